Context: an optimization exercise on an open-source flow, tuned for small area. The choices shown serve that exercise and are no tape-out recipe. The RTL was checked by simulation tests, not by an equivalence proof against the original design. Order is by start time. A run may have started before the one above it ended, and the first run may already hold edits. Some runs may be left out. An edit can pass the tests and still lose a function that they never use. The clock cells of runs 10 to 12, 14 to 18 and 20 to 23 come from the design's own scripts or RTL, not from TritonCTS. The clock input has no modelled driver; a real chip could not lean on it and would need a root buffer or a full tree. Power figures rest on the tool's default switching activity, not on a simulated workload.

File: flow/run.sh
#!/bin/bash
# synth_recipe.tcl (not shown) runs the flow's synth.tcl, then flattens the netlist and writes it again
# the make line also repeats each setting of config.mk as NAME=value (left out here)
make -C /OpenROAD-flow-scripts/flow DESIGN_CONFIG=/design/flow/config.mk WORK_HOME=/design/flow/orfs CLKGATE_MAP_FILE= SYNTH_SCRIPT=/design/flow/synth_recipe.tcl finish
File: flow/config.mk
export PLATFORM = sky130hd
export DESIGN_NAME = super_mario_music
export DESIGN_NICKNAME = super_mario_music
export VERILOG_FILES = /design/flow/design.v
export SDC_FILE = /design/flow/constraint.sdc
export NUM_CORES = 4
export LEC_CHECK = 0
export CAP_MARGIN = 20
export CORE_MARGIN = 2
export CORE_UTILIZATION = 40
export SLEW_MARGIN = 20
export SYNTH_MEMORY_MAX_BITS = 65536
File: flow/constraint.sdc
create_clock -name core_clock -period 125.0 [get_ports {clk_1MHz}]
set_input_delay 25.0000 -clock core_clock [delete_from_list [all_inputs] [get_ports {clk_1MHz}]]
set_output_delay 25.0000 -clock core_clock [all_outputs]
set_load 0.01 [all_outputs]
File: flow/design.v
module super_mario_music (
    input wire clk_1MHz,  
    input wire rst,
    output reg piezo      
);
    integer note_index;               
    reg [31:0] counter;               
    reg [31:0] duration_counter;      
    reg [15:0] tempo;
    reg [31:0] tempo_count;
    always @(posedge clk_1MHz or posedge rst) begin
        if(rst) begin
            note_index = 0;
            counter = 0;
            duration_counter = 0;
            tempo = 200;
            tempo_count = 0;
            piezo <= 0;
        end
        else begin
            if(frequency(notes(note_index))==0)begin
                piezo <= 0;
            end
            else if (counter >= ((10000 / frequency(notes(note_index))) / 2)) begin
                piezo <= ~piezo;  
                counter <= 0;
            end else begin
                counter <= counter + 1;
            end
            if (duration_counter >= (((4*60)*10000)/(durations(note_index)*tempo))) begin
                duration_counter <= 0;
                note_index <= note_index + 1;
                if (note_index == 308) begin  
                    note_index <= 0;
                end
            end else begin
                duration_counter <= duration_counter + 1;
            end
            if(tempo_count >= 50000) begin
                tempo_count <= 0;
                tempo = tempo + 2;
                if(tempo >= 400)
                    tempo = 400;
            end
            else begin
                tempo_count <= tempo_count + 1;
            end
        end
    end
    function [8*4-1:0] notes(input [31:0] idx);
        case (idx)
            0: notes = "E5";
            1: notes = "E5";
            2: notes = "REST";
            3: notes = "E5";
            4: notes = "REST";
            5: notes = "C5";
            6: notes = "E5";
            7: notes = "G5";
            8: notes = "REST";
            9: notes = "G4";
            10: notes = "REST";
            11: notes = "C5";
            12: notes = "G4";
            13: notes = "REST";
            14: notes = "E4";
            15: notes = "A4";
            16: notes = "B4";
            17: notes = "AS4";
            18: notes = "A4";
            19: notes = "G4";
            20: notes = "E5";
            21: notes = "G5";
            22: notes = "A5";
            23: notes = "F5";
            24: notes = "G5";
            25: notes = "REST";
            26: notes = "E5";
            27: notes = "C5";
            28: notes = "D5";
            29: notes = "B4";
            30: notes = "C5";
            31: notes = "G4";
            32: notes = "REST";
            33: notes = "E4";
            34: notes = "A4";
            35: notes = "B4";
            36: notes = "AS4";
            37: notes = "A4";
            38: notes = "G4";
            39: notes = "E5";
            40: notes = "G5";
            41: notes = "A5";
            42: notes = "F5";
            43: notes = "G5";
            44: notes = "REST";
            45: notes = "E5";
            46: notes = "C5";
            47: notes = "D5";
            48: notes = "B4";
            49: notes = "REST";
            50: notes = "G5";
            51: notes = "FS5";
            52: notes = "F5";
            53: notes = "DS5";
            54: notes = "E5";
            55: notes = "REST";
            56: notes = "GS4";
            57: notes = "A4";
            58: notes = "C4";
            59: notes = "REST";
            60: notes = "A4";
            61: notes = "C5";
            62: notes = "D5";
            63: notes = "REST";
            64: notes = "DS5";
            65: notes = "REST";
            66: notes = "D5";
            67: notes = "C5";
            68: notes = "REST";
            69: notes = "REST";
            70: notes = "G5";
            71: notes = "FS5";
            72: notes = "F5";
            73: notes = "DS5";
            74: notes = "E5";
            75: notes = "REST";
            76: notes = "GS4";
            77: notes = "A4";
            78: notes = "C4";
            79: notes = "REST";
            80: notes = "A4";
            81: notes = "C5";
            82: notes = "D5";
            83: notes = "REST";
            84: notes = "DS5";
            85: notes = "REST";
            86: notes = "D5";
            87: notes = "C5";
            88: notes = "REST";
            89: notes = "C5";
            90: notes = "C5";
            91: notes = "C5";
            92: notes = "REST";
            93: notes = "C5";
            94: notes = "D5";
            95: notes = "E5";
            96: notes = "C5";
            97: notes = "A4";
            98: notes = "G4";
            99: notes = "C5";
            100: notes = "C5";
            101: notes = "C5";
            102: notes = "REST";
            103: notes = "C5";
            104: notes = "D5";
            105: notes = "E5";
            106: notes = "REST";
            107: notes = "C5";
            108: notes = "C5";
            109: notes = "C5";
            110: notes = "REST";
            111: notes = "C5";
            112: notes = "D5";
            113: notes = "E5";
            114: notes = "C5";
            115: notes = "A4";
            116: notes = "G4";
            117: notes = "E5";
            118: notes = "E5";
            119: notes = "REST";
            120: notes = "E5";
            121: notes = "REST";
            122: notes = "C5";
            123: notes = "E5";
            124: notes = "G5";
            125: notes = "REST";
            126: notes = "G4";
            127: notes = "REST";
            128: notes = "C5";
            129: notes = "G4";
            130: notes = "REST";
            131: notes = "E4";
            132: notes = "A4";
            133: notes = "B4";
            134: notes = "AS4";
            135: notes = "A4";
            136: notes = "G4";
            137: notes = "E5";
            138: notes = "G5";
            139: notes = "A5";
            140: notes = "F5";
            141: notes = "G5";
            142: notes = "REST";
            143: notes = "E5";
            144: notes = "C5";
            145: notes = "D5";
            146: notes = "B4";
            147: notes = "C5";
            148: notes = "G4";
            149: notes = "REST";
            150: notes = "E4";
            151: notes = "A4";
            152: notes = "B4";
            153: notes = "AS4";
            154: notes = "A4";
            155: notes = "G4";
            156: notes = "E5";
            157: notes = "G5";
            158: notes = "A5";
            159: notes = "F5";
            160: notes = "G5";
            161: notes = "REST";
            162: notes = "E5";
            163: notes = "C5";
            164: notes = "D5";
            165: notes = "B4";
            166: notes = "E5";
            167: notes = "C5";
            168: notes = "G4";
            169: notes = "REST";
            170: notes = "GS4";
            171: notes = "A4";
            172: notes = "F5";
            173: notes = "F5";
            174: notes = "A4";
            175: notes = "D5";
            176: notes = "A5";
            177: notes = "A5";
            178: notes = "A5";
            179: notes = "G5";
            180: notes = "F5";
            181: notes = "E5";
            182: notes = "C5";
            183: notes = "A4";
            184: notes = "G4";
            185: notes = "E5";
            186: notes = "C5";
            187: notes = "G4";
            188: notes = "REST";
            189: notes = "GS4";
            190: notes = "A4";
            191: notes = "F5";
            192: notes = "F5";
            193: notes = "A4";
            194: notes = "B4";
            195: notes = "F5";
            196: notes = "F5";
            197: notes = "F5";
            198: notes = "E5";
            199: notes = "D5";
            200: notes = "C5";
            201: notes = "E4";
            202: notes = "E4";
            203: notes = "C4";
            204: notes = "E5";
            205: notes = "C5";
            206: notes = "G4";
            207: notes = "REST";
            208: notes = "GS4";
            209: notes = "A4";
            210: notes = "F5";
            211: notes = "F5";
            212: notes = "A4";
            213: notes = "D5";
            214: notes = "A5";
            215: notes = "A5";
            216: notes = "A5";
            217: notes = "G5";
            218: notes = "F5";
            219: notes = "E5";
            220: notes = "C5";
            221: notes = "A4";
            222: notes = "G4";
            223: notes = "E5";
            224: notes = "C5";
            225: notes = "G4";
            226: notes = "REST";
            227: notes = "GS4";
            228: notes = "A4";
            229: notes = "F5";
            230: notes = "F5";
            231: notes = "A4";
            232: notes = "B4";
            233: notes = "F5";
            234: notes = "F5";
            235: notes = "F5";
            236: notes = "E5";
            237: notes = "D5";
            238: notes = "C5";
            239: notes = "E4";
            240: notes = "E4";
            241: notes = "C4";
            242: notes = "C5";
            243: notes = "C5";
            244: notes = "C5";
            245: notes = "REST";
            246: notes = "C5";
            247: notes = "D5";
            248: notes = "E5";
            249: notes = "REST";
            250: notes = "C5";
            251: notes = "C5";
            252: notes = "C5";
            253: notes = "REST";
            254: notes = "C5";
            255: notes = "D5";
            256: notes = "E5";
            257: notes = "C5";
            258: notes = "A4";
            259: notes = "G4";
            260: notes = "E5";
            261: notes = "E5";
            262: notes = "REST";
            263: notes = "E5";
            264: notes = "REST";
            265: notes = "C5";
            266: notes = "E5";
            267: notes = "G5";
            268: notes = "REST";
            269: notes = "G4";
            270: notes = "REST";
            271: notes = "E5";
            272: notes = "C5";
            273: notes = "G4";
            274: notes = "REST";
            275: notes = "GS4";
            276: notes = "A4";
            277: notes = "F5";
            278: notes = "F5";
            279: notes = "A4";
            280: notes = "D5";
            281: notes = "A5";
            282: notes = "A5";
            283: notes = "A5";
            284: notes = "G5";
            285: notes = "F5";
            286: notes = "E5";
            287: notes = "C5";
            288: notes = "A4";
            289: notes = "G4";
            290: notes = "E5";
            291: notes = "C5";
            292: notes = "G4";
            293: notes = "REST";
            294: notes = "GS4";
            295: notes = "A4";
            296: notes = "F5";
            297: notes = "F5";
            298: notes = "A4";
            299: notes = "B4";
            300: notes = "F5";
            301: notes = "F5";
            302: notes = "F5";
            303: notes = "E5";
            304: notes = "D5";
            305: notes = "C5";
            306: notes = "E4";
            307: notes = "E4";
            308: notes = "C4";
            default: notes = 0;
        endcase
    endfunction
    function [31:0] durations(input [31:0] idx);
        case (idx)
            0: durations = 8;
            1: durations = 8;
            2: durations = 8;
            3: durations = 8;
            4: durations = 8;
            5: durations = 8;
            6: durations = 8;
            7: durations = 4;
            8: durations = 4;
            9: durations = 8;
            10: durations = 4;
            11: durations = 6;
            12: durations = 8;
            13: durations = 4;
            14: durations = 6;
            15: durations = 4;
            16: durations = 4;
            17: durations = 8;
            18: durations = 4;
            19: durations = 12;
            20: durations = 12;
            21: durations = 12;
            22: durations = 4;
            23: durations = 8;
            24: durations = 8;
            25: durations = 8;
            26: durations = 4;
            27: durations = 8;
            28: durations = 8;
            29: durations = 6;
            30: durations = 6;
            31: durations = 8;
            32: durations = 4;
            33: durations = 6;
            34: durations = 4;
            35: durations = 4;
            36: durations = 8;
            37: durations = 4;
            38: durations = 12;
            39: durations = 12;
            40: durations = 12;
            41: durations = 4;
            42: durations = 8;
            43: durations = 8;
            44: durations = 8;
            45: durations = 4;
            46: durations = 8;
            47: durations = 8;
            48: durations = 6;
            49: durations = 4;
            50: durations = 8;
            51: durations = 8;
            52: durations = 8;
            53: durations = 4;
            54: durations = 8;
            55: durations = 8;
            56: durations = 8;
            57: durations = 8;
            58: durations = 8;
            59: durations = 8;
            60: durations = 8;
            61: durations = 8;
            62: durations = 8;
            63: durations = 4;
            64: durations = 4;
            65: durations = 8;
            66: durations = 6;
            67: durations = 2;
            68: durations = 2;
            69: durations = 4;
            70: durations = 8;
            71: durations = 8;
            72: durations = 8;
            73: durations = 4;
            74: durations = 8;
            75: durations = 8;
            76: durations = 8;
            77: durations = 8;
            78: durations = 8;
            79: durations = 8;
            80: durations = 8;
            81: durations = 8;
            82: durations = 8;
            83: durations = 4;
            84: durations = 4;
            85: durations = 8;
            86: durations = 6;
            87: durations = 2;
            88: durations = 2;
            89: durations = 8;
            90: durations = 4;
            91: durations = 8;
            92: durations = 8;
            93: durations = 8;
            94: durations = 4;
            95: durations = 8;
            96: durations = 4;
            97: durations = 8;
            98: durations = 2;
            99: durations = 8;
            100: durations = 4;
            101: durations = 8;
            102: durations = 8;
            103: durations = 8;
            104: durations = 8;
            105: durations = 8;
            106: durations = 1;
            107: durations = 8;
            108: durations = 4;
            109: durations = 8;
            110: durations = 8;
            111: durations = 8;
            112: durations = 4;
            113: durations = 8;
            114: durations = 4;
            115: durations = 8;
            116: durations = 2;
            117: durations = 8;
            118: durations = 8;
            119: durations = 8;
            120: durations = 8;
            121: durations = 8;
            122: durations = 8;
            123: durations = 4;
            124: durations = 4;
            125: durations = 4;
            126: durations = 4;
            127: durations = 4;
            128: durations = 6;
            129: durations = 8;
            130: durations = 4;
            131: durations = 6;
            132: durations = 4;
            133: durations = 4;
            134: durations = 8;
            135: durations = 4;
            136: durations = 12;
            137: durations = 12;
            138: durations = 12;
            139: durations = 4;
            140: durations = 8;
            141: durations = 8;
            142: durations = 8;
            143: durations = 4;
            144: durations = 8;
            145: durations = 8;
            146: durations = 6;
            147: durations = 6;
            148: durations = 8;
            149: durations = 4;
            150: durations = 6;
            151: durations = 4;
            152: durations = 4;
            153: durations = 8;
            154: durations = 4;
            155: durations = 12;
            156: durations = 12;
            157: durations = 12;
            158: durations = 4;
            159: durations = 8;
            160: durations = 8;
            161: durations = 8;
            162: durations = 4;
            163: durations = 8;
            164: durations = 8;
            165: durations = 6;
            166: durations = 8;
            167: durations = 4;
            168: durations = 8;
            169: durations = 4;
            170: durations = 4;
            171: durations = 8;
            172: durations = 4;
            173: durations = 8;
            174: durations = 2;
            175: durations = 12;
            176: durations = 12;
            177: durations = 12;
            178: durations = 12;
            179: durations = 12;
            180: durations = 12;
            181: durations = 8;
            182: durations = 4;
            183: durations = 8;
            184: durations = 2;
            185: durations = 8;
            186: durations = 4;
            187: durations = 8;
            188: durations = 4;
            189: durations = 4;
            190: durations = 8;
            191: durations = 4;
            192: durations = 8;
            193: durations = 2;
            194: durations = 8;
            195: durations = 4;
            196: durations = 8;
            197: durations = 12;
            198: durations = 12;
            199: durations = 12;
            200: durations = 8;
            201: durations = 4;
            202: durations = 8;
            203: durations = 2;
            204: durations = 8;
            205: durations = 4;
            206: durations = 8;
            207: durations = 4;
            208: durations = 4;
            209: durations = 8;
            210: durations = 4;
            211: durations = 8;
            212: durations = 2;
            213: durations = 12;
            214: durations = 12;
            215: durations = 12;
            216: durations = 12;
            217: durations = 12;
            218: durations = 12;
            219: durations = 8;
            220: durations = 4;
            221: durations = 8;
            222: durations = 2;
            223: durations = 8;
            224: durations = 4;
            225: durations = 8;
            226: durations = 4;
            227: durations = 4;
            228: durations = 8;
            229: durations = 4;
            230: durations = 8;
            231: durations = 2;
            232: durations = 8;
            233: durations = 4;
            234: durations = 8;
            235: durations = 12;
            236: durations = 12;
            237: durations = 12;
            238: durations = 8;
            239: durations = 4;
            240: durations = 8;
            241: durations = 2;
            242: durations = 8;
            243: durations = 4;
            244: durations = 8;
            245: durations = 8;
            246: durations = 8;
            247: durations = 8;
            248: durations = 8;
            249: durations = 1;
            250: durations = 8;
            251: durations = 4;
            252: durations = 8;
            253: durations = 8;
            254: durations = 8;
            255: durations = 4;
            256: durations = 8;
            257: durations = 4;
            258: durations = 8;
            259: durations = 2;
            260: durations = 8;
            261: durations = 8;
            262: durations = 8;
            263: durations = 8;
            264: durations = 8;
            265: durations = 8;
            266: durations = 4;
            267: durations = 4;
            268: durations = 4;
            269: durations = 4;
            270: durations = 4;
            271: durations = 8;
            272: durations = 4;
            273: durations = 8;
            274: durations = 4;
            275: durations = 4;
            276: durations = 8;
            277: durations = 4;
            278: durations = 8;
            279: durations = 2;
            280: durations = 12;
            281: durations = 12;
            282: durations = 12;
            283: durations = 12;
            284: durations = 12;
            285: durations = 12;
            286: durations = 8;
            287: durations = 4;
            288: durations = 8;
            289: durations = 2;
            290: durations = 8;
            291: durations = 4;
            292: durations = 8;
            293: durations = 4;
            294: durations = 4;
            295: durations = 8;
            296: durations = 4;
            297: durations = 8;
            298: durations = 2;
            299: durations = 8;
            300: durations = 4;
            301: durations = 8;
            302: durations = 12;
            303: durations = 12;
            304: durations = 12;
            305: durations = 8;
            306: durations = 4;
            307: durations = 8;
            308: durations = 2;
            default: durations = 0;
        endcase
    endfunction
    function [31:0] frequency(input [8*4-1:0] note);
        case (note)
            "B0": frequency = 31;
            "C1": frequency = 33;
            "CS1": frequency = 35;
            "D1": frequency = 37;
            "DS1": frequency = 39;
            "E1": frequency = 41;
            "F1": frequency = 44;
            "FS1": frequency = 46;
            "G1": frequency = 49;
            "GS1": frequency = 52;
            "A1": frequency = 55;
            "AS1": frequency = 58;
            "B1": frequency = 62;
            "C2": frequency = 65;
            "CS2": frequency = 69;
            "D2": frequency = 73;
            "DS2": frequency = 78;
            "E2": frequency = 82;
            "F2": frequency = 87;
            "FS2": frequency = 93;
            "G2": frequency = 98;
            "GS2": frequency = 104;
            "A2": frequency = 110;
            "AS2": frequency = 117;
            "B2": frequency = 123;
            "C3": frequency = 131;
            "CS3": frequency = 139;
            "D3": frequency = 147;
            "DS3": frequency = 156;
            "E3": frequency = 165;
            "F3": frequency = 175;
            "FS3": frequency = 185;
            "G3": frequency = 196;
            "GS3": frequency = 208;
            "A3": frequency = 220;
            "AS3": frequency = 233;
            "B3": frequency = 247;
            "C4": frequency = 262;
            "CS4": frequency = 277;
            "D4": frequency = 294;
            "DS4": frequency = 311;
            "E4": frequency = 330;
            "F4": frequency = 349;
            "FS4": frequency = 370;
            "G4": frequency = 392;
            "GS4": frequency = 415;
            "A4": frequency = 440;
            "AS4": frequency = 466;
            "B4": frequency = 494;
            "C5": frequency = 523;
            "CS5": frequency = 554;
            "D5": frequency = 587;
            "DS5": frequency = 622;
            "E5": frequency = 659;
            "F5": frequency = 698;
            "FS5": frequency = 740;
            "G5": frequency = 784;
            "GS5": frequency = 831;
            "A5": frequency = 880;
            "AS5": frequency = 932;
            "B5": frequency = 988;
            "C6": frequency = 1047;
            "CS6": frequency = 1109;
            "D6": frequency = 1175;
            "DS6": frequency = 1245;
            "E6": frequency = 1319;
            "F6": frequency = 1397;
            "FS6": frequency = 1480;
            "G6": frequency = 1568;
            "GS6": frequency = 1661;
            "A6": frequency = 1760;
            "AS6": frequency = 1865;
            "B6": frequency = 1976;
            "C7": frequency = 2093;
            "CS7": frequency = 2217;
            "D7": frequency = 2349;
            "DS7": frequency = 2489;
            "E7": frequency = 2637;
            "F7": frequency = 2794;
            "FS7": frequency = 2960;
            "G7": frequency = 3136;
            "GS7": frequency = 3322;
            "A7": frequency = 3520;
            "AS7": frequency = 3729;
            "B7": frequency = 3951;
            "C8": frequency = 4186;
            "CS8": frequency = 4435;
            "D8": frequency = 4699;
            "DS8": frequency = 4978;
            "REST": frequency = 0;
            default: frequency = 0;
        endcase
    endfunction
endmodule
==> results of run 1 <==
cell usage in the layout (no fill, tap or decap), drive strengths merged, types with 21 or more instances in the layout:
cell type and count:
a211oi 70, a21boi 32, a21o 373, a21oi 614
a311oi 32, a31o 23, a31oi 82, and2 132
and3 96, and4 24, buf 125, conb 57
dfrtp 141, fa 27, ha 862, inv 299
mux2 130, mux2i 56, nand2 657, nand2b 267
nand3 224, nand4 125, nor2 777, nor2b 121
nor3 273, nor3b 23, nor4 64, o211ai 47
o21a 304, o21ai 567, o21bai 56, o22ai 33
o311ai 24, o31a 25, o31ai 174, or2 48
or3 91, or4 21, xnor2 352, xor2 203
kinds of logic (layout without fill, tap and decap cells):
group / after synthesis / count (layout) / synth area share
AO/OA/AOI/OAI: 2722 / 2722 / 0.3155
XOR/XNOR: 556 / 556 / 0.08420
adder cells (fa/ha/maj): 891 / 891 / 0.1950
buffers and inverters: 604 / 473 / 0.04355
flip-flops: 144 / 144 / 0.06200
multiplexers: 189 / 189 / 0.03650
other: 2 / 58 / 0.0001291
AND/OR/NAND/NOR: 3019 / 3020 / 0.2631
routing by layer:
layer,up-vias,routed length [um],GRT usage,part of all wire
met5,-,0,0,0
met4,0,6260,0.07717,0.033
met3,431,11140,0.02186,0.058
met2,1985,86390,0.4163,0.45
met1,28470,87270,0.3354,0.46
li1,30060,-,-,-
area by class of cell:
| type | instances | area [sq um] | share of cell area |
|---|---|---|---|
| inverter | 313 | 1244 | 0.02026 |
| antenna | 1 | 2.502 | 0.00004075 |
| timing repair inverter | 1 | 5.005 | 0.00008151 |
| clock buffer | 17 | 425.4 | 0.006928 |
| multi-input combinational | 7435 | 52570 | 0.8562 |
| tap | 1903 | 2381 | 0.03878 |
| clock inverter | 15 | 145.1 | 0.002364 |
| sequential | 144 | 3621 | 0.05897 |
| timing repair buffer | 127 | 1003 | 0.01634 |
metrics by stage:
stage	setup TNS, ns	utilization	cells	area [sq um]
after floorplan	0	-	8182	58380
after global placement	0	0.4194	9897	60390
after detailed placement	0	0.4194	9897	60390
after CTS	0	0.4233	9929	60960
after global routing	-0.1464	0.4264	9955	61400
final	0	0.4264	9956	61400
what timing repair did:
item,4_1_cts,5_1_grt
setup buffers,0,24
resized for setup,0,60
setup endpoints to repair,0,64
flip-flops by register name (all words and copies together) (netlist names):
name and cells:
duration_counter 32, piezo 1, tempo_count 32, note_index 32
counter 32, tempo 15
==> impl_metrics.yaml, run 1 <==
timing:
  hold_viol_final: 0
  slew_headroom: 0.3108
  holdWs_ns: 0.4908
  post-route-min-period_ns: 115.58
  setup_slack_ns: 9.418
  max_freq_ghz: 0.008652
  fin_skew_ns: 0.01194
  slew_violations: 0
  period_share: 0.9247
  setup_violations: 0
  worstMarginPinSlew_ns: 1.008
pwr:
  internal_power_mw: 285.7
  powerSeq_uw: 60.1
  total_power_mw: 667.7
  cellLeakagePower_nw: 25.40
  power_frac_comb: 1.000
  pg_clk_uw: 50.7
  p_sw_mw: 382.0
  clkPwrFrac: 0
  p_comb_mw: 668
  seqPwrFrac: 0
  ir_worst_vdd_mv: 12.94
  netSwitchingFraction: 0.5720
  p_per_area_nw_per_um2: 10870
  power_leader: "combinational cells"
drt:
  ant_nets: 0
  drt-initial-drc-count: 5457
  drc_errors: 0
  dr.pass1.iters: 7
  finalWirelength_um: 191100
  via_per_inst: 6.122
  wl_per_cell_um: 19.19
  vias: 60950
cts:
  clock_path_buffers: 2
  hold_buffers: 0
  path_clk_slew_ns: 0.07
  root_buffer: "clkbuf_16"
  cts_buffers: 17
  cts_tree: "yes"
  clock_latency_ns: 0.46
  cts_max_level: 4
  cts.sinks: 144
synthesis:
  synth_area_per_cell_sq_um: 7.158
  synth_common_cells: "ha_1, nor2_1, nand2_1"
  ys_top_cells_by_area: "ha_1, dfrtp_1, xnor2_1, a21oi_1, nor2_1"
  synth_seq_cells: 144
  synth.cell_area_sq_um: 58180
  synthFlopType: "dfrtp_1"
  yosysSeqAreaShare: 0.06200
  synth_top_area_frac: 0.1854
  yosys_warnings: 1
  synth_most_common_cell: "ha_1"
  synth_cell_types: 155
  synthArstFlopShare: 1.000
  synth-edff-count: 0
  yosysTopAreaCell: "ha_1"
  syn_inst: 8127
min_path:
  min_to: "note_index[31]"
  hold_path_depth: 1
  hold_path.class: "flop to flop"
  hold_path.startpoint: "note_index[31]"
setup_path:
  cp_data_required_time_ns: 125.38
  reg2reg_setup_slack_ns: 9.42
  endpoint: "note_index[31]"
  critPathLaunchType: "flop"
  crit_arrival_ns: 115.96
  cp_top_family: "compound AO/OA/AOI/OAI gates"
  end_kind: "flop"
  critical_path_class: "flop to flop"
  cpPeakStageDelay_ns: 0.63
  crit_cells: 655
  cp_common_cell: "o21a_1"
  r2r-end: "note_index[31]"
  r2r_start: "note_index[2]"
  path_max_fanout: 42
  critPathSlowestCell: "dfrtp_4"
  reg2reg_depth: 655
  cp.buffers_inverters: 36
  crit_start: "note_index[2]"
die:
  start_util: 0.4040
  die_x_um: 385.4
  core_area_sq_um: 144000
  rows: 139
  die-area_sq_um: 148500
  io_pins: 3
  die_h_um: 385.4
placed_design:
  dp_hpwl_um: 145200
  port_buffers: 2
  dp_slack_ns: 3.314
  place_congestion: 0.9909
global_routing:
  grt_pass1_wl_um: 306600
  grt_util_all_layers: 0.2484
  grt_max_degree: 77
  grt.overflow.total: 0
  grt_pass1_vias: 57700
  antenna_found_initial: 0
final_layout:
  synthToLayoutAreaGrowth_pct: 5.542
  drive_gt1_frac: 0.06682
  fillers: 14810
  nets: 8930
run:
  drv_cap: 0
run_status:
  status: "finished clean"
==> run 2: changes to the inputs <==
==> flow/design.v (replaced) <==
module super_mario_music (
    input wire clk_1MHz,  
    input wire rst,
    output reg piezo      
);
    reg [6:0]  a;         
    reg [4:0]  p;         
    reg [4:0]  cnt;       
    reg [13:0] b;         
    reg [13:0] t0;        
    reg [15:0] tc;        
    wire [8:0] u_o;
    smm_u u_rom (.i(a), .o(u_o));
    wire [3:0] tcode = u_o[3:0];
    wire [3:0] dv    = u_o[7:4];
    wire       last  = u_o[8];
    wire [6:0] nstart;
    smm_p p_rom (.i(p), .o(nstart));
    wire [5:0] t_o;
    smm_t t_rom (.i({piezo, tcode, cnt}), .o(t_o));
    wire [6:0] dl;
    smm_d d_rom (.i(t0[12:5]), .o(dl));
    function [13:0] add14_4(input [13:0] x, input [3:0] y);
        integer i; reg c;
        begin
            c = 1'b0;
            for (i = 0; i < 14; i = i + 1) begin
                add14_4[i] = x[i] ^ (i < 4 ? y[i] : 1'b0) ^ c;
                c = (x[i] & (i < 4 ? y[i] : 1'b0)) | (c & (x[i] ^ (i < 4 ? y[i] : 1'b0)));
            end
        end
    endfunction
    function gt14(input [13:0] x, input [13:0] y);  
        integer i; reg g;
        begin
            g = 1'b0;
            for (i = 0; i < 14; i = i + 1)
                g = (x[i] & ~y[i]) | (~(x[i] ^ y[i]) & g);
            gt14 = g;
        end
    endfunction
    function [13:0] sub14_7(input [13:0] x, input [6:0] y);
        integer i; reg bw; reg yi;
        begin
            bw = 1'b0;
            for (i = 0; i < 14; i = i + 1) begin
                yi = (i < 7) ? y[i] : 1'b0;
                sub14_7[i] = x[i] ^ yi ^ bw;
                bw = (~x[i] & yi) | (bw & ~(x[i] ^ yi));
            end
        end
    endfunction
    function [6:0] inc7(input [6:0] x);
        integer i; reg c;
        begin
            c = 1'b1;
            for (i = 0; i < 7; i = i + 1) begin
                inc7[i] = x[i] ^ c;
                c = c & x[i];
            end
        end
    endfunction
    function [4:0] inc5(input [4:0] x);
        integer i; reg c;
        begin
            c = 1'b1;
            for (i = 0; i < 5; i = i + 1) begin
                inc5[i] = x[i] ^ c;
                c = c & x[i];
            end
        end
    endfunction
    wire [13:0] bn   = add14_4(b, dv);
    wire        nend = gt14(bn, t0);                    
    wire        tend = (tc == 16'd6656);               
    wire        inc  = tend & (t0 != 14'd6000);
    wire        fb   = tc[15] ^ tc[13] ^ tc[12] ^ tc[10] ^ tend;
    always @(posedge clk_1MHz or posedge rst) begin
        if (rst) begin
            a <= 7'd0; p <= 5'd0; cnt <= 5'd0; piezo <= 1'b0;
            b <= 14'd0; t0 <= 14'd12000; tc <= 16'd13312;
        end else begin
            cnt   <= t_o[4:0];
            piezo <= t_o[5];
            b     <= nend ? 14'd0 : bn;
            if (nend) begin
                if (last) begin
                    a <= nstart;
                    p <= (p == 5'd25) ? 5'd0 : inc5(p);
                end else begin
                    a <= inc7(a);
                end
            end
            t0 <= sub14_7(t0, inc ? dl : 7'd0);
            tc <= {tc[14:0], fb};
        end
    end
endmodule
module smm_u (
    input  wire [6:0] i,
    output wire [8:0] o
);
  wire new_n17, new_n18, new_n19, new_n20, new_n21, new_n22, new_n23,
  new_n24, new_n25, new_n26, new_n27, new_n28, new_n29, new_n30, new_n31,
  new_n32, new_n33, new_n34, new_n35, new_n36, new_n37, new_n38, new_n39,
  new_n40, new_n41, new_n42, new_n43, new_n44, new_n45, new_n46, new_n47,
  new_n48, new_n49, new_n50, new_n51, new_n52, new_n53, new_n54, new_n55,
  new_n56, new_n57, new_n58, new_n59, new_n60, new_n61, new_n62, new_n63,
  new_n65, new_n66, new_n67, new_n68, new_n69, new_n70, new_n71, new_n72,
  new_n73, new_n74, new_n75, new_n76, new_n77, new_n78, new_n79, new_n80,
  new_n81, new_n82, new_n83, new_n84, new_n85, new_n86, new_n87, new_n88,
  new_n89, new_n90, new_n91, new_n92, new_n93, new_n94, new_n95, new_n96,
  new_n97, new_n98, new_n99, new_n100, new_n101, new_n102, new_n103,
  new_n104, new_n105, new_n106, new_n107, new_n108, new_n109, new_n110,
  new_n111, new_n112, new_n113, new_n114, new_n115, new_n116, new_n117,
  new_n118, new_n119, new_n120, new_n121, new_n122, new_n123, new_n124,
  new_n125, new_n126, new_n127, new_n129, new_n130, new_n131, new_n132,
  new_n133, new_n134, new_n135, new_n136, new_n137, new_n138, new_n139,
  new_n140, new_n141, new_n142, new_n143, new_n144, new_n145, new_n146,
  new_n148, new_n149, new_n150, new_n151, new_n152, new_n153, new_n154,
  new_n155, new_n156, new_n157, new_n158, new_n159, new_n160, new_n161,
  new_n162, new_n163, new_n164, new_n165, new_n166, new_n167, new_n168,
  new_n169, new_n170, new_n171, new_n173, new_n174, new_n175, new_n176,
  new_n177, new_n178, new_n179, new_n180, new_n181, new_n182, new_n183,
  new_n184, new_n185, new_n186, new_n187, new_n188, new_n189, new_n190,
  new_n191, new_n192, new_n193, new_n194, new_n195, new_n196, new_n197,
  new_n198, new_n199, new_n200, new_n202, new_n203, new_n206, new_n207,
  new_n208, new_n209, new_n210, new_n211, new_n212, new_n213, new_n214,
  new_n215, new_n217, new_n218, new_n219, new_n220, new_n221;
  assign new_n17 = ~i[0] & i[1];
  assign new_n18 = i[5] & new_n17;
  assign new_n19 = i[0] & i[3];
  assign new_n20 = ~i[0] & ~i[2];
  assign new_n21 = ~new_n19 & ~new_n20;
  assign new_n22 = i[4] & ~new_n21;
  assign new_n23 = i[3] & ~new_n22;
  assign new_n24 = ~i[0] & i[5];
  assign new_n25 = ~i[3] & i[4];
  assign new_n26 = i[1] & ~new_n25;
  assign new_n27 = i[2] & ~new_n26;
  assign new_n28 = ~new_n24 & ~new_n27;
  assign new_n29 = ~new_n23 & new_n28;
  assign new_n30 = i[3] & ~i[4];
  assign new_n31 = i[0] & i[1];
  assign new_n32 = new_n30 & ~new_n31;
  assign new_n33 = i[6] & ~new_n32;
  assign new_n34 = ~new_n29 & new_n33;
  assign new_n35 = ~i[4] & ~i[6];
  assign new_n36 = ~i[1] & ~i[3];
  assign new_n37 = ~i[2] & new_n36;
  assign new_n38 = ~i[2] & i[5];
  assign new_n39 = ~i[1] & ~new_n38;
  assign new_n40 = ~new_n20 & ~new_n39;
  assign new_n41 = ~new_n37 & ~new_n40;
  assign new_n42 = new_n35 & ~new_n41;
  assign new_n43 = i[1] & i[3];
  assign new_n44 = new_n42 & ~new_n43;
  assign new_n45 = i[6] & new_n38;
  assign new_n46 = new_n31 & new_n45;
  assign new_n47 = i[0] & i[2];
  assign new_n48 = ~new_n20 & ~new_n47;
  assign new_n49 = ~i[0] & ~i[6];
  assign new_n50 = ~i[4] & ~i[5];
  assign new_n51 = i[1] & new_n50;
  assign new_n52 = ~new_n49 & new_n51;
  assign new_n53 = ~new_n48 & new_n52;
  assign new_n54 = ~new_n46 & ~new_n53;
  assign new_n55 = ~new_n36 & new_n48;
  assign new_n56 = i[4] & i[5];
  assign new_n57 = ~i[2] & i[3];
  assign new_n58 = new_n56 & ~new_n57;
  assign new_n59 = i[4] & ~i[6];
  assign new_n60 = ~new_n58 & new_n59;
  assign new_n61 = ~new_n55 & new_n60;
  assign new_n62 = new_n54 & ~new_n61;
  assign new_n63 = ~new_n44 & new_n62;
  assign o[1] = new_n34 | ~new_n63;
  assign new_n65 = ~i[2] & i[4];
  assign new_n66 = o[1] & ~new_n65;
  assign new_n67 = i[5] & new_n31;
  assign new_n68 = ~i[5] & ~i[6];
  assign new_n69 = i[0] & ~i[1];
  assign new_n70 = new_n68 & new_n69;
  assign new_n71 = ~new_n67 & ~new_n70;
  assign new_n72 = ~o[1] & new_n71;
  assign new_n73 = ~i[3] & ~new_n72;
  assign new_n74 = ~new_n66 & new_n73;
  assign new_n75 = ~new_n18 & ~new_n74;
  assign new_n76 = ~new_n17 & ~new_n69;
  assign new_n77 = ~new_n68 & ~new_n76;
  assign new_n78 = new_n31 & new_n68;
  assign new_n79 = ~new_n77 & ~new_n78;
  assign new_n80 = i[3] & ~new_n79;
  assign new_n81 = ~i[3] & new_n67;
  assign new_n82 = i[1] & i[4];
  assign new_n83 = new_n49 & new_n82;
  assign new_n84 = ~new_n81 & ~new_n83;
  assign new_n85 = ~new_n80 & new_n84;
  assign new_n86 = ~new_n75 & new_n85;
  assign new_n87 = i[1] & i[5];
  assign new_n88 = i[0] & ~new_n87;
  assign new_n89 = ~new_n25 & ~new_n88;
  assign new_n90 = ~i[1] & ~i[2];
  assign new_n91 = ~new_n87 & ~new_n90;
  assign new_n92 = new_n32 & new_n91;
  assign new_n93 = i[6] & ~new_n92;
  assign new_n94 = ~i[5] & ~new_n69;
  assign new_n95 = new_n25 & new_n94;
  assign new_n96 = ~new_n93 & ~new_n95;
  assign new_n97 = ~new_n89 & ~new_n96;
  assign new_n98 = ~new_n86 & ~new_n97;
  assign new_n99 = i[2] & ~new_n98;
  assign new_n100 = ~i[2] & ~new_n85;
  assign new_n101 = ~new_n99 & ~new_n100;
  assign new_n102 = ~new_n19 & ~new_n24;
  assign new_n103 = ~new_n47 & new_n102;
  assign new_n104 = new_n42 & new_n103;
  assign new_n105 = ~i[0] & new_n56;
  assign new_n106 = ~new_n104 & ~new_n105;
  assign new_n107 = new_n101 & new_n106;
  assign new_n108 = ~new_n24 & ~new_n82;
  assign new_n109 = i[3] & ~new_n108;
  assign new_n110 = ~i[2] & ~i[3];
  assign new_n111 = new_n50 & new_n110;
  assign new_n112 = ~new_n36 & ~new_n111;
  assign new_n113 = ~i[0] & ~new_n112;
  assign new_n114 = ~new_n109 & ~new_n113;
  assign new_n115 = new_n58 & new_n114;
  assign new_n116 = ~new_n50 & ~new_n115;
  assign new_n117 = ~i[1] & ~i[5];
  assign new_n118 = new_n19 & ~new_n117;
  assign new_n119 = i[2] & i[3];
  assign new_n120 = ~new_n18 & ~new_n119;
  assign new_n121 = i[2] & new_n30;
  assign new_n122 = ~new_n120 & ~new_n121;
  assign new_n123 = ~new_n118 & ~new_n122;
  assign new_n124 = ~i[6] & ~new_n123;
  assign new_n125 = ~new_n116 & new_n124;
  assign new_n126 = i[6] & ~new_n114;
  assign new_n127 = ~new_n125 & ~new_n126;
  assign o[0] = ~new_n107 | ~new_n127;
  assign new_n129 = new_n82 & new_n101;
  assign new_n130 = new_n124 & ~new_n129;
  assign new_n131 = i[2] & ~new_n25;
  assign new_n132 = ~i[1] & ~new_n131;
  assign new_n133 = i[5] & new_n110;
  assign new_n134 = ~new_n132 & ~new_n133;
  assign new_n135 = i[6] & ~new_n134;
  assign new_n136 = i[0] & ~new_n50;
  assign new_n137 = ~new_n58 & ~new_n136;
  assign new_n138 = ~new_n135 & new_n137;
  assign new_n139 = i[2] & i[6];
  assign new_n140 = ~new_n69 & new_n139;
  assign new_n141 = new_n136 & ~new_n140;
  assign new_n142 = ~i[0] & new_n50;
  assign new_n143 = new_n114 & new_n142;
  assign new_n144 = ~new_n141 & ~new_n143;
  assign new_n145 = ~new_n138 & new_n144;
  assign new_n146 = ~new_n74 & ~new_n145;
  assign o[2] = new_n130 | ~new_n146;
  assign new_n148 = new_n31 & new_n110;
  assign new_n149 = ~new_n35 & ~new_n148;
  assign new_n150 = i[2] & new_n19;
  assign new_n151 = ~i[4] & ~new_n150;
  assign new_n152 = ~new_n149 & new_n151;
  assign new_n153 = i[0] & ~i[2];
  assign new_n154 = new_n117 & new_n153;
  assign new_n155 = i[2] & ~i[5];
  assign new_n156 = ~new_n154 & ~new_n155;
  assign new_n157 = new_n152 & ~new_n156;
  assign new_n158 = ~i[6] & ~new_n65;
  assign new_n159 = new_n87 & ~new_n158;
  assign new_n160 = ~new_n61 & new_n159;
  assign new_n161 = ~new_n157 & ~new_n160;
  assign new_n162 = i[3] & ~new_n161;
  assign new_n163 = new_n25 & new_n153;
  assign new_n164 = ~new_n96 & new_n163;
  assign new_n165 = i[5] & new_n47;
  assign new_n166 = new_n152 & new_n165;
  assign new_n167 = ~new_n38 & ~new_n121;
  assign new_n168 = i[6] & new_n69;
  assign new_n169 = ~new_n167 & new_n168;
  assign new_n170 = ~new_n166 & ~new_n169;
  assign new_n171 = ~new_n164 & new_n170;
  assign o[3] = new_n162 | ~new_n171;
  assign new_n173 = i[1] & ~i[5];
  assign new_n174 = ~new_n36 & ~new_n173;
  assign new_n175 = ~new_n139 & ~new_n174;
  assign new_n176 = ~i[0] & ~new_n175;
  assign new_n177 = ~new_n78 & ~new_n176;
  assign new_n178 = i[4] & ~new_n177;
  assign new_n179 = ~i[4] & new_n153;
  assign new_n180 = new_n82 & new_n155;
  assign new_n181 = ~new_n25 & ~new_n180;
  assign new_n182 = ~new_n179 & new_n181;
  assign new_n183 = new_n93 & new_n182;
  assign new_n184 = ~new_n154 & ~new_n183;
  assign new_n185 = ~new_n178 & new_n184;
  assign new_n186 = new_n85 & ~new_n117;
  assign new_n187 = new_n185 & ~new_n186;
  assign new_n188 = new_n149 & ~new_n187;
  assign new_n189 = new_n20 & new_n114;
  assign new_n190 = new_n54 & new_n152;
  assign new_n191 = ~new_n189 & new_n190;
  assign new_n192 = ~new_n188 & ~new_n191;
  assign new_n193 = i[2] & new_n174;
  assign new_n194 = ~new_n22 & ~new_n165;
  assign new_n195 = ~new_n193 & new_n194;
  assign new_n196 = new_n93 & ~new_n195;
  assign new_n197 = ~new_n17 & new_n155;
  assign new_n198 = new_n30 & new_n91;
  assign new_n199 = ~new_n197 & new_n198;
  assign new_n200 = ~new_n196 & ~new_n199;
  assign o[6] = new_n192 | ~new_n200;
  assign new_n202 = ~new_n36 & o[6];
  assign new_n203 = new_n158 & ~new_n202;
  assign o[7] = ~new_n185 | new_n203;
  assign o[4] = new_n111 & ~o[7];
  assign new_n206 = new_n69 & ~new_n139;
  assign new_n207 = ~new_n140 & ~new_n206;
  assign new_n208 = ~i[3] & ~new_n207;
  assign new_n209 = ~o[7] & new_n208;
  assign new_n210 = ~new_n71 & ~new_n123;
  assign new_n211 = ~new_n203 & new_n210;
  assign new_n212 = new_n37 & new_n56;
  assign new_n213 = new_n42 & new_n199;
  assign new_n214 = ~new_n212 & ~new_n213;
  assign new_n215 = ~new_n211 & new_n214;
  assign o[5] = new_n209 | ~new_n215;
  assign new_n217 = new_n17 & new_n30;
  assign new_n218 = new_n107 & new_n217;
  assign new_n219 = ~new_n211 & ~new_n218;
  assign new_n220 = ~new_n42 & ~new_n219;
  assign new_n221 = ~o[4] & ~new_n209;
  assign o[8] = new_n220 | ~new_n221;
endmodule
module smm_p (
    input  wire [4:0] i,
    output wire [6:0] o
);
  wire new_n13, new_n14, new_n15, new_n16, new_n17, new_n18, new_n19,
  new_n20, new_n21, new_n22, new_n23, new_n24, new_n25, new_n26, new_n27,
  new_n28, new_n29, new_n30, new_n32, new_n33, new_n34, new_n35, new_n36,
  new_n37, new_n38, new_n39, new_n40, new_n41, new_n43, new_n44, new_n45,
  new_n46, new_n48, new_n49, new_n50, new_n51, new_n54, new_n56;
  assign new_n13 = ~i[2] & i[4];
  assign new_n14 = ~i[3] & ~new_n13;
  assign new_n15 = i[0] & ~new_n14;
  assign new_n16 = ~i[0] & i[2];
  assign new_n17 = ~i[3] & new_n16;
  assign new_n18 = ~new_n15 & ~new_n17;
  assign new_n19 = ~i[0] & i[4];
  assign new_n20 = ~i[3] & ~new_n19;
  assign new_n21 = ~new_n18 & new_n20;
  assign new_n22 = i[0] & i[2];
  assign new_n23 = ~i[4] & new_n22;
  assign new_n24 = ~new_n13 & ~new_n23;
  assign new_n25 = i[1] & ~i[4];
  assign new_n26 = ~i[1] & i[4];
  assign new_n27 = ~new_n25 & ~new_n26;
  assign new_n28 = ~new_n24 & new_n27;
  assign new_n29 = i[3] & new_n19;
  assign new_n30 = ~new_n28 & ~new_n29;
  assign o[5] = new_n21 | ~new_n30;
  assign new_n32 = i[2] & ~o[5];
  assign new_n33 = ~i[1] & ~i[2];
  assign new_n34 = ~i[3] & ~new_n33;
  assign new_n35 = ~new_n32 & new_n34;
  assign new_n36 = ~i[3] & new_n23;
  assign new_n37 = new_n19 & ~new_n33;
  assign new_n38 = ~new_n36 & ~new_n37;
  assign new_n39 = ~new_n13 & ~new_n25;
  assign new_n40 = i[0] & i[3];
  assign new_n41 = ~new_n39 & new_n40;
  assign o[1] = new_n38 & ~new_n41;
  assign new_n43 = ~i[1] & i[3];
  assign new_n44 = ~new_n24 & new_n43;
  assign new_n45 = ~new_n21 & ~new_n44;
  assign new_n46 = o[1] & new_n45;
  assign o[0] = ~new_n35 & new_n46;
  assign new_n48 = ~new_n27 & ~new_n38;
  assign new_n49 = ~new_n18 & ~new_n48;
  assign new_n50 = ~i[3] & i[4];
  assign new_n51 = new_n33 & ~new_n50;
  assign o[2] = ~new_n49 & ~new_n51;
  assign o[3] = new_n45 & ~new_n48;
  assign new_n54 = i[1] & ~new_n18;
  assign o[4] = new_n35 | new_n54;
  assign new_n56 = ~new_n19 & new_n51;
  assign o[6] = ~new_n35 & ~new_n56;
endmodule
module smm_t (
    input  wire [9:0] i,
    output wire [5:0] o
);
  wire new_n17, new_n18, new_n19, new_n20, new_n21, new_n22, new_n23,
  new_n24, new_n25, new_n26, new_n27, new_n28, new_n29, new_n30, new_n31,
  new_n32, new_n33, new_n34, new_n35, new_n36, new_n37, new_n38, new_n39,
  new_n40, new_n41, new_n42, new_n43, new_n44, new_n45, new_n46, new_n47,
  new_n48, new_n49, new_n50, new_n51, new_n52, new_n53, new_n54, new_n55,
  new_n56, new_n57, new_n58, new_n59, new_n60, new_n61, new_n62, new_n63,
  new_n64, new_n65, new_n66, new_n67, new_n68, new_n69, new_n71, new_n72,
  new_n73, new_n74, new_n75, new_n76, new_n77, new_n78, new_n79, new_n80,
  new_n81, new_n82, new_n83, new_n84, new_n85, new_n86, new_n87, new_n89,
  new_n90, new_n91, new_n92, new_n93, new_n94, new_n95, new_n96, new_n97,
  new_n98, new_n99, new_n100, new_n102, new_n103, new_n104, new_n105,
  new_n106, new_n108, new_n109, new_n110, new_n111, new_n113, new_n114,
  new_n115, new_n116, new_n117;
  assign new_n17 = ~i[7] & ~i[8];
  assign new_n18 = ~i[5] & ~i[6];
  assign new_n19 = new_n17 & new_n18;
  assign new_n20 = i[0] & new_n19;
  assign new_n21 = ~i[0] & ~i[1];
  assign new_n22 = i[5] & new_n21;
  assign new_n23 = new_n17 & ~new_n22;
  assign new_n24 = ~i[3] & ~i[4];
  assign new_n25 = i[3] & i[8];
  assign new_n26 = i[3] & i[7];
  assign new_n27 = new_n22 & new_n26;
  assign new_n28 = ~new_n25 & ~new_n27;
  assign new_n29 = ~i[2] & ~new_n28;
  assign new_n30 = ~new_n24 & ~new_n29;
  assign new_n31 = ~new_n23 & ~new_n30;
  assign new_n32 = i[0] & i[1];
  assign new_n33 = i[2] & i[5];
  assign new_n34 = ~i[4] & ~new_n33;
  assign new_n35 = new_n32 & ~new_n34;
  assign new_n36 = i[4] & i[5];
  assign new_n37 = i[8] & ~new_n36;
  assign new_n38 = ~new_n35 & new_n37;
  assign new_n39 = ~i[0] & new_n25;
  assign new_n40 = ~i[2] & new_n24;
  assign new_n41 = ~new_n39 & ~new_n40;
  assign new_n42 = ~new_n38 & new_n41;
  assign new_n43 = i[5] & ~new_n42;
  assign new_n44 = ~new_n31 & ~new_n43;
  assign new_n45 = i[6] & ~new_n38;
  assign new_n46 = ~i[7] & ~new_n45;
  assign new_n47 = i[1] & ~i[5];
  assign new_n48 = ~new_n32 & ~new_n47;
  assign new_n49 = ~i[7] & ~new_n48;
  assign new_n50 = new_n24 & ~new_n49;
  assign new_n51 = ~i[2] & ~i[4];
  assign new_n52 = i[7] & new_n48;
  assign new_n53 = i[3] & ~new_n52;
  assign new_n54 = new_n51 & ~new_n53;
  assign new_n55 = ~new_n50 & ~new_n54;
  assign new_n56 = ~new_n46 & new_n55;
  assign new_n57 = ~i[2] & new_n26;
  assign new_n58 = ~i[1] & new_n57;
  assign new_n59 = i[8] & ~new_n32;
  assign new_n60 = ~new_n25 & ~new_n59;
  assign new_n61 = ~new_n58 & new_n60;
  assign new_n62 = new_n56 & new_n61;
  assign new_n63 = i[6] & ~new_n62;
  assign new_n64 = new_n44 & ~new_n63;
  assign new_n65 = i[2] & ~i[6];
  assign new_n66 = i[8] & ~new_n65;
  assign new_n67 = i[4] & ~new_n66;
  assign new_n68 = ~i[0] & ~new_n67;
  assign new_n69 = ~new_n64 & new_n68;
  assign o[0] = new_n20 | new_n69;
  assign new_n71 = ~new_n22 & new_n26;
  assign new_n72 = ~i[4] & ~new_n44;
  assign new_n73 = i[8] & ~new_n72;
  assign new_n74 = ~new_n71 & ~new_n73;
  assign new_n75 = ~i[6] & ~new_n74;
  assign new_n76 = ~new_n64 & ~new_n75;
  assign new_n77 = ~new_n33 & ~new_n51;
  assign new_n78 = i[8] & ~new_n77;
  assign new_n79 = ~i[1] & ~new_n78;
  assign new_n80 = ~new_n76 & new_n79;
  assign new_n81 = i[6] & ~new_n47;
  assign new_n82 = ~new_n32 & new_n57;
  assign new_n83 = new_n81 & new_n82;
  assign new_n84 = i[1] & ~new_n19;
  assign new_n85 = ~new_n83 & new_n84;
  assign new_n86 = ~new_n69 & new_n85;
  assign new_n87 = ~new_n21 & ~new_n86;
  assign o[1] = ~new_n80 & new_n87;
  assign new_n89 = new_n32 & new_n51;
  assign new_n90 = ~new_n64 & new_n89;
  assign new_n91 = ~new_n18 & new_n59;
  assign new_n92 = ~new_n19 & ~new_n91;
  assign new_n93 = i[2] & ~new_n92;
  assign new_n94 = ~i[7] & ~new_n18;
  assign new_n95 = ~new_n21 & new_n94;
  assign new_n96 = ~new_n81 & new_n95;
  assign new_n97 = i[2] & ~i[3];
  assign new_n98 = ~new_n32 & new_n97;
  assign new_n99 = ~new_n96 & new_n98;
  assign new_n100 = ~new_n93 & ~new_n99;
  assign o[2] = new_n90 | ~new_n100;
  assign new_n102 = i[3] & ~new_n92;
  assign new_n103 = ~new_n17 & new_n32;
  assign new_n104 = new_n97 & new_n103;
  assign new_n105 = ~new_n83 & ~new_n104;
  assign new_n106 = ~new_n29 & new_n105;
  assign o[3] = new_n102 | ~new_n106;
  assign new_n108 = i[6] & new_n25;
  assign new_n109 = ~o[3] & new_n108;
  assign new_n110 = i[4] & ~new_n92;
  assign new_n111 = ~new_n75 & new_n110;
  assign o[4] = new_n109 | new_n111;
  assign new_n113 = i[9] & ~new_n64;
  assign new_n114 = i[5] & new_n64;
  assign new_n115 = ~new_n56 & ~new_n114;
  assign new_n116 = ~new_n75 & new_n115;
  assign new_n117 = ~i[9] & ~new_n116;
  assign o[5] = new_n113 | new_n117;
endmodule
module smm_d (
    input  wire [7:0] i,
    output wire [6:0] o
);
  wire new_n16, new_n17, new_n18, new_n19, new_n20, new_n21, new_n22,
  new_n23, new_n24, new_n25, new_n26, new_n27, new_n28, new_n29, new_n30,
  new_n31, new_n32, new_n33, new_n34, new_n35, new_n36, new_n37, new_n38,
  new_n39, new_n40, new_n41, new_n42, new_n43, new_n44, new_n45, new_n46,
  new_n47, new_n48, new_n49, new_n50, new_n51, new_n52, new_n53, new_n54,
  new_n55, new_n56, new_n57, new_n58, new_n59, new_n60, new_n61, new_n62,
  new_n63, new_n64, new_n65, new_n66, new_n67, new_n68, new_n69, new_n70,
  new_n71, new_n72, new_n73, new_n75, new_n76, new_n77, new_n78, new_n79,
  new_n80, new_n81, new_n82, new_n83, new_n84, new_n85, new_n86, new_n87,
  new_n88, new_n89, new_n90, new_n91, new_n92, new_n93, new_n94, new_n95,
  new_n96, new_n97, new_n98, new_n100, new_n101, new_n102, new_n103,
  new_n104, new_n105, new_n106, new_n107, new_n108, new_n109, new_n110,
  new_n111, new_n112, new_n113, new_n114, new_n115, new_n116, new_n117,
  new_n118, new_n119, new_n120, new_n121, new_n122, new_n123, new_n124,
  new_n126, new_n127, new_n128, new_n129, new_n130, new_n131, new_n132,
  new_n133, new_n134, new_n135, new_n136, new_n138, new_n139, new_n140,
  new_n141, new_n142, new_n143, new_n144, new_n145, new_n147, new_n148,
  new_n149;
  assign new_n16 = ~i[0] & ~i[2];
  assign new_n17 = ~i[6] & new_n16;
  assign new_n18 = ~i[2] & ~i[4];
  assign new_n19 = i[7] & new_n18;
  assign new_n20 = ~new_n17 & ~new_n19;
  assign new_n21 = i[3] & ~new_n20;
  assign new_n22 = ~i[0] & ~new_n21;
  assign new_n23 = ~i[5] & ~new_n22;
  assign new_n24 = ~i[1] & ~i[2];
  assign new_n25 = ~i[0] & ~i[3];
  assign new_n26 = new_n24 & new_n25;
  assign new_n27 = i[6] & new_n26;
  assign new_n28 = ~i[6] & i[7];
  assign new_n29 = i[5] & ~new_n28;
  assign new_n30 = i[2] & i[6];
  assign new_n31 = ~new_n29 & ~new_n30;
  assign new_n32 = i[4] & ~new_n31;
  assign new_n33 = ~new_n27 & ~new_n32;
  assign new_n34 = ~new_n23 & new_n33;
  assign new_n35 = ~i[6] & new_n25;
  assign new_n36 = i[3] & ~i[5];
  assign new_n37 = i[7] & new_n36;
  assign new_n38 = ~new_n35 & ~new_n37;
  assign new_n39 = i[4] & ~new_n38;
  assign new_n40 = ~i[2] & new_n39;
  assign new_n41 = i[1] & i[7];
  assign new_n42 = new_n18 & new_n41;
  assign new_n43 = i[2] & ~i[3];
  assign new_n44 = i[5] & i[6];
  assign new_n45 = i[0] & ~new_n44;
  assign new_n46 = ~new_n43 & new_n45;
  assign new_n47 = ~new_n42 & new_n46;
  assign new_n48 = ~new_n40 & new_n47;
  assign new_n49 = ~new_n34 & ~new_n48;
  assign new_n50 = ~i[1] & i[7];
  assign new_n51 = ~i[3] & ~new_n50;
  assign new_n52 = ~i[4] & ~i[5];
  assign new_n53 = ~i[6] & new_n24;
  assign new_n54 = i[0] & ~i[1];
  assign new_n55 = ~i[4] & new_n54;
  assign new_n56 = i[3] & ~new_n55;
  assign new_n57 = ~new_n53 & new_n56;
  assign new_n58 = ~new_n52 & ~new_n57;
  assign new_n59 = ~i[0] & ~i[1];
  assign new_n60 = ~new_n41 & ~new_n59;
  assign new_n61 = ~i[0] & ~i[4];
  assign new_n62 = new_n60 & new_n61;
  assign new_n63 = i[1] & new_n18;
  assign new_n64 = i[5] & new_n41;
  assign new_n65 = ~new_n17 & ~new_n64;
  assign new_n66 = ~new_n63 & new_n65;
  assign new_n67 = ~new_n62 & new_n66;
  assign new_n68 = ~new_n58 & new_n67;
  assign new_n69 = ~new_n51 & ~new_n68;
  assign new_n70 = ~i[2] & i[5];
  assign new_n71 = ~i[6] & ~new_n70;
  assign new_n72 = new_n29 & new_n71;
  assign new_n73 = ~new_n69 & ~new_n72;
  assign o[0] = new_n49 | ~new_n73;
  assign new_n75 = ~i[0] & new_n50;
  assign new_n76 = i[2] & ~new_n75;
  assign new_n77 = ~new_n27 & ~new_n76;
  assign new_n78 = i[6] & ~i[7];
  assign new_n79 = ~i[4] & ~new_n78;
  assign new_n80 = i[1] & ~new_n79;
  assign new_n81 = i[0] & i[7];
  assign new_n82 = ~new_n52 & ~new_n81;
  assign new_n83 = ~new_n80 & new_n82;
  assign new_n84 = i[7] & new_n52;
  assign new_n85 = ~new_n25 & new_n84;
  assign new_n86 = ~new_n83 & ~new_n85;
  assign new_n87 = ~new_n77 & new_n86;
  assign new_n88 = ~new_n30 & ~new_n41;
  assign new_n89 = ~i[3] & ~new_n88;
  assign new_n90 = new_n36 & new_n60;
  assign new_n91 = ~new_n89 & ~new_n90;
  assign new_n92 = i[4] & ~new_n91;
  assign new_n93 = i[4] & i[7];
  assign new_n94 = i[5] & new_n24;
  assign new_n95 = ~new_n93 & new_n94;
  assign new_n96 = ~new_n28 & ~new_n95;
  assign new_n97 = ~new_n21 & new_n96;
  assign new_n98 = ~new_n92 & new_n97;
  assign o[1] = new_n87 | ~new_n98;
  assign new_n100 = ~i[3] & ~i[5];
  assign new_n101 = ~new_n93 & new_n100;
  assign new_n102 = ~new_n37 & ~new_n101;
  assign new_n103 = ~new_n27 & ~new_n102;
  assign new_n104 = i[3] & ~new_n50;
  assign new_n105 = ~i[2] & i[6];
  assign new_n106 = new_n104 & ~new_n105;
  assign new_n107 = ~i[4] & new_n30;
  assign new_n108 = ~i[3] & ~new_n53;
  assign new_n109 = ~new_n107 & new_n108;
  assign new_n110 = ~new_n106 & ~new_n109;
  assign new_n111 = i[4] & new_n78;
  assign new_n112 = ~new_n42 & ~new_n100;
  assign new_n113 = ~new_n111 & new_n112;
  assign new_n114 = ~new_n110 & new_n113;
  assign new_n115 = ~new_n103 & ~new_n114;
  assign new_n116 = i[2] & i[3];
  assign new_n117 = i[6] & ~new_n52;
  assign new_n118 = new_n116 & ~new_n117;
  assign new_n119 = ~i[6] & new_n52;
  assign new_n120 = i[4] & i[5];
  assign new_n121 = i[3] & new_n120;
  assign new_n122 = ~new_n119 & ~new_n121;
  assign new_n123 = i[0] & ~new_n122;
  assign new_n124 = ~new_n118 & ~new_n123;
  assign o[2] = new_n115 | ~new_n124;
  assign new_n126 = ~new_n54 & new_n116;
  assign new_n127 = new_n44 & ~new_n126;
  assign new_n128 = i[7] & new_n26;
  assign new_n129 = ~new_n71 & ~new_n128;
  assign new_n130 = ~new_n127 & new_n129;
  assign new_n131 = ~i[4] & ~new_n130;
  assign new_n132 = ~i[7] & new_n18;
  assign new_n133 = ~new_n25 & new_n132;
  assign new_n134 = ~new_n28 & ~new_n62;
  assign new_n135 = ~new_n133 & new_n134;
  assign new_n136 = ~new_n39 & new_n135;
  assign o[3] = new_n131 | ~new_n136;
  assign new_n138 = i[7] & ~new_n26;
  assign new_n139 = new_n52 & ~new_n138;
  assign new_n140 = i[1] & ~i[5];
  assign new_n141 = new_n30 & ~new_n140;
  assign new_n142 = new_n104 & new_n141;
  assign new_n143 = ~i[7] & new_n25;
  assign new_n144 = new_n120 & ~new_n143;
  assign new_n145 = ~new_n142 & ~new_n144;
  assign o[4] = new_n139 | ~new_n145;
  assign new_n147 = i[4] & ~new_n43;
  assign new_n148 = new_n138 & ~new_n147;
  assign new_n149 = ~new_n117 & ~new_n119;
  assign o[5] = new_n148 | ~new_n149;
  assign o[6] = ~i[7] & ~new_n119;
endmodule
--- a/flow/config.mk
+++ b/flow/config.mk
@@ -7,2 +7,3 @@
 export LEC_CHECK = 0
+export ABC_AREA = 1
 export CAP_MARGIN = 20
==> run 2 against run 1 <==
Effect of this change:
- critical path type is now flop to output pin
- critical endpoint is now piezo
- synthesized cell count fell by 92%
- setup slack improved by 89 ns
- global-route usage fell by 6.5 points
- still clean
- clock-buffer cell count fell by 8
==> impl_metrics.yaml, run 2 <==
timing:
  worstMarginPinSlew_ns: 0.9073
  final.setup.tns_ns: 0
  slew_headroom: 0.3937
  period_share: 0.2098
  fin_skew_ns: 0.005987
  setup_slack_ns: 98.78
  rsz0062_at_grt: "no"
  max_freq_ghz: 0.03814
  slew_violations: 0
  hold_viol_final: 0
  post-route-min-period_ns: 26.22
  setup_violations: 0
cts:
  clock_path_buffers: 2
  cts_buffers: 9
  cts_max_level: 3
  clock_latency_ns: 0.33
  cts.sinks: 62
  cts_resized: 0
  root_buffer: "clkbuf_16"
  hold_buffers: 0
  path_clk_slew_ns: 0.05
  postCtsSetupBuffers: 0
  cts_tree: "yes"
synthesis:
  yosysTopAreaCell: "dfrtp_1"
  synthArstFlopShare: 1.000
  synth_top_area_frac: 0.2588
  synth_area_per_cell_sq_um: 7.373
  synthFlopType: "dfrtp_1"
  synth-edff-count: 0
  ys_top_cells_by_area: "dfrtp_1, ha_1, nand2_1, inv_1, dfstp_2"
  synth_seq_cells: 62
  syn_inst: 682
  yosys_warnings: 1
  synth.cell_area_sq_um: 5029
  synth_cell_types: 54
  yosysSeqAreaShare: 0.3110
  synth_most_common_cell: "nand2_1"
  synth_common_cells: "nand2_1, inv_1, nor2_1"
setup_path:
  path_cells: "clkdlybuf4s50_1"
  path_max_fanout: 3
  cp_data_required_time_ns: 100.00
  crit_arrival_ns: 1.22
  end_kind: "output pin"
  cp.buffers_inverters: 1
  critPathSlowestCell: "clkdlybuf4s50_1"
  critPathLaunchType: "flop"
  cp_top_family: "buffers and inverters"
  critical_path_class: "flop to output pin"
  cpPeakStageDelay_ns: 0.54
min_path:
  hold_path.class: "flop to flop"
placed_design:
  port_buffers: 2
  place_congestion: 0.9900
  dp_hpwl_um: 8412
  dp_slack_ns: 98.87
die:
  die_h_um: 116.1
  start_util: 0.4135
  die_x_um: 116.1
  core_area_sq_um: 12160
  die-area_sq_um: 13480
  rows: 40
  io_pins: 3
run_status:
  status: "finished clean"
final_layout:
  final_common_cell: "nand2_1"
  largest-register: "tc"
  largest_reg_flops: 16
  final_cell_mix: "nand2_1, inv_1, nor2_1"
  fillers: 1200
  synthToLayoutAreaGrowth_pct: 9.505
  antenna_cells: 0
  drive_gt1_frac: 0.1022
  nets: 738
  largestRegisters: "tc x16, b x14, t0 x14"
global_routing:
  grt_pass1_vias: 4202
  grt_max_degree: 63
  grt.overflow.total: 0
  antenna_found_initial: 0
  grt_util_all_layers: 0.1839
  grt_pass1_wl_um: 19760
drt:
  via_per_inst: 5.271
  vias: 4496
  dr.pass1.iters: 5
  ant_nets: 0
  drt-initial-drc-count: 378
  drc_errors: 0
  finalWirelength_um: 11410
  wl_per_cell_um: 13.38
run:
  drv_cap: 0
-- run 2: cell count changes in the layout (fill, tap and decap cells not counted), sizes merged, moves of 177 or more --
cell	before	now
ha	862	47
nor2	777	70
a21oi	614	31
o21ai	567	48
nand2	657	170
a21o	373	0
xnor2	352	1
o21a	304	0
nand2b	267	0
nor3	273	12
xor2	203	4
nand3	224	34
inv	299	122
-- run 2: kinds of logic after synthesis --
kind of cell / Yosys count / synth area share
buffers and inverters: 140 / 0.1140
AND/OR/NAND/NOR: 308 / 0.2819
AO/OA/AOI/OAI: 111 / 0.1316
adder cells (fa/ha/maj): 56 / 0.1528
XOR/XNOR: 5 / 0.008708
flip-flops: 62 / 0.3110
-- run 2: area by class of cell --
type / instances / area, sq um / area share
Tap cell: 168 / 210.2 / 0.03817
Inverter: 124 / 465.4 / 0.08453
Clock buffer: 9 / 225.2 / 0.04090
Multi-Input combinational cell: 480 / 2892 / 0.5251
Timing Repair Buffer: 3 / 27.53 / 0.004999
Clock inverter: 7 / 122.6 / 0.02227
Sequential cell: 62 / 1564 / 0.2840
-- run 2: worst paths after layout --
kind	start	cells past startpoint	slack [ns]	to
hold / removal	tc[4]	0	0.38	tc[5]
max in group asynchronous	rst	3	99.28	cnt[1]
min in group asynchronous	rst	3	25.21	b[11]
setup / recovery	piezo	1	98.78	piezo
hold reg to reg	tc[4]	0	0.38	tc[5]
setup reg to reg	a[3]	35	117.70	p[3]
-- run 2: per-layer routing --
metal	vias to the layer above	global-route usage	share of wire	routed length, um
met5	-	0	0	0
met4	0	0.06349	0.024	274
met3	25	0.03892	0.064	732
met2	186	0.2901	0.46	5245
met1	2070	0.2527	0.45	5157
li1	2215	-	-	-
-- run 2: per-stage QoR --
step	hold WS, ns	instances	utilization	instance area (sq um)
floorplan	0.3540	682	-	5029
global placement	0.3630	837	0.4242	5159
detailed placement	0.3648	837	0.4242	5159
CTS	0.3786	853	0.4528	5507
global route	0.3823	853	0.4528	5507
finish	0.3764	853	0.4528	5507
Power of run 2 is not shown: the default activity estimate is doubtful for this run.
==> run 3: changes to the inputs <==
--- a/flow/config.mk
+++ b/flow/config.mk
@@ -11,2 +11,5 @@
 export CORE_UTILIZATION = 40
+export CTS_BUF_LIST = sky130_fd_sc_hd__clkbuf_4
+export CTS_CLUSTER_DIAMETER = 500
+export CTS_CLUSTER_SIZE = 64
 export SLEW_MARGIN = 20
==> run 3 against run 2 <==
Effect of this change:
- design area down 2.9%
- setup slack got worse by 0.11 ns
- via count fell by 0.11%
- register-to-register slack is essentially flat
- core utilization is 1.3 points lower
- worst hold slack improved by 0.012 ns
- die area stayed put
- global-route usage down 0.19 points
- critical path depth is the same
- critical path type unchanged
==> impl_metrics.yaml, run 3 <==
setup_path:
  crit_arrival_ns: 1.33
  cp_data_required_time_ns: 100.00
  cp.buffers_inverters: 1
  cpPeakStageDelay_ns: 0.54
  critPathLaunchType: "flop"
  cp_top_family: "buffers and inverters"
  critical_path_class: "flop to output pin"
  r2r_start: "a[3]"
  path_max_fanout: 3
  crit_start: "piezo"
  path_cells: "clkdlybuf4s50_1"
  end_kind: "output pin"
  critPathSlowestCell: "clkdlybuf4s50_1"
synthesis:
  synth_cell_types: 54
  syn_inst: 682
  synth_common_cells: "nand2_1, inv_1, nor2_1"
  synth_compound_area_frac: 0.1316
  ys_top_cells_by_area: "dfrtp_1, ha_1, nand2_1, inv_1, dfstp_2"
  yosysSeqAreaShare: 0.3110
  yosysTopAreaCell: "dfrtp_1"
  synth-xor-area-share: 0.008709
  synth_most_common_cell: "nand2_1"
  synth-adder-area-share: 0.1528
  synth-simple-area-share: 0.2819
  synthArstFlopShare: 1.000
  synth_top_area_frac: 0.2588
  synth_top_family_by_area: "simple AND/OR/NAND/NOR gates"
  synthFlopType: "dfrtp_1"
  yosys_warnings: 1
  synth-edff-count: 0
  synth_seq_cells: 62
  synth.cell_area_sq_um: 5029
  synth_area_per_cell_sq_um: 7.373
  synthMuxAreaShare: 0
drt:
  via_per_inst: 5.265
  drc_errors: 0
  drt-initial-drc-count: 395
  vias: 4491
  ant_nets: 0
  dr.pass1.iters: 7
  wl_per_cell_um: 13.17
  finalWirelength_um: 11240
final_layout:
  fillers: 1223
  antenna_cells: 0
  final_cell_mix: "nand2_1, inv_1, nor2_1"
  nets: 738
  regArea_sq_um: 1564
  largest_reg_flops: 16
  drive_gt1_frac: 0.1022
  final_common_cell: "nand2_1"
  largest-register: "tc"
  multiInputGateArea_sq_um: 2892
  largestRegisters: "tc x16, b x14, t0 x14"
  synthToLayoutAreaGrowth_pct: 6.370
cts:
  postCtsSetupBuffers: 0
  root_buffer: "clkbuf_4"
  clock_path_buffers: 2
  hold_buffers: 0
  cts_buffers: 9
  cts_tree: "yes"
  cts_resized: 0
  clock_latency_ns: 0.42
  cts_max_level: 3
  path_clk_slew_ns: 0.11
  cts.sinks: 62
timing:
  setup_violations: 0
  rsz0062_at_grt: "no"
  worstMarginPinSlew_ns: 0.9009
  final.setup.tns_ns: 0
  fin_skew_ns: 0.01196
  slew_headroom: 0.3980
  slew_violations: 0
  post-route-min-period_ns: 26.33
  period_share: 0.2106
  max_freq_ghz: 0.03798
  hold_viol_final: 0
global_routing:
  grt_pass1_vias: 4181
  antenna_found_initial: 0
  grt_pass1_wl_um: 19640
  grt_max_degree: 63
  grt.overflow.total: 0
  grt_util_all_layers: 0.1820
die:
  rows: 40
  die_x_um: 116.1
  core_area_sq_um: 12160
  io_pins: 3
  die_h_um: 116.1
  die-area_sq_um: 13480
  start_util: 0.4135
run_status:
  status: "finished clean"
min_path:
  hold_path.startpoint: "tc[4]"
  hold_path.class: "flop to flop"
placed_design:
  port_buffers: 2
  place_congestion: 0.9900
  dp_hpwl_um: 8412
run:
  drv_cap: 0
[run 3: cell count changes in the layout (fill, tap and decap cells not counted)]
cell       before  now
clkbuf_16       9    0
clkbuf_4        0    9
[run 3: cell type report]
class                      instances  share of cell area
timing repair buffer               3            0.005146
clock buffer                       9             0.01263
multi-input combinational        480              0.5406
sequential                        62              0.2924
tap                              168             0.03930
clock inverter                     7             0.02292
inverter                         124             0.08702
[run 3: routing by layer]
metal,track usage,vias to the layer above,share of wire,routed length [um]
li1,-,2213,-,-
met1,0.2514,2048,0.45,5034
met2,0.2873,195,0.46,5136
met3,0.03736,35,0.069,775
met4,0.06111,0,0.026,292
met5,0,-,0,0
[run 3: kinds of logic after synthesis]
family          after synthesis
compound gates              111
fa+ha+maj                    56
simple gates                308
flops                        62
buf+inv                     140
xor+xnor                      5
[run 3: path summary, 6_finish.rpt]
check	slack (ns)	end	cells after the start
min in group asynchronous	25.11	b[11]	3
setup / recovery	98.67	piezo	1
hold / removal	0.39	tc[5]	0
setup reg to reg	117.70	p[3]	35
max in group asynchronous	99.39	piezo	3
hold reg to reg	0.39	tc[5]	0
[run 3: worst reg2reg max path: cells and delay by family, from the launching register on]
kind,cells,cell delay (ns)
fa+ha+maj,13,3.35
buf+inv,2,0.37
flops,1,0.67
compound gates,5,0.47
simple gates,15,2.34
[run 3: stage by stage]
stage	hold slack, ns	util	setup slack (ns)	instance area (sq um)	std cells
finish	0.3884	0.4398	98.67	5349	853
global route	0.3888	0.4398	98.58	5349	853
CTS	0.3850	0.4398	98.62	5349	853
detailed placement	0.3648	0.4242	98.87	5159	837
global placement	0.3630	0.4242	98.86	5159	837
floorplan	0.3540	-	98.48	5029	682
Power of run 3 is not shown: the default activity estimate is doubtful for this run.
==> run 4: changes to the inputs <==
--- a/flow/config.mk
+++ b/flow/config.mk
@@ -10,6 +10,6 @@
 export CORE_MARGIN = 2
-export CORE_UTILIZATION = 40
-export CTS_BUF_LIST = sky130_fd_sc_hd__clkbuf_4
+export CORE_UTILIZATION = 70
+export CTS_BUF_LIST = sky130_fd_sc_hd__clkbuf_8
 export CTS_CLUSTER_DIAMETER = 500
-export CTS_CLUSTER_SIZE = 64
+export CTS_CLUSTER_SIZE = 100
 export SLEW_MARGIN = 20
==> run 4 against run 3 <==
Effect of this change:
- non-clock buffer count stayed put
- highest routed layer unchanged
- synthesized area is the same
- critical path type unchanged
- still clean on timing, DRC and antenna
- critical endpoint unchanged
- synthesized cell count is the same
==> impl_metrics.yaml, run 4 <==
synthesis:
  synthArstFlopShare: 1.000
  yosysSeqAreaShare: 0.3110
  synthFlopType: "dfrtp_1"
  synth.cell_area_sq_um: 5029
  synth_cell_types: 54
  syn_inst: 682
  synth_common_cells: "nand2_1, inv_1, nor2_1"
  ys_top_cells_by_area: "dfrtp_1, ha_1, nand2_1, inv_1, dfstp_2"
  synth_most_common_cell: "nand2_1"
  yosysTopAreaCell: "dfrtp_1"
  synth_top_area_frac: 0.2588
  synth-edff-count: 0
  synth_seq_cells: 62
  yosys_warnings: 1
  synth_area_per_cell_sq_um: 7.373
drt:
  ant_nets: 0
  finalWirelength_um: 11570
  wl_per_cell_um: 14.82
  drt-initial-drc-count: 410
  drc_errors: 0
  via_per_inst: 5.944
  vias: 4642
  dr.pass1.iters: 5
setup_path:
  cpPeakStageDelay_ns: 0.55
  endpoint: "piezo"
  reg2reg_setup_slack_ns: 117.59
  path_cells: "clkdlybuf4s50_1"
  r2r_start: "a[3]"
  r2r-end: "p[2]"
  path_max_fanout: 3
  cp.buffers_inverters: 1
  crit_cells: 1
  critPathLaunchType: "flop"
  critical_path_class: "flop to output pin"
  critPathSlowestCell: "clkdlybuf4s50_1"
  crit_start: "piezo"
  cp_data_required_time_ns: 100.00
  reg2reg_depth: 35
  cp_top_family: "buffers and inverters"
  crit_arrival_ns: 1.24
  end_kind: "output pin"
global_routing:
  grt_max_degree: 63
  grt_pass1_vias: 4331
  grt_util_all_layers: 0.3202
  grt.overflow.total: 0
  antenna_found_initial: 0
  grt_pass1_wl_um: 19730
timing:
  max_freq_ghz: 0.03811
  rsz0062_at_grt: "no"
  slew_violations: 0
  worstMarginPinSlew_ns: 0.8994
  slew_headroom: 0.3990
  fin_skew_ns: 0.005158
  setup_violations: 0
  hold_viol_final: 0
  final.setup.tns_ns: 0
  post-route-min-period_ns: 26.24
  period_share: 0.2099
final_layout:
  drive_gt1_frac: 0.1007
  antenna_cells: 0
  synthToLayoutAreaGrowth_pct: 4.553
  largestRegisters: "tc x16, b x14, t0 x14"
  largest-register: "tc"
  final_common_cell: "nand2_1"
  multiInputGateArea_sq_um: 2892
  largest_reg_flops: 16
  fillers: 503
  regArea_sq_um: 1564
  nets: 738
  final_cell_mix: "nand2_1, inv_1, nor2_1"
die:
  io_pins: 3
  die_h_um: 88.76
  start_util: 0.7321
  core_area_sq_um: 6869
  die-area_sq_um: 7877
  die_x_um: 88.76
  rows: 30
run_status:
  status: "finished clean"
min_path:
  hold_path_depth: 0
  hold_path.class: "flop to flop"
  hold_path.startpoint: "tc[3]"
cts:
  cts.sinks: 62
  cts_resized: 0
  path_clk_slew_ns: 0.07
  cts_tree: "yes"
  hold_buffers: 0
  cts_buffers: 9
  root_buffer: "clkbuf_8"
  cts_max_level: 3
  postCtsSetupBuffers: 0
  clock_latency_ns: 0.33
  clock_path_buffers: 2
placed_design:
  place_congestion: 0.9691
  port_buffers: 2
  dp_hpwl_um: 8477
run:
  drv_cap: 0
[run 4: cell counts after synthesis]
No cell type changed its count.
[run 4: worst min path at each step]
stage	to
2_1_floorplan	tc[2]
3_3_place_gp	tc[10]
3_5_place_dp	tc[4]
4_1_cts	tc[4]
5_1_grt	tc[4]
6_report	tc[4]
[run 4: logic make-up after synthesis]
| kind of cell | count (synthesis) | share of synthesized area |
|---|---|---|
| AO/OA/AOI/OAI | 111 | 0.1316 |
| XOR/XNOR | 5 | 0.008708 |
| AND/OR/NAND/NOR | 308 | 0.2819 |
| adder cells (fa/ha/maj) | 56 | 0.1528 |
| buffers and inverters | 140 | 0.1140 |
| flip-flops | 62 | 0.3110 |
[run 4: cell type report]
type,instances,share of cell area
Clock buffer,9,0.02356
Clock inverter,7,0.01238
Inverter,124,0.08853
Multi-Input combinational cell,480,0.5500
Sequential cell,62,0.2975
Tap cell,96,0.02285
Timing Repair Buffer,3,0.005236
[run 4: metrics by stage]
step / setup WS (ns) / instances / area, sq um / util / hold slack [ns]
after global placement: 98.92 / 765 / 5069 / 0.7379 / 0.3581
after CTS: 98.74 / 781 / 5258 / 0.7654 / 0.3765
after global routing: 98.68 / 781 / 5258 / 0.7654 / 0.3802
final: 98.76 / 781 / 5258 / 0.7654 / 0.3752
after detailed placement: 98.90 / 765 / 5069 / 0.7379 / 0.3654
after floorplan: 98.48 / 682 / 5029 / - / 0.3540
[run 4: layer usage]
layer | vias to the layer above | global-route usage | share of wire
li1 | 2222 | - | -
met5 | - | 0 | 0
met4 | 0 | 0.1212 | 0.025
met1 | 2104 | 0.4414 | 0.43
met3 | 49 | 0.05597 | 0.089
met2 | 267 | 0.5068 | 0.46
Power of run 4 is not shown: the default activity estimate is doubtful for this run.
==> run 5: changes to the inputs <==
==> flow/flow/run.sh (new file) <==
#!/bin/bash
# standard layout, full log kept in the work folder
bash standard.sh > standard.log 2>&1
==> flow/standard.sh (new file) <==
#!/bin/bash
# synth_recipe.tcl (not shown) runs the flow's synth.tcl, then flattens the netlist and writes it again
# the make line also repeats each setting of config.mk as NAME=value (left out here)
make -C /OpenROAD-flow-scripts/flow DESIGN_CONFIG=/design/flow/config.mk WORK_HOME=/design/flow/orfs CLKGATE_MAP_FILE= SYNTH_SCRIPT=/design/flow/synth_recipe.tcl "${@:-finish}"
--- a/flow/config.mk
+++ b/flow/config.mk
@@ -10,6 +10,3 @@
 export CORE_MARGIN = 2
-export CORE_UTILIZATION = 70
-export CTS_BUF_LIST = sky130_fd_sc_hd__clkbuf_8
-export CTS_CLUSTER_DIAMETER = 500
-export CTS_CLUSTER_SIZE = 100
+export CORE_UTILIZATION = 40
 export SLEW_MARGIN = 20
removed: flow/run.sh
==> run 5 against run 4 <==
Effect of this change:
- core utilization fell by 31 points
- via count fell by 3.1%
- synthesized area did not move
- critical endpoint unchanged
- synthesized cell count did not move
- still clean
- non-clock buffer count did not move
- sequential cell count did not move
- design area rose by 4.7%
- setup slack improved by 0.019 ns
- register-to-register slack improved by 0.11 ns
- sequential share of layout area fell by 1.3 points
- clock skew rose by 0.00083 ns
- highest routed layer unchanged
- final cell count rose by 9.2%
==> impl_metrics.yaml, run 5 <==
die:
  io_pins: 3
  die-area_sq_um: 13480
  die_h_um: 116.1
  start_util: 0.4135
  core_area_sq_um: 12160
  die_x_um: 116.1
  rows: 40
synthesis:
  synth_cell_types: 54
  ys_top_cells_by_area: "dfrtp_1, ha_1, nand2_1, inv_1, dfstp_2"
  syn_inst: 682
  yosysTopAreaCell: "dfrtp_1"
  synth_most_common_cell: "nand2_1"
  synth_seq_cells: 62
  yosys_warnings: 1
  synthFlopType: "dfrtp_1"
  synthArstFlopShare: 1.000
  synth-edff-count: 0
  synth.cell_area_sq_um: 5029
  synth_top_area_frac: 0.2588
  synth_area_per_cell_sq_um: 7.373
  synth_common_cells: "nand2_1, inv_1, nor2_1"
  yosysSeqAreaShare: 0.3110
cts:
  clock_latency_ns: 0.33
  root_buffer: "clkbuf_16"
  cts.sinks: 62
  cts_tree: "yes"
  hold_buffers: 0
  path_clk_slew_ns: 0.05
  cts_buffers: 9
  clock_path_buffers: 2
  postCtsSetupBuffers: 0
  cts_resized: 0
  cts_max_level: 3
setup_path:
  cp.buffers_inverters: 1
  cp_top_family: "buffers and inverters"
  critPathLaunchType: "flop"
  cp_data_required_time_ns: 100.00
  critPathSlowestCell: "clkdlybuf4s50_1"
  cpPeakStageDelay_ns: 0.54
  r2r_start: "a[3]"
  path_cells: "clkdlybuf4s50_1"
  reg2reg_setup_slack_ns: 117.70
  crit_arrival_ns: 1.22
  reg2reg_depth: 35
  r2r-end: "p[3]"
  end_kind: "output pin"
  critical_path_class: "flop to output pin"
  path_max_fanout: 3
global_routing:
  grt_util_all_layers: 0.1839
  grt_pass1_vias: 4202
  grt_pass1_wl_um: 19760
  grt.overflow.total: 0
  grt_max_degree: 63
  antenna_found_initial: 0
final_layout:
  final_common_cell: "nand2_1"
  synthToLayoutAreaGrowth_pct: 9.505
  antenna_cells: 0
  largest-register: "tc"
  drive_gt1_frac: 0.1022
  final_cell_mix: "nand2_1, inv_1, nor2_1"
  largest_reg_flops: 16
  post-route-util: 0.4528
  nets: 738
  largestRegisters: "tc x16, b x14, t0 x14"
  fin_area_sq_um: 5507
timing:
  fin_skew_ns: 0.005987
  period_share: 0.2098
  worstMarginPinSlew_ns: 0.9073
  slew_headroom: 0.3937
  post-route-min-period_ns: 26.22
  max_freq_ghz: 0.03814
  rsz0062_at_grt: "no"
  setup_slack_ns: 98.78
  slew_violations: 0
  hold_viol_final: 0
  setup_violations: 0
  final.setup.tns_ns: 0
drt:
  drt-initial-drc-count: 378
  dr.pass1.iters: 5
  vias: 4496
  finalWirelength_um: 11410
  ant_nets: 0
  drc_errors: 0
  via_per_inst: 5.271
  wl_per_cell_um: 13.38
min_path:
  hold_path.class: "flop to flop"
  min_to: "tc[5]"
  hold_path.startpoint: "tc[4]"
  hold_path_depth: 0
placed_design:
  post_dp_cell_area_sq_um: 5159
  dp_slack_ns: 98.87
  dp_hpwl_um: 8412
  place_congestion: 0.9900
  port_buffers: 2
run:
  drv_cap: 0
run_status:
  status: "finished clean"
-- run 5: cell counts after synthesis --
No cell type changed its count.
-- run 5: logic make-up (layout without fill, tap and decap cells) --
| logic type | after synthesis | after routing | share of synthesized area |
|---|---|---|---|
| and+or+nand+nor | 308 | 308 | 0.2819 |
| buffers and inverters | 140 | 143 | 0.1140 |
| AOI/OAI and AO/OA | 111 | 111 | 0.1316 |
| DFF | 62 | 62 | 0.3110 |
| adders and majority gates | 56 | 56 | 0.1528 |
| xor gates and xnor gates | 5 | 5 | 0.008708 |
-- run 5: worst max path at each step --
stage                      from     to  depth (start not counted)
after global routing      piezo  piezo                          1
final                     piezo  piezo                          1
after floorplan             rst   a[0]                          1
after CTS                 piezo  piezo                          1
after global placement      rst  tc[9]                          3
after detailed placement    rst  piezo                          3
-- run 5: stage by stage --
stage / hold slack, ns / cells
after CTS: 0.3786 / 853
final: 0.3764 / 853
after floorplan: 0.3540 / 682
after global routing: 0.3823 / 853
after global placement: 0.3630 / 837
after detailed placement: 0.3648 / 837
-- run 5: cell type report --
type / count / area [sq um]
clock inverter: 7 / 122.6
fill: 1200 / 6655
inverter: 124 / 465.4
sequential: 62 / 1564
timing repair buffer: 3 / 27.53
clock buffer: 9 / 225.2
multi-input combinational: 480 / 2892
tap: 168 / 210.2
-- run 5: metal layers --
| metal | up-vias | share of wire | global-route usage |
|---|---|---|---|
| met4 | 0 | 0.024 | 0.06349 |
| met5 | - | 0 | 0 |
| li1 | 2215 | - | - |
| met3 | 25 | 0.064 | 0.03892 |
| met1 | 2070 | 0.45 | 0.2527 |
| met2 | 186 | 0.46 | 0.2901 |
Power of run 5 is not shown: the default activity estimate is doubtful for this run.
==> run 6: changes to the inputs <==
==> flow/flow/run.sh (replaced) <==
#!/bin/bash
# Standard ORFS layout with one extra step: before floorplanning, every
# combinational cell is swapped to its smallest drive strength (the clock
# period is long, so the upsizing done during synthesis buys nothing).
# Each tool's full output goes to standard.log in this folder.
set -uo pipefail
export PRE_FLOORPLAN_TCL=$PWD/flow/downsize.tcl
bash standard.sh > standard.log 2>&1
==> flow/flow/downsize.tcl (new file) <==
# Swap each combinational cell to the smallest-area variant of the same function
# (same base name, different drive strength). Registers keep their cell type.
set db [ord::get_db]
set block [ord::get_db_block]
set dont_use {}
if {[info exists ::env(DONT_USE_CELLS)]} { set dont_use $::env(DONT_USE_CELLS) }
array set best {}
foreach lib [$db getLibs] {
  foreach m [$lib getMasters] {
    set n [$m getName]
    if {![regexp {^(sky130_fd_sc_hd__[a-z0-9]+)_([0-9]+)$} $n -> base drv]} { continue }
    set skip 0
    foreach pat $dont_use { if {[string match $pat $n]} { set skip 1 } }
    if {$skip} { continue }
    set a [expr {[$m getWidth] * [$m getHeight]}]
    if {![info exists best($base)] || $a < [lindex $best($base) 1]} { set best($base) [list $m $a] }
  }
}
set nswap 0
foreach inst [$block getInsts] {
  set m [$inst getMaster]
  set n [$m getName]
  if {![regexp {^(sky130_fd_sc_hd__[a-z0-9]+)_([0-9]+)$} $n -> base drv]} { continue }
  if {[regexp {^sky130_fd_sc_hd__(df|sdf|edf|dl|tap|fill|decap|conb|lpflow)} $n]} { continue }
  if {![info exists best($base)]} { continue }
  set bm [lindex $best($base) 0]
  set ba [lindex $best($base) 1]
  set a [expr {[$m getWidth] * [$m getHeight]}]
  if {$ba < $a} {
    $inst swapMaster $bm
    incr nswap
  }
}
puts "downsize: swapped $nswap instances"
--- a/flow/config.mk
+++ b/flow/config.mk
@@ -10,3 +10,6 @@
 export CORE_MARGIN = 2
-export CORE_UTILIZATION = 40
+export CORE_UTILIZATION = 70
+export CTS_BUF_LIST = sky130_fd_sc_hd__clkbuf_8
+export CTS_CLUSTER_DIAMETER = 500
+export CTS_CLUSTER_SIZE = 100
 export SLEW_MARGIN = 20
==> run 6 against run 5 <==
Effect of this change:
- wire length grew 5.0%
- first-iteration DRC count increased by 13%
- synthesized cell count unchanged
- design area fell by 8.1%
- maximum frequency about the same
- global-route usage is 16 points higher
- core utilization up 30 points
- largest cell class unchanged
==> impl_metrics.yaml, run 6 <==
synthesis:
  syn_inst: 682
  yosys_warnings: 1
min_path:
  hold_path.class: "flop to flop"
  hold_path.startpoint: "tc[4]"
drt:
  wl_per_cell_um: 15.66
  ant_nets: 0
  dr.pass1.iters: 5
  drt-initial-drc-count: 426
  drc_errors: 0
  finalWirelength_um: 11980
  vias: 4643
  via_per_inst: 6.069
placed_design:
  port_buffers: 2
  place_congestion: 1.027
  dp_hpwl_um: 8965
  numPlacedInstances: 749
setup_path:
  path_max_fanout: 3
  crit_arrival_ns: 1.24
  critPathLaunchType: "flop"
  cpPeakStageDelay_ns: 0.54
  end_kind: "output pin"
  path_cells: "clkdlybuf4s50_1"
  crit_start: "piezo"
  critical_path_class: "flop to output pin"
  reg2reg_setup_slack_ns: 117.37
  cp_top_family: "buffers and inverters"
  cp.buffers_inverters: 1
  critPathSlowestCell: "clkdlybuf4s50_1"
  cp_data_required_time_ns: 100.00
  r2r_start: "a[5]"
timing:
  slew_violations: 0
  fin_skew_ns: 0.01045
  slew_headroom: 0.3741
  max_freq_ghz: 0.03811
  rsz0062_at_grt: "no"
  post-route-min-period_ns: 26.24
  final.setup.tns_ns: 0
  period_share: 0.2099
  hold_viol_final: 0
  setup_violations: 0
  worstMarginPinSlew_ns: 0.9366
final_layout:
  fillers: 516
  antenna_cells: 0
  largestRegisters: "tc x16, b x14, t0 x14"
  final_common_cell: "nand2_1"
  final_cell_mix: "nand2_1, inv_1, nor2_1"
  multiInputGateArea_sq_um: 2728
  nets: 738
  largest-register: "tc"
  drive_gt1_frac: 0.04964
  layout.cells.non_filler: 765
  regArea_sq_um: 1564
  largest_reg_flops: 16
cts:
  cts_buffers: 9
  cts_resized: 0
  root_buffer: "clkbuf_8"
  hold_buffers: 0
  clock_path_buffers: 2
  clock_latency_ns: 0.34
  path_clk_slew_ns: 0.07
  postCtsSetupBuffers: 0
  cts_tree: "yes"
  cts_max_level: 3
  cts.sinks: 62
die:
  die_x_um: 86.96
  io_pins: 3
  core_area_sq_um: 6719
  start_util: 0.7169
  die-area_sq_um: 7561
  die_h_um: 86.96
  rows: 30
global_routing:
  grt_pass1_wl_um: 20660
  grt_pass1_vias: 4600
  grt_util_all_layers: 0.3436
  antenna_found_initial: 0
  grt.overflow.total: 0
  grt_max_degree: 63
run:
  drv_cap: 0
run_status:
  status: "finished clean"
[run 6: cell type report]
| type | count | share of cell area |
|---|---|---|
| Inverter | 124 | 0.09194 |
| Sequential cell | 62 | 0.3089 |
| Clock inverter | 5 | 0.005190 |
| Clock buffer | 11 | 0.02991 |
| Multi-Input combinational cell | 480 | 0.5388 |
| Timing Repair Buffer | 3 | 0.005437 |
| Tap cell | 80 | 0.01977 |
[run 6: worst paths after layout]
path,endpoint,cells past startpoint
worst max-delay path,piezo,1
worst min-delay path,tc[5],0
worst max register to register,p[1],34
worst min register to register,tc[5],0
max in group asynchronous,a[5],3
min in group asynchronous,cnt[3],3
[run 6: per-layer routing]
| layer | track usage | wire [um] |
|---|---|---|
| met3 | 0.07488 | 1044 |
| met1 | 0.4605 | 5031 |
| met2 | 0.5621 | 5662 |
| met5 | 0 | 0 |
| met4 | 0.09801 | 243 |
[run 6: through the flow]
stage	hold slack (ns)	utilization	area [sq um]	setup WS, ns
global placement	0.3590	0.7270	4885	98.90
finish	0.3784	0.7534	5062	98.76
CTS	0.3783	0.7534	5062	98.74
detailed placement	0.3637	0.7270	4885	98.90
global route	0.3875	0.7534	5062	98.70
floorplan	0.3540	-	4817	98.48
Power of run 6 is not shown: the default activity estimate is doubtful for this run.
==> run 7: changes to the inputs <==
--- a/flow/flow/run.sh
+++ b/flow/flow/run.sh
@@ -7,2 +7,3 @@
 export PRE_FLOORPLAN_TCL=$PWD/flow/downsize.tcl
+export CTS_ARGS="-sink_clustering_enable -sink_clustering_size 100 -sink_clustering_max_diameter 2000 -buf_list sky130_fd_sc_hd__clkbuf_16 -dont_use_dummy_load -repair_clock_nets"
 bash standard.sh > standard.log 2>&1
==> run 7 against run 6 <==
Effect of this change:
- sequential share of layout area shrank 0.29 points
- setup slack gained 0.018 ns
- largest cell class unchanged
- die area is the same
- wire length grew 2.5%
- worst hold slack lost 0.0055 ns
==> impl_metrics.yaml, run 7 <==
setup_path:
  crit_start: "piezo"
  r2r-end: "p[1]"
  critPathSlowestCell: "clkdlybuf4s50_1"
  crit_cells: 1
  critical_path_class: "flop to output pin"
  cpPeakStageDelay_ns: 0.54
  end_kind: "output pin"
  reg2reg_setup_slack_ns: 117.33
  reg2reg_depth: 34
  endpoint: "piezo"
  critPathLaunchType: "flop"
  crit_arrival_ns: 1.23
  path_cells: "clkdlybuf4s50_1"
  cp_top_family: "buffers and inverters"
  path_max_fanout: 3
  cp.buffers_inverters: 1
  r2r_start: "a[5]"
  cp_data_required_time_ns: 100.00
cts:
  cts_resized: 0
  clock_latency_ns: 0.33
  cts_tree: "yes"
  postCtsSetupBuffers: 0
  path_clk_slew_ns: 0.05
  cts.sinks: 62
  cts_buffers: 9
  root_buffer: "clkbuf_16"
  cts_max_level: 3
  hold_buffers: 0
  clock_path_buffers: 2
drt:
  drt-initial-drc-count: 439
  dr.pass1.iters: 10
  wl_met1_um: 4991
  met3_length_um: 1138
  ant_nets: 0
  drc_errors: 0
  wl_met2_um: 5695
  via_per_inst: 6.199
  finalWirelength_um: 12280
  wl_per_cell_um: 16.20
  vias: 4699
  highest_layer: "met4"
run_status:
  status: "finished clean"
die:
  rows: 30
  die-area_sq_um: 7561
  die_h_um: 86.96
  io_pins: 3
  core_area_sq_um: 6719
  die_x_um: 86.96
  start_util: 0.7169
synthesis:
  yosys_warnings: 1
  syn_inst: 682
final_layout:
  largest_reg_flops: 16
  nets: 738
  largestRegisters: "tc x16, b x14, t0 x14"
  drive_gt1_frac: 0.04130
  final_cell_mix: "nand2_1, inv_1, nor2_1"
  final_common_cell: "nand2_1"
  largest-register: "tc"
  antenna_cells: 0
  layout.cells.non_filler: 758
timing:
  period_share: 0.2098
  setup_violations: 0
  post-route-min-period_ns: 26.23
  final.setup.tns_ns: 0
  fin_skew_ns: 0.01653
  worstMarginPinSlew_ns: 0.9470
  hold_viol_final: 0
  rsz0062_at_grt: "no"
  slew_violations: 0
  slew_headroom: 0.3671
  max_freq_ghz: 0.03813
placed_design:
  dp_hpwl_um: 8965
  place_congestion: 1.027
  numPlacedInstances: 749
  port_buffers: 2
min_path:
  hold_path_depth: 0
  hold_path.class: "flop to flop"
global_routing:
  grt_max_degree: 63
  grt_pass1_vias: 4666
  antenna_found_initial: 0
  grt_pass1_wl_um: 21050
  grt.overflow.total: 0
  grt_util_all_layers: 0.3524
run:
  drv_cap: 0
==> run 7: worst min-delay path by stage <==
stage	start	to	slack (ns)
global placement	tc[9]	tc[10]	0.36
floorplan	tc[1]	tc[2]	0.35
CTS	tc[4]	tc[5]	0.37
detailed placement	tc[4]	tc[5]	0.36
finish	tc[11]	tc[12]	0.37
global route	tc[12]	tc[13]	0.38
==> run 7: layout make-up <==
type / instances / area (sq um)
fill: 506 / 1609
timing repair buffer: 3 / 27.53
clock buffer: 9 / 225.2
sequential: 62 / 1564
multi-input combinational: 480 / 2728
tap: 80 / 100.1
inverter: 124 / 465.4
==> run 7: metrics by stage <==
step / hold slack (ns) / setup WS, ns / cell area, sq um / util
3_5_place_dp: 0.3637 / 98.90 / 4885 / 0.7270
2_1_floorplan: 0.3540 / 98.48 / 4817 / -
5_1_grt: 0.3845 / 98.74 / 5110 / 0.7605
4_1_cts: 0.3740 / 98.77 / 5110 / 0.7605
3_3_place_gp: 0.3590 / 98.90 / 4885 / 0.7270
6_report: 0.3729 / 98.77 / 5110 / 0.7605
==> run 7: per-layer routing <==
layer  track usage  up-vias
met2        0.5822      273
li1              -     2196
met1        0.4477     2159
met3       0.08531       71
met5             0        -
met4        0.1321        0
Power of run 7 is not shown: the default activity estimate is doubtful for this run.
==> run 8: changes to the inputs <==
--- a/flow/flow/run.sh
+++ b/flow/flow/run.sh
@@ -7,3 +7,3 @@
 export PRE_FLOORPLAN_TCL=$PWD/flow/downsize.tcl
-export CTS_ARGS="-sink_clustering_enable -sink_clustering_size 100 -sink_clustering_max_diameter 2000 -buf_list sky130_fd_sc_hd__clkbuf_16 -dont_use_dummy_load -repair_clock_nets"
+export CTS_ARGS="-buf_list sky130_fd_sc_hd__clkbuf_8 -dont_use_dummy_load -repair_clock_nets"
 bash standard.sh > standard.log 2>&1
==> run 8 against run 7 <==
Effect of this change:
- design area fell by 2.0%
- worst hold slack about the same
- critical path depth unchanged
- wire length is 3.0% lower
- die area unchanged
- setup slack got worse by 0.0052 ns
- non-clock buffer count unchanged
- highest routed layer unchanged
- first-iteration DRC count fell by 5.0%
==> impl_metrics.yaml, run 8 <==
global_routing:
  grt_pass1_vias: 4583
  grt.overflow.total: 0
  antenna_found_initial: 0
  grt_util_all_layers: 0.3416
  grt_pass1_wl_um: 20600
  grt_max_degree: 63
timing:
  setup_violations: 0
  post-route-min-period_ns: 26.23
  hold_viol_final: 0
  slew_violations: 0
  fin_skew_ns: 0.02110
  slew_headroom: 0.3706
  period_share: 0.2098
  final.setup.tns_ns: 0
  worstMarginPinSlew_ns: 0.9418
  max_freq_ghz: 0.03812
  rsz0062_at_grt: "no"
drt:
  vias: 4647
  drt-initial-drc-count: 417
  via_per_inst: 6.131
  wl_per_cell_um: 15.71
  drc_errors: 0
  dr.pass1.iters: 5
  ant_nets: 0
  finalWirelength_um: 11910
final_layout:
  layout.cells.non_filler: 758
  final_cell_mix: "nand2_1, inv_1, nor2_1"
  largest_reg_flops: 16
  nets: 738
  final_common_cell: "nand2_1"
  antenna_cells: 0
  largestRegisters: "tc x16, b x14, t0 x14"
  drive_gt1_frac: 0.04130
  largest-register: "tc"
synthesis:
  syn_inst: 682
  yosys_warnings: 1
cts:
  root_buffer: "clkbuf_8"
  path_clk_slew_ns: 0.07
  hold_buffers: 0
  cts_max_level: 3
  cts_buffers: 9
  cts.sinks: 62
  clock_path_buffers: 2
  clock_latency_ns: 0.34
  cts_resized: 0
  postCtsSetupBuffers: 0
  cts_tree: "yes"
min_path:
  hold_path_depth: 0
  hold_path.class: "flop to flop"
placed_design:
  place_congestion: 1.027
  port_buffers: 2
  numPlacedInstances: 749
  dp_hpwl_um: 8965
setup_path:
  crit_cells: 1
  cpPeakStageDelay_ns: 0.54
  path_cells: "clkdlybuf4s50_1"
  critPathLaunchType: "flop"
  end_kind: "output pin"
  crit_arrival_ns: 1.23
  cp.buffers_inverters: 1
  cp_data_required_time_ns: 100.00
  critPathSlowestCell: "clkdlybuf4s50_1"
  reg2reg_setup_slack_ns: 117.38
  path_max_fanout: 3
  cp_top_family: "buffers and inverters"
  reg2reg_depth: 36
  critical_path_class: "flop to output pin"
die:
  core_area_sq_um: 6719
  die_h_um: 86.96
  start_util: 0.7169
  rows: 30
  die_x_um: 86.96
  io_pins: 3
  die-area_sq_um: 7561
run:
  drv_cap: 0
run_status:
  status: "finished clean"
run 8: path summary, 6_finish.rpt:
kind | from | end
max in group asynchronous | rst | a[5]
setup reg to reg | a[1] | p[1]
hold / removal | tc[11] | tc[12]
hold reg to reg | tc[11] | tc[12]
setup / recovery | piezo | piezo
min in group asynchronous | rst | cnt[3]
run 8: per-stage QoR:
stage / cell area, sq um / hold WS, ns / util / worst slack (ns)
floorplan: 4817 / 0.3540 / - / 98.48
global placement: 4885 / 0.3590 / 0.7270 / 98.90
detailed placement: 4885 / 0.3637 / 0.7270 / 98.90
CTS: 5009 / 0.3762 / 0.7454 / 98.75
global route: 5009 / 0.3855 / 0.7454 / 98.72
finish: 5009 / 0.3730 / 0.7454 / 98.77
run 8: cell type report:
type	count	area, sq um
clock buffer	9	123.9
fill	523	1710
inverter	124	465.4
multi-input combinational	480	2728
sequential	62	1564
tap	80	100.1
timing repair buffer	3	27.53
run 8: metal layers:
layer	track usage	wire [um]	up-vias
met4	0.09659	235	0
met1	0.4544	5048	2163
met3	0.06635	961	35
met2	0.5690	5663	250
met5	0	0	-
li1	-	-	2199
run 8: worst register-to-register path: cells and delay by family, from the launching register on:
family,cells,cell delay (ns)
flip-flops,1,0.55
adder cells (fa/ha/maj),14,3.58
AND/OR/NAND/NOR,14,2.39
AO/OA/AOI/OAI,6,0.86
buffers and inverters,2,0.15
Power of run 8 is not shown: the default activity estimate is doubtful for this run.
==> run 9: changes to the inputs <==
==> flow/flow/run.sh (replaced) <==
#!/bin/bash
# Standard ORFS layout with two extra steps:
#  * before floorplanning, every combinational cell is swapped to its smallest
#    drive strength (the clock period is long, so synthesis's upsizing buys nothing);
#  * after CTS, the clock tree is replaced by one clock buffer driving every register.
# Each tool's full output goes to standard.log in this folder.
set -uo pipefail
export PRE_FLOORPLAN_TCL=$PWD/flow/downsize.tcl
export POST_CTS_TCL=$PWD/flow/cts_single.tcl
export FLOW_CLOCK_PORT=clk_1MHz
export FLOW_CLOCK_BUF=sky130_fd_sc_hd__clkbuf_16
export CTS_ARGS="-buf_list sky130_fd_sc_hd__clkbuf_8 -dont_use_dummy_load -repair_clock_nets"
bash standard.sh > standard.log 2>&1
==> flow/flow/cts_single.tcl (new file) <==
# Replace the clock tree that CTS built with one clock buffer that drives every
# register clock pin directly (all registers see the same clock arrival).
set db [ord::get_db]
set block [ord::get_db_block]
set clk_bterm [$block findBTerm $::env(FLOW_CLOCK_PORT)]
set root_net [$clk_bterm getNet]
set sinks {}
set old_insts {}
set old_nets {}
proc collect_sinks {net} {
  global sinks old_insts old_nets
  foreach it [$net getITerms] {
    if {![$it isInputSignal] && [$it getIoType] ne "INPUT"} { continue }
    set inst [$it getInst]
    set mname [[$inst getMaster] getName]
    if {[string match "sky130_fd_sc_hd__clkbuf_*" $mname] || [string match "sky130_fd_sc_hd__clkinv*" $mname] || [string match "sky130_fd_sc_hd__bufinv*" $mname]} {
      lappend old_insts $inst
      foreach ot [$inst getITerms] {
        if {[$ot isOutputSignal]} {
          set on [$ot getNet]
          if {$on ne "NULL" && $on ne ""} { lappend old_nets $on; collect_sinks $on }
        }
      }
    } else {
      lappend sinks $it
    }
  }
}
collect_sinks $root_net
puts "cts_single: [llength $sinks] sinks, removing [llength $old_insts] clock cells"
set master [$db findMaster $::env(FLOW_CLOCK_BUF)]
set buf [odb::dbInst_create $block $master "clkbuf_root"]
set net [odb::dbNet_create $block "clknet_root"]
$net setSigType CLOCK
set sx 0; set sy 0
foreach it $sinks {
  set bb [[$it getInst] getBBox]
  set sx [expr {$sx + ([$bb xMin] + [$bb xMax]) / 2}]
  set sy [expr {$sy + ([$bb yMin] + [$bb yMax]) / 2}]
  $it disconnect
  $it connect $net
}
foreach inst $old_insts { odb::dbInst_destroy $inst }
foreach n $old_nets { if {[llength [$n getITerms]] == 0} { odb::dbNet_destroy $n } }
foreach it [$buf getITerms] {
  set mt [$it getMTerm]
  if {[$mt getName] eq "A"} { $it connect $root_net }
  if {[$mt getName] eq "X"} { $it connect $net }
}
set n [llength $sinks]
$buf setLocation [expr {$sx / $n}] [expr {$sy / $n}]
$buf setPlacementStatus PLACED
detailed_placement
check_placement -verbose
estimate_parasitics -placement
report_clock_skew
==> run 9 against run 8 <==
Effect of this change:
- the run now fails in clock tree synthesis (4_1_cts)
- synthesized cell count stayed put
==> impl_metrics.yaml, run 9 <==
die:
  die_x_um: 86.96
  die_h_um: 86.96
  rows: 30
  start_util: 0.7169
  io_pins: 3
run_status:
  status: "aborted with a tool error"
  lastStage: "clock tree synthesis (4_1_cts)"
  firstError: "Error: cts.tcl, 90 divide by zero"
synthesis:
  syn_inst: 682
  yosys_warnings: 1
placed_design:
  port_buffers: 2
  dp_hpwl_um: 8965
  place_congestion: 1.027
[run 9: how the worst min path moves through the flow]
stage | cells after the start | slack (ns) | to | start
detailed placement | 0 | 0.36 | tc[5] | tc[4]
global placement | 0 | 0.36 | tc[10] | tc[9]
floorplan | 0 | 0.35 | tc[2] | tc[1]
[run 9: power groups by stage]
stage / registers (mW) / clock network, mW / logic, mW
3_5_place_dp: 0.0204 / 0 / 0.000456
3_3_place_gp: 0.0204 / 0 / 0.000453
2_1_floorplan: 0.0204 / 0 / 0.000292
[run 9: stage by stage]
| stage | util | cells | setup WS, ns | area (sq um) | hold WS (ns) |
|---|---|---|---|---|---|
| after floorplan | - | 682 | 98.48 | 4817 | 0.3540 |
| after global placement | 0.7270 | 749 | 98.90 | 4885 | 0.3590 |
| after detailed placement | 0.7270 | 749 | 98.90 | 4885 | 0.3637 |
==> run 10: changes to the inputs <==
--- a/flow/flow/run.sh
+++ b/flow/flow/run.sh
@@ -11,2 +11,3 @@
 export FLOW_CLOCK_BUF=sky130_fd_sc_hd__clkbuf_16
+export FLOW_CLOCK_GROUPS=3
 export CTS_ARGS="-buf_list sky130_fd_sc_hd__clkbuf_8 -dont_use_dummy_load -repair_clock_nets"
==> flow/flow/cts_single.tcl (replaced) <==
# Replace the clock tree that CTS built with one clock buffer that drives every
# register clock pin directly (all registers see the same clock arrival).
set db [ord::get_db]
set block [ord::get_db_block]
set clk_bterm [$block findBTerm $::env(FLOW_CLOCK_PORT)]
set root_net [$clk_bterm getNet]
set ::cs_sinks {}
set ::cs_old_insts {}
set ::cs_old_nets {}
proc collect_sinks {net} {

  foreach it [$net getITerms] {
    if {![$it isInputSignal] && [$it getIoType] ne "INPUT"} { continue }
    set inst [$it getInst]
    set mname [[$inst getMaster] getName]
    if {[string match "sky130_fd_sc_hd__clkbuf_*" $mname] || [string match "sky130_fd_sc_hd__clkinv*" $mname] || [string match "sky130_fd_sc_hd__bufinv*" $mname]} {
      lappend ::cs_old_insts $inst
      foreach ot [$inst getITerms] {
        if {[$ot isOutputSignal]} {
          set on [$ot getNet]
          if {$on ne "NULL" && $on ne ""} { lappend ::cs_old_nets $on; collect_sinks $on }
        }
      }
    } else {
      lappend ::cs_sinks $it
    }
  }
}
collect_sinks $root_net
puts "cts_single: [llength $::cs_sinks] sinks, removing [llength $::cs_old_insts] clock cells"
set master [$db findMaster $::env(FLOW_CLOCK_BUF)]
set ngroups $::env(FLOW_CLOCK_GROUPS)
# sink positions
set pts {}
foreach it $::cs_sinks {
  set bb [[$it getInst] getBBox]
  lappend pts [list [expr {([$bb xMin] + [$bb xMax]) / 2.0}] [expr {([$bb yMin] + [$bb yMax]) / 2.0}]]
  $it disconnect
}
foreach inst $::cs_old_insts { odb::dbInst_destroy $inst }
foreach n $::cs_old_nets { if {[llength [$n getITerms]] == 0} { odb::dbNet_destroy $n } }
# k-means on sink positions, seeded by sorting on x then y
set n [llength $pts]
set order [lsort -real -index 0 $pts]
set cents {}
for {set g 0} {$g < $ngroups} {incr g} {
  lappend cents [lindex $order [expr {int(($g + 0.5) * $n / $ngroups)}]]
}
for {set iter 0} {$iter < 50} {incr iter} {
  set asg {}
  foreach p $pts {
    set bd 1e18; set bg 0
    for {set g 0} {$g < $ngroups} {incr g} {
      set c [lindex $cents $g]
      set d [expr {abs([lindex $p 0] - [lindex $c 0]) + abs([lindex $p 1] - [lindex $c 1])}]
      if {$d < $bd} { set bd $d; set bg $g }
    }
    lappend asg $bg
  }
  set newc {}
  for {set g 0} {$g < $ngroups} {incr g} {
    set sx 0.0; set sy 0.0; set k 0
    foreach p $pts a $asg { if {$a == $g} { set sx [expr {$sx + [lindex $p 0]}]; set sy [expr {$sy + [lindex $p 1]}]; incr k } }
    if {$k > 0} { lappend newc [list [expr {$sx / $k}] [expr {$sy / $k}]] } else { lappend newc [lindex $cents $g] }
  }
  set cents $newc
}
for {set g 0} {$g < $ngroups} {incr g} {
  set buf [odb::dbInst_create $block $master "clkbuf_root_$g"]
  set net [odb::dbNet_create $block "clknet_root_$g"]
  $net setSigType CLOCK
  foreach it [$buf getITerms] {
    set mt [$it getMTerm]
    if {[$mt getName] eq "A"} { $it connect $root_net }
    if {[$mt getName] eq "X"} { $it connect $net }
  }
  set k 0
  foreach it $::cs_sinks a $asg { if {$a == $g} { $it connect $net; incr k } }
  set c [lindex $cents $g]
  $buf setLocation [expr {int([lindex $c 0])}] [expr {int([lindex $c 1])}]
  $buf setPlacementStatus PLACED
  puts "cts_single: buffer $g drives $k registers"
}
detailed_placement
check_placement -verbose
estimate_parasitics -placement
report_clock_skew
==> run 10 against run 9 <==
Effect of this change:
- synthesized cell count unchanged
- the run now finishes clean
==> impl_metrics.yaml, run 10 <==
die:
  core_area_sq_um: 6719
  rows: 30
  die_x_um: 86.96
  die_h_um: 86.96
  die-area_sq_um: 7561
  start_util: 0.7169
  io_pins: 3
drt:
  ant_nets: 0
  vias: 4607
  dr.pass1.iters: 9
  drt-initial-drc-count: 336
  via_per_inst: 6.126
  wl_per_cell_um: 15.68
  drc_errors: 0
  finalWirelength_um: 11790
setup_path:
  cpPeakStageDelay_ns: 0.54
  cp_data_required_time_ns: 100.00
  end_kind: "output pin"
  path_cells: "clkdlybuf4s50_1"
  path_max_fanout: 3
  cp.buffers_inverters: 1
  critPathLaunchType: "flop"
  crit_arrival_ns: 1.06
  critPathSlowestCell: "clkdlybuf4s50_1"
  critical_path_class: "flop to output pin"
  cp_top_family: "buffers and inverters"
min_path:
  hold_path.class: "flop to flop"
timing:
  worstMarginPinSlew_ns: 0.9409
  rsz0062_at_grt: "no"
  fin_skew_ns: 0.009555
  setup_violations: 0
  slew_headroom: 0.3712
  period_share: 0.2084
  slew_violations: 0
  post-route-min-period_ns: 26.06
  hold_viol_final: 0
  final.setup.tns_ns: 0
  max_freq_ghz: 0.03838
final_layout:
  fillers: 530
  largestRegisters: "tc x16, b x14, t0 x14"
  drive_gt1_frac: 0.03274
  antenna_cells: 0
  largest_reg_flops: 16
  final_cell_mix: "nand2_1, inv_1, nor2_1"
  largest-register: "tc"
  nets: 732
  final_common_cell: "nand2_1"
synthesis:
  yosys_warnings: 1
  syn_inst: 682
global_routing:
  antenna_found_initial: 0
  grt_util_all_layers: 0.3347
  grt_pass1_vias: 4545
  grt_pass1_wl_um: 20470
  grt.overflow.total: 0
  grt_max_degree: 63
cts:
  clock_latency_ns: 0.15
  cts.sinks: 62
  path_clk_slew_ns: 0.09
run_status:
  status: "finished clean"
placed_design:
  dp_hpwl_um: 8965
  port_buffers: 2
  place_congestion: 1.027
run:
  drv_cap: 0
==> run 10: area by class of cell <==
class	count	area (sq um)	area share
multi-input combinational	480	2728	0.5499
inverter	124	465.4	0.09384
sequential	62	1564	0.3153
tap	80	100.1	0.02018
buffer	3	75.07	0.01514
timing repair buffer	3	27.53	0.005550
==> run 10: final timing paths <==
check / end / from / slack [ns] / cells past startpoint
max in group asynchronous: a[6] / rst / 99.11 / 3
max: piezo / piezo / 98.94 / 1
max reg2reg: p[1] / a[5] / 117.35 / 34
min: tc[5] / tc[4] / 0.38 / 0
min in group asynchronous: piezo / rst / 25.38 / 3
min reg2reg: tc[5] / tc[4] / 0.38 / 0
==> run 10: worst reg2reg max path, delay by kind of cell, from the launching register on <==
family,cells,cell delay (ns)
flops,1,0.58
fa+ha+maj,13,3.27
compound gates,5,0.99
simple gates,14,2.58
buf+inv,2,0.15
==> run 10: routing by layer <==
layer / up-vias / GRT usage / part of all wire
met5: - / 0 / 0
met4: 0 / 0.07813 / 0.018
li1: 2184 / - / -
met1: 2146 / 0.4473 / 0.42
met3: 28 / 0.05213 / 0.087
met2: 249 / 0.5725 / 0.48
==> run 10: through the flow <==
| step | instance area, sq um | setup slack (ns) | utilization | hold WS (ns) | std cells |
|---|---|---|---|---|---|
| 5_1_grt | 4960 | 98.90 | 0.7382 | 0.3904 | 752 |
| 2_1_floorplan | 4817 | 98.48 | - | 0.3540 | 682 |
| 3_3_place_gp | 4885 | 98.90 | 0.7270 | 0.3590 | 749 |
| 6_report | 4960 | 98.94 | 0.7382 | 0.3841 | 752 |
| 3_5_place_dp | 4885 | 98.90 | 0.7270 | 0.3637 | 749 |
Power of run 10 is not shown: the default activity estimate is doubtful for this run.
==> run 11: changes to the inputs <==
--- a/flow/flow/run.sh
+++ b/flow/flow/run.sh
@@ -11,3 +11,3 @@
 export FLOW_CLOCK_BUF=sky130_fd_sc_hd__clkbuf_16
-export FLOW_CLOCK_GROUPS=3
+export FLOW_CLOCK_GROUPS=2
 export CTS_ARGS="-buf_list sky130_fd_sc_hd__clkbuf_8 -dont_use_dummy_load -repair_clock_nets"
==> run 11 against run 10 <==
Effect of this change:
- design area down 0.50%
- synthesized cell count unchanged
- critical endpoint unchanged
- die area unchanged
- maximum frequency down 0.16%
- sequential share of layout area up 0.16 points
- highest routed layer unchanged
- critical path type unchanged
- global-route usage up 0.054 points
- clock skew down 0.0013 ns
==> impl_metrics.yaml, run 11 <==
run_status:
  status: "finished clean"
die:
  die_h_um: 86.96
  core_area_sq_um: 6719
  start_util: 0.7169
  io_pins: 3
  die_x_um: 86.96
  rows: 30
  die-area_sq_um: 7561
final_layout:
  nets: 731
  largest_reg_flops: 16
  final_cell_mix: "nand2_1, inv_1, nor2_1"
  drive_gt1_frac: 0.03130
  largest-register: "tc"
  largestRegisters: "tc x16, b x14, t0 x14"
  final_common_cell: "nand2_1"
  antenna_cells: 0
timing:
  slew_headroom: 0.3660
  setup_violations: 0
  post-route-min-period_ns: 26.10
  period_share: 0.2088
  rsz0062_at_grt: "no"
  fin_skew_ns: 0.008253
  final.setup.tns_ns: 0
  max_freq_ghz: 0.03832
  slew_violations: 0
  worstMarginPinSlew_ns: 0.9487
  setup_slack_ns: 98.90
  hold_viol_final: 0
synthesis:
  syn_inst: 682
  yosys_warnings: 1
placed_design:
  port_buffers: 2
  place_congestion: 1.027
  dp_slack_ns: 98.90
  dp_hpwl_um: 8965
global_routing:
  grt_max_degree: 63
  antenna_found_initial: 0
  grt.overflow.total: 0
  grt_util_all_layers: 0.3352
  grt_pass1_wl_um: 20550
  grt_pass1_vias: 4559
drt:
  drc_errors: 0
  wl_per_cell_um: 15.76
  finalWirelength_um: 11840
  dr.pass1.iters: 7
  ant_nets: 0
  drt-initial-drc-count: 408
  vias: 4628
  via_per_inst: 6.162
setup_path:
  critical_path_class: "flop to output pin"
  cp_top_family: "buffers and inverters"
  end_kind: "output pin"
  path_cells: "clkdlybuf4s50_1"
  cpPeakStageDelay_ns: 0.54
  crit_arrival_ns: 1.10
  crit_start: "piezo"
  r2r_start: "a[4]"
  path_max_fanout: 3
  cp.buffers_inverters: 1
  critPathLaunchType: "flop"
  cp_data_required_time_ns: 100.00
  critPathSlowestCell: "clkdlybuf4s50_1"
cts:
  clock_latency_ns: 0.17
  path_clk_slew_ns: 0.12
  cts.sinks: 62
min_path:
  hold_path.startpoint: "tc[14]"
  hold_path.class: "flop to flop"
run:
  drv_cap: 0
-- run 11: changes by cell type in the layout (fill, tap and decap cells not counted), sizes merged --
cell	previous run	this run
clkbuf	3	2
-- run 11: per-layer routing --
metal,vias to the layer above,global-route usage,part of all wire
met5,-,0,0
met4,0,0.08239,0.020
met3,34,0.04739,0.085
met2,250,0.5684,0.47
met1,2155,0.4538,0.42
li1,2189,-,-
-- run 11: area by class of cell --
| cell class | instances | area (sq um) |
|---|---|---|
| tap | 80 | 100.1 |
| fill | 530 | 1784 |
| sequential | 62 | 1564 |
| multi-input combinational | 480 | 2728 |
| buffer | 2 | 50.05 |
| timing repair buffer | 3 | 27.53 |
| inverter | 124 | 465.4 |
-- run 11: metrics by stage --
step	utilization	cell area (sq um)	hold WS, ns	cells
3_3_place_gp	0.7270	4885	0.3590	749
6_report	0.7345	4935	0.3918	751
5_1_grt	0.7345	4935	0.3940	751
3_5_place_dp	0.7270	4885	0.3637	749
2_1_floorplan	-	4817	0.3540	682
-- run 11: final timing paths --
| kind | endpoint | slack, ns | cells after the start |
|---|---|---|---|
| setup / recovery | piezo | 98.90 | 1 |
| hold / removal | tc[15] | 0.39 | 0 |
| setup reg to reg | p[1] | 117.39 | 34 |
| hold reg to reg | tc[15] | 0.39 | 0 |
| max in group asynchronous | t0[8] | 99.14 | 3 |
| min in group asynchronous | cnt[3] | 25.34 | 3 |
Power of run 11 is not shown: the default activity estimate is doubtful for this run.
==> run 12: changes to the inputs <==
==> flow/design.v (replaced) <==
module super_mario_music (
    input wire clk_1MHz,  
    input wire rst,
    output reg piezo      
);
    wire [3:0] sid;       
    reg  [4:0] off;       
    wire [8:0] a = {sid, off};
    reg [4:0]  p;         
    reg [4:0]  cnt;       
    reg [13:0] b;         
    reg [13:0] t0;        
    reg [15:0] tc;        
    wire [8:0] u_o;
    smm_u u_rom (.i(a), .o(u_o));
    wire [3:0] tcode = u_o[3:0];
    wire [3:0] dcode = u_o[4+3:4];
    wire       last  = u_o[8];
    wire [3:0] dv = dcode;
    smm_p p_rom (.i(p), .o(sid));
    wire ge_o;
    smm_g g_rom (.i({tcode, cnt}), .o(ge_o));
    wire rest = ~tcode[0] & ~tcode[1] & ~tcode[2] & ~tcode[3];
    wire [5:0] t_o = rest ? {1'b0, cnt} : ge_o ? {~piezo, 5'd0} : {piezo, nx_cnt(cnt)};
    wire [6:0] dl;
    smm_d d_rom (.i(t0[12:5]), .o(dl));
    function [13:0] add14_4(input [13:0] x, input [3:0] y);
        integer i; reg c;
        begin
            c = 1'b0;
            for (i = 0; i < 14; i = i + 1) begin
                add14_4[i] = x[i] ^ (i < 4 ? y[i] : 1'b0) ^ c;
                c = (x[i] & (i < 4 ? y[i] : 1'b0)) | (c & (x[i] ^ (i < 4 ? y[i] : 1'b0)));
            end
        end
    endfunction
    function gt14(input [13:0] x, input [13:0] y);  
        integer i; reg g;
        begin
            g = 1'b0;
            for (i = 0; i < 14; i = i + 1)
                g = (x[i] & ~y[i]) | (~(x[i] ^ y[i]) & g);
            gt14 = g;
        end
    endfunction
    function [13:0] sub14_7(input [13:0] x, input [6:0] y);
        integer i; reg bw; reg yi;
        begin
            bw = 1'b0;
            for (i = 0; i < 14; i = i + 1) begin
                yi = (i < 7) ? y[i] : 1'b0;
                sub14_7[i] = x[i] ^ yi ^ bw;
                bw = (~x[i] & yi) | (bw & ~(x[i] ^ yi));
            end
        end
    endfunction
    function [6:0] inc7(input [6:0] x);
        integer i; reg c;
        begin
            c = 1'b1;
            for (i = 0; i < 7; i = i + 1) begin
                inc7[i] = x[i] ^ c;
                c = c & x[i];
            end
        end
    endfunction
    function [4:0] nx_off(input [4:0] x);
        nx_off = inc5(x);
    endfunction
    function [4:0] nx_p(input [4:0] x);  
        nx_p = {x[3:0], x[4] ^ x[2]};
    endfunction
    function [4:0] nx_cnt(input [4:0] x);
        nx_cnt = inc5(x);
    endfunction
    function [4:0] inc5(input [4:0] x);
        integer i; reg c;
        begin
            c = 1'b1;
            for (i = 0; i < 5; i = i + 1) begin
                inc5[i] = x[i] ^ c;
                c = c & x[i];
            end
        end
    endfunction
    wire [13:0] bn   = add14_4(b, dv);
    wire        nend = gt14(bn, t0);                    
    wire        tend = (tc == 16'd6656);               
    wire        inc  = tend;
    wire        fb   = tc[15] ^ tc[13] ^ tc[12] ^ tc[10] ^ tend;
    always @(posedge clk_1MHz or posedge rst) begin
        if (rst) begin
            off <= 5'd0;
            p <= 5'd1; cnt <= 5'd0; piezo <= 1'b0;
            b <= 14'd0; t0 <= 14'd12000; tc <= 16'd13312;
        end else begin
            cnt   <= t_o[4:0];
            piezo <= t_o[5];
            b     <= nend ? 14'd0 : bn;
            if (nend) begin
                if (last) begin
                    off <= 5'd0;
                    p <= (p == 5'd26) ? 5'd1 : nx_p(p);
                end else begin
                    off <= nx_off(off);
                end
            end
            t0 <= sub14_7(t0, inc ? dl : 7'd0);
            tc <= {tc[14:0], fb};
        end
    end
endmodule
module smm_u (
    input  wire [8:0] i,
    output wire [8:0] o
);
  wire new_n19, new_n20, new_n21, new_n22, new_n23, new_n24, new_n25,
  new_n26, new_n27, new_n28, new_n29, new_n30, new_n31, new_n32, new_n33,
  new_n34, new_n35, new_n36, new_n37, new_n38, new_n39, new_n40, new_n41,
  new_n42, new_n43, new_n44, new_n45, new_n46, new_n47, new_n48, new_n49,
  new_n50, new_n51, new_n52, new_n53, new_n54, new_n55, new_n56, new_n57,
  new_n58, new_n59, new_n60, new_n61, new_n62, new_n63, new_n64, new_n65,
  new_n66, new_n67, new_n68, new_n69, new_n70, new_n71, new_n72, new_n73,
  new_n74, new_n75, new_n76, new_n77, new_n78, new_n79, new_n81, new_n82,
  new_n83, new_n84, new_n85, new_n86, new_n87, new_n88, new_n89, new_n90,
  new_n91, new_n92, new_n93, new_n94, new_n95, new_n96, new_n97, new_n98,
  new_n99, new_n100, new_n101, new_n102, new_n103, new_n104, new_n105,
  new_n106, new_n107, new_n108, new_n109, new_n110, new_n111, new_n112,
  new_n113, new_n114, new_n115, new_n116, new_n117, new_n118, new_n119,
  new_n120, new_n121, new_n122, new_n123, new_n124, new_n125, new_n126,
  new_n127, new_n128, new_n130, new_n131, new_n132, new_n133, new_n134,
  new_n135, new_n136, new_n137, new_n138, new_n139, new_n140, new_n141,
  new_n142, new_n143, new_n144, new_n145, new_n146, new_n147, new_n148,
  new_n149, new_n150, new_n151, new_n152, new_n153, new_n154, new_n155,
  new_n157, new_n158, new_n159, new_n160, new_n161, new_n162, new_n163,
  new_n164, new_n165, new_n166, new_n167, new_n168, new_n169, new_n170,
  new_n171, new_n172, new_n173, new_n174, new_n175, new_n176, new_n179,
  new_n180, new_n181, new_n182, new_n183, new_n184, new_n185, new_n186,
  new_n187, new_n188, new_n189, new_n190, new_n191, new_n192, new_n194,
  new_n195, new_n196, new_n197, new_n198, new_n199, new_n200, new_n201,
  new_n202, new_n203, new_n204, new_n205, new_n206, new_n207, new_n208,
  new_n209, new_n210, new_n211, new_n212, new_n213, new_n214, new_n215,
  new_n216, new_n217, new_n218, new_n220, new_n221, new_n222, new_n223,
  new_n224, new_n225, new_n226, new_n227, new_n228, new_n229, new_n230,
  new_n231, new_n232, new_n233, new_n234, new_n235, new_n236, new_n237,
  new_n238, new_n239, new_n240, new_n241, new_n243, new_n244, new_n245,
  new_n246, new_n247;
  assign new_n19 = ~i[1] & ~i[3];
  assign new_n20 = ~i[5] & ~i[7];
  assign new_n21 = ~i[8] & new_n20;
  assign new_n22 = new_n19 & new_n21;
  assign new_n23 = i[5] & i[7];
  assign new_n24 = ~i[1] & ~new_n23;
  assign new_n25 = i[5] & ~i[7];
  assign new_n26 = i[1] & ~new_n25;
  assign new_n27 = ~new_n24 & ~new_n26;
  assign new_n28 = i[6] & i[7];
  assign new_n29 = i[2] & ~new_n28;
  assign new_n30 = ~new_n27 & new_n29;
  assign new_n31 = ~new_n22 & new_n30;
  assign new_n32 = i[1] & i[6];
  assign new_n33 = ~i[4] & ~i[5];
  assign new_n34 = new_n32 & ~new_n33;
  assign new_n35 = i[1] & ~i[7];
  assign new_n36 = ~new_n34 & new_n35;
  assign new_n37 = ~i[6] & new_n25;
  assign new_n38 = i[3] & new_n37;
  assign new_n39 = ~i[3] & new_n23;
  assign new_n40 = ~i[2] & ~new_n39;
  assign new_n41 = ~new_n38 & new_n40;
  assign new_n42 = ~new_n36 & new_n41;
  assign new_n43 = ~new_n31 & ~new_n42;
  assign new_n44 = i[0] & ~new_n43;
  assign new_n45 = new_n19 & new_n25;
  assign new_n46 = ~i[0] & ~new_n45;
  assign new_n47 = i[1] & i[2];
  assign new_n48 = ~i[5] & ~i[6];
  assign new_n49 = ~i[7] & ~new_n48;
  assign new_n50 = new_n47 & ~new_n49;
  assign new_n51 = ~i[5] & i[7];
  assign new_n52 = ~i[6] & new_n51;
  assign new_n53 = ~new_n34 & ~new_n52;
  assign new_n54 = ~new_n50 & new_n53;
  assign new_n55 = new_n46 & new_n54;
  assign new_n56 = ~new_n44 & ~new_n55;
  assign new_n57 = i[0] & ~i[1];
  assign new_n58 = i[8] & ~new_n57;
  assign new_n59 = ~i[2] & ~i[6];
  assign new_n60 = ~i[1] & i[3];
  assign new_n61 = ~i[0] & new_n60;
  assign new_n62 = ~new_n59 & new_n61;
  assign new_n63 = ~new_n58 & ~new_n62;
  assign new_n64 = ~i[1] & ~i[2];
  assign new_n65 = ~i[3] & new_n64;
  assign new_n66 = ~new_n63 & ~new_n65;
  assign new_n67 = i[5] & i[6];
  assign new_n68 = ~i[7] & new_n19;
  assign new_n69 = ~new_n47 & ~new_n68;
  assign new_n70 = new_n67 & ~new_n69;
  assign new_n71 = i[0] & ~i[5];
  assign new_n72 = ~i[0] & ~i[8];
  assign new_n73 = ~new_n71 & ~new_n72;
  assign new_n74 = ~i[3] & ~i[6];
  assign new_n75 = ~new_n73 & new_n74;
  assign new_n76 = ~new_n51 & ~new_n75;
  assign new_n77 = ~new_n70 & new_n76;
  assign new_n78 = new_n64 & ~new_n77;
  assign new_n79 = ~new_n66 & ~new_n78;
  assign o[0] = new_n56 | ~new_n79;
  assign new_n81 = ~i[2] & ~i[3];
  assign new_n82 = i[2] & ~i[7];
  assign new_n83 = ~i[3] & ~new_n26;
  assign new_n84 = new_n82 & ~new_n83;
  assign new_n85 = i[5] & new_n35;
  assign new_n86 = ~new_n47 & ~new_n85;
  assign new_n87 = ~i[0] & ~new_n86;
  assign new_n88 = ~i[5] & i[6];
  assign new_n89 = i[0] & new_n88;
  assign new_n90 = ~new_n87 & ~new_n89;
  assign new_n91 = ~new_n84 & ~new_n90;
  assign new_n92 = ~new_n81 & ~new_n91;
  assign new_n93 = ~i[8] & new_n71;
  assign new_n94 = ~new_n32 & ~new_n93;
  assign new_n95 = ~i[4] & ~new_n94;
  assign new_n96 = ~i[1] & ~i[6];
  assign new_n97 = ~new_n95 & ~new_n96;
  assign new_n98 = new_n20 & ~new_n97;
  assign new_n99 = ~i[8] & new_n81;
  assign new_n100 = ~new_n98 & new_n99;
  assign new_n101 = ~new_n92 & ~new_n100;
  assign new_n102 = ~i[1] & i[2];
  assign new_n103 = ~i[0] & ~new_n102;
  assign new_n104 = ~i[2] & ~new_n60;
  assign new_n105 = new_n37 & ~new_n104;
  assign new_n106 = i[1] & ~i[6];
  assign new_n107 = new_n23 & new_n106;
  assign new_n108 = i[0] & ~i[3];
  assign new_n109 = i[8] & ~new_n108;
  assign new_n110 = ~new_n107 & ~new_n109;
  assign new_n111 = ~new_n105 & new_n110;
  assign new_n112 = ~new_n103 & ~new_n111;
  assign new_n113 = ~i[0] & ~i[5];
  assign new_n114 = new_n28 & new_n113;
  assign new_n115 = new_n23 & new_n74;
  assign new_n116 = ~new_n114 & ~new_n115;
  assign new_n117 = ~new_n62 & new_n116;
  assign new_n118 = new_n64 & ~new_n117;
  assign new_n119 = new_n21 & new_n50;
  assign new_n120 = i[1] & i[4];
  assign new_n121 = i[5] & new_n120;
  assign new_n122 = i[6] & ~new_n23;
  assign new_n123 = ~new_n74 & new_n102;
  assign new_n124 = ~new_n122 & new_n123;
  assign new_n125 = ~new_n121 & ~new_n124;
  assign new_n126 = ~new_n119 & new_n125;
  assign new_n127 = ~new_n118 & new_n126;
  assign new_n128 = ~new_n112 & new_n127;
  assign o[1] = new_n101 | ~new_n128;
  assign new_n130 = i[3] & ~i[5];
  assign new_n131 = ~new_n64 & new_n130;
  assign new_n132 = ~i[1] & i[4];
  assign new_n133 = i[0] & ~new_n132;
  assign new_n134 = ~new_n131 & new_n133;
  assign new_n135 = ~new_n70 & new_n134;
  assign new_n136 = ~i[2] & new_n52;
  assign new_n137 = new_n64 & new_n67;
  assign new_n138 = ~new_n120 & ~new_n137;
  assign new_n139 = new_n46 & new_n138;
  assign new_n140 = ~new_n136 & new_n139;
  assign new_n141 = ~new_n47 & ~new_n65;
  assign new_n142 = i[8] & ~new_n141;
  assign new_n143 = ~new_n25 & ~new_n60;
  assign new_n144 = ~new_n82 & new_n143;
  assign new_n145 = i[6] & ~new_n47;
  assign new_n146 = ~new_n144 & new_n145;
  assign new_n147 = ~new_n142 & ~new_n146;
  assign new_n148 = new_n140 & new_n147;
  assign new_n149 = ~new_n135 & ~new_n148;
  assign new_n150 = ~new_n25 & ~new_n57;
  assign new_n151 = i[2] & new_n74;
  assign new_n152 = ~new_n51 & ~new_n151;
  assign new_n153 = ~new_n150 & ~new_n152;
  assign new_n154 = ~i[1] & new_n52;
  assign new_n155 = ~new_n153 & ~new_n154;
  assign o[2] = new_n149 | ~new_n155;
  assign new_n157 = i[1] & new_n108;
  assign new_n158 = new_n82 & new_n157;
  assign new_n159 = i[7] & ~new_n47;
  assign new_n160 = ~i[0] & ~new_n64;
  assign new_n161 = new_n159 & new_n160;
  assign new_n162 = ~new_n158 & ~new_n161;
  assign new_n163 = new_n88 & ~new_n162;
  assign new_n164 = new_n20 & ~new_n64;
  assign new_n165 = i[0] & i[3];
  assign new_n166 = ~new_n37 & new_n165;
  assign new_n167 = ~new_n164 & new_n166;
  assign new_n168 = ~i[4] & new_n108;
  assign new_n169 = ~new_n61 & ~new_n168;
  assign new_n170 = ~i[2] & new_n37;
  assign new_n171 = ~new_n169 & new_n170;
  assign new_n172 = i[0] & new_n47;
  assign new_n173 = ~i[3] & ~new_n172;
  assign new_n174 = i[8] & ~new_n173;
  assign new_n175 = ~new_n171 & ~new_n174;
  assign new_n176 = ~new_n167 & new_n175;
  assign o[3] = new_n163 | ~new_n176;
  assign o[4] = new_n52 & new_n172;
  assign new_n179 = ~i[0] & ~i[4];
  assign new_n180 = ~new_n67 & new_n179;
  assign new_n181 = ~new_n48 & new_n180;
  assign new_n182 = ~new_n105 & ~new_n181;
  assign new_n183 = new_n68 & ~new_n182;
  assign new_n184 = ~new_n157 & ~new_n183;
  assign new_n185 = new_n170 & ~new_n184;
  assign new_n186 = ~i[1] & ~new_n71;
  assign new_n187 = i[4] & ~new_n186;
  assign new_n188 = ~i[8] & ~new_n67;
  assign new_n189 = i[0] & ~new_n188;
  assign new_n190 = ~new_n51 & ~new_n189;
  assign new_n191 = i[3] & ~new_n190;
  assign new_n192 = ~new_n187 & ~new_n191;
  assign o[5] = new_n185 | ~new_n192;
  assign new_n194 = ~new_n57 & ~new_n159;
  assign new_n195 = ~i[3] & new_n67;
  assign new_n196 = ~new_n194 & new_n195;
  assign new_n197 = ~i[2] & i[7];
  assign new_n198 = ~new_n106 & new_n197;
  assign new_n199 = ~new_n132 & ~new_n198;
  assign new_n200 = new_n71 & ~new_n199;
  assign new_n201 = ~new_n102 & ~new_n108;
  assign new_n202 = i[8] & ~new_n201;
  assign new_n203 = ~new_n51 & ~new_n88;
  assign new_n204 = new_n172 & new_n203;
  assign new_n205 = ~new_n202 & ~new_n204;
  assign new_n206 = ~new_n200 & new_n205;
  assign new_n207 = ~new_n196 & new_n206;
  assign new_n208 = ~i[5] & ~new_n72;
  assign new_n209 = i[3] & ~new_n208;
  assign new_n210 = ~new_n85 & ~new_n209;
  assign new_n211 = new_n59 & ~new_n210;
  assign new_n212 = i[3] & i[6];
  assign new_n213 = ~new_n24 & new_n212;
  assign new_n214 = ~new_n107 & ~new_n114;
  assign new_n215 = ~new_n213 & new_n214;
  assign new_n216 = i[2] & ~new_n215;
  assign new_n217 = ~new_n183 & ~new_n216;
  assign new_n218 = ~new_n211 & new_n217;
  assign o[6] = ~new_n207 | ~new_n218;
  assign new_n220 = ~new_n57 & new_n173;
  assign new_n221 = ~new_n102 & ~new_n220;
  assign new_n222 = ~i[3] & ~new_n48;
  assign new_n223 = ~new_n221 & ~new_n222;
  assign new_n224 = ~new_n39 & ~new_n170;
  assign new_n225 = ~new_n194 & ~new_n224;
  assign new_n226 = ~new_n223 & ~new_n225;
  assign new_n227 = i[3] & new_n88;
  assign new_n228 = ~new_n95 & ~new_n227;
  assign new_n229 = ~i[2] & ~i[7];
  assign new_n230 = ~new_n228 & new_n229;
  assign new_n231 = ~i[0] & i[7];
  assign new_n232 = i[2] & ~i[3];
  assign new_n233 = ~new_n231 & new_n232;
  assign new_n234 = ~new_n90 & new_n233;
  assign new_n235 = i[7] & new_n81;
  assign new_n236 = ~new_n132 & new_n188;
  assign new_n237 = ~new_n235 & new_n236;
  assign new_n238 = ~new_n38 & new_n237;
  assign new_n239 = ~i[0] & ~new_n238;
  assign new_n240 = ~new_n234 & ~new_n239;
  assign new_n241 = ~new_n230 & new_n240;
  assign o[7] = ~new_n226 | ~new_n241;
  assign new_n243 = i[3] & ~new_n88;
  assign new_n244 = new_n26 & new_n243;
  assign new_n245 = ~new_n113 & new_n120;
  assign new_n246 = ~o[4] & ~new_n245;
  assign new_n247 = ~new_n244 & new_n246;
  assign o[8] = new_n191 | ~new_n247;
endmodule
module smm_p (
    input  wire [4:0] i,
    output wire [3:0] o
);
  wire new_n10, new_n11, new_n12, new_n13, new_n14, new_n15, new_n16,
  new_n17, new_n18, new_n19, new_n20, new_n21, new_n22, new_n23, new_n24,
  new_n25, new_n27, new_n28, new_n29, new_n30, new_n31, new_n32, new_n33,
  new_n35, new_n36, new_n37, new_n38, new_n39, new_n40, new_n42, new_n43,
  new_n44;
  assign new_n10 = i[3] & i[4];
  assign new_n11 = ~i[1] & ~i[2];
  assign new_n12 = new_n10 & new_n11;
  assign new_n13 = i[0] & ~i[4];
  assign new_n14 = ~i[2] & new_n13;
  assign new_n15 = i[0] & i[1];
  assign new_n16 = i[4] & ~new_n15;
  assign new_n17 = i[1] & i[2];
  assign new_n18 = ~new_n16 & ~new_n17;
  assign new_n19 = ~new_n14 & new_n18;
  assign new_n20 = ~new_n12 & ~new_n19;
  assign new_n21 = i[0] & i[2];
  assign new_n22 = i[4] & ~new_n21;
  assign new_n23 = ~i[3] & ~new_n22;
  assign new_n24 = i[2] & ~new_n10;
  assign new_n25 = ~new_n23 & new_n24;
  assign o[0] = ~new_n20 | new_n25;
  assign new_n27 = i[3] & ~i[4];
  assign new_n28 = ~new_n11 & ~new_n17;
  assign new_n29 = new_n27 & ~new_n28;
  assign new_n30 = ~i[0] & ~i[1];
  assign new_n31 = i[3] & ~new_n30;
  assign new_n32 = new_n16 & ~new_n31;
  assign new_n33 = ~new_n21 & ~new_n32;
  assign o[1] = new_n29 | ~new_n33;
  assign new_n35 = ~new_n15 & ~new_n30;
  assign new_n36 = i[3] & ~new_n35;
  assign new_n37 = ~i[4] & ~new_n17;
  assign new_n38 = ~i[1] & ~i[3];
  assign new_n39 = new_n22 & ~new_n38;
  assign new_n40 = ~new_n37 & ~new_n39;
  assign o[2] = new_n36 | new_n40;
  assign new_n42 = ~i[0] & i[3];
  assign new_n43 = ~new_n14 & ~new_n42;
  assign new_n44 = i[1] & ~new_n43;
  assign o[3] = ~new_n27 & new_n44;
endmodule
module smm_d (
    input  wire [7:0] i,
    output wire [6:0] o
);
  wire new_n16, new_n17, new_n18, new_n19, new_n20, new_n21, new_n22,
  new_n23, new_n24, new_n25, new_n26, new_n27, new_n28, new_n29, new_n30,
  new_n31, new_n32, new_n33, new_n34, new_n35, new_n36, new_n37, new_n38,
  new_n39, new_n40, new_n41, new_n42, new_n43, new_n44, new_n45, new_n46,
  new_n47, new_n48, new_n49, new_n50, new_n51, new_n52, new_n53, new_n54,
  new_n55, new_n56, new_n57, new_n58, new_n59, new_n60, new_n61, new_n62,
  new_n63, new_n64, new_n66, new_n67, new_n68, new_n69, new_n70, new_n71,
  new_n72, new_n73, new_n74, new_n75, new_n76, new_n77, new_n78, new_n79,
  new_n80, new_n81, new_n82, new_n83, new_n84, new_n85, new_n86, new_n87,
  new_n88, new_n89, new_n90, new_n91, new_n92, new_n93, new_n94, new_n95,
  new_n96, new_n97, new_n98, new_n100, new_n101, new_n102, new_n103,
  new_n104, new_n105, new_n106, new_n107, new_n108, new_n109, new_n110,
  new_n111, new_n112, new_n113, new_n114, new_n115, new_n116, new_n117,
  new_n118, new_n119, new_n120, new_n122, new_n123, new_n124, new_n125,
  new_n126, new_n127, new_n128, new_n129, new_n130, new_n131, new_n132,
  new_n133, new_n134, new_n135, new_n137, new_n138, new_n139, new_n140,
  new_n142, new_n143, new_n144, new_n145, new_n146;
  assign new_n16 = ~i[3] & i[7];
  assign new_n17 = i[4] & new_n16;
  assign new_n18 = i[7] & ~new_n17;
  assign new_n19 = ~i[2] & ~new_n18;
  assign new_n20 = ~i[5] & ~new_n19;
  assign new_n21 = ~i[1] & ~i[2];
  assign new_n22 = ~i[4] & new_n21;
  assign new_n23 = i[2] & i[3];
  assign new_n24 = ~new_n22 & ~new_n23;
  assign new_n25 = i[0] & new_n24;
  assign new_n26 = ~i[0] & ~i[1];
  assign new_n27 = ~i[2] & ~i[4];
  assign new_n28 = new_n26 & new_n27;
  assign new_n29 = ~new_n25 & ~new_n28;
  assign new_n30 = new_n20 & ~new_n29;
  assign new_n31 = ~i[2] & i[3];
  assign new_n32 = ~i[6] & new_n31;
  assign new_n33 = ~new_n16 & ~new_n32;
  assign new_n34 = ~i[4] & ~i[5];
  assign new_n35 = ~i[1] & ~new_n34;
  assign new_n36 = ~new_n33 & new_n35;
  assign new_n37 = i[4] & i[6];
  assign new_n38 = i[2] & new_n37;
  assign new_n39 = ~new_n32 & ~new_n38;
  assign new_n40 = ~i[0] & ~new_n39;
  assign new_n41 = ~i[0] & ~i[3];
  assign new_n42 = new_n21 & new_n41;
  assign new_n43 = i[6] & new_n42;
  assign new_n44 = ~new_n40 & ~new_n43;
  assign new_n45 = ~new_n36 & new_n44;
  assign new_n46 = i[3] & ~i[4];
  assign new_n47 = i[0] & i[5];
  assign new_n48 = ~i[1] & ~new_n47;
  assign new_n49 = ~i[0] & ~i[7];
  assign new_n50 = i[1] & ~new_n49;
  assign new_n51 = ~new_n48 & ~new_n50;
  assign new_n52 = ~new_n24 & ~new_n51;
  assign new_n53 = new_n46 & ~new_n52;
  assign new_n54 = ~i[6] & ~new_n49;
  assign new_n55 = i[4] & ~new_n54;
  assign new_n56 = i[2] & ~i[6];
  assign new_n57 = ~i[7] & new_n56;
  assign new_n58 = i[1] & i[7];
  assign new_n59 = new_n23 & new_n58;
  assign new_n60 = ~new_n57 & ~new_n59;
  assign new_n61 = ~new_n55 & new_n60;
  assign new_n62 = i[5] & ~new_n61;
  assign new_n63 = ~new_n53 & ~new_n62;
  assign new_n64 = new_n45 & new_n63;
  assign o[0] = new_n30 | ~new_n64;
  assign new_n66 = i[4] & ~new_n41;
  assign new_n67 = ~i[6] & ~new_n66;
  assign new_n68 = i[0] & new_n67;
  assign new_n69 = ~new_n17 & ~new_n68;
  assign new_n70 = ~i[2] & new_n69;
  assign new_n71 = i[6] & ~i[7];
  assign new_n72 = ~i[4] & ~new_n71;
  assign new_n73 = ~i[5] & new_n41;
  assign new_n74 = new_n72 & ~new_n73;
  assign new_n75 = i[1] & ~new_n74;
  assign new_n76 = ~new_n70 & new_n75;
  assign new_n77 = ~i[5] & ~new_n43;
  assign new_n78 = new_n22 & ~new_n77;
  assign new_n79 = i[3] & i[4];
  assign new_n80 = ~i[5] & new_n79;
  assign new_n81 = ~new_n26 & ~new_n58;
  assign new_n82 = new_n80 & new_n81;
  assign new_n83 = ~new_n21 & ~new_n34;
  assign new_n84 = ~i[2] & ~i[5];
  assign new_n85 = ~i[7] & ~new_n84;
  assign new_n86 = ~new_n83 & new_n85;
  assign new_n87 = i[2] & i[7];
  assign new_n88 = new_n47 & new_n87;
  assign new_n89 = ~new_n86 & ~new_n88;
  assign new_n90 = ~new_n82 & new_n89;
  assign new_n91 = i[7] & new_n46;
  assign new_n92 = ~new_n38 & ~new_n91;
  assign new_n93 = ~new_n23 & ~new_n92;
  assign new_n94 = ~new_n32 & ~new_n54;
  assign new_n95 = ~i[0] & ~new_n94;
  assign new_n96 = ~new_n93 & ~new_n95;
  assign new_n97 = new_n90 & new_n96;
  assign new_n98 = ~new_n78 & new_n97;
  assign o[1] = new_n76 | ~new_n98;
  assign new_n100 = new_n69 & new_n77;
  assign new_n101 = ~i[4] & ~new_n23;
  assign new_n102 = i[2] & new_n101;
  assign new_n103 = ~new_n31 & ~new_n102;
  assign new_n104 = i[6] & ~new_n103;
  assign new_n105 = ~i[6] & new_n21;
  assign new_n106 = ~i[3] & new_n105;
  assign new_n107 = i[5] & ~new_n106;
  assign new_n108 = i[4] & new_n71;
  assign new_n109 = new_n27 & new_n58;
  assign new_n110 = ~new_n108 & ~new_n109;
  assign new_n111 = new_n107 & new_n110;
  assign new_n112 = ~new_n104 & new_n111;
  assign new_n113 = ~new_n100 & ~new_n112;
  assign new_n114 = i[2] & ~new_n37;
  assign new_n115 = i[7] & ~new_n114;
  assign new_n116 = i[5] & i[6];
  assign new_n117 = ~new_n105 & ~new_n116;
  assign new_n118 = ~new_n115 & new_n117;
  assign new_n119 = ~new_n88 & ~new_n118;
  assign new_n120 = i[3] & ~new_n119;
  assign o[2] = new_n113 | new_n120;
  assign new_n122 = ~new_n56 & ~new_n80;
  assign new_n123 = ~new_n78 & new_n122;
  assign new_n124 = i[7] & ~new_n123;
  assign new_n125 = ~new_n20 & new_n101;
  assign new_n126 = ~i[4] & new_n51;
  assign new_n127 = ~new_n67 & ~new_n126;
  assign new_n128 = ~new_n125 & new_n127;
  assign new_n129 = i[7] & ~new_n42;
  assign new_n130 = new_n34 & ~new_n129;
  assign new_n131 = ~i[1] & i[2];
  assign new_n132 = new_n130 & ~new_n131;
  assign new_n133 = i[6] & ~new_n132;
  assign new_n134 = ~i[6] & new_n34;
  assign new_n135 = ~new_n91 & ~new_n134;
  assign o[5] = new_n133 | ~new_n135;
  assign new_n137 = ~i[7] & ~new_n42;
  assign new_n138 = ~i[4] & ~new_n137;
  assign new_n139 = ~o[5] & new_n138;
  assign new_n140 = ~new_n128 & ~new_n139;
  assign o[3] = new_n124 | new_n140;
  assign new_n142 = i[7] & new_n32;
  assign new_n143 = ~new_n58 & new_n72;
  assign new_n144 = ~new_n101 & ~new_n143;
  assign new_n145 = ~new_n142 & new_n144;
  assign new_n146 = new_n107 & new_n145;
  assign o[4] = new_n130 | new_n146;
  assign o[6] = ~i[7] & ~new_n134;
endmodule
module smm_g (
    input  wire [8:0] i,
    output wire [0:0] o
);
  wire new_n11, new_n12, new_n13, new_n14, new_n15, new_n16, new_n17,
  new_n18, new_n19, new_n20, new_n21, new_n22, new_n23, new_n24, new_n25,
  new_n26, new_n27, new_n28, new_n29, new_n30, new_n31, new_n32, new_n33,
  new_n34, new_n35;
  assign new_n11 = i[0] & i[1];
  assign new_n12 = i[5] & ~new_n11;
  assign new_n13 = i[2] & ~new_n12;
  assign new_n14 = ~i[7] & i[8];
  assign new_n15 = ~new_n13 & new_n14;
  assign new_n16 = ~i[6] & i[8];
  assign new_n17 = ~i[7] & ~new_n16;
  assign new_n18 = i[2] & new_n17;
  assign new_n19 = ~i[3] & ~new_n18;
  assign new_n20 = ~i[0] & i[5];
  assign new_n21 = i[6] & new_n20;
  assign new_n22 = i[1] & ~new_n21;
  assign new_n23 = ~i[6] & ~new_n20;
  assign new_n24 = ~i[2] & i[7];
  assign new_n25 = i[3] & ~new_n24;
  assign new_n26 = ~new_n23 & ~new_n25;
  assign new_n27 = ~new_n22 & new_n26;
  assign new_n28 = ~new_n19 & ~new_n27;
  assign new_n29 = ~new_n15 & new_n28;
  assign new_n30 = ~i[4] & ~new_n29;
  assign new_n31 = i[4] & new_n11;
  assign new_n32 = i[8] & ~new_n31;
  assign new_n33 = i[6] & ~new_n32;
  assign new_n34 = ~i[5] & new_n17;
  assign new_n35 = ~new_n33 & new_n34;
  assign o[0] = ~new_n30 & ~new_n35;
endmodule
==> flow/flow/run.sh (replaced) <==
#!/bin/bash
# Standard ORFS layout (standard.sh) with two extra steps, run as ORFS hooks:
#  * PRE_FLOORPLAN: every combinational cell is swapped to its smallest drive
#    strength (the clock period is long; synthesis's upsizing buys nothing);
#  * POST_CTS: the clock tree is replaced by three clock buffers, each driving
#    the registers of one area of the die; every register gets its clock through
#    one buffer, so all registers see the same clock arrival.
# Each tool's full output goes to standard.log in this folder.
set -uo pipefail
export PRE_FLOORPLAN_TCL=$PWD/flow/downsize.tcl
export POST_CTS_TCL=$PWD/flow/cts_single.tcl
export FLOW_CLOCK_PORT=clk_1MHz
export FLOW_CLOCK_BUF=sky130_fd_sc_hd__clkbuf_16
export FLOW_CLOCK_GROUPS=3
export CTS_ARGS="-buf_list sky130_fd_sc_hd__clkbuf_8 -dont_use_dummy_load -repair_clock_nets"
bash standard.sh > standard.log 2>&1
--- a/flow/config.mk
+++ b/flow/config.mk
@@ -11,5 +11,2 @@
 export CORE_UTILIZATION = 70
-export CTS_BUF_LIST = sky130_fd_sc_hd__clkbuf_8
-export CTS_CLUSTER_DIAMETER = 500
-export CTS_CLUSTER_SIZE = 100
 export SLEW_MARGIN = 20
==> run 12 against run 11 <==
Effect of this change:
- still clean on timing, DRC and antenna
- wire length decreased by 6.9%
- final cell count decreased by 9.7%
- first-iteration DRC count increased by 56%
- worst hold slack got worse by 0.0047 ns
- synthesized cell count decreased by 11%
- register-to-register slack improved by 0.49 ns
- setup slack improved by 0.052 ns
- design area decreased by 7.0%
- global-route usage decreased by 0.76 points
- sequential cell count decreased by 2
- maximum frequency increased by 0.20%
- clock skew increased by 0.022 ns
- critical endpoint unchanged
==> impl_metrics.yaml, run 12 <==
placed_design:
  dp_hpwl_um: 8211
  place_congestion: 1.073
  numPlacedInstances: 675
  port_buffers: 2
setup_path:
  end_kind: "output pin"
  critPathLaunchType: "flop"
  path_max_fanout: 3
  path_cells: "clkdlybuf4s50_1"
  cp_top_family: "buffers and inverters"
  critical_path_class: "flop to output pin"
  r2r_start: "p[1]"
  cp_data_required_time_ns: 100.00
  cp.buffers_inverters: 1
  reg2reg_setup_slack_ns: 117.88
  cpPeakStageDelay_ns: 0.54
  r2r-end: "p[2]"
  crit_arrival_ns: 1.04
  critPathSlowestCell: "clkdlybuf4s50_1"
  reg2reg_depth: 37
die:
  die-area_sq_um: 6989
  die_h_um: 83.60
  start_util: 0.7107
  core_area_sq_um: 6241
  die_x_um: 83.60
  rows: 29
  io_pins: 3
drt:
  via_per_inst: 6.205
  drc_errors: 0
  wl_per_cell_um: 16.25
  finalWirelength_um: 11020
  dr.pass1.iters: 6
  drt-initial-drc-count: 635
  ant_nets: 0
  vias: 4207
final_layout:
  largestRegisters: "tc x16, b x14, t0 x14"
  nets: 656
  largest_reg_flops: 16
  final_common_cell: "nand2_1"
  multiInputGateArea_sq_um: 2451
  regArea_sq_um: 1515
  drive_gt1_frac: 0.03993
  antenna_cells: 0
  fillers: 498
  layout.cells.non_filler: 678
  largest-register: "tc"
  final_cell_mix: "nand2_1, inv_1, nor2_1"
min_path:
  min_to: "tc[13]"
  hold_path.startpoint: "tc[12]"
  hold_path_depth: 0
  hold_path.class: "flop to flop"
cts:
  clock_latency_ns: 0.16
  path_clk_slew_ns: 0.10
  cts.sinks: 60
timing:
  slew_violations: 0
  setup_violations: 0
  final.setup.tns_ns: 0
  hold_viol_final: 0
  worstMarginPinSlew_ns: 0.9215
  holdWs_ns: 0.3871
  max_freq_ghz: 0.03840
  period_share: 0.2084
  rsz0062_at_grt: "no"
  slew_headroom: 0.3842
  fin_skew_ns: 0.02980
  post-route-min-period_ns: 26.04
global_routing:
  grt.overflow.total: 0
  antenna_found_initial: 0
  grt_pass1_wl_um: 18750
  grt_pass1_vias: 3958
  grt_util_all_layers: 0.3276
  grt_max_degree: 61
run_status:
  status: "finished clean"
synthesis:
  yosys_warnings: 1
  syn_inst: 609
run:
  drv_cap: 0
==> run 12: worst max path at each step <==
stage / startpoint / to / slack [ns] / depth (start not counted)
2_1_floorplan: rst / b[0] / 98.53 / 1
3_3_place_gp: rst / p[2] / 98.93 / 3
3_5_place_dp: rst / t0[8] / 98.91 / 3
5_1_grt: piezo / piezo / 98.91 / 1
6_report: piezo / piezo / 98.96 / 1
==> run 12: layout make-up <==
class	instances	area share
plain buffers	3	0.01636
inverters	109	0.08915
flip-flops and latches	60	0.3302
multi-input cells	424	0.5341
well taps	77	0.02099
repair buffers	5	0.009269
==> run 12: metal layers <==
| metal | wire, um | GRT usage | vias to the layer above |
|---|---|---|---|
| met5 | 0 | 0 | - |
| met3 | 1016 | 0.04550 | 55 |
| met2 | 5214 | 0.5447 | 274 |
| met4 | 425 | 0.1188 | 0 |
| li1 | - | - | 1953 |
| met1 | 4363 | 0.4400 | 1925 |
==> run 12: stage by stage <==
stage	util	instance area, sq um	setup WS, ns
finish	0.7354	4589	98.96
detailed placement	0.7233	4514	98.91
global route	0.7354	4589	98.91
floorplan	-	4436	98.53
global placement	0.7233	4514	98.93
Power of run 12 is not shown: the default activity estimate is doubtful for this run.
==> run 13: changes to the inputs <==
==> flow/flow/run.sh (replaced) <==
#!/bin/bash
# Standard ORFS layout (standard.sh) with two extra steps, run as ORFS hooks:
#  * PRE_FLOORPLAN: the combinational logic is re-mapped for area with OpenROAD's
#    restructure (ABC) on the platform liberty less its don't-use cells, and every
#    combinational cell is then swapped to its smallest drive strength (the clock
#    period is long; synthesis's upsizing buys nothing); registers are untouched;
#  * POST_CTS: the clock tree is replaced by three clock buffers, each driving
#    the registers of one area of the die; every register gets its clock through
#    one buffer, so all registers see the same clock arrival; the port buffers
#    become the smallest plain buffer.
# Each tool's full output goes to standard.log in this folder.
set -uo pipefail
export PRE_FLOORPLAN_TCL=$PWD/flow/prefloorplan.tcl
export POST_CTS_TCL=$PWD/flow/cts_single.tcl
export FLOW_CLOCK_PORT=clk_1MHz
export FLOW_CLOCK_BUF=sky130_fd_sc_hd__clkbuf_16
export FLOW_CLOCK_GROUPS=3
export CTS_ARGS="-buf_list sky130_fd_sc_hd__clkbuf_8 -dont_use_dummy_load -repair_clock_nets"
bash standard.sh > standard.log 2>&1
--- a/flow/flow/cts_single.tcl
+++ b/flow/flow/cts_single.tcl
@@ -83,2 +83,10 @@
 }
+# port buffers: use the smallest plain buffer
+set b1 [$db findMaster sky130_fd_sc_hd__buf_1]
+foreach inst [$block getInsts] {
+  if {[regexp {^(input|output)[0-9]+$} [$inst getName]] && [[$inst getMaster] getName] ne "sky130_fd_sc_hd__buf_1"} {
+    puts "cts_single: port buffer [$inst getName] [[$inst getMaster] getName] -> sky130_fd_sc_hd__buf_1"
+    $inst swapMaster $b1
+  }
+}
 detailed_placement
==> flow/flow/libfilter.py (new file) <==
#!/usr/bin/env python3
"""Copy a liberty file without the cells that match any of the given glob patterns."""
import sys, re, fnmatch
src, dst, pats = sys.argv[1], sys.argv[2], sys.argv[3:]
text = open(src).read()
out = []; i = 0; n = len(text)
cell_re = re.compile(r'\n(\s*)cell\s*\(\s*"?([A-Za-z0-9_]+)"?\s*\)\s*\{')
while True:
    m = cell_re.search(text, i)
    if not m:
        out.append(text[i:]); break
    name = m.group(2)
    # find the end of the cell block by brace counting
    j = m.end(); depth = 1
    while depth:
        c = text[j]
        if c == '{': depth += 1
        elif c == '}': depth -= 1
        j += 1
    if any(fnmatch.fnmatch(name, p) for p in pats):
        out.append(text[i:m.start()])
    else:
        out.append(text[i:j])
    i = j
open(dst, 'w').write(''.join(out))
==> flow/flow/prefloorplan.tcl (new file) <==
# Before floorplanning: re-map the combinational logic for area with OpenROAD's
# restructure (ABC), using the platform liberty without its don't-use cells,
# then swap every remaining combinational cell to its smallest drive strength.
# Registers are not touched.
set flowdir [file dirname [info script]]
set workdir [file normalize [file join $flowdir .. rmp_work]]
file mkdir $workdir
set lib_in [lindex $::env(LIB_FILES) 0]
set lib_out [file join $workdir area.lib]
exec python3 [file join $flowdir libfilter.py] $lib_in $lib_out {*}$::env(DONT_USE_CELLS)
puts "prefloorplan: design area before restructure"
report_design_area
set_dont_use $::env(DONT_USE_CELLS)
restructure -target area -liberty_file $lib_out \
  -tielo_port [join $::env(TIELO_CELL_AND_PORT) /] \
  -tiehi_port [join $::env(TIEHI_CELL_AND_PORT) /] \
  -work_dir $workdir -abc_logfile [file join $workdir abc.log]
puts "prefloorplan: design area after restructure"
report_design_area
source [file join $flowdir downsize.tcl]
report_design_area
==> run 13 against run 12 <==
Effect of this change:
- the flow now stops in floorplan (2_1_floorplan)
- synthesized cell count down 16%
==> impl_metrics.yaml, run 13 <==
synthesis:
  synth_area_per_cell_sq_um: 7.620
  syn_inst: 510
  synth.cell_area_sq_um: 3886
  yosys_warnings: 1
die:
  die_h_um: 78.51
  rows: 27
  die_x_um: 78.51
  start_util: 0.7145
run_status:
  lastStage: "floorplan (2_1_floorplan)"
  firstError: "[ERROR EST-0104] inconsistent parasitics state"
  status: "aborted with a tool error"
==> run 14: changes to the inputs <==
==> flow/flow/run.sh (replaced) <==
#!/bin/bash
# The standard layout (standard.sh) with two extra steps:
#  * after synthesis, restructure.tcl re-maps the combinational logic of
#    1_synth.odb for area with OpenROAD's restructure (ABC) on the platform
#    liberty less its don't-use cells, and swaps every combinational cell to its
#    smallest drive strength (the clock period is long; synthesis's upsizing buys
#    nothing); registers are untouched;
#  * after CTS (ORFS POST_CTS hook), cts_single.tcl replaces the clock tree by
#    three clock buffers, each driving the registers of one area of the die, so
#    every register gets its clock through one buffer and all see the same clock
#    arrival; the port buffers become the smallest plain buffer.
# Each tool's full output goes to a log of its own in this folder.
set -uo pipefail
bash standard.sh synth > synth.log 2>&1 || exit 1
mkdir -p rmp_work
RMP_RESULTS=$PWD/orfs/results/$FLOW_PLATFORM/super_mario_music/base \
RMP_LIB=$FLOW_HOME/platforms/$FLOW_PLATFORM/lib/sky130_fd_sc_hd__tt_025C_1v80.lib \
RMP_WORK=$PWD/rmp_work \
  openroad -no_init -exit flow/restructure.tcl > restructure.log 2>&1 || exit 1
export POST_CTS_TCL=$PWD/flow/cts_single.tcl
export FLOW_CLOCK_PORT=clk_1MHz
export FLOW_CLOCK_BUF=sky130_fd_sc_hd__clkbuf_16
export FLOW_CLOCK_GROUPS=3
export CTS_ARGS="-buf_list sky130_fd_sc_hd__clkbuf_8 -dont_use_dummy_load -repair_clock_nets"
bash standard.sh > standard.log 2>&1
==> flow/flow/restructure.tcl (new file) <==
# Run between the standard flow's synthesis and the rest of its flow, in a fresh OpenROAD:
# re-map the combinational logic of 1_synth.odb for area with restructure (ABC),
# on the platform liberty less its don't-use cells, then swap every combinational
# cell to its smallest drive strength. Registers are not touched.
set res $::env(RMP_RESULTS)
set lib $::env(RMP_LIB)
set work $::env(RMP_WORK)
read_db $res/1_synth.odb
read_liberty $lib
read_sdc $res/1_synth.sdc
source $::env(FLOW_HOME)/platforms/$::env(FLOW_PLATFORM)/setRC.tcl
set ::env(DONT_USE_CELLS) "sky130_fd_sc_hd__lpflow_* sky130_fd_sc_hd__probe_p_8 sky130_fd_sc_hd__probec_p_8"
exec python3 [file join [file dirname [info script]] libfilter.py] $lib $work/area.lib {*}$::env(DONT_USE_CELLS)
set_dont_use $::env(DONT_USE_CELLS)
puts "restructure: design area before"
report_design_area
restructure -target area -liberty_file $work/area.lib \
  -tielo_port sky130_fd_sc_hd__conb_1/LO -tiehi_port sky130_fd_sc_hd__conb_1/HI \
  -work_dir $work
puts "restructure: design area after"
report_design_area
source [file join [file dirname [info script]] downsize.tcl]
report_design_area
write_db $res/1_synth.odb
removed: flow/flow/prefloorplan.tcl
==> run 14 against run 13 <==
Effect of this change:
- now clean on timing, DRC and antenna
- synthesized cell count unchanged
- synthesized area unchanged
==> impl_metrics.yaml, run 14 <==
setup_path:
  cpPeakStageDelay_ns: 0.39
  path_cells: "buf_1"
  end_kind: "output pin"
  cp_top_family: "flip-flops"
  r2r_start: "p[0]"
  critPathSlowestCell: "dfrtp_1"
  critPathLaunchType: "flop"
  critical_path_class: "flop to output pin"
  cp.buffers_inverters: 1
  r2r-end: "off[1]"
  path_max_fanout: 3
  reg2reg_depth: 36
  crit_arrival_ns: 0.67
  reg2reg_setup_slack_ns: 116.43
  cp_data_required_time_ns: 100.00
run_status:
  status: "finished clean"
final_layout:
  drive_gt1_frac: 0.03475
  synthToLayoutAreaGrowth_pct: 5.022
  final_cell_mix: "nor2_1, o21ai_0, clkinv_1"
  multiInputGateArea_sq_um: 2146
  largestRegisters: "tc x16, b x14, t0 x14"
  regArea_sq_um: 1515
  largest_reg_flops: 16
  fillers: 397
  nets: 522
  largest-register: "tc"
  final_common_cell: "nor2_1"
  antenna_cells: 0
global_routing:
  met3_usage: 0.04483
  grt_util_all_layers: 0.3473
  grt_pass1_wl_um: 17380
  antenna_found_initial: 0
  use_met1: 0.4629
  use_met2: 0.5983
  grt.busiest_layer: "met2"
  grt_pass1_vias: 3721
  grt.overflow.total: 0
  grt_max_degree: 61
timing:
  post-route-min-period_ns: 25.67
  worstMarginPinSlew_ns: 0.8889
  slew_violations: 0
  fin_skew_ns: 0.05234
  max_freq_ghz: 0.03896
  period_share: 0.2053
  slew_headroom: 0.4074
  final.setup.tns_ns: 0
  rsz0062_at_grt: "no"
  setup_violations: 0
  hold_viol_final: 0
drt:
  via_per_inst: 6.924
  drt-initial-drc-count: 707
  finalWirelength_um: 10470
  ant_nets: 0
  vias: 4085
  dr.pass1.iters: 9
  wl_per_cell_um: 17.74
  drc_errors: 0
min_path:
  hold_path.startpoint: "tc[2]"
  hold_path_depth: 0
  hold_path.class: "flop to flop"
  min_to: "tc[3]"
die:
  die_x_um: 78.51
  die_h_um: 78.51
  rows: 27
  io_pins: 3
  die-area_sq_um: 6164
  start_util: 0.7145
  core_area_sq_um: 5439
synthesis:
  synth_area_per_cell_sq_um: 7.620
  syn_inst: 510
  synth.cell_area_sq_um: 3886
  yosys_warnings: 1
placed_design:
  dp_hpwl_um: 7322
  place_congestion: 1.014
  port_buffers: 2
cts:
  clock_latency_ns: 0.17
  cts.sinks: 60
  path_clk_slew_ns: 0.11
run:
  drv_cap: 0
## run 14: layer usage
layer	routed length (um)	vias up	share of wire
met2	5000	286	0.48
met1	4260	1849	0.41
met3	903	48	0.086
met5	0	-	0
met4	300	0	0.029
li1	-	1902	-
## run 14: final cells by class
class / instances / area share
multi-input cells: 390 / 0.5258
flip-flops and latches: 60 / 0.3712
inverters: 60 / 0.05518
well taps: 72 / 0.02207
plain buffers: 3 / 0.01839
repair buffers: 5 / 0.007357
## run 14: stage by stage
| step | hold WS, ns | std cells | setup slack (ns) | instance area, sq um | utilization |
|---|---|---|---|---|---|
| after floorplan | 0.3456 | 510 | 99.08 | 3886 | - |
| after global placement | 0.3530 | 587 | 98.95 | 4019 | 0.7389 |
| after detailed placement | 0.3553 | 587 | 98.93 | 4019 | 0.7389 |
| after global routing | 0.3932 | 590 | 99.27 | 4081 | 0.7504 |
| final | 0.3809 | 590 | 99.33 | 4081 | 0.7504 |
## run 14: worst max path at each step
stage                from     end  cells after the start  slack (ns)
floorplan             rst    b[0]                      1       99.08
global placement      rst  cnt[1]                      3       98.95
detailed placement    rst    b[4]                      3       98.93
global route          rst    b[4]                      3       99.27
finish              piezo   piezo                      1       99.33
Power of run 14 is not shown: the default activity estimate is doubtful for this run.
==> run 15: changes to the inputs <==
==> flow/design.v (replaced) <==
module super_mario_music (
    input wire clk_1MHz,  
    input wire rst,
    output reg piezo      
);
    wire [3:0] sid;       
    reg  [4:0] off;       
    wire [8:0] a = {sid, off};
    reg [4:0]  p;         
    reg [4:0]  cnt;       
    reg [13:0] b;         
    reg [13:0] t0;        
    reg [15:0] tc;        
    wire [7:0] u_o;
    smm_u u_rom (.i(a), .o(u_o));
    wire [3:0] tcode = u_o[3:0];
    wire [2:0] dcode = u_o[4+2:4];
    wire       last  = u_o[7];
    wire [3:0] dv;
    smm_v v_rom (.i(dcode), .o(dv));
    smm_p p_rom (.i(p), .o(sid));
    wire ge_o;
    smm_g g_rom (.i({tcode, cnt}), .o(ge_o));
    wire rest = ~tcode[0] & ~tcode[1] & ~tcode[2] & ~tcode[3];
    wire [5:0] t_o = rest ? {1'b0, cnt} : ge_o ? {~piezo, 5'd0} : {piezo, nx_cnt(cnt)};
    wire [6:0] dl;
    smm_d d_rom (.i(t0[12:5]), .o(dl));
    function [13:0] add14_4(input [13:0] x, input [3:0] y);
        integer i; reg c;
        begin
            c = 1'b0;
            for (i = 0; i < 14; i = i + 1) begin
                add14_4[i] = x[i] ^ (i < 4 ? y[i] : 1'b0) ^ c;
                c = (x[i] & (i < 4 ? y[i] : 1'b0)) | (c & (x[i] ^ (i < 4 ? y[i] : 1'b0)));
            end
        end
    endfunction
    function gt14(input [13:0] x, input [13:0] y);  
        integer i; reg g;
        begin
            g = 1'b0;
            for (i = 0; i < 14; i = i + 1)
                g = (x[i] & ~y[i]) | (~(x[i] ^ y[i]) & g);
            gt14 = g;
        end
    endfunction
    function [13:0] sub14_7(input [13:0] x, input [6:0] y);
        integer i; reg bw; reg yi;
        begin
            bw = 1'b0;
            for (i = 0; i < 14; i = i + 1) begin
                yi = (i < 7) ? y[i] : 1'b0;
                sub14_7[i] = x[i] ^ yi ^ bw;
                bw = (~x[i] & yi) | (bw & ~(x[i] ^ yi));
            end
        end
    endfunction
    function [6:0] inc7(input [6:0] x);
        integer i; reg c;
        begin
            c = 1'b1;
            for (i = 0; i < 7; i = i + 1) begin
                inc7[i] = x[i] ^ c;
                c = c & x[i];
            end
        end
    endfunction
    function [4:0] nx_off(input [4:0] x);
        nx_off = inc5(x);
    endfunction
    function [4:0] nx_p(input [4:0] x);  
        nx_p = {x[3:0], x[4] ^ x[2]};
    endfunction
    function [4:0] nx_cnt(input [4:0] x);
        nx_cnt = inc5(x);
    endfunction
    function [4:0] inc5(input [4:0] x);
        integer i; reg c;
        begin
            c = 1'b1;
            for (i = 0; i < 5; i = i + 1) begin
                inc5[i] = x[i] ^ c;
                c = c & x[i];
            end
        end
    endfunction
    wire [13:0] bn   = add14_4(b, dv);
    wire        nend = gt14(bn, t0);                    
    wire        tend = (tc == 16'd6656);               
    wire        inc  = tend;
    wire        fb   = tc[15] ^ tc[13] ^ tc[12] ^ tc[10] ^ tend;
    always @(posedge clk_1MHz or posedge rst) begin
        if (rst) begin
            off <= 5'd0;
            p <= 5'd1; cnt <= 5'd0; piezo <= 1'b0;
            b <= 14'd0; t0 <= 14'd12000; tc <= 16'd13312;
        end else begin
            cnt   <= t_o[4:0];
            piezo <= t_o[5];
            b     <= nend ? 14'd0 : bn;
            if (nend) begin
                if (last) begin
                    off <= 5'd0;
                    p <= (p == 5'd26) ? 5'd1 : nx_p(p);
                end else begin
                    off <= nx_off(off);
                end
            end
            t0 <= sub14_7(t0, inc ? dl : 7'd0);
            tc <= {tc[14:0], fb};
        end
    end
endmodule
module smm_u (
    input  wire [8:0] i,
    output wire [7:0] o
);
  wire new_n18, new_n19, new_n20, new_n21, new_n22, new_n23, new_n24,
  new_n25, new_n26, new_n27, new_n28, new_n29, new_n30, new_n31, new_n32,
  new_n33, new_n34, new_n35, new_n36, new_n37, new_n38, new_n39, new_n40,
  new_n41, new_n42, new_n43, new_n44, new_n45, new_n46, new_n47, new_n48,
  new_n49, new_n50, new_n51, new_n52, new_n53, new_n54, new_n55, new_n56,
  new_n57, new_n58, new_n59, new_n60, new_n61, new_n62, new_n63, new_n64,
  new_n65, new_n66, new_n67, new_n68, new_n69, new_n70, new_n71, new_n72,
  new_n73, new_n74, new_n75, new_n76, new_n77, new_n78, new_n79, new_n80,
  new_n81, new_n82, new_n83, new_n84, new_n85, new_n86, new_n87, new_n88,
  new_n89, new_n90, new_n91, new_n92, new_n93, new_n94, new_n95, new_n96,
  new_n98, new_n99, new_n100, new_n101, new_n102, new_n103, new_n104,
  new_n105, new_n106, new_n107, new_n108, new_n109, new_n111, new_n112,
  new_n113, new_n114, new_n115, new_n116, new_n117, new_n118, new_n119,
  new_n120, new_n121, new_n122, new_n123, new_n124, new_n125, new_n126,
  new_n127, new_n128, new_n129, new_n130, new_n131, new_n132, new_n133,
  new_n134, new_n135, new_n136, new_n137, new_n138, new_n139, new_n140,
  new_n141, new_n142, new_n143, new_n145, new_n146, new_n147, new_n148,
  new_n149, new_n150, new_n151, new_n152, new_n153, new_n154, new_n155,
  new_n156, new_n157, new_n158, new_n160, new_n161, new_n162, new_n163,
  new_n164, new_n165, new_n166, new_n167, new_n168, new_n169, new_n170,
  new_n171, new_n172, new_n173, new_n174, new_n175, new_n177, new_n178,
  new_n179, new_n180, new_n181, new_n182, new_n183, new_n184, new_n185,
  new_n186, new_n187, new_n188, new_n189, new_n190, new_n191, new_n192,
  new_n193, new_n194, new_n195, new_n196, new_n197, new_n198, new_n199,
  new_n201, new_n202, new_n203, new_n204, new_n205, new_n206, new_n207,
  new_n208, new_n209, new_n210, new_n211, new_n212, new_n214;
  assign new_n18 = ~i[5] & i[7];
  assign new_n19 = ~i[0] & i[7];
  assign new_n20 = ~i[6] & ~new_n19;
  assign new_n21 = ~new_n18 & ~new_n20;
  assign new_n22 = ~i[2] & ~new_n21;
  assign new_n23 = i[0] & i[2];
  assign new_n24 = i[6] & new_n23;
  assign new_n25 = i[8] & new_n24;
  assign new_n26 = ~i[0] & i[6];
  assign new_n27 = ~i[8] & new_n26;
  assign new_n28 = ~new_n25 & ~new_n27;
  assign new_n29 = ~new_n22 & new_n28;
  assign new_n30 = ~i[1] & i[3];
  assign new_n31 = i[5] & new_n30;
  assign new_n32 = ~i[3] & ~i[5];
  assign new_n33 = ~new_n31 & ~new_n32;
  assign new_n34 = i[1] & ~new_n18;
  assign new_n35 = new_n19 & ~new_n34;
  assign new_n36 = new_n33 & new_n35;
  assign new_n37 = ~i[4] & i[5];
  assign new_n38 = i[8] & new_n37;
  assign new_n39 = ~new_n31 & ~new_n38;
  assign new_n40 = i[0] & ~i[2];
  assign new_n41 = ~new_n39 & new_n40;
  assign new_n42 = ~i[0] & ~i[5];
  assign new_n43 = i[1] & i[2];
  assign new_n44 = new_n42 & new_n43;
  assign new_n45 = ~new_n41 & ~new_n44;
  assign new_n46 = ~new_n36 & new_n45;
  assign new_n47 = i[1] & i[4];
  assign new_n48 = i[2] & i[5];
  assign new_n49 = ~i[0] & i[3];
  assign new_n50 = i[1] & new_n49;
  assign new_n51 = new_n48 & ~new_n50;
  assign new_n52 = ~new_n47 & ~new_n51;
  assign new_n53 = ~i[8] & ~new_n52;
  assign new_n54 = i[0] & i[1];
  assign new_n55 = ~i[1] & ~i[3];
  assign new_n56 = ~i[2] & new_n55;
  assign new_n57 = ~new_n54 & ~new_n56;
  assign new_n58 = ~i[6] & ~i[7];
  assign new_n59 = ~new_n57 & new_n58;
  assign new_n60 = ~i[5] & ~i[7];
  assign new_n61 = i[2] & new_n26;
  assign new_n62 = new_n60 & new_n61;
  assign new_n63 = ~new_n59 & ~new_n62;
  assign new_n64 = ~new_n53 & new_n63;
  assign new_n65 = new_n46 & new_n64;
  assign new_n66 = ~new_n29 & new_n65;
  assign new_n67 = i[0] & ~i[5];
  assign new_n68 = ~i[3] & ~i[7];
  assign new_n69 = new_n67 & new_n68;
  assign new_n70 = ~new_n49 & ~new_n69;
  assign new_n71 = ~i[1] & ~new_n70;
  assign new_n72 = ~new_n66 & new_n71;
  assign new_n73 = ~i[1] & ~i[2];
  assign new_n74 = i[8] & new_n73;
  assign new_n75 = i[6] & i[8];
  assign new_n76 = new_n19 & ~new_n75;
  assign new_n77 = i[7] & new_n43;
  assign new_n78 = i[8] & new_n77;
  assign new_n79 = ~new_n76 & ~new_n78;
  assign new_n80 = new_n46 & new_n79;
  assign new_n81 = ~new_n74 & ~new_n80;
  assign new_n82 = ~new_n29 & new_n55;
  assign new_n83 = i[0] & ~i[8];
  assign new_n84 = ~i[7] & ~new_n83;
  assign new_n85 = i[5] & ~new_n84;
  assign new_n86 = ~i[4] & ~i[7];
  assign new_n87 = new_n40 & new_n86;
  assign new_n88 = i[4] & i[8];
  assign new_n89 = ~i[0] & new_n88;
  assign new_n90 = i[6] & new_n60;
  assign new_n91 = ~new_n89 & ~new_n90;
  assign new_n92 = ~new_n87 & new_n91;
  assign new_n93 = ~new_n85 & new_n92;
  assign new_n94 = i[1] & ~new_n93;
  assign new_n95 = ~new_n82 & ~new_n94;
  assign new_n96 = ~new_n81 & new_n95;
  assign o[0] = new_n72 | ~new_n96;
  assign new_n98 = i[3] & i[8];
  assign new_n99 = i[3] & new_n27;
  assign new_n100 = ~new_n38 & ~new_n99;
  assign new_n101 = i[1] & ~i[2];
  assign new_n102 = ~new_n100 & new_n101;
  assign new_n103 = ~new_n98 & new_n102;
  assign new_n104 = new_n26 & ~new_n68;
  assign new_n105 = new_n74 & new_n104;
  assign new_n106 = ~i[7] & ~new_n55;
  assign new_n107 = new_n25 & ~new_n106;
  assign new_n108 = ~new_n105 & ~new_n107;
  assign new_n109 = ~new_n103 & new_n108;
  assign o[1] = ~new_n65 | ~new_n109;
  assign new_n111 = i[2] & ~i[6];
  assign new_n112 = ~new_n34 & new_n111;
  assign new_n113 = ~i[1] & i[4];
  assign new_n114 = ~new_n112 & ~new_n113;
  assign new_n115 = new_n43 & new_n90;
  assign new_n116 = ~new_n73 & new_n98;
  assign new_n117 = i[0] & ~new_n116;
  assign new_n118 = ~new_n115 & new_n117;
  assign new_n119 = new_n114 & new_n118;
  assign new_n120 = ~i[3] & i[5];
  assign new_n121 = ~i[6] & new_n120;
  assign new_n122 = ~new_n90 & ~new_n121;
  assign new_n123 = new_n73 & ~new_n122;
  assign new_n124 = ~i[6] & ~new_n43;
  assign new_n125 = new_n18 & new_n124;
  assign new_n126 = ~i[0] & ~new_n47;
  assign new_n127 = ~new_n125 & new_n126;
  assign new_n128 = i[5] & new_n77;
  assign new_n129 = ~i[3] & ~new_n48;
  assign new_n130 = ~i[1] & new_n75;
  assign new_n131 = ~new_n129 & new_n130;
  assign new_n132 = ~new_n128 & ~new_n131;
  assign new_n133 = new_n127 & new_n132;
  assign new_n134 = ~new_n123 & new_n133;
  assign new_n135 = ~new_n119 & ~new_n134;
  assign new_n136 = i[0] & new_n18;
  assign new_n137 = ~new_n27 & ~new_n136;
  assign new_n138 = new_n55 & ~new_n137;
  assign new_n139 = ~i[2] & new_n19;
  assign new_n140 = ~i[3] & new_n48;
  assign new_n141 = ~new_n139 & ~new_n140;
  assign new_n142 = ~i[8] & ~new_n141;
  assign new_n143 = ~new_n138 & ~new_n142;
  assign o[2] = new_n135 | ~new_n143;
  assign new_n145 = i[8] & ~new_n43;
  assign new_n146 = ~i[2] & ~i[4];
  assign new_n147 = ~i[8] & ~new_n146;
  assign new_n148 = new_n120 & ~new_n147;
  assign new_n149 = ~new_n145 & new_n148;
  assign new_n150 = ~new_n98 & ~new_n149;
  assign new_n151 = new_n117 & ~new_n150;
  assign new_n152 = new_n19 & ~new_n73;
  assign new_n153 = new_n79 & new_n152;
  assign new_n154 = i[3] & ~i[6];
  assign new_n155 = ~new_n42 & new_n154;
  assign new_n156 = new_n73 & new_n99;
  assign new_n157 = ~new_n155 & ~new_n156;
  assign new_n158 = ~new_n153 & new_n157;
  assign o[3] = new_n151 | ~new_n158;
  assign new_n160 = ~i[0] & ~i[6];
  assign new_n161 = ~i[2] & ~new_n160;
  assign new_n162 = ~new_n55 & ~new_n161;
  assign new_n163 = new_n49 & new_n60;
  assign new_n164 = ~i[4] & ~new_n54;
  assign new_n165 = ~i[8] & ~new_n164;
  assign new_n166 = ~new_n163 & ~new_n165;
  assign new_n167 = ~new_n162 & new_n166;
  assign new_n168 = i[6] & ~new_n38;
  assign new_n169 = ~i[7] & ~new_n168;
  assign new_n170 = ~i[4] & i[6];
  assign new_n171 = i[5] & ~new_n73;
  assign new_n172 = ~new_n170 & new_n171;
  assign new_n173 = ~i[3] & ~new_n60;
  assign new_n174 = ~new_n172 & new_n173;
  assign new_n175 = ~new_n169 & ~new_n174;
  assign o[4] = ~new_n167 | ~new_n175;
  assign new_n177 = ~new_n33 & ~new_n43;
  assign new_n178 = new_n73 & new_n83;
  assign new_n179 = i[0] & ~new_n98;
  assign new_n180 = new_n38 & new_n179;
  assign new_n181 = ~new_n178 & ~new_n180;
  assign new_n182 = ~new_n177 & new_n181;
  assign new_n183 = ~i[7] & ~new_n182;
  assign new_n184 = i[8] & ~new_n120;
  assign new_n185 = new_n43 & ~new_n184;
  assign new_n186 = ~i[2] & new_n32;
  assign new_n187 = ~new_n90 & ~new_n113;
  assign new_n188 = ~new_n186 & new_n187;
  assign new_n189 = ~new_n185 & new_n188;
  assign new_n190 = ~i[0] & ~new_n189;
  assign new_n191 = i[1] & ~i[8];
  assign new_n192 = ~new_n24 & ~new_n191;
  assign new_n193 = i[7] & ~new_n192;
  assign new_n194 = ~new_n48 & ~new_n54;
  assign new_n195 = new_n124 & ~new_n194;
  assign new_n196 = ~new_n76 & ~new_n195;
  assign new_n197 = ~new_n193 & new_n196;
  assign new_n198 = ~new_n102 & new_n197;
  assign new_n199 = ~new_n190 & new_n198;
  assign o[5] = new_n183 | ~new_n199;
  assign new_n201 = ~new_n57 & new_n149;
  assign new_n202 = new_n182 & new_n201;
  assign new_n203 = new_n88 & ~new_n126;
  assign new_n204 = i[6] & new_n67;
  assign new_n205 = ~i[7] & ~new_n204;
  assign new_n206 = i[3] & ~new_n160;
  assign new_n207 = ~new_n205 & new_n206;
  assign new_n208 = new_n77 & new_n83;
  assign new_n209 = new_n47 & ~new_n89;
  assign new_n210 = ~new_n208 & ~new_n209;
  assign new_n211 = ~new_n207 & new_n210;
  assign new_n212 = ~new_n203 & new_n211;
  assign o[6] = new_n202 | ~new_n212;
  assign new_n214 = i[1] & new_n154;
  assign o[7] = ~new_n211 | new_n214;
endmodule
module smm_p (
    input  wire [4:0] i,
    output wire [3:0] o
);
  wire new_n10, new_n11, new_n12, new_n13, new_n14, new_n15, new_n16,
  new_n17, new_n18, new_n19, new_n20, new_n21, new_n22, new_n23, new_n24,
  new_n26, new_n27, new_n28, new_n29, new_n30, new_n31, new_n33, new_n34,
  new_n35, new_n36, new_n37, new_n38, new_n40, new_n41, new_n42;
  assign new_n10 = ~i[1] & ~i[3];
  assign new_n11 = i[1] & i[3];
  assign new_n12 = ~new_n10 & ~new_n11;
  assign new_n13 = i[4] & ~new_n12;
  assign new_n14 = ~i[0] & new_n13;
  assign new_n15 = i[0] & ~i[2];
  assign new_n16 = new_n12 & new_n15;
  assign new_n17 = ~i[0] & ~i[3];
  assign new_n18 = ~new_n16 & ~new_n17;
  assign new_n19 = ~i[2] & ~i[3];
  assign new_n20 = ~i[1] & i[2];
  assign new_n21 = ~new_n19 & ~new_n20;
  assign new_n22 = ~new_n13 & ~new_n21;
  assign new_n23 = ~i[3] & ~new_n22;
  assign new_n24 = ~new_n18 & ~new_n23;
  assign o[0] = new_n14 | new_n24;
  assign new_n26 = ~i[4] & ~new_n17;
  assign new_n27 = ~new_n21 & new_n26;
  assign new_n28 = i[0] & i[2];
  assign new_n29 = i[1] & i[4];
  assign new_n30 = ~new_n19 & new_n29;
  assign new_n31 = ~new_n28 & new_n30;
  assign o[1] = ~new_n27 & ~new_n31;
  assign new_n33 = i[0] & ~i[1];
  assign new_n34 = ~i[4] & ~new_n33;
  assign new_n35 = new_n15 & new_n34;
  assign new_n36 = i[2] & ~new_n34;
  assign new_n37 = ~new_n35 & ~new_n36;
  assign new_n38 = ~new_n14 & new_n37;
  assign o[2] = new_n23 | ~new_n38;
  assign new_n40 = ~i[2] & ~new_n12;
  assign new_n41 = new_n26 & ~new_n40;
  assign new_n42 = i[4] & ~new_n16;
  assign o[3] = new_n41 | new_n42;
endmodule
module smm_d (
    input  wire [7:0] i,
    output wire [6:0] o
);
  wire new_n16, new_n17, new_n18, new_n19, new_n20, new_n21, new_n22,
  new_n23, new_n24, new_n25, new_n26, new_n27, new_n28, new_n29, new_n30,
  new_n31, new_n32, new_n33, new_n34, new_n35, new_n36, new_n37, new_n38,
  new_n39, new_n40, new_n41, new_n42, new_n43, new_n44, new_n45, new_n46,
  new_n47, new_n48, new_n49, new_n50, new_n51, new_n52, new_n53, new_n54,
  new_n55, new_n56, new_n57, new_n58, new_n59, new_n60, new_n61, new_n62,
  new_n63, new_n64, new_n66, new_n67, new_n68, new_n69, new_n70, new_n71,
  new_n72, new_n73, new_n74, new_n75, new_n76, new_n77, new_n78, new_n79,
  new_n80, new_n81, new_n82, new_n83, new_n84, new_n85, new_n86, new_n87,
  new_n88, new_n89, new_n90, new_n91, new_n92, new_n93, new_n94, new_n95,
  new_n96, new_n97, new_n98, new_n100, new_n101, new_n102, new_n103,
  new_n104, new_n105, new_n106, new_n107, new_n108, new_n109, new_n110,
  new_n111, new_n112, new_n113, new_n114, new_n115, new_n116, new_n117,
  new_n118, new_n119, new_n120, new_n122, new_n123, new_n124, new_n125,
  new_n126, new_n127, new_n128, new_n129, new_n130, new_n131, new_n132,
  new_n133, new_n134, new_n135, new_n137, new_n138, new_n139, new_n140,
  new_n142, new_n143, new_n144, new_n145, new_n146;
  assign new_n16 = ~i[3] & i[7];
  assign new_n17 = i[4] & new_n16;
  assign new_n18 = i[7] & ~new_n17;
  assign new_n19 = ~i[2] & ~new_n18;
  assign new_n20 = ~i[5] & ~new_n19;
  assign new_n21 = ~i[1] & ~i[2];
  assign new_n22 = ~i[4] & new_n21;
  assign new_n23 = i[2] & i[3];
  assign new_n24 = ~new_n22 & ~new_n23;
  assign new_n25 = i[0] & new_n24;
  assign new_n26 = ~i[0] & ~i[1];
  assign new_n27 = ~i[2] & ~i[4];
  assign new_n28 = new_n26 & new_n27;
  assign new_n29 = ~new_n25 & ~new_n28;
  assign new_n30 = new_n20 & ~new_n29;
  assign new_n31 = ~i[2] & i[3];
  assign new_n32 = ~i[6] & new_n31;
  assign new_n33 = ~new_n16 & ~new_n32;
  assign new_n34 = ~i[4] & ~i[5];
  assign new_n35 = ~i[1] & ~new_n34;
  assign new_n36 = ~new_n33 & new_n35;
  assign new_n37 = i[4] & i[6];
  assign new_n38 = i[2] & new_n37;
  assign new_n39 = ~new_n32 & ~new_n38;
  assign new_n40 = ~i[0] & ~new_n39;
  assign new_n41 = ~i[0] & ~i[3];
  assign new_n42 = new_n21 & new_n41;
  assign new_n43 = i[6] & new_n42;
  assign new_n44 = ~new_n40 & ~new_n43;
  assign new_n45 = ~new_n36 & new_n44;
  assign new_n46 = i[3] & ~i[4];
  assign new_n47 = i[0] & i[5];
  assign new_n48 = ~i[1] & ~new_n47;
  assign new_n49 = ~i[0] & ~i[7];
  assign new_n50 = i[1] & ~new_n49;
  assign new_n51 = ~new_n48 & ~new_n50;
  assign new_n52 = ~new_n24 & ~new_n51;
  assign new_n53 = new_n46 & ~new_n52;
  assign new_n54 = ~i[6] & ~new_n49;
  assign new_n55 = i[4] & ~new_n54;
  assign new_n56 = i[2] & ~i[6];
  assign new_n57 = ~i[7] & new_n56;
  assign new_n58 = i[1] & i[7];
  assign new_n59 = new_n23 & new_n58;
  assign new_n60 = ~new_n57 & ~new_n59;
  assign new_n61 = ~new_n55 & new_n60;
  assign new_n62 = i[5] & ~new_n61;
  assign new_n63 = ~new_n53 & ~new_n62;
  assign new_n64 = new_n45 & new_n63;
  assign o[0] = new_n30 | ~new_n64;
  assign new_n66 = i[4] & ~new_n41;
  assign new_n67 = ~i[6] & ~new_n66;
  assign new_n68 = i[0] & new_n67;
  assign new_n69 = ~new_n17 & ~new_n68;
  assign new_n70 = ~i[2] & new_n69;
  assign new_n71 = i[6] & ~i[7];
  assign new_n72 = ~i[4] & ~new_n71;
  assign new_n73 = ~i[5] & new_n41;
  assign new_n74 = new_n72 & ~new_n73;
  assign new_n75 = i[1] & ~new_n74;
  assign new_n76 = ~new_n70 & new_n75;
  assign new_n77 = ~i[5] & ~new_n43;
  assign new_n78 = new_n22 & ~new_n77;
  assign new_n79 = i[3] & i[4];
  assign new_n80 = ~i[5] & new_n79;
  assign new_n81 = ~new_n26 & ~new_n58;
  assign new_n82 = new_n80 & new_n81;
  assign new_n83 = ~new_n21 & ~new_n34;
  assign new_n84 = ~i[2] & ~i[5];
  assign new_n85 = ~i[7] & ~new_n84;
  assign new_n86 = ~new_n83 & new_n85;
  assign new_n87 = i[2] & i[7];
  assign new_n88 = new_n47 & new_n87;
  assign new_n89 = ~new_n86 & ~new_n88;
  assign new_n90 = ~new_n82 & new_n89;
  assign new_n91 = i[7] & new_n46;
  assign new_n92 = ~new_n38 & ~new_n91;
  assign new_n93 = ~new_n23 & ~new_n92;
  assign new_n94 = ~new_n32 & ~new_n54;
  assign new_n95 = ~i[0] & ~new_n94;
  assign new_n96 = ~new_n93 & ~new_n95;
  assign new_n97 = new_n90 & new_n96;
  assign new_n98 = ~new_n78 & new_n97;
  assign o[1] = new_n76 | ~new_n98;
  assign new_n100 = new_n69 & new_n77;
  assign new_n101 = ~i[4] & ~new_n23;
  assign new_n102 = i[2] & new_n101;
  assign new_n103 = ~new_n31 & ~new_n102;
  assign new_n104 = i[6] & ~new_n103;
  assign new_n105 = ~i[6] & new_n21;
  assign new_n106 = ~i[3] & new_n105;
  assign new_n107 = i[5] & ~new_n106;
  assign new_n108 = i[4] & new_n71;
  assign new_n109 = new_n27 & new_n58;
  assign new_n110 = ~new_n108 & ~new_n109;
  assign new_n111 = new_n107 & new_n110;
  assign new_n112 = ~new_n104 & new_n111;
  assign new_n113 = ~new_n100 & ~new_n112;
  assign new_n114 = i[2] & ~new_n37;
  assign new_n115 = i[7] & ~new_n114;
  assign new_n116 = i[5] & i[6];
  assign new_n117 = ~new_n105 & ~new_n116;
  assign new_n118 = ~new_n115 & new_n117;
  assign new_n119 = ~new_n88 & ~new_n118;
  assign new_n120 = i[3] & ~new_n119;
  assign o[2] = new_n113 | new_n120;
  assign new_n122 = ~new_n56 & ~new_n80;
  assign new_n123 = ~new_n78 & new_n122;
  assign new_n124 = i[7] & ~new_n123;
  assign new_n125 = ~new_n20 & new_n101;
  assign new_n126 = ~i[4] & new_n51;
  assign new_n127 = ~new_n67 & ~new_n126;
  assign new_n128 = ~new_n125 & new_n127;
  assign new_n129 = i[7] & ~new_n42;
  assign new_n130 = new_n34 & ~new_n129;
  assign new_n131 = ~i[1] & i[2];
  assign new_n132 = new_n130 & ~new_n131;
  assign new_n133 = i[6] & ~new_n132;
  assign new_n134 = ~i[6] & new_n34;
  assign new_n135 = ~new_n91 & ~new_n134;
  assign o[5] = new_n133 | ~new_n135;
  assign new_n137 = ~i[7] & ~new_n42;
  assign new_n138 = ~i[4] & ~new_n137;
  assign new_n139 = ~o[5] & new_n138;
  assign new_n140 = ~new_n128 & ~new_n139;
  assign o[3] = new_n124 | new_n140;
  assign new_n142 = i[7] & new_n32;
  assign new_n143 = ~new_n58 & new_n72;
  assign new_n144 = ~new_n101 & ~new_n143;
  assign new_n145 = ~new_n142 & new_n144;
  assign new_n146 = new_n107 & new_n145;
  assign o[4] = new_n130 | new_n146;
  assign o[6] = ~i[7] & ~new_n134;
endmodule
module smm_v (
    input  wire [2:0] i,
    output wire [3:0] o
);
  wire new_n10, new_n11;
  assign o[0] = i[1] & i[2];
  assign o[1] = ~i[1] & i[2];
  assign new_n10 = i[0] & i[1];
  assign new_n11 = ~i[0] & i[2];
  assign o[2] = ~new_n10 & ~new_n11;
  assign o[3] = i[1] & ~i[2];
endmodule
module smm_g (
    input  wire [8:0] i,
    output wire [0:0] o
);
  wire new_n11, new_n12, new_n13, new_n14, new_n15, new_n16, new_n17,
  new_n18, new_n19, new_n20, new_n21, new_n22, new_n23, new_n24, new_n25,
  new_n26, new_n27, new_n28, new_n29, new_n30, new_n31, new_n32, new_n33,
  new_n34, new_n35;
  assign new_n11 = i[0] & i[1];
  assign new_n12 = i[5] & ~new_n11;
  assign new_n13 = i[2] & ~new_n12;
  assign new_n14 = ~i[7] & i[8];
  assign new_n15 = ~new_n13 & new_n14;
  assign new_n16 = ~i[6] & i[8];
  assign new_n17 = ~i[7] & ~new_n16;
  assign new_n18 = i[2] & new_n17;
  assign new_n19 = ~i[3] & ~new_n18;
  assign new_n20 = ~i[0] & i[5];
  assign new_n21 = i[6] & new_n20;
  assign new_n22 = i[1] & ~new_n21;
  assign new_n23 = ~i[6] & ~new_n20;
  assign new_n24 = ~i[2] & i[7];
  assign new_n25 = i[3] & ~new_n24;
  assign new_n26 = ~new_n23 & ~new_n25;
  assign new_n27 = ~new_n22 & new_n26;
  assign new_n28 = ~new_n19 & ~new_n27;
  assign new_n29 = ~new_n15 & new_n28;
  assign new_n30 = ~i[4] & ~new_n29;
  assign new_n31 = i[4] & new_n11;
  assign new_n32 = i[8] & ~new_n31;
  assign new_n33 = i[6] & ~new_n32;
  assign new_n34 = ~i[5] & new_n17;
  assign new_n35 = ~new_n33 & new_n34;
  assign o[0] = ~new_n30 & ~new_n35;
endmodule
--- a/flow/flow/run.sh
+++ b/flow/flow/run.sh
@@ -8,3 +8,3 @@
 #  * after CTS (ORFS POST_CTS hook), cts_single.tcl replaces the clock tree by
-#    three clock buffers, each driving the registers of one area of the die, so
+#    four clock buffers, each driving the registers of one area of the die, so
 #    every register gets its clock through one buffer and all see the same clock
@@ -22,3 +22,3 @@
 export FLOW_CLOCK_BUF=sky130_fd_sc_hd__clkbuf_16
-export FLOW_CLOCK_GROUPS=3
+export FLOW_CLOCK_GROUPS=4
 export CTS_ARGS="-buf_list sky130_fd_sc_hd__clkbuf_8 -dont_use_dummy_load -repair_clock_nets"
==> run 15 against run 14 <==
Effect of this change:
- still clean on timing, DRC and antenna
- design area shrank 1.9%
- synthesized area down 2.8%
- setup slack got worse by 0.015 ns
- wire length decreased by 9.7%
- final cell count is 4.7% lower
- sequential share of layout area is 0.72 points higher
- global-route usage down 1.5 points
- worst hold slack got worse by 0.0018 ns
- largest cell class unchanged
==> impl_metrics.yaml, run 15 <==
drt:
  dr.pass1.iters: 6
  drc_errors: 0
  wl_per_cell_um: 16.81
  drt-initial-drc-count: 630
  vias: 3907
  ant_nets: 0
  finalWirelength_um: 9449
  via_per_inst: 6.952
final_layout:
  drive_gt1_frac: 0.04065
  synthToLayoutAreaGrowth_pct: 5.995
  antenna_cells: 0
  final_common_cell: "nor2_1"
  largest_reg_flops: 16
  nets: 496
  largest-register: "tc"
  post-route-util: 0.7741
  largestRegisters: "tc x16, b x14, t0 x14"
  final_cell_mix: "nor2_1, o21ai_0, clkinv_1"
  fillers: 369
setup_path:
  reg2reg_setup_slack_ns: 117.08
  cp_data_required_time_ns: 100.00
  critPathSlowestCell: "dfrtp_1"
  crit_arrival_ns: 0.68
  end_kind: "output pin"
  path_cells: "buf_1"
  path_max_fanout: 3
  cp.buffers_inverters: 1
  cp_top_family: "flip-flops"
  critical_path_class: "flop to output pin"
  critPathLaunchType: "flop"
  cpPeakStageDelay_ns: 0.38
timing:
  setup_violations: 0
  slew_violations: 0
  rsz0062_at_grt: "no"
  post-route-min-period_ns: 25.68
  fin_skew_ns: 0.02424
  final.setup.tns_ns: 0
  worstMarginPinSlew_ns: 1.030
  period_share: 0.2054
  slew_headroom: 0.3060
  holdWs_ns: 0.3790
  hold_viol_final: 0
  max_freq_ghz: 0.03894
global_routing:
  grt.overflow.total: 0
  grt_max_degree: 61
  grt_pass1_vias: 3635
  grt_util_all_layers: 0.3323
  antenna_found_initial: 0
  grt_pass1_wl_um: 16410
min_path:
  hold_path.class: "flop to flop"
die:
  die_h_um: 77.46
  die-area_sq_um: 6000
  start_util: 0.7303
  io_pins: 3
  die_x_um: 77.46
  rows: 26
  core_area_sq_um: 5172
placed_design:
  port_buffers: 2
  dp_hpwl_um: 6716
  place_congestion: 1.049
synthesis:
  syn_inst: 482
  yosys_warnings: 1
  synth_area_per_cell_sq_um: 7.837
  synth.cell_area_sq_um: 3777
cts:
  clock_latency_ns: 0.14
  path_clk_slew_ns: 0.08
  cts.sinks: 60
run:
  drv_cap: 0
run_status:
  status: "finished clean"
-- run 15: cell types whose count changed in the layout (fill, tap and decap cells not counted), sizes merged, moves of 5 or more --
cell,change
a31oi,-8
a2bb2oi,-5
nor3,+9
o22ai,-5
nand2,-12
nor2,-7
o32ai,+5
xor2,+6
-- run 15: area by class of cell --
type | instances | area, sq um | area share
Tap cell | 70 | 87.58 | 0.02188
Buffer | 4 | 100.1 | 0.02500
Inverter | 58 | 217.7 | 0.05438
Timing Repair Buffer | 6 | 37.54 | 0.009375
Multi-Input combinational cell | 364 | 2046 | 0.5109
Sequential cell | 60 | 1515 | 0.3784
-- run 15: final timing paths --
check | startpoint | end | cells past startpoint
worst max-delay path | piezo | piezo | 1
worst min register to register | tc[11] | tc[12] | 0
min in group asynchronous | rst | tc[3] | 3
max in group asynchronous | rst | t0[12] | 3
worst max register to register | p[1] | off[3] | 40
worst min-delay path | tc[11] | tc[12] | 0
-- run 15: stage by stage --
| step | instance area [sq um] | worst slack (ns) | cells |
|---|---|---|---|
| after global routing | 4004 | 99.28 | 562 |
| final | 4004 | 99.32 | 562 |
| after floorplan | 3777 | 99.08 | 482 |
| after detailed placement | 3916 | 98.92 | 558 |
| after global placement | 3916 | 98.96 | 558 |
-- run 15: metal layers --
metal  vias to the layer above  share of wire  global-route usage
li1                       1819              -                   -
met1                      1792           0.41              0.4531
met2                       256           0.47              0.5504
met3                        40          0.085             0.04767
met4                         0          0.028              0.1089
met5                         -              0                   0
Power of run 15 is not shown: the default activity estimate is doubtful for this run.
==> run 16: changes to the inputs <==
--- a/flow/flow/run.sh
+++ b/flow/flow/run.sh
@@ -22,3 +22,3 @@
 export FLOW_CLOCK_BUF=sky130_fd_sc_hd__clkbuf_16
-export FLOW_CLOCK_GROUPS=4
+export FLOW_CLOCK_GROUPS=3
 export CTS_ARGS="-buf_list sky130_fd_sc_hd__clkbuf_8 -dont_use_dummy_load -repair_clock_nets"
==> run 16 against run 15 <==
Effect of this change:
- still clean on timing, DRC and antenna
- sequential share of layout area up 0.24 points
- register-to-register slack worse by 0.06 ns
- design area is 0.62% lower
- synthesized cell count did not move
- core utilization down 0.48 points
- maximum frequency barely moved
- wire length rose by 0.80%
- critical path depth unchanged
- worst hold slack improved by 0.0064 ns
- die area stayed put
- global-route usage is 0.33 points lower
- largest cell class unchanged
==> impl_metrics.yaml, run 16 <==
min_path:
  min_to: "tc[12]"
  hold_path.class: "flop to flop"
  hold_path.startpoint: "tc[11]"
  hold_path_depth: 0
timing:
  fin_skew_ns: 0.01809
  final.setup.tns_ns: 0
  max_freq_ghz: 0.03893
  rsz0062_at_grt: "no"
  post-route-min-period_ns: 25.69
  slew_violations: 0
  worstMarginPinSlew_ns: 0.9977
  hold_viol_final: 0
  period_share: 0.2055
  slew_headroom: 0.3279
  setup_violations: 0
setup_path:
  cp_data_required_time_ns: 100.00
  r2r_start: "p[1]"
  r2r-end: "off[3]"
  cp_top_family: "flip-flops"
  reg2reg_depth: 40
  end_kind: "output pin"
  cpPeakStageDelay_ns: 0.38
  critPathLaunchType: "flop"
  cp.buffers_inverters: 1
  crit_arrival_ns: 0.69
  critical_path_class: "flop to output pin"
  path_cells: "buf_1"
  critPathSlowestCell: "dfrtp_1"
  reg2reg_setup_slack_ns: 117.02
  path_max_fanout: 3
synthesis:
  synth.cell_area_sq_um: 3777
  syn_inst: 482
  synth_area_per_cell_sq_um: 7.837
  yosys_warnings: 1
placed_design:
  place_congestion: 1.049
  port_buffers: 2
  dp_hpwl_um: 6716
die:
  start_util: 0.7303
  rows: 26
  io_pins: 3
  die_x_um: 77.46
  die_h_um: 77.46
  die-area_sq_um: 6000
  core_area_sq_um: 5172
drt:
  dr.pass1.iters: 6
  drt-initial-drc-count: 564
  ant_nets: 0
  via_per_inst: 6.968
  finalWirelength_um: 9525
  vias: 3909
  wl_per_cell_um: 16.98
  drc_errors: 0
global_routing:
  antenna_found_initial: 0
  grt_pass1_vias: 3659
  grt_max_degree: 61
  grt.overflow.total: 0
  grt_util_all_layers: 0.3291
  grt_pass1_wl_um: 16270
cts:
  clock_latency_ns: 0.15
  cts.sinks: 60
  path_clk_slew_ns: 0.09
final_layout:
  nets: 495
  drive_gt1_frac: 0.03870
  largest-register: "tc"
  final_common_cell: "nor2_1"
  antenna_cells: 0
  largestRegisters: "tc x16, b x14, t0 x14"
  largest_reg_flops: 16
  final_cell_mix: "nor2_1, o21ai_0, clkinv_1"
  synthToLayoutAreaGrowth_pct: 5.333
run_status:
  status: "finished clean"
run:
  drv_cap: 0
-- run 16: final cells by class --
| cell class | count | area, sq um |
|---|---|---|
| multi-input combinational | 364 | 2046 |
| sequential | 60 | 1515 |
| fill | 372 | 1194 |
| inverter | 58 | 217.7 |
| tap | 70 | 87.58 |
| buffer | 3 | 75.07 |
| timing repair buffer | 6 | 37.54 |
-- run 16: per-layer routing --
layer  up-vias  track usage  wire (um)
li1       1817            -          -
met1      1783       0.4422       3965
met2       259       0.5400       4442
met3        50      0.05000        843
met4         0       0.1286        273
met5         -            0          0
-- run 16: worst max-delay path by stage --
stage,cells past startpoint,to,startpoint
after global placement,3,cnt[2],rst
after global routing,1,piezo,piezo
final,1,piezo,piezo
after floorplan,1,b[0],rst
after detailed placement,3,b[1],rst
-- run 16: per-stage QoR --
stage / instances / setup slack (ns) / utilization / cell area (sq um) / hold WS, ns
after global routing: 561 / 99.28 / 0.7692 / 3979 / 0.3970
after detailed placement: 558 / 98.92 / 0.7571 / 3916 / 0.3650
after floorplan: 482 / 99.08 / - / 3777 / 0.3540
final: 561 / 99.31 / 0.7692 / 3979 / 0.3855
after global placement: 558 / 98.96 / 0.7571 / 3916 / 0.3584
Power of run 16 is not shown: the default activity estimate is doubtful for this run.
==> run 17: changes to the inputs <==
--- a/flow/flow/run.sh
+++ b/flow/flow/run.sh
@@ -21,4 +21,4 @@
 export FLOW_CLOCK_PORT=clk_1MHz
-export FLOW_CLOCK_BUF=sky130_fd_sc_hd__clkbuf_16
-export FLOW_CLOCK_GROUPS=3
+export FLOW_CLOCK_BUF=sky130_fd_sc_hd__clkbuf_8
+export FLOW_CLOCK_GROUPS=4
 export CTS_ARGS="-buf_list sky130_fd_sc_hd__clkbuf_8 -dont_use_dummy_load -repair_clock_nets"
==> run 17 against run 16 <==
Effect of this change:
- synthesized cell count stayed put
- synthesized area did not move
- clock skew is 0.020 ns higher
- via count is 0.64% lower
- first-iteration DRC count increased by 18%
- sequential share of layout area grew 0.19 points
==> impl_metrics.yaml, run 17 <==
synthesis:
  synth_area_per_cell_sq_um: 7.837
  synth.cell_area_sq_um: 3777
  yosys_warnings: 1
  syn_inst: 482
placed_design:
  port_buffers: 2
  dp_hpwl_um: 6716
  place_congestion: 1.049
global_routing:
  antenna_found_initial: 0
  grt_pass1_wl_um: 16020
  grt_pass1_vias: 3641
  grt_max_degree: 61
  grt_util_all_layers: 0.3248
  grt.overflow.total: 0
drt:
  drc_errors: 0
  drt-initial-drc-count: 664
  via_per_inst: 6.911
  wl_per_cell_um: 16.56
  dr.pass1.iters: 7
  vias: 3884
  ant_nets: 0
  finalWirelength_um: 9309
min_path:
  hold_path.class: "flop to flop"
die:
  io_pins: 3
  rows: 26
  die_x_um: 77.46
  die-area_sq_um: 6000
  start_util: 0.7303
  core_area_sq_um: 5172
  die_h_um: 77.46
final_layout:
  synthToLayoutAreaGrowth_pct: 4.803
  largest_reg_flops: 16
  final_common_cell: "nor2_1"
  drive_gt1_frac: 0.04065
  largest-register: "tc"
  final_cell_mix: "nor2_1, o21ai_0, clkinv_1"
  nets: 496
  antenna_cells: 0
  largestRegisters: "tc x16, b x14, t0 x14"
timing:
  rsz0062_at_grt: "no"
  final.setup.tns_ns: 0
  max_freq_ghz: 0.03889
  slew_headroom: 0.3616
  period_share: 0.2057
  fin_skew_ns: 0.03858
  post-route-min-period_ns: 25.72
  slew_violations: 0
  setup_violations: 0
  hold_viol_final: 0
  worstMarginPinSlew_ns: 0.9475
setup_path:
  cpPeakStageDelay_ns: 0.41
  critPathLaunchType: "flop"
  path_max_fanout: 3
  path_cells: "buf_1"
  cp_top_family: "flip-flops"
  cp.buffers_inverters: 1
  critical_path_class: "flop to output pin"
  critPathSlowestCell: "dfrtp_1"
  cp_data_required_time_ns: 100.00
  crit_arrival_ns: 0.71
  end_kind: "output pin"
cts:
  cts.sinks: 60
  clock_latency_ns: 0.17
  path_clk_slew_ns: 0.11
run_status:
  status: "finished clean"
run:
  drv_cap: 0
==> run 17: worst reg2reg max path: cells and delay by family, from the launching register on <==
| kind | cells | cell delay, ns |
|---|---|---|
| AO/OA/AOI/OAI | 15 | 3.31 |
| flip-flops | 1 | 0.43 |
| AND/OR/NAND/NOR | 15 | 2.20 |
| buffers and inverters | 10 | 1.88 |
==> run 17: per-layer routing <==
metal / GRT usage / vias to the layer above / share of wire
li1: - / 1826 / -
met1: 0.4383 / 1781 / 0.42
met2: 0.5296 / 238 / 0.47
met3: 0.04186 / 39 / 0.084
met4: 0.1411 / 0 / 0.030
met5: 0 / - / 0
==> run 17: path summary, 6_finish.rpt <==
kind	from	endpoint	slack, ns	cells after the start
worst max-delay path	piezo	piezo	99.29	1
worst min-delay path	tc[2]	tc[3]	0.37	0
worst max register to register	p[1]	off[3]	117.11	40
worst min register to register	tc[2]	tc[3]	0.37	0
max in group asynchronous	rst	t0[12]	99.47	3
min in group asynchronous	rst	tc[3]	25.01	3
==> run 17: final cells by class <==
class                           instances  area (sq um)
Buffer                                  4         55.05
Fill cell                             374          1214
Inverter                               58         217.7
Multi-Input combinational cell        364          2046
Sequential cell                        60          1515
Tap cell                               70         87.58
Timing Repair Buffer                    6         37.54
==> run 17: per-stage QoR <==
step / setup WS, ns / area (sq um) / cells / utilization / hold WS (ns)
2_1_floorplan: 99.08 / 3777 / 482 / - / 0.3540
3_3_place_gp: 98.96 / 3916 / 558 / 0.7571 / 0.3584
3_5_place_dp: 98.92 / 3916 / 558 / 0.7571 / 0.3650
5_1_grt: 99.24 / 3959 / 562 / 0.7654 / 0.3915
6_report: 99.29 / 3959 / 562 / 0.7654 / 0.3724
Power of run 17 is not shown: the default activity estimate is doubtful for this run.
==> run 18: changes to the inputs <==
--- a/flow/flow/run.sh
+++ b/flow/flow/run.sh
@@ -8,3 +8,3 @@
 #  * after CTS (ORFS POST_CTS hook), cts_single.tcl replaces the clock tree by
-#    four clock buffers, each driving the registers of one area of the die, so
+#    three clock buffers, each driving the registers of one area of the die, so
 #    every register gets its clock through one buffer and all see the same clock
@@ -21,4 +21,4 @@
 export FLOW_CLOCK_PORT=clk_1MHz
-export FLOW_CLOCK_BUF=sky130_fd_sc_hd__clkbuf_8
-export FLOW_CLOCK_GROUPS=4
+export FLOW_CLOCK_BUF=sky130_fd_sc_hd__clkbuf_16
+export FLOW_CLOCK_GROUPS=3
 export CTS_ARGS="-buf_list sky130_fd_sc_hd__clkbuf_8 -dont_use_dummy_load -repair_clock_nets"
==> run 18 against run 17 <==
Effect of this change:
- still clean
- sequential share of layout area is 0.19 points lower
- first-iteration DRC count is 15% lower
- die area stayed put
- design area is 0.51% higher
- synthesized cell count stayed put
- global-route usage is 0.43 points higher
- final cell count is 0.18% lower
- via count is 0.64% higher
- maximum frequency is 0.12% higher
- setup slack better by 0.030 ns
==> impl_metrics.yaml, run 18 <==
final_layout:
  drive_gt1_frac: 0.03870
  regArea_sq_um: 1515
  fillers: 372
  nets: 495
  largestRegisters: "tc x16, b x14, t0 x14"
  synthToLayoutAreaGrowth_pct: 5.333
  antenna_cells: 0
  multiInputGateArea_sq_um: 2046
  largest-register: "tc"
  final_common_cell: "nor2_1"
  largest_reg_flops: 16
  final_cell_mix: "nor2_1, o21ai_0, clkinv_1"
setup_path:
  critical_path_class: "flop to output pin"
  cpPeakStageDelay_ns: 0.38
  endpoint: "piezo"
  cp_top_family: "flip-flops"
  cp.buffers_inverters: 1
  critPathSlowestCell: "dfrtp_1"
  reg2reg_depth: 40
  end_kind: "output pin"
  critPathLaunchType: "flop"
  path_max_fanout: 3
  r2r_start: "p[1]"
  crit_cells: 1
  r2r-end: "off[3]"
  crit_arrival_ns: 0.69
  reg2reg_setup_slack_ns: 117.02
  crit_start: "piezo"
  path_cells: "buf_1"
  cp_data_required_time_ns: 100.00
drt:
  dr.pass1.iters: 6
  wl_per_cell_um: 16.98
  via_per_inst: 6.968
  drt-initial-drc-count: 564
  ant_nets: 0
  drc_errors: 0
  met3_length_um: 843
  finalWirelength_um: 9525
  vias: 3909
  highest_layer: "met4"
  wl_met2_um: 4442
  wl_met1_um: 3965
timing:
  post-route-min-period_ns: 25.69
  max_freq_ghz: 0.03893
  slew_headroom: 0.3279
  setup_violations: 0
  final.setup.tns_ns: 0
  period_share: 0.2055
  slew_violations: 0
  hold_viol_final: 0
  rsz0062_at_grt: "no"
  worstMarginPinSlew_ns: 0.9977
  fin_skew_ns: 0.01809
synthesis:
  yosys_warnings: 1
  syn_inst: 482
  synth.cell_area_sq_um: 3777
  synth_area_per_cell_sq_um: 7.837
die:
  die_x_um: 77.46
  core_area_sq_um: 5172
  io_pins: 3
  start_util: 0.7303
  rows: 26
  die_h_um: 77.46
  die-area_sq_um: 6000
run_status:
  status: "finished clean"
min_path:
  hold_path.startpoint: "tc[11]"
  hold_path.class: "flop to flop"
  hold_path_depth: 0
global_routing:
  grt_pass1_wl_um: 16270
  grt_max_degree: 61
  grt_util_all_layers: 0.3291
  grt_pass1_vias: 3659
  antenna_found_initial: 0
  grt.overflow.total: 0
placed_design:
  place_congestion: 1.049
  port_buffers: 2
  dp_hpwl_um: 6716
cts:
  clock_latency_ns: 0.15
  path_clk_slew_ns: 0.09
  cts.sinks: 60
run:
  drv_cap: 0
==> run 18: metal layers <==
metal,track usage,up-vias
met4,0.1286,0
met2,0.5400,259
met1,0.4422,1783
met3,0.05000,50
met5,0,-
li1,-,1817
==> run 18: how the worst min path moves through the flow <==
stage,end,slack [ns]
final,tc[12],0.39
after global placement,tc[3],0.36
after global routing,tc[8],0.40
after floorplan,tc[1],0.35
after detailed placement,tc[4],0.37
==> run 18: layout make-up <==
cell class	instances	area share
buffer	3	0.01887
inverter	58	0.05472
multi-input combinational	364	0.5141
sequential	60	0.3808
tap	70	0.02201
timing repair buffer	6	0.009434
==> run 18: through the flow <==
stage	setup slack [ns]	instances	util	hold slack [ns]	area, sq um
2_1_floorplan	99.08	482	-	0.3540	3777
3_3_place_gp	98.96	558	0.7571	0.3584	3916
3_5_place_dp	98.92	558	0.7571	0.3650	3916
5_1_grt	99.28	561	0.7692	0.3970	3979
6_report	99.31	561	0.7692	0.3855	3979
Power of run 18 is not shown: the default activity estimate is doubtful for this run.
==> run 19: changes to the inputs <==
--- a/flow/config.mk
+++ b/flow/config.mk
@@ -10,3 +10,3 @@
 export CORE_MARGIN = 2
-export CORE_UTILIZATION = 70
+export CORE_UTILIZATION = 85
 export SLEW_MARGIN = 20
==> run 19 against run 18 <==
Effect of this change:
- the run now fails in global placement without I/O (3_1_place_gp_skip_io)
- synthesized area stayed put
- synthesized cell count stayed put
==> impl_metrics.yaml, run 19 <==
run_status:
  status: "aborted with a tool error"
  firstError: "[ERROR GPL-0301] Utilization 102.454 % exceeds 100%."
  lastStage: "global placement without I/O (3_1_place_gp_skip_io)"
die:
  die_h_um: 70.67
  rows: 24
  die_x_um: 70.67
  start_util: 0.8736
synthesis:
  syn_inst: 482
  yosys_warnings: 1
  synth_area_per_cell_sq_um: 7.837
  synth.cell_area_sq_um: 3777
==> run 20: changes to the inputs <==
--- a/flow/flow/run.sh
+++ b/flow/flow/run.sh
@@ -21,4 +21,4 @@
 export FLOW_CLOCK_PORT=clk_1MHz
-export FLOW_CLOCK_BUF=sky130_fd_sc_hd__clkbuf_16
-export FLOW_CLOCK_GROUPS=3
+export FLOW_CLOCK_BUF=sky130_fd_sc_hd__clkbuf_8
+export FLOW_CLOCK_GROUPS=4
 export CTS_ARGS="-buf_list sky130_fd_sc_hd__clkbuf_8 -dont_use_dummy_load -repair_clock_nets"
--- a/flow/config.mk
+++ b/flow/config.mk
@@ -10,3 +10,3 @@
 export CORE_MARGIN = 2
-export CORE_UTILIZATION = 85
+export CORE_UTILIZATION = 78
 export SLEW_MARGIN = 20
==> run 20 against run 19 <==
Effect of this change:
- the run now finishes clean
- synthesized area unchanged
- synthesized cell count stayed put
==> impl_metrics.yaml, run 20 <==
final_layout:
  largest-register: "tc"
  largest_reg_flops: 16
  largestRegisters: "tc x16, b x14, t0 x14"
  final_cell_mix: "nor2_1, o21ai_0, clkinv_1"
  fillers: 290
  layout.cells.non_filler: 546
  drive_gt1_frac: 0.04065
  multiInputGateArea_sq_um: 2046
  synthToLayoutAreaGrowth_pct: 4.273
  final_common_cell: "nor2_1"
  nets: 496
  regArea_sq_um: 1515
  antenna_cells: 0
setup_path:
  cp_data_required_time_ns: 100.00
  crit_arrival_ns: 0.68
  critical_path_class: "flop to output pin"
  cpPeakStageDelay_ns: 0.38
  critPathLaunchType: "flop"
  path_cells: "buf_1"
  path_max_fanout: 3
  critPathSlowestCell: "dfrtp_1"
  end_kind: "output pin"
  cp.buffers_inverters: 1
  cp_top_family: "flip-flops"
cts:
  path_clk_slew_ns: 0.12
  cts.sinks: 60
  clock_latency_ns: 0.17
die:
  rows: 25
  die-area_sq_um: 5415
  io_pins: 3
  die_h_um: 73.59
  start_util: 0.8051
  core_area_sq_um: 4692
  die_x_um: 73.59
drt:
  via_per_inst: 7.374
  drc_errors: 0
  wl_per_cell_um: 18.11
  ant_nets: 0
  dr.pass1.iters: 6
  vias: 4026
  drt-initial-drc-count: 704
  finalWirelength_um: 9889
run_status:
  status: "finished clean"
synthesis:
  synth.cell_area_sq_um: 3777
  syn_inst: 482
  yosys_warnings: 1
  synth_area_per_cell_sq_um: 7.837
timing:
  setup_violations: 0
  final.setup.tns_ns: 0
  slew_headroom: 0.3646
  post-route-min-period_ns: 25.68
  fin_skew_ns: 0.03413
  slew_violations: 0
  hold_viol_final: 0
  max_freq_ghz: 0.03895
  period_share: 0.2054
  rsz0062_at_grt: "no"
  worstMarginPinSlew_ns: 0.9432
placed_design:
  place_congestion: 1.096
  numPlacedInstances: 542
  port_buffers: 2
  dp_hpwl_um: 6751
global_routing:
  grt_max_degree: 61
  grt_pass1_vias: 3459
  grt.overflow.total: 0
  grt_util_all_layers: 0.3807
  antenna_found_initial: 0
  grt_pass1_wl_um: 16170
run:
  drv_cap: 0
min_path:
  hold_path.class: "flop to flop"
## run 20: layout make-up
| class | count | area share |
|---|---|---|
| inverters | 58 | 0.05527 |
| well taps | 54 | 0.01715 |
| flip-flops and latches | 60 | 0.3847 |
| multi-input cells | 364 | 0.5194 |
| plain buffers | 4 | 0.01398 |
| repair buffers | 6 | 0.009530 |
## run 20: routing by layer
metal	up-vias	GRT usage	part of all wire
li1	1814	-	-
met5	-	0	0
met4	0	0.09091	0.031
met3	69	0.08916	0.11
met1	1833	0.5050	0.39
met2	310	0.6349	0.47
## run 20: final timing paths
kind | cells past startpoint | slack, ns | from | end
max in group asynchronous | 3 | 99.48 | rst | off[3]
worst max register to register | 40 | 116.85 | p[3] | off[3]
worst max-delay path | 1 | 99.32 | piezo | piezo
worst min register to register | 0 | 0.39 | tc[5] | tc[6]
worst min-delay path | 0 | 0.39 | tc[5] | tc[6]
min in group asynchronous | 3 | 25.00 | rst | tc[0]
## run 20: per-stage QoR
step / area [sq um] / worst slack, ns / util / hold WS, ns
after floorplan: 3777 / 99.08 / - / 0.3540
after global placement: 3896 / 98.97 / 0.8304 / 0.3554
after detailed placement: 3896 / 98.94 / 0.8304 / 0.3612
after global routing: 3939 / 99.28 / 0.8395 / 0.4071
final: 3939 / 99.32 / 0.8395 / 0.3915
Power of run 20 is not shown: the default activity estimate is doubtful for this run.
==> run 21: changes to the inputs <==
--- a/flow/flow/run.sh
+++ b/flow/flow/run.sh
@@ -21,4 +21,4 @@
 export FLOW_CLOCK_PORT=clk_1MHz
-export FLOW_CLOCK_BUF=sky130_fd_sc_hd__clkbuf_8
-export FLOW_CLOCK_GROUPS=4
+export FLOW_CLOCK_BUF=sky130_fd_sc_hd__clkbuf_16
+export FLOW_CLOCK_GROUPS=3
 export CTS_ARGS="-buf_list sky130_fd_sc_hd__clkbuf_8 -dont_use_dummy_load -repair_clock_nets"
==> run 21 against run 20 <==
Effect of this change:
- sequential cell count stayed put
- worst hold slack lost 0.0068 ns
- design area is 0.51% higher
- global-route usage rose by 0.79 points
- final cell count shrank 0.18%
- maximum frequency about the same
- synthesized cell count unchanged
- via count is 1.3% higher
- clock skew is 0.012 ns lower
- wire length rose by 2.7%
- register-to-register slack barely moved
==> impl_metrics.yaml, run 21 <==
synthesis:
  yosys_warnings: 1
  synth.cell_area_sq_um: 3777
  synth_area_per_cell_sq_um: 7.837
  syn_inst: 482
setup_path:
  crit_arrival_ns: 0.69
  cp.buffers_inverters: 1
  reg2reg_setup_slack_ns: 116.84
  r2r-end: "off[3]"
  crit_start: "piezo"
  cp_data_required_time_ns: 100.00
  critical_path_class: "flop to output pin"
  end_kind: "output pin"
  reg2reg_depth: 40
  crit_cells: 1
  cpPeakStageDelay_ns: 0.38
  critPathSlowestCell: "dfrtp_1"
  r2r_start: "p[3]"
  critPathLaunchType: "flop"
  cp_top_family: "flip-flops"
  path_max_fanout: 3
  path_cells: "buf_1"
timing:
  rsz0062_at_grt: "no"
  worstMarginPinSlew_ns: 0.9630
  slew_violations: 0
  fin_skew_ns: 0.02171
  period_share: 0.2055
  max_freq_ghz: 0.03892
  slew_headroom: 0.3512
  hold_viol_final: 0
  post-route-min-period_ns: 25.69
  holdWs_ns: 0.3847
  setup_violations: 0
  final.setup.tns_ns: 0
placed_design:
  place_congestion: 1.096
  port_buffers: 2
  dp_hpwl_um: 6751
die:
  start_util: 0.8051
  core_area_sq_um: 4692
  die_h_um: 73.59
  io_pins: 3
  die-area_sq_um: 5415
  die_x_um: 73.59
  rows: 25
drt:
  drc_errors: 0
  vias: 4079
  via_per_inst: 7.484
  finalWirelength_um: 10150
  ant_nets: 0
  wl_per_cell_um: 18.63
  dr.pass1.iters: 6
  drt-initial-drc-count: 738
min_path:
  hold_path.startpoint: "tc[5]"
  min_to: "tc[6]"
  hold_path.class: "flop to flop"
  hold_path_depth: 0
final_layout:
  drive_gt1_frac: 0.03870
  antenna_cells: 0
  largestRegisters: "tc x16, b x14, t0 x14"
  synthToLayoutAreaGrowth_pct: 4.803
  post-route-util: 0.8437
  final_common_cell: "nor2_1"
  final_cell_mix: "nor2_1, o21ai_0, clkinv_1"
  fillers: 282
  multiInputGateArea_sq_um: 2046
  regArea_sq_um: 1515
  largest-register: "tc"
  largest_reg_flops: 16
  nets: 495
global_routing:
  grt_util_all_layers: 0.3886
  grt_pass1_wl_um: 16500
  grt_pass1_vias: 3504
  antenna_found_initial: 0
  grt.overflow.total: 0
  grt_max_degree: 61
run:
  drv_cap: 0
cts:
  clock_latency_ns: 0.15
  cts.sinks: 60
  path_clk_slew_ns: 0.09
run_status:
  status: "finished clean"
[run 21: worst max path at each step]
stage                         to  slack (ns)
final                      piezo       99.31
after global routing       piezo       99.27
after detailed placement  cnt[3]       98.94
after global placement     t0[1]       98.97
after floorplan             b[0]       99.08
[run 21: per-stage QoR]
step / instances / worst slack (ns) / instance area [sq um]
after floorplan: 482 / 99.08 / 3777
final: 545 / 99.31 / 3959
after detailed placement: 542 / 98.94 / 3896
after global routing: 545 / 99.27 / 3959
after global placement: 542 / 98.97 / 3896
[run 21: area by class of cell]
type | instances | area share
Buffer | 3 | 0.01896
Inverter | 58 | 0.05499
Multi-Input combinational cell | 364 | 0.5168
Sequential cell | 60 | 0.3827
Tap cell | 54 | 0.01707
Timing Repair Buffer | 6 | 0.009482
[run 21: metal layers]
layer	up-vias	track usage	share of wire
met1	1860	0.5203	0.39
li1	1811	-	-
met3	72	0.08093	0.11
met4	0	0.1030	0.037
met2	336	0.6448	0.46
met5	-	0	0
Power of run 21 is not shown: the default activity estimate is doubtful for this run.
==> run 22: changes to the inputs <==
--- a/flow/config.mk
+++ b/flow/config.mk
@@ -8,6 +8,6 @@
 export ABC_AREA = 1
-export CAP_MARGIN = 20
+export CAP_MARGIN = 0
 export CORE_MARGIN = 2
-export CORE_UTILIZATION = 78
-export SLEW_MARGIN = 20
+export CORE_UTILIZATION = 70
+export SLEW_MARGIN = 0
 export SYNTH_MEMORY_MAX_BITS = 65536
==> run 22 against run 21 <==
Effect of this change:
- critical path depth unchanged
- global-route usage is 6.0 points lower
- sequential cell count unchanged
- still clean
- synthesized area did not move
- first-iteration DRC count shrank 24%
- core utilization fell by 7.5 points
- register-to-register slack gained 0.18 ns
==> impl_metrics.yaml, run 22 <==
global_routing:
  grt_max_degree: 61
  grt.overflow.total: 0
  grt_pass1_vias: 3659
  grt_util_all_layers: 0.3291
  grt_pass1_wl_um: 16270
  antenna_found_initial: 0
final_layout:
  post-route-util: 0.7692
  largest_reg_flops: 16
  antenna_cells: 0
  final_common_cell: "nor2_1"
  drive_gt1_frac: 0.03870
  largestRegisters: "tc x16, b x14, t0 x14"
  synthToLayoutAreaGrowth_pct: 5.333
  nets: 495
  final_cell_mix: "nor2_1, o21ai_0, clkinv_1"
  fin_area_sq_um: 3979
  largest-register: "tc"
placed_design:
  port_buffers: 2
  post_dp_cell_area_sq_um: 3916
  dp_hpwl_um: 6716
  place_congestion: 1.049
drt:
  wl_per_cell_um: 16.98
  finalWirelength_um: 9525
  drt-initial-drc-count: 564
  via_per_inst: 6.968
  ant_nets: 0
  dr.pass1.iters: 6
  vias: 3909
  drc_errors: 0
setup_path:
  critical_path_class: "flop to output pin"
  cp_top_family: "flip-flops"
  path_max_fanout: 3
  cp.buffers_inverters: 1
  critPathLaunchType: "flop"
  critPathSlowestCell: "dfrtp_1"
  end_kind: "output pin"
  cp_data_required_time_ns: 100.00
  cpPeakStageDelay_ns: 0.38
  path_cells: "buf_1"
  crit_arrival_ns: 0.69
die:
  rows: 26
  core_area_sq_um: 5172
  die-area_sq_um: 6000
  die_x_um: 77.46
  io_pins: 3
  die_h_um: 77.46
  start_util: 0.7303
synthesis:
  syn_inst: 482
  synth_area_per_cell_sq_um: 7.837
  synth.cell_area_sq_um: 3777
  yosys_warnings: 1
cts:
  cts.sinks: 60
  clock_latency_ns: 0.15
  path_clk_slew_ns: 0.09
timing:
  rsz0062_at_grt: "no"
  holdWs_ns: 0.3855
  worstMarginPinSlew_ns: 0.9977
  post-route-min-period_ns: 25.69
  slew_headroom: 0.3279
  setup_violations: 0
  final.setup.tns_ns: 0
  period_share: 0.2055
  hold_viol_final: 0
  fin_skew_ns: 0.01809
  max_freq_ghz: 0.03893
  slew_violations: 0
run:
  drv_cap: 0
run_status:
  status: "finished clean"
min_path:
  hold_path.class: "flop to flop"
[run 22: layout make-up]
| type | instances | area [sq um] |
|---|---|---|
| Tap cell | 70 | 87.58 |
| Timing Repair Buffer | 6 | 37.54 |
| Buffer | 3 | 75.07 |
| Inverter | 58 | 217.7 |
| Fill cell | 372 | 1194 |
| Sequential cell | 60 | 1515 |
| Multi-Input combinational cell | 364 | 2046 |
[run 22: metal layers]
| layer | vias to the layer above | track usage | routed length (um) |
|---|---|---|---|
| li1 | 1817 | - | - |
| met4 | 0 | 0.1286 | 273 |
| met5 | - | 0 | 0 |
| met1 | 1783 | 0.4422 | 3965 |
| met2 | 259 | 0.5400 | 4442 |
| met3 | 50 | 0.05000 | 843 |
[run 22: stage by stage]
stage	std cells	worst slack [ns]
global route	561	99.28
global placement	558	98.96
detailed placement	558	98.92
floorplan	482	99.08
finish	561	99.31
[run 22: final timing paths]
| check | slack, ns | cells after the start | startpoint | endpoint |
|---|---|---|---|---|
| worst max-delay path | 99.31 | 1 | piezo | piezo |
| worst min-delay path | 0.39 | 0 | tc[11] | tc[12] |
| worst max register to register | 117.02 | 40 | p[1] | off[3] |
| worst min register to register | 0.39 | 0 | tc[11] | tc[12] |
| max in group asynchronous | 99.47 | 3 | rst | off[1] |
| min in group asynchronous | 25.03 | 3 | rst | tc[9] |
Power of run 22 is not shown: the default activity estimate is doubtful for this run.
==> run 23: changes to the inputs <==
--- a/flow/flow/run.sh
+++ b/flow/flow/run.sh
@@ -17,3 +17,3 @@
 RMP_LIB=$FLOW_HOME/platforms/$FLOW_PLATFORM/lib/sky130_fd_sc_hd__tt_025C_1v80.lib \
-RMP_WORK=$PWD/rmp_work \
+RMP_WORK=$PWD/rmp_work RMP_FANOUT=9 \
   openroad -no_init -exit flow/restructure.tcl > restructure.log 2>&1 || exit 1
==> flow/flow/fanout_size.tcl (new file) <==
# Give the drivers of nets with many loads the next drive strength (x2), so that
# placement's slew repair need not add buffers for them.
set db [ord::get_db]
set block [ord::get_db_block]
set nup 0
foreach net [$block getNets] {
  set loads 0; set drv ""
  foreach it [$net getITerms] {
    if {[$it isOutputSignal]} { set drv $it } elseif {[$it isInputSignal]} { incr loads }
  }
  if {$drv eq "" || $loads < $::env(RMP_FANOUT)} { continue }
  set inst [$drv getInst]
  set n [[$inst getMaster] getName]
  if {[regexp {^sky130_fd_sc_hd__(df|sdf|edf|dl|conb)} $n]} { continue }
  if {![regexp {^(sky130_fd_sc_hd__[a-z0-9]+)_([0-9]+)$} $n -> base drv_s]} { continue }
  if {$drv_s >= 2} { continue }
  set m2 [$db findMaster ${base}_2]
  if {$m2 eq "NULL" || $m2 eq ""} { continue }
  $inst swapMaster $m2
  incr nup
}
puts "fanout_size: upsized $nup drivers"
--- a/flow/flow/restructure.tcl
+++ b/flow/flow/restructure.tcl
@@ -22,2 +22,3 @@
 source [file join [file dirname [info script]] downsize.tcl]
+source [file join [file dirname [info script]] fanout_size.tcl]
 report_design_area
--- a/flow/config.mk
+++ b/flow/config.mk
@@ -8,6 +8,6 @@
 export ABC_AREA = 1
-export CAP_MARGIN = 0
+export CAP_MARGIN = 20
 export CORE_MARGIN = 2
 export CORE_UTILIZATION = 70
-export SLEW_MARGIN = 0
+export SLEW_MARGIN = 20
 export SYNTH_MEMORY_MAX_BITS = 65536
==> run 23 against run 22 <==
Effect of this change:
- worst hold slack worse by 0.031 ns
- register-to-register slack lost 0.44 ns
- critical endpoint unchanged
- highest routed layer unchanged
- via count up 2.4%
- clock skew grew 0.0044 ns
- critical path depth is the same
- sequential cell count unchanged
- core utilization barely moved
- global-route usage up 2.8 points
- maximum frequency is essentially flat
==> impl_metrics.yaml, run 23 <==
synthesis:
  synth.cell_area_sq_um: 3805
  syn_inst: 482
  synth_area_per_cell_sq_um: 7.894
  yosys_warnings: 1
timing:
  slew_violations: 0
  final.setup.tns_ns: 0
  period_share: 0.2055
  setup_violations: 0
  fin_skew_ns: 0.02251
  max_freq_ghz: 0.03893
  post-route-min-period_ns: 25.69
  slew_headroom: 0.3614
  hold_viol_final: 0
  worstMarginPinSlew_ns: 0.9560
  holdWs_ns: 0.3549
  rsz0062_at_grt: "no"
final_layout:
  drive_gt1_frac: 0.05133
  post-route-util: 0.7687
  largest_reg_flops: 16
  antenna_cells: 0
  largest-register: "tc"
  nets: 491
  largestRegisters: "tc x16, b x14, t0 x14"
  synthToLayoutAreaGrowth_pct: 4.505
  final_common_cell: "nor2_1"
  final_cell_mix: "nor2_1, o21ai_0, clkinv_1"
drt:
  ant_nets: 0
  vias: 4002
  drt-initial-drc-count: 716
  dr.pass1.iters: 7
  drc_errors: 0
  via_per_inst: 7.185
  wl_per_cell_um: 18.47
  finalWirelength_um: 10290
setup_path:
  cp_data_required_time_ns: 100.00
  path_max_fanout: 3
  cp.buffers_inverters: 1
  cp_top_family: "flip-flops"
  critical_path_class: "flop to output pin"
  end_kind: "output pin"
  critPathLaunchType: "flop"
  crit_arrival_ns: 0.69
  path_cells: "buf_1"
  cpPeakStageDelay_ns: 0.40
  critPathSlowestCell: "dfrtp_1"
die:
  die-area_sq_um: 6041
  io_pins: 3
  die_h_um: 77.73
  start_util: 0.7356
  rows: 26
  die_x_um: 77.73
  core_area_sq_um: 5172
placed_design:
  place_congestion: 1.011
  port_buffers: 2
  dp_hpwl_um: 7098
run:
  drv_cap: 0
global_routing:
  grt.overflow.total: 0
  grt_max_degree: 61
  grt_util_all_layers: 0.3573
  grt_pass1_wl_um: 17660
  grt_pass1_vias: 3844
  antenna_found_initial: 0
min_path:
  hold_path.class: "flop to flop"
cts:
  clock_latency_ns: 0.15
  path_clk_slew_ns: 0.09
  cts.sinks: 60
run_status:
  status: "finished clean"
run 23: layout make-up:
type	instances	area (sq um)
inverter	58	229.0
fill	364	1196
sequential	60	1515
multi-input combinational	364	2062
tap	70	87.58
timing repair buffer	2	7.507
buffer	3	75.07
run 23: metrics by stage:
stage / setup WS [ns] / std cells / instance area, sq um
floorplan: 99.51 / 482 / 3805
detailed placement: 98.82 / 554 / 3913
global placement: 98.86 / 554 / 3913
global route: 99.27 / 557 / 3976
finish: 99.31 / 557 / 3976
run 23: final timing paths:
path | slack, ns | cells past startpoint | end | start
setup / recovery | 99.31 | 1 | piezo | piezo
hold / removal | 0.35 | 0 | tc[9] | tc[8]
setup reg to reg | 116.58 | 37 | p[3] | p[1]
hold reg to reg | 0.35 | 0 | tc[9] | tc[8]
max in group asynchronous | 99.55 | 2 | b[9] | rst
min in group asynchronous | 24.96 | 2 | tc[6] | rst
run 23: routing by layer:
| metal | part of all wire | global-route usage | vias up |
|---|---|---|---|
| li1 | - | - | 1806 |
| met5 | 0 | 0 | - |
| met3 | 0.099 | 0.06860 | 60 |
| met2 | 0.47 | 0.5957 | 301 |
| met1 | 0.41 | 0.4656 | 1835 |
| met4 | 0.030 | 0.1268 | 0 |
Power of run 23 is not shown: the default activity estimate is doubtful for this run.

## re-timing with driven ports
Ports are ideal in the flow. The routed layouts listed here were re-timed in OpenROAD.
Step 1 assumes that a clkbuf_16 drives the clock port and a buf_2 every other input.
Step 2 moves the port delays by t, midway between the first and last clock arrival at a register: inputs arrive t later, outputs are due t later. That takes back most of the time a late clock gives input paths.
Slacks: ideal ports / drivers / drivers and shift; pairs: ideal ports / drivers.
run	shift t [ns]	setup slack, ns	worst setup path at the end
run 1	0.491	9.418 / 9.418 / 9.418	register to register
run 2	0.366	98.778 / 98.740 / 98.934	input, reset recovery
run 3	0.447	98.671 / 98.641 / 98.951	input, reset recovery
run 4	0.365	98.760 / 98.725 / 98.941	input, reset recovery
run 5	0.366	98.778 / 98.740 / 98.934	input, reset recovery
run 6	0.368	98.757 / 98.727 / 98.936	input, reset recovery
run 7	0.361	98.775 / 98.740 / 98.922	input, reset recovery
run 8	0.359	98.770 / 98.737 / 98.936	input, reset recovery
run 10	0.208	98.944 / 98.880 / 98.941	input, reset recovery
run 11	0.226	98.903 / 98.848 / 98.950	input, reset recovery
run 12	0.207	98.956 / 98.894 / 98.928	input, reset recovery
run 14	0.208	99.334 / 99.274 / 99.279	input, reset recovery
run 15	0.201	99.319 / 99.248 / 99.305	input, reset recovery
run 16	0.205	99.315 / 99.251 / 99.305	input, reset recovery
run 17	0.204	99.285 / 99.228 / 99.292	input, reset recovery
run 18	0.205	99.315 / 99.251 / 99.305	input, reset recovery
run 20	0.210	99.324 / 99.265 / 99.310	input, reset recovery
run 21	0.202	99.309 / 99.248 / 99.324	input, reset recovery
run 22	0.205	99.315 / 99.251 / 99.305	input, reset recovery
run 23	0.206	99.313 / 99.250 / 99.390	input, reset recovery
After both steps setup and hold are still met in every run listed. The setup slack of run 14, which loses most, moves by -0.060 ns with the drivers and by -0.055 ns with both steps. The worst setup slack also covers recovery checks on asynchronous resets.
